Source: an optimization exercise on an open RTL-to-GDS flow (aim: small area). Production flows keep margins and buffers that such runs may drop. RTL that was checked went through simulation tests only; none was proved equivalent to the original. Runs are listed by start time; runs that overlapped did not see each other's results, and the first one shown may already differ from the original design. The series may have gaps, and a smaller design here may also do less where the tests do not look. Only the layout flow was run in runs 8, 17 and 18; the RTL was not checked for function there. The clock cells of runs 7 to 18 come from the design's own scripts or RTL, not from TritonCTS. No driver is modelled on the clock port, so clock power and skew are understated where the tree is cut down; a real chip needs a root buffer or a tree.

==> design.v <==
module KEY_INPUT(
	input logic KEY0,
	input logic KEY4,
	input logic KEY3,
	input logic SW1,
	input logic SW2,
	input logic SW3,
	input logic SW4,
	input logic clk,
	input logic rst_n,  
	output logic [7:0]angle1,
	output logic [7:0]angle2,
	output logic [7:0]angle3,
	output logic [7:0]angle4);
	logic [3:0] switches;
	logic [7:0] angle_1, angle_2, angle_3, angle_4;
	assign switches = {SW1,SW2,SW3,SW4};
	always_ff@(posedge clk)
	begin
	if (rst_n == 1'b0)
	begin
		angle_1 <= '0;
		angle_2 <= '0;
		angle_3 <= '0;
		angle_4 <= '0;
	end
	else
	begin
			if (KEY0 == 0)
			begin
				if (switches == 4'b1000 && (angle1 <= 8'd177) && angle_1 == angle1)  
				begin
					angle_1 <= angle1+4'd3;
					if (angle_1 > 180)
						angle_1 <= 180;
				end
				else if (switches == 4'b0100 && (angle2 <= 8'd177) && angle_2 == angle2)  
				begin
					angle_2 <= angle2+4'd3;
					if (angle_2 > 180)
						angle_2 <= 180;
				end
				else if (switches == 4'b0010 && (angle3 <= 8'd177) && angle_3 == angle3)  
				begin
						angle_3 <= angle3+4'd3;
					if (angle_3 > 180)
						angle_3 <= 180;
				end
				else if (switches == 4'b0001 && (angle4 <= 8'd177) && angle_4 == angle4)  
				begin
					angle_4 <= angle4+4'd3;
					if (angle_4 > 180)
						angle_4 <= 180;
				end
			end
			else if (KEY3 == 0)
			begin
				if (switches == 4'b1000 && (angle1 >= 8'd3) && angle_1 == angle1)  
				begin
					angle_1 <= angle1-4'd3;
					if (angle_1 > 180)
						angle_1 <= 0;
				end
				else if (switches == 4'b0100 && (angle2 >= 8'd3) && angle_2 == angle2)  
				begin
					angle_2 <= angle2-4'd3;
					if (angle_2 > 180)
						angle_2 <= 0;
				end
				else if (switches == 4'b0010 && (angle3 >= 8'd3) && angle_3 == angle3)  
				begin
					angle_3 <= angle3-4'd3;
					if (angle_3 > 180)
						angle_3 <= 0;
				end
				else if (switches == 4'b0001 && (angle4 >= 8'd03) && angle_4 == angle4)  
				begin
					angle_4 <= angle4-4'd3;
					if (angle_4 > 180)
						angle_4 <= 0;
				end
			end
			else
			begin 
			if (switches == 4'b1000 && angle_1 == angle1)  
				begin
					angle_1 <= angle_1;
				end
			else if (switches == 4'b0100 && angle_2 == angle2)  
				begin
					angle_2 <= angle_2;
				end
			else if (switches == 4'b0010 && angle_3 == angle3)  
				begin
					angle_3 <= angle_3;
				end
			else if (switches == 4'b0001 && angle_4 == angle4)  
				begin
					angle_4 <= angle_4;
				end
			end
			if (KEY4 == 0 && KEY0 == 1 && KEY3 ==1) 
			begin
				if (switches == 4'b1000 && angle_1 == angle1 && KEY0 == 1 && KEY3 ==1)  
				begin
					angle_1 <= 8'd10;
				end
				else if (switches == 4'b0100 && angle_2 == angle2 && KEY0 == 1 && KEY3 ==1)  
				begin
					angle_2 <= 8'd10;
				end
				else if (switches == 4'b0010 && angle_3 == angle3 && KEY0 == 1 && KEY3 ==1)  
				begin
						angle_3 <= 8'd100;
				end
				else if (switches == 4'b0001 && angle_4 == angle4 && KEY0 == 1 && KEY3 ==1)  
				begin
					angle_4 <= 8'd10;
				end
			end
	end
	end
	always_ff@(posedge clk)
	begin
	if (rst_n == 1'b0)
	begin
		angle1 <= '0;
		angle2 <= '0;
		angle3 <= '0;
		angle4 <= '0;
	end
	else
	begin
	if (KEY0 == 1 && KEY4 == 1 && KEY3 == 1)
	begin
		if (switches == 4'b1000 && angle_1 != angle1)  
		begin
			angle1 <= angle_1;
		end
		else if (switches == 4'b0100 && angle_2 != angle2)  
		begin
			angle2 <= angle_2;
		end
		else if (switches == 4'b0010 && angle_3 != angle3)  
		begin
			angle3 <= angle_3;
		end
		else if (switches == 4'b0001 && angle_4 != angle4)  
		begin
			angle4 <= angle_4;
		end
	end
	else
	begin
		if (switches == 4'b1000)  
		begin
			angle1 <= angle1;
		end
		else if (switches == 4'b0100)  
		begin
			angle2 <= angle2;
		end
		else if (switches == 4'b0010)  
		begin
			angle3 <= angle3;
		end
		else if (switches == 4'b0001)  
		begin
			angle4 <= angle4;
		end
	end
	end
	end
endmodule
module PWM_SERVO_CONTROL (
	output logic servo1,
	output logic servo2,
	output logic servo3,
	output logic servo4,
	input logic clk,
	input logic rst_n,  
	input logic nextangle,  
	input logic [7:0]angle1,
	input logic [7:0]angle2,
	input logic [7:0]angle3,
	input logic [7:0]angle4);
	logic [17:0]timer_t1;  
	logic [17:0]timer_t2;
	logic [17:0]timer_t3;
	logic [17:0]timer_t4;
	localparam logic [19:0]mxvlue = 20'd1000000;  
	typedef int unsigned state_t1;
	state_t1 state1;
	state_t1 next_state1;
	always_comb begin : timer_1_state_logic
		next_state1 = state1;
		case (state1)
			mxvlue: next_state1 = 0;
			default: next_state1 = (state1 + 1);
		endcase
	end
	always_ff @(posedge clk) 
	begin
		if (rst_n == 1'b0)
			begin
				timer_t1 <= '0;
				timer_t2 <= '0;
				timer_t3 <= '0;
				timer_t4 <= '0;
				state1 <= '0;
				servo1 <= 0;
				servo2 <= 0;
				servo3 <= 0;
				servo4 <= 0;
			end
		else if(nextangle == 1'd1)
			begin
				timer_t1 <= 16'd50000 + angle1 * 10'd275;
				timer_t2 <= 16'd50000 + angle2 * 10'd275;
				timer_t3 <= 17'd50000 + angle3 * 10'd275;
				timer_t4 <= 16'd50000 + angle4 * 10'd275;
				state1 <= next_state1;
				if (state1 > mxvlue-timer_t1)
					servo1 <= 1;
				else
					servo1 <= 0;
				if (state1 > mxvlue-timer_t2)
					servo2 <= 1;
				else
					servo2 <= 0;
				if (state1 > mxvlue-timer_t3)
					servo3 <= 1;
				else
					servo3 <= 0;
				if (state1 > mxvlue-timer_t4)
					servo4 <= 1;
				else
					servo4 <= 0;
			end
		else
			begin
				state1 <= next_state1;
				if (state1 > mxvlue-timer_t1)
					servo1 <= 1;
				else
					servo1 <= 0;
				if (state1 > mxvlue-timer_t2)
					servo2 <= 1;
				else
					servo2 <= 0;
				if (state1 > mxvlue-timer_t3)
					servo3 <= 1;
				else
					servo3 <= 0;
				if (state1 > mxvlue-timer_t4)
					servo4 <= 1;
				else
					servo4 <= 0;
			end
	end
endmodule
module ANGLE_DECODE(
	input logic [7:0]angle1,
	input logic [7:0]angle2,
	input logic [7:0]angle3,
	input logic [7:0]angle4,
	input logic SW1,
	input logic SW2,
	input logic SW3,
	input logic SW4,
	input logic clk,
	input logic rst_n,  
	output logic [11:0]angle_out);
	logic [3:0] switches;
	logic [7:0] angle1_1, angle1_2, angle1_3, angle2_1, angle2_2, angle2_3, angle3_1, angle3_2, angle3_3, angle4_1, angle4_2, angle4_3;
	logic [11:0] angle_out_1, angle_out_2, angle_out_3, angle_out_4;
	assign switches = {SW1,SW2,SW3,SW4};
	always@(posedge clk)
	begin
		if (rst_n == 1'b0)
		begin
			angle1_1 <= '0;
			angle1_2 <= '0;
			angle1_3 <= '0;
			angle2_1 <= '0;
			angle2_2 <= '0;
			angle2_3 <= '0;
			angle3_1 <= '0;
			angle3_2 <= '0;
			angle3_3 <= '0;
			angle4_1 <= '0;
			angle4_2 <= '0;
			angle4_3 <= '0;
			angle_out_1 <= '0;
			angle_out_2 <= '0;
			angle_out_3 <= '0;
			angle_out_4 <= '0;
			angle_out <= '0;
		end
		else
		case(switches)
			4'b1000:
			begin
				angle1_1 <= (angle1 / 8'd100)% 8'd10;
				angle1_2 <= (angle1/ 8'd10) % 8'd10;
				angle1_3 <= angle1 % 8'd10;
				angle_out_1 <= {angle1_1[3:0], angle1_2[3:0], angle1_3[3:0]};
				angle_out <= angle_out_1;
			end
			4'b0100:
			begin
				angle2_1 <= (angle2 / 8'd100) % 8'd10;
				angle2_2 <= (angle2 / 8'd10) % 8'd10;
				angle2_3 <= angle2 % 8'd10;
				angle_out_2 <= {angle2_1[3:0], angle2_2[3:0], angle2_3[3:0]};
				angle_out <= angle_out_2;
			end
			4'b0010:
			begin
				angle3_1 <= (angle3 / 8'd100) % 8'd10;
				angle3_2 <= (angle3 / 8'd10) % 8'd10;
				angle3_3 <= angle3 % 8'd10;
				angle_out_3 <= {angle3_1[3:0], angle3_2[3:0], angle3_3[3:0]};
				angle_out <= angle_out_3;
			end
			4'b0001:
			begin
				angle4_1 <= (angle4 / 8'd100) % 8'd10;
				angle4_2 <= (angle4 / 8'd10) % 8'd10;
				angle4_3 <= angle4 % 8'd10;
				angle_out_4 <= {angle4_1[3:0], angle4_2[3:0], angle4_3[3:0]};
				angle_out <= angle_out_4;
			end
			default: angle_out <= angle_out;
		endcase
	end
endmodule
module LED_7seg(
	 input [11:0] Data_in,
	 input clk,
	 output [6:0] seg_H, seg_M, seg_L
);
reg [6:0] SevenSeg_H;
reg [6:0] SevenSeg_M;
reg [6:0] SevenSeg_L;
always @(*)
begin
	case(Data_in[3:0])
	 4'h0: SevenSeg_L = 7'b0000001;		 
    4'h1: SevenSeg_L = 7'b1001111;		 
    4'h2: SevenSeg_L = 7'b0010010;		 
    4'h3: SevenSeg_L = 7'b0000110;		 
    4'h4: SevenSeg_L = 7'b1001100;		 
    4'h5: SevenSeg_L = 7'b0100100;		 
    4'h6: SevenSeg_L = 7'b0100000;		 
    4'h7: SevenSeg_L = 7'b0001111;		 
    4'h8: SevenSeg_L = 7'b0000000;		 
    4'h9: SevenSeg_L = 7'b0001100;		 
	 4'ha: SevenSeg_L = 7'b0001000;		 
	 4'hb: SevenSeg_L = 7'b1100000;		 
	 4'hc: SevenSeg_L = 7'b0110001;		 
	 4'hd: SevenSeg_L = 7'b1000010;		 
	 4'he: SevenSeg_L = 7'b0110000;		 
	 4'hf: SevenSeg_L = 7'b0111000;		 
	endcase
	case(Data_in[7:4])
	 4'h0: SevenSeg_M = 7'b0000001;		 
    4'h1: SevenSeg_M = 7'b1001111;		 
    4'h2: SevenSeg_M = 7'b0010010;		 
    4'h3: SevenSeg_M = 7'b0000110;		 
    4'h4: SevenSeg_M = 7'b1001100;		 
    4'h5: SevenSeg_M = 7'b0100100;		 
    4'h6: SevenSeg_M = 7'b0100000;		 
    4'h7: SevenSeg_M = 7'b0001111;		 
    4'h8: SevenSeg_M = 7'b0000000;		 
    4'h9: SevenSeg_M = 7'b0001100;		 
	 4'ha: SevenSeg_M = 7'b0001000;		 
	 4'hb: SevenSeg_M = 7'b1100000;		 
	 4'hc: SevenSeg_M = 7'b0110001;		 
	 4'hd: SevenSeg_M = 7'b1000010;		 
	 4'he: SevenSeg_M = 7'b0110000;		 
	 4'hf: SevenSeg_M = 7'b0111000;		 
	 endcase
	 case(Data_in[11:8])
	 4'h0: SevenSeg_H = 7'b0000001;		 
    4'h1: SevenSeg_H = 7'b1001111;		 
    4'h2: SevenSeg_H = 7'b0010010;		 
    4'h3: SevenSeg_H = 7'b0000110;		 
    4'h4: SevenSeg_H = 7'b1001100;		 
    4'h5: SevenSeg_H = 7'b0100100;		 
    4'h6: SevenSeg_H = 7'b0100000;		 
    4'h7: SevenSeg_H = 7'b0001111;		 
    4'h8: SevenSeg_H = 7'b0000000;		 
    4'h9: SevenSeg_H = 7'b0001100;		 
	 4'ha: SevenSeg_H = 7'b0001000;		 
	 4'hb: SevenSeg_H = 7'b1100000;		 
	 4'hc: SevenSeg_H = 7'b0110001;		 
	 4'hd: SevenSeg_H = 7'b1000010;		 
	 4'he: SevenSeg_H = 7'b0110000;		 
	 4'hf: SevenSeg_H = 7'b0111000;		 
	endcase
end
assign {seg_H[0],seg_H[1],seg_H[2],seg_H[3],seg_H[4],seg_H[5],seg_H[6]} = SevenSeg_H;
assign {seg_M[0],seg_M[1],seg_M[2],seg_M[3],seg_M[4],seg_M[5],seg_M[6]} = SevenSeg_M;
assign {seg_L[0],seg_L[1],seg_L[2],seg_L[3],seg_L[4],seg_L[5],seg_L[6]} = SevenSeg_L;
endmodule
module servo_ctrl_top (
	input  logic       clk,
	input  logic       rst_n,
	input  logic       KEY0,
	input  logic       KEY3,
	input  logic       KEY4,
	input  logic       SW0,
	input  logic       SW1,
	input  logic       SW2,
	input  logic       SW3,
	input  logic       SW4,
	output logic       servo1,
	output logic       servo2,
	output logic       servo3,
	output logic       servo4,
	output logic [6:0] seg_H,
	output logic [6:0] seg_M,
	output logic [6:0] seg_L);
	logic [7:0]  angle1, angle2, angle3, angle4;
	logic [11:0] angle_out;
	KEY_INPUT KEY_INPUT (
		.KEY0(KEY0), .KEY4(KEY4), .KEY3(KEY3),
		.SW1(SW1), .SW2(SW2), .SW3(SW3), .SW4(SW4),
		.clk(clk), .rst_n(rst_n),
		.angle1(angle1), .angle2(angle2), .angle3(angle3), .angle4(angle4));
	PWM_SERVO_CONTROL PWM_SERVO_CONTROL (
		.servo1(servo1), .servo2(servo2), .servo3(servo3), .servo4(servo4),
		.clk(clk), .rst_n(rst_n), .nextangle(SW0),
		.angle1(angle1), .angle2(angle2), .angle3(angle3), .angle4(angle4));
	ANGLE_DECODE ANGLE_DECODE (
		.angle1(angle1), .angle2(angle2), .angle3(angle3), .angle4(angle4),
		.SW1(SW1), .SW2(SW2), .SW3(SW3), .SW4(SW4),
		.clk(clk), .rst_n(rst_n), .angle_out(angle_out));
	LED_7seg LED_7seg (
		.Data_in(angle_out), .clk(clk),
		.seg_H(seg_H), .seg_M(seg_M), .seg_L(seg_L));
endmodule
==> run.sh <==
#!/bin/bash
# synth_recipe.tcl (not shown) runs the flow's synth.tcl, then flattens the netlist and writes it again
# the make line also repeats each setting of config.mk as NAME=value (left out here)
make -C /OpenROAD-flow-scripts/flow DESIGN_CONFIG=/design/flow/config.mk WORK_HOME=/design/flow/orfs CLKGATE_MAP_FILE= SYNTH_SCRIPT=/design/flow/synth_recipe.tcl finish
==> config.mk <==
export PLATFORM = sky130hd
export DESIGN_NAME = servo_ctrl_top
export DESIGN_NICKNAME = servo_ctrl_top
export VERILOG_FILES = /design/flow/design.v
export SDC_FILE = /design/flow/constraint.sdc
export NUM_CORES = 4
export LEC_CHECK = 0
export CAP_MARGIN = 20
export CORE_MARGIN = 2
export CORE_UTILIZATION = 40
export SLEW_MARGIN = 20
==> constraint.sdc <==
create_clock -name core_clock -period 20.0 [get_ports {clk}]
set_input_delay 4.0000 -clock core_clock [delete_from_list [all_inputs] [get_ports {clk}]]
set_output_delay 4.0000 -clock core_clock [all_outputs]
set_load 0.01 [all_outputs]
==> metrics.log, run 1 <==
INFO  metric timing.critical_path.fanout_max = 39
INFO  metric worstHoldPathCells = 2
INFO  metric finalSetupViolCount = 0
INFO  metric die-width = between 200 and 300 µm
INFO  metric rr_worst_depth = 19
INFO  metric filler_cell_count = roughly 6500
INFO  metric cts.sinks = approximately 280
INFO  metric final_wtd_congestion = 0.893
INFO  metric grt.total_usage = 20.4%
INFO  metric cts_inserted_buffers = 34
INFO  metric post_dp_cell_area = 27200 µm²
INFO  metric min_path_type = register to register
INFO  metric htree_levels = 2
INFO  metric crit_chain = clkdlybuf4s50_1 -> nor4b_2 -> buf_4 -> nor3_1 -> nand2_1 -> o21ai_0 -> a21oi_1 -> inv_1 -> ha_1 -> a211oi_1 -> a31oi_1 -> o22a_1
INFO  metric ff2ff_setup_slack = 13880 ps
INFO  metric maximum_number_of_pins_on_one_net_before_global_route_repair = 73
INFO  metric dr.first_iter.drc_count = around 1700
INFO  metric worst-setup-path-type = input port to register
INFO  metric regToRegEndpoint = ANGLE_DECODE.angle3_2[2]
INFO  metric area.growth.synth_to_final = 8.71%
INFO  metric first_pass_grt_wire_length = about 110000 µm
INFO  metric achievable-frequency = roughly 0.14 GHz
INFO  metric worstHoldStart = ANGLE_DECODE.angle2_3[2]
INFO  metric synth_top_flop_cell = dfxtp_1
INFO  metric drive_gt1_share = about 5.7%
INFO  metric worstPathArrival = approximately 7900 ps
INFO  metric synth-warning-count = 4
INFO  metric unrepaired_setup_endpoints_after_global_routing = false
INFO  metric reg2reg_from = KEY_INPUT.angle3[3]
INFO  metric critical_path.top_delay_family = simple AND/OR/NAND/NOR gates
INFO  metric post_cts.repair.setup_buffers = 0
INFO  metric syn-mean-instance-area = approximately 8 µm²
INFO  metric placementRows = slightly above 90
INFO  metric die-area = about 67000 µm²
INFO  metric routed_wl = approximately 70000 µm
INFO  metric drcViolationCount = 0
INFO  metric synthCells = between 3000 and 4000
INFO  metric worst-slew-pin-transition = between 1000 and 1500 ps
INFO  metric final_min_period_over_clock_period = between 30% and 40%
INFO  metric yosysUniqueCellTypes = 119
INFO  metric ctsLongestPathBuffers = 3
INFO  metric finish.net_count = between 3000 and 4000
INFO  metric antenna_cells_inserted = 0
INFO  metric result_of_the_run = complete, no violations
INFO  metric path_clk_slew = ~60 ps
INFO  metric die_h = ~260 µm
INFO  metric synth-seq-cells = 281
INFO  metric detailed_place_hpwl = 51200 µm
INFO  metric detail_route.first_pass.iterations = 6
INFO  metric post_cts_resize_count = 0
INFO  metric finalInstanceArea = 28400 µm²
INFO  metric drt-wirelength-per-cell = about 17 µm
INFO  metric antenna_violating_nets_post_route = 0
INFO  metric ioPinCount = 35
INFO  metric cts-root-buf = clkbuf_16
INFO  metric sequential_cell_area_fraction_in_the_yosys_report = a little over a fifth
INFO  metric avgViaCountPerCell = between 5 and 6
INFO  metric grt_overflow = 0
INFO  metric synth-edff-count = 0
INFO  metric finalHoldViolCount = 0
INFO  metric cts-hold-fix-buffers = 0
INFO  metric timing.max_cap.violations = 0
INFO  metric critPathSlowestCell = nor3_1
INFO  metric finalSetupTns = 0 ps
INFO  metric antenna_found_initial = 0
INFO  metric timing.hold.worst_endpoint = ANGLE_DECODE.angle_out_2[2]
INFO  metric critical_path.endpoint_type = register
INFO  metric startpoint_type = input port
INFO  metric final-max-slew-violation-count = 0
INFO  metric clk_latency = between 500 and 600 ps
INFO  metric placeableCoreArea = 64600 µm²
INFO  metric finalWorstPathRequiredPeriod = around 7400 ps
INFO  metric crit_path_max_incr_delay = a little under 900 ps
INFO  metric slew-limit-headroom = 28.1%
INFO  metric buffer_ports.inserted = 33
INFO  metric via_count = around 23000
INFO  metric synth_area = around 26000 µm²
INFO  metric initial_utilization = around two fifths
INFO  metric tritoncts = yes
INFO  metric number_of_global_route_vias_before_repair = roughly 22000
INFO  metric cp_num_buf_inv = 3
INFO  metric async_flop_share = 0%
INFO  metric cp_data_required_time = 20440 ps
INFO  metric finalClockSkew = about 23 ps
-- cells by family after synthesis --
family,synth area share (%)
AOI/OAI and AO/OA,22.2
xor gates and xnor gates,8.28
adders and majority gates,19.4
buffers and inverters,5.37
DFF,21.5
muxes,3.91
other,0.0143
and+or+nand+nor,19.3
-- how the worst max path moves through the flow --
stage / start / to / cells past startpoint
6_report: SW3 / LED_7seg.SevenSeg_M[3] / 12
4_1_cts: SW3 / LED_7seg.SevenSeg_L[6] / 9
3_3_place_gp: SW3 / LED_7seg.SevenSeg_L[6] / 9
3_5_place_dp: SW3 / LED_7seg.SevenSeg_L[6] / 9
5_1_grt: SW3 / LED_7seg.SevenSeg_M[6] / 13
2_1_floorplan: SW3 / LED_7seg.SevenSeg_M[3] / 10
-- final cells by class --
type / instances / area (µm²) / area share (%)
well taps: 855 / 1070 / 3.76
clock inverters: 9 / 170 / 0.599
inverters: 213 / 808 / 2.84
repair buffers: 67 / 573 / 2.02
flip-flops and latches: 281 / 5630 / 19.8
multi-input cells: 2660 / 19200 / 67.5
clock buffers: 50 / 1000 / 3.52
-- metrics by stage --
stage               setup WS (ps)  hold WS, ps  instances  util (%)
detailed placement          11710          439       4076      42.2
CTS                         12310          449       4135      44.0
floorplan                   13320          427       3281         -
global placement            11710          436       4076      42.2
global route                12210          468       4135      44.0
finish                      12600          447       4135      44.0
-- flip-flops by register name, indices dropped and copies added (netlist names), 10 cells and up --
register / cells
PWM_SERVO_CONTROL.state1: 32
PWM_SERVO_CONTROL.timer_t2: 18
ANGLE_DECODE.angle_out_2: 10
PWM_SERVO_CONTROL.timer_t3: 18
PWM_SERVO_CONTROL.timer_t1: 18
ANGLE_DECODE.angle_out_3: 10
PWM_SERVO_CONTROL.timer_t4: 18
ANGLE_DECODE.angle_out_1: 10
ANGLE_DECODE.angle_out: 10
ANGLE_DECODE.angle_out_4: 10
-- cell usage after synthesis, types with 9 or more instances --
cell type | instances | share of area [%]
o211ai_1 | 25 | 0.72
a21o_1 | 35 | 1.0
nand2b_1 | 28 | 0.67
a21boi_0 | 18 | 0.52
o22ai_1 | 17 | 0.41
o21a_1 | 42 | 1.2
a211oi_1 | 57 | 1.6
or2_2 | 13 | 0.31
nand3b_1 | 17 | 0.49
nor3_1 | 70 | 1.3
nand3_1 | 69 | 1.3
a31oi_1 | 38 | 0.91
or3_1 | 35 | 0.84
ha_1 | 367 | 18
dfxtp_1 | 281 | 22
nor2_1 | 327 | 4.7
nand4_1 | 34 | 0.81
clkbuf_1 | 87 | 1.2
a32oi_1 | 12 | 0.40
nand2_1 | 305 | 4.4
nor2b_1 | 33 | 0.79
a221oi_1 | 9 | 0.30
buf_1 | 11 | 0.16
o31ai_1 | 21 | 0.60
o21bai_1 | 12 | 0.34
nor3b_1 | 15 | 0.43
o21ai_0 | 174 | 3.3
and2_1 | 27 | 0.65
and3_1 | 22 | 0.53
a211o_1 | 10 | 0.33
o21ai_1 | 17 | 0.33
inv_1 | 199 | 2.9
mux2i_1 | 93 | 3.6
nor4_1 | 24 | 0.57
a21oi_1 | 220 | 4.2
buf_2 | 14 | 0.27
a41oi_1 | 9 | 0.30
xor2_1 | 89 | 3.0
a222oi_1 | 10 | 0.38
fa_1 | 24 | 1.8
xnor2_1 | 155 | 5.2
-- layout by cell type (no fill, tap or decap), types with 42 or more instances in the layout --
cell type  count
ha_1         367
nor2_1       327
nand2_1      305
dfxtp_1      281
a21oi_1      220
inv_1        199
o21ai_0      173
xnor2_1      155
mux2i_1       93
xor2_1        89
nor3_1        70
nand3_1       69
a211oi_1      57
o21a_1        42
-- routing by layer --
metal / global-route usage (%) / up-vias / wire length (µm)
met5: 0 / - / 0
met4: 6.19 / 0 / 1840
met3: 2.59 / 114 / 2960
met2: 34.2 / 480 / 31700
met1: 27.3 / 10800 / 33100
li1: - / 11700 / -
-- worst register-to-register path: cells and delay by family, from the launching register on --
kind	cells	cell delay (ps)
adder cells (fa/ha/maj)	3	980
AND/OR/NAND/NOR	3	930
flip-flops	1	830
AO/OA/AOI/OAI	9	2230
buffers and inverters	3	750
multiplexers	1	340
Power of run 1 is not shown: the default activity estimate is doubtful for this run.
==> run 2, diff against run 1 <==
==> design.v (replaced) <==
module KEY_INPUT(
	input  logic            clk,
	input  logic            rst_n,
	input  logic            KEY0,
	input  logic            KEY3,
	input  logic            KEY4,
	input  logic            SW1,
	input  logic            SW2,
	input  logic            SW3,
	input  logic            SW4,
	output logic [3:0][5:0] aq,
	output logic [3:0]      ar,
	output logic [5:0]      dq,
	output logic            dr);
	localparam logic [1:0] NONE = 2'd0, UP = 2'd1, DOWN = 2'd2, PRESET = 2'd3;
	logic [3:0][1:0] op;
	logic [3:0][1:0] ph;
	logic [3:0][5:0] oq;
	logic [3:0]      orr;
	logic [3:0] sel;
	assign sel[0] = SW1 & ~SW2 & ~SW3 & ~SW4;
	assign sel[1] = ~SW1 & SW2 & ~SW3 & ~SW4;
	assign sel[2] = ~SW1 & ~SW2 & SW3 & ~SW4;
	assign sel[3] = ~SW1 & ~SW2 & ~SW3 & SW4;
	wire any = |sel;
	wire keys_up = KEY0 & KEY3 & KEY4;
	logic [5:0] sq, soq;
	logic       sr, sor;
	logic [1:0] sop, sph;
	always_comb begin
		sq = '0; sr = 1'b0; soq = '0; sor = 1'b0; sop = '0; sph = '0;
		for (int j = 0; j < 4; j++)
			if (sel[j]) begin
				sq  = sq  | aq[j];
				sr  = sr  | ar[j];
				soq = soq | oq[j];
				sor = sor | orr[j];
				sop = sop | op[j];
				sph = sph | ph[j];
			end
	end
	wire [5:0] presetq = sel[2] ? 6'd33 : 6'd3;    
	wire pend = (sop != NONE);
	wire commit = keys_up & pend;
	logic [5:0] nq;
	logic       nr;
	always_comb begin
		nr = sr;
		case (sop)
			UP:      nq = sq + 6'd1;
			DOWN:    nq = sq - 6'd1;
			PRESET:  begin nq = presetq; nr = 1'b1; end
			default: nq = sq;
		endcase
	end
	logic [1:0] nop;
	always_comb begin
		if (keys_up)
			nop = NONE;
		else if (pend)
			nop = sop;
		else if (!KEY0)
			nop = ({1'b0, sq} + {6'd0, sr} <= 7'd59) ? UP : NONE;
		else if (!KEY3)
			nop = (sq != 6'd0) ? DOWN : NONE;
		else
			nop = (sq == presetq && sr) ? NONE : PRESET;
	end
	wire [1:0] nph = commit ? 2'd2 : (sph == 2'd2 ? 2'd1 : 2'd0);
	always_ff @(posedge clk) begin
		if (!rst_n) begin
			aq <= '0;
			ar <= '0;
			op <= '0;
			ph <= '0;
		end else begin
			for (int j = 0; j < 4; j++)
				if (sel[j]) begin
					op[j] <= nop;
					ph[j] <= nph;
					if (commit) begin
						aq[j] <= nq;
						ar[j] <= nr;
					end
				end
		end
	end
	always_ff @(posedge clk)
		for (int j = 0; j < 4; j++)
			if (sel[j] && commit) begin
				oq[j]  <= sq;
				orr[j] <= sr;
			end
	always_ff @(posedge clk) begin
		if (!rst_n) begin
			dq <= '0;
			dr <= 1'b0;
		end else if (any) begin
			dq <= (sph == 2'd0) ? sq : soq;
			dr <= (sph == 2'd0) ? sr : sor;
		end
	end
endmodule
module PWM_SERVO_CONTROL (
	input  logic            clk,
	input  logic            rst_n,
	input  logic            nextangle,
	input  logic [3:0][5:0] pq,
	input  logic [3:0]      pr,
	output logic [3:0]      servo);
	logic [9:0]  n;
	logic [10:0] m;
	logic        on;    
	wire frame_end = m[10] & m[7] & m[5] & m[4] & m[3] & m[2] & n[6] & n[5] & n[2];
	wire n_end = n[9] & n[8] & n[5] & n[4] & n[3];
	always_ff @(posedge clk) begin
		if (!rst_n) begin
			n <= '0;
			m <= '0;
		end else if (frame_end) begin
			n <= '0;
			m <= '0;
		end else if (n_end) begin
			n <= '0;
			m <= m + 11'd1;
		end else
			n <= n + 10'd1;
	end
	wire big = (m[10:6] >= 5'd18);
	wire mid = (m[10:6] == 5'd17);
	wire t0 = (n > 10'd425);
	wire t1 = (n > 10'd150);
	logic [3:0] hit;
	always_comb
		for (int j = 0; j < 4; j++)
			hit[j] = big | (mid & (({1'b0, pq[j]} + {1'b0, m[5:0]} + {6'd0, pr[j] ? t1 : t0}) >= 7'd64));
	always_ff @(posedge clk) begin
		if (!rst_n) begin
			on <= 1'b0;
			servo <= '0;
		end else begin
			on <= on | nextangle;
			servo <= on ? hit : 4'b0;
		end
	end
endmodule
module ANGLE_DECODE(
	input  logic [5:0]  q,
	input  logic        r,
	output logic [11:0] bcd);
	logic [7:0] a, rem;
	logic       h;
	always_comb begin
		a = {1'b0, q, 1'b0} + {2'b0, q} + {7'd0, r};
		h = (a >= 8'd100);
		rem = h ? a - 8'd100 : a;
		bcd = {3'b0, h, 4'(rem / 8'd10), 4'(rem % 8'd10)};
	end
endmodule
module LED_7seg(
	 input [11:0] Data_in,
	 input clk,
	 output [6:0] seg_H, seg_M, seg_L
);
reg [6:0] SevenSeg_H;
reg [6:0] SevenSeg_M;
reg [6:0] SevenSeg_L;
always @(*)
begin
	case(Data_in[3:0])
	 4'h0: SevenSeg_L = 7'b0000001;		 
    4'h1: SevenSeg_L = 7'b1001111;		 
    4'h2: SevenSeg_L = 7'b0010010;		 
    4'h3: SevenSeg_L = 7'b0000110;		 
    4'h4: SevenSeg_L = 7'b1001100;		 
    4'h5: SevenSeg_L = 7'b0100100;		 
    4'h6: SevenSeg_L = 7'b0100000;		 
    4'h7: SevenSeg_L = 7'b0001111;		 
    4'h8: SevenSeg_L = 7'b0000000;		 
    4'h9: SevenSeg_L = 7'b0001100;		 
	 4'ha: SevenSeg_L = 7'b0001000;		 
	 4'hb: SevenSeg_L = 7'b1100000;		 
	 4'hc: SevenSeg_L = 7'b0110001;		 
	 4'hd: SevenSeg_L = 7'b1000010;		 
	 4'he: SevenSeg_L = 7'b0110000;		 
	 4'hf: SevenSeg_L = 7'b0111000;		 
	endcase
	case(Data_in[7:4])
	 4'h0: SevenSeg_M = 7'b0000001;		 
    4'h1: SevenSeg_M = 7'b1001111;		 
    4'h2: SevenSeg_M = 7'b0010010;		 
    4'h3: SevenSeg_M = 7'b0000110;		 
    4'h4: SevenSeg_M = 7'b1001100;		 
    4'h5: SevenSeg_M = 7'b0100100;		 
    4'h6: SevenSeg_M = 7'b0100000;		 
    4'h7: SevenSeg_M = 7'b0001111;		 
    4'h8: SevenSeg_M = 7'b0000000;		 
    4'h9: SevenSeg_M = 7'b0001100;		 
	 4'ha: SevenSeg_M = 7'b0001000;		 
	 4'hb: SevenSeg_M = 7'b1100000;		 
	 4'hc: SevenSeg_M = 7'b0110001;		 
	 4'hd: SevenSeg_M = 7'b1000010;		 
	 4'he: SevenSeg_M = 7'b0110000;		 
	 4'hf: SevenSeg_M = 7'b0111000;		 
	 endcase
	 case(Data_in[11:8])
	 4'h0: SevenSeg_H = 7'b0000001;		 
    4'h1: SevenSeg_H = 7'b1001111;		 
    4'h2: SevenSeg_H = 7'b0010010;		 
    4'h3: SevenSeg_H = 7'b0000110;		 
    4'h4: SevenSeg_H = 7'b1001100;		 
    4'h5: SevenSeg_H = 7'b0100100;		 
    4'h6: SevenSeg_H = 7'b0100000;		 
    4'h7: SevenSeg_H = 7'b0001111;		 
    4'h8: SevenSeg_H = 7'b0000000;		 
    4'h9: SevenSeg_H = 7'b0001100;		 
	 4'ha: SevenSeg_H = 7'b0001000;		 
	 4'hb: SevenSeg_H = 7'b1100000;		 
	 4'hc: SevenSeg_H = 7'b0110001;		 
	 4'hd: SevenSeg_H = 7'b1000010;		 
	 4'he: SevenSeg_H = 7'b0110000;		 
	 4'hf: SevenSeg_H = 7'b0111000;		 
	endcase
end
assign {seg_H[0],seg_H[1],seg_H[2],seg_H[3],seg_H[4],seg_H[5],seg_H[6]} = SevenSeg_H;
assign {seg_M[0],seg_M[1],seg_M[2],seg_M[3],seg_M[4],seg_M[5],seg_M[6]} = SevenSeg_M;
assign {seg_L[0],seg_L[1],seg_L[2],seg_L[3],seg_L[4],seg_L[5],seg_L[6]} = SevenSeg_L;
endmodule
module servo_ctrl_top (
	input  logic       clk,
	input  logic       rst_n,
	input  logic       KEY0,
	input  logic       KEY3,
	input  logic       KEY4,
	input  logic       SW0,
	input  logic       SW1,
	input  logic       SW2,
	input  logic       SW3,
	input  logic       SW4,
	output logic       servo1,
	output logic       servo2,
	output logic       servo3,
	output logic       servo4,
	output logic [6:0] seg_H,
	output logic [6:0] seg_M,
	output logic [6:0] seg_L);
	logic [3:0][5:0] aq;    
	logic [3:0]      ar;
	logic [3:0][5:0] pq;    
	logic [3:0]      pr;
	logic [5:0]      dq;    
	logic            dr;
	KEY_INPUT KEY_INPUT (
		.clk(clk), .rst_n(rst_n), .KEY0(KEY0), .KEY3(KEY3), .KEY4(KEY4),
		.SW1(SW1), .SW2(SW2), .SW3(SW3), .SW4(SW4),
		.aq(aq), .ar(ar), .dq(dq), .dr(dr));
	always_ff @(posedge clk)
		if (SW0) begin
			pq <= aq;
			pr <= ar;
		end
	PWM_SERVO_CONTROL PWM_SERVO_CONTROL (
		.clk(clk), .rst_n(rst_n), .nextangle(SW0), .pq(pq), .pr(pr),
		.servo({servo4, servo3, servo2, servo1}));
	logic [11:0] bcd;
	ANGLE_DECODE ANGLE_DECODE (.q(dq), .r(dr), .bcd(bcd));
	LED_7seg LED_7seg (
		.Data_in(bcd), .clk(clk),
		.seg_H(seg_H), .seg_M(seg_M), .seg_L(seg_L));
endmodule
--- a/config.mk
+++ b/config.mk
@@ -7,2 +7,3 @@
 export LEC_CHECK = 0
+export ABC_AREA = 1
 export CAP_MARGIN = 20
==> metrics.log, run 2 <==
INFO  metric tritoncts = yes
INFO  metric path_clk_slew = 60 ps (about the same)
INFO  metric worst_path_most_repeated_cell = nand2_2
INFO  metric timing.max_cap.violations = 0 (unchanged)
INFO  metric syn-mean-instance-area = 8.14 µm² (+2.2%)
INFO  metric synthCells = 957 (-71%)
INFO  metric worst-slew-pin-transition = 1050 ps (-21.7 ps)
INFO  metric min_path_type = register to register
INFO  metric area.growth.synth_to_final = 14.7%
INFO  metric ioPinCount = 35 (unchanged)
INFO  metric finalHoldViolCount = 0 (unchanged)
INFO  metric cts-root-buf = clkbuf_16
INFO  metric yosysTopAreaCell = edfxtp_1
INFO  metric startpoint_type = register
INFO  metric worst-setup-path-type = register to output pin
INFO  metric synth_area = 7790 µm² (-70%)
INFO  metric final_wtd_congestion = 0.872 (-2.3%)
INFO  metric critical_path.endpoint_type = output pin
INFO  metric placementRows = 51 (-45%)
INFO  metric die-area = 20600 µm² (-69%)
INFO  metric avgViaCountPerCell = 4.98 (-11%)
INFO  metric number_of_global_route_vias_before_repair = 5992 (-73%)
INFO  metric synth-seq-cells = 133 (-53%)
INFO  metric most_common_library_cell_in_the_layout_ignoring_fill_and_taps = nand2_1
INFO  metric achievable-frequency = 0.103 GHz (-23%)
INFO  metric worstPathArrival = 5670 ps (-2180 ps)
INFO  metric placeableCoreArea = 19300 µm² (-70%)
INFO  metric synth-warning-count = 5 (+1)
INFO  metric htree_levels = 4 (+2)
INFO  metric sequential_cell_area_fraction_in_the_yosys_report = 41.4% (+20 points)
INFO  metric cts-hold-fix-buffers = 0 (unchanged)
INFO  metric slew-limit-headroom = 29.8% (+1.7 points)
INFO  metric clk_latency = 420 ps (-130 ps)
INFO  metric detail_route.first_pass.iterations = 5 (-1)
INFO  metric post_cts_resize_count = 0 (unchanged)
INFO  metric filler_cell_count = 1902 (-71%)
INFO  metric post_cts.repair.setup_buffers = 0 (unchanged)
INFO  metric finalWorstPathRequiredPeriod = 9670 ps (+2260 ps)
INFO  metric final-max-slew-violation-count = 0 (unchanged)
INFO  metric synth-edff-count = 56 (+56)
INFO  metric first_pass_grt_wire_length = 28400 µm (-75%)
INFO  metric antenna_cells_inserted = 0 (unchanged)
INFO  metric antenna_found_initial = 0 (unchanged)
INFO  metric synthTopCellsByCount = nand2_1, inv_1, dfxtp_1, nor2_1, a21oi_1
INFO  metric yosysUniqueCellTypes = 49 (-59%)
INFO  metric critical_path.top_delay_family = simple AND/OR/NAND/NOR gates
INFO  metric initial_utilization = 40.4% (-0.045 points)
INFO  metric grt_overflow = 0 (unchanged)
INFO  metric async_flop_share = 0% (unchanged)
INFO  metric die-width = 144 µm (-45%)
INFO  metric finalClockSkew = 15.2 ps (-8.01 ps)
INFO  metric final_cell_mix = nand2_1, inv_1, dfxtp_1
INFO  metric result_of_the_run = complete, no violations
INFO  metric die_h = 144 µm (-45%)
INFO  metric multi_input_comb_area = 3900 µm² (-80%)
INFO  metric critPathSlowestCell = clkdlybuf4s50_1
INFO  metric post-synth-top-area-fraction = 21.6% (+0.062 points)
INFO  metric cp_data_required_time = 16000 ps (-4440 ps)
INFO  metric drive_gt1_share = 9.88% (+4.2 points)
INFO  metric via_count = 6315 (-73%)
INFO  metric dr.first_iter.drc_count = 337 (-80%)
INFO  metric sequential_cell_area = 3220 µm² (-43%)
INFO  metric finalSetupTns = 0 ps (unchanged)
INFO  metric final_min_period_over_clock_period = 48.3% (+11 points)
INFO  metric crit_path_max_incr_delay = 520 ps (-360 ps)
INFO  metric grt.total_usage = 17.3% (-3.2 points)
INFO  metric timing.critical_path.fanout_max = 14 (-64%)
INFO  metric synth_top_flop_cell = dfxtp_1
INFO  metric drcViolationCount = 0 (unchanged)
INFO  metric drt-wirelength-per-cell = 13.2 µm (-21%)
INFO  metric finish.net_count = 1060 (-71%)
INFO  metric maximum_number_of_pins_on_one_net_before_global_route_repair = 30 (-59%)
INFO  metric buffer_ports.inserted = 31 (-6.1%)
INFO  metric unrepaired_setup_endpoints_after_global_routing = false
INFO  metric routed_wl = 16800 µm (-76%)
INFO  metric ctsLongestPathBuffers = 2 (-1)
INFO  metric cts.sinks = 133 (-53%)
INFO  metric most_frequently_used_cell_type_in_the_post_synthesis_netlist = nand2_1
INFO  metric synth_top_cells_by_area = edfxtp_1, dfxtp_1, ha_1, nand2_1, inv_1
INFO  metric detailed_place_hpwl = 12100 µm (-76%)
INFO  metric cp_num_buf_inv = 7 (+4)
INFO  metric antenna_violating_nets_post_route = 0 (unchanged)
INFO  metric cts_inserted_buffers = 17 (-50%)
INFO  metric finalSetupViolCount = 0 (unchanged)
==> run 2: path summary, 6_finish.rpt <==
path | depth (start not counted) | slack (ps) | to | startpoint
max | 42 | 10330 | seg_L[3] | KEY_INPUT.dq[0]
min | 0 | 430 | pr[2] | KEY_INPUT.ar[2]
max reg2reg | 18 | 17040 | KEY_INPUT.aq[5] | KEY_INPUT.op[1]
min reg2reg | 0 | 430 | pr[2] | KEY_INPUT.ar[2]
==> run 2: logic make-up (layout without fill, tap and decap cells) <==
| kind of cell | Yosys count | in the layout | share of synthesized area [%] |
|---|---|---|---|
| other cells | 2 | 3 | 0.0964 |
| buf+inv | 176 | 220 | 8.81 |
| xor+xnor | 12 | 12 | 1.44 |
| compound gates | 195 | 195 | 14.6 |
| flops | 133 | 133 | 41.4 |
| fa+ha+maj | 61 | 61 | 10.8 |
| simple gates | 378 | 378 | 22.9 |
==> run 2: area by class of cell <==
class	instances	area share, %
clock inverters	14	1.43
repair buffers	37	3.98
flip-flops and latches	133	36.1
well taps	265	3.71
inverters	151	6.34
clock buffers	18	4.80
multi-input cells	649	43.7
==> run 2: per-stage QoR <==
stage               hold slack (ps)  cell area (µm²)  utilization (%)  setup WS, ps  cells
finish                          430             8940             46.4         10330   1267
global route                    446             8940             46.4          9790   1267
floorplan                       408             7800                -         11680    958
detailed placement              417             8380             43.5         10750   1235
global placement                414             8380             43.5         10850   1235
CTS                             431             8940             46.4         10290   1267
==> run 2: per-layer routing <==
metal | GRT usage, % | routed length (µm) | vias up
li1 | - | - | 3258
met1 | 22.6 | 8210 | 2943
met2 | 29.0 | 7800 | 93
met3 | 3.33 | 523 | 21
met4 | 5.26 | 252 | 0
met5 | 0 | 0 | -
Power of run 2 is not shown: the default activity estimate is doubtful for this run.
==> run 3, diff against run 2 <==
--- a/design.v
+++ b/design.v
@@ -16,5 +16,5 @@
 	logic [3:0][1:0] op;
-	logic [3:0][1:0] ph;
-	logic [3:0][5:0] oq;
-	logic [3:0]      orr;
+	logic [3:0]      f;
+	logic [3:0][5:0] vq;
+	logic [3:0]      vr;
 	logic [3:0] sel;
@@ -26,7 +26,7 @@
 	wire keys_up = KEY0 & KEY3 & KEY4;
-	logic [5:0] sq, soq;
-	logic       sr, sor;
-	logic [1:0] sop, sph;
-	always_comb begin
-		sq = '0; sr = 1'b0; soq = '0; sor = 1'b0; sop = '0; sph = '0;
+	logic [5:0] sq, svq;
+	logic       sr, svr, sf;
+	logic [1:0] sop;
+	always_comb begin
+		sq = '0; sr = 1'b0; svq = '0; svr = 1'b0; sop = '0; sf = 1'b0;
 		for (int j = 0; j < 4; j++)
@@ -35,6 +35,6 @@
 				sr  = sr  | ar[j];
-				soq = soq | oq[j];
-				sor = sor | orr[j];
+				svq = svq | vq[j];
+				svr = svr | vr[j];
 				sop = sop | op[j];
-				sph = sph | ph[j];
+				sf  = sf  | f[j];
 			end
@@ -68,36 +68,19 @@
 	end
-	wire [1:0] nph = commit ? 2'd2 : (sph == 2'd2 ? 2'd1 : 2'd0);
-	always_ff @(posedge clk) begin
-		if (!rst_n) begin
-			aq <= '0;
-			ar <= '0;
-			op <= '0;
-			ph <= '0;
-		end else begin
-			for (int j = 0; j < 4; j++)
-				if (sel[j]) begin
-					op[j] <= nop;
-					ph[j] <= nph;
-					if (commit) begin
-						aq[j] <= nq;
-						ar[j] <= nr;
-					end
-				end
+	wire [6:0] wa = {nq, nr} & {7{rst_n}};
+	wire [6:0] wv = (sf ? {sq, sr} : {svq, svr}) & {7{rst_n}};
+	wire [1:0] wop = nop & {2{rst_n}};
+	wire       wf = ~commit | ~rst_n;
+	always_ff @(posedge clk)
+		for (int j = 0; j < 4; j++) begin
+			if (!rst_n || (sel[j] && commit))
+				{aq[j], ar[j]} <= wa;
+			if (!rst_n || sel[j]) begin
+				{vq[j], vr[j]} <= wv;
+				op[j] <= wop;
+				f[j] <= wf;
+			end
 		end
-	end
 	always_ff @(posedge clk)
-		for (int j = 0; j < 4; j++)
-			if (sel[j] && commit) begin
-				oq[j]  <= sq;
-				orr[j] <= sr;
-			end
-	always_ff @(posedge clk) begin
-		if (!rst_n) begin
-			dq <= '0;
-			dr <= 1'b0;
-		end else if (any) begin
-			dq <= (sph == 2'd0) ? sq : soq;
-			dr <= (sph == 2'd0) ? sr : sor;
-		end
-	end
+		if (!rst_n || any)
+			{dq, dr} <= {svq, svr} & {7{rst_n}};
 endmodule
==> flow/run.sh (new file) <==
#!/bin/bash
# Standard layout, unchanged.
bash standard.sh > standard.log 2>&1
==> standard.sh (new file) <==
#!/bin/bash
# synth_recipe.tcl (not shown) runs the flow's synth.tcl, then flattens the netlist and writes it again
# the make line also repeats each setting of config.mk as NAME=value (left out here)
make -C /OpenROAD-flow-scripts/flow DESIGN_CONFIG=/design/flow/config.mk WORK_HOME=/design/flow/orfs CLKGATE_MAP_FILE= SYNTH_SCRIPT=/design/flow/synth_recipe.tcl "${@:-finish}"
removed: run.sh
==> metrics.log, run 3 <==
INFO  metric timing.critical_path.fanout_max = 14 (unchanged)
INFO  metric dr.first_iter.drc_count = 366 (+8.6%)
INFO  metric drive_gt1_share = 12.3% (+2.4 points)
INFO  metric die_h = 142 µm (-1.2%)
INFO  metric finalWorstPathRequiredPeriod = 9630 ps (-40.3 ps)
INFO  metric critical_path.startpoint = KEY_INPUT.dq[0]
INFO  metric via_count = 5446 (-14%)
INFO  metric final_wtd_congestion = 0.816 (-6.4%)
INFO  metric number_of_global_route_vias_before_repair = 5203 (-13%)
INFO  metric unrepaired_setup_endpoints_after_global_routing = false
INFO  metric avgViaCountPerCell = 5.04 (+1.2%)
INFO  metric critical_path.endpoint = seg_L[3]
INFO  metric synth-warning-count = 5 (unchanged)
INFO  metric post_cts.repair.setup_buffers = 0 (unchanged)
INFO  metric die-width = 142 µm (-1.2%)
INFO  metric min_path_type = register to register
INFO  metric worst_path_most_repeated_cell = nand2_1
INFO  metric clk_latency = 410 ps (about the same)
INFO  metric ff2ff_setup_slack = 16640 ps (-400 ps)
INFO  metric antenna_found_initial = 0 (unchanged)
INFO  metric finish.net_count = 903 (-15%)
INFO  metric cts_inserted_buffers = 17 (unchanged)
INFO  metric detailed_place_hpwl = 11100 µm (-7.9%)
INFO  metric grt.total_usage = 15.9% (-1.4 points)
INFO  metric worst-setup-path-type = register to output pin
INFO  metric regToRegEndpoint = KEY_INPUT.aq[17]
INFO  metric placeableCoreArea = 18700 µm² (-2.9%)
INFO  metric die-area = 20100 µm² (-2.4%)
INFO  metric startpoint_type = register
INFO  metric async_flop_share = 0% (unchanged)
INFO  metric post-synth-top-area-fraction = 40.7% (+19 points)
INFO  metric final_cell_mix = nand2_1, edfxtp_1, inv_1
INFO  metric buffer_ports.inserted = 31 (unchanged)
INFO  metric antenna_cells_inserted = 0 (unchanged)
INFO  metric detail_route.first_pass.iterations = 7 (+2)
INFO  metric synth_top_flop_cell = edfxtp_1
INFO  metric grt_overflow = 0 (unchanged)
INFO  metric worstPathArrival = 5630 ps (-40 ps)
INFO  metric rr_worst_depth = 16 (-2)
INFO  metric drcViolationCount = 0 (unchanged)
INFO  metric finalSetupTns = 0 ps (unchanged)
INFO  metric achievable-frequency = 0.104 GHz (+0.42%)
INFO  metric final-max-slew-violation-count = 0 (unchanged)
INFO  metric crit_path_max_incr_delay = 520 ps (about the same)
INFO  metric cts-hold-fix-buffers = 0 (unchanged)
INFO  metric yosysUniqueCellTypes = 55 (+12%)
INFO  metric slew-limit-headroom = 47.7% (+18 points)
INFO  metric result_of_the_run = complete, no violations
INFO  metric cts-root-buf = clkbuf_16
INFO  metric synth-seq-cells = 129 (-3.0%)
INFO  metric ioPinCount = 35 (unchanged)
INFO  metric cp_data_required_time = 16000 ps (about the same)
INFO  metric path_clk_slew = 60 ps (about the same)
INFO  metric maximum_number_of_pins_on_one_net_before_global_route_repair = 30 (unchanged)
INFO  metric synth-edff-count = 103 (+84%)
INFO  metric synth_area = 7600 µm² (-2.4%)
INFO  metric critical_path.top_delay_family = simple AND/OR/NAND/NOR gates
INFO  metric critPathSlowestCell = clkdlybuf4s50_1
INFO  metric synth_top_cells_by_area = edfxtp_1, ha_1, dfxtp_1, nand2_1, inv_1
INFO  metric timing.max_cap.violations = 0 (unchanged)
INFO  metric synthCells = 793 (-17%)
INFO  metric logic_depth_of_the_worst_setup_path_including_buffers = 35 (-17%)
INFO  metric sequential_cell_area_fraction_in_the_yosys_report = 47.5% (+6.2 points)
INFO  metric initial_utilization = 40.6% (+0.21 points)
INFO  metric reg2reg_from = KEY_INPUT.op[3]
INFO  metric final_min_period_over_clock_period = 48.1% (-0.20 points)
INFO  metric tritoncts = yes
INFO  metric area.growth.synth_to_final = 14.9%
INFO  metric most_frequently_used_cell_type_in_the_post_synthesis_netlist = nand2_1
INFO  metric cp_num_buf_inv = 6 (-1)
INFO  metric worst-slew-pin-transition = 779 ps (-270 ps)
INFO  metric post_cts_resize_count = 0 (unchanged)
INFO  metric synthTopCellsByCount = nand2_1, edfxtp_1, inv_1
INFO  metric critical_path.endpoint_type = output pin
INFO  metric finalHoldViolCount = 0 (unchanged)
INFO  metric placementRows = 50 (-2.0%)
INFO  metric htree_levels = 4 (unchanged)
INFO  metric most_common_library_cell_in_the_layout_ignoring_fill_and_taps = nand2_1
INFO  metric cts.sinks = 129 (-3.0%)
INFO  metric first_pass_grt_wire_length = 25300 µm (-11%)
INFO  metric syn-mean-instance-area = 9.59 µm² (+18%)
INFO  metric routed_wl = 15100 µm (-9.9%)
INFO  metric finalClockSkew = 9.35 ps (-5.87 ps)
INFO  metric drt-wirelength-per-cell = 14.0 µm (+5.7%)
INFO  metric yosysTopAreaCell = edfxtp_1
INFO  metric ctsLongestPathBuffers = 2 (unchanged)
INFO  metric antenna_violating_nets_post_route = 0 (unchanged)
INFO  metric finalSetupViolCount = 0 (unchanged)
run 3: cell types whose count changed after synthesis, moves of 6 or more:
cell and change:
nand2_2 -7, o21ai_0 -33, dfxtp_1 -51, nand4_1 -6, nand2_1 -32, edfxtp_1 +47, o22ai_1 -6, o211ai_1 -13
a32o_1 +15, nor2_1 -20, a21oi_1 -15, inv_1 -39
run 3: cell families (layout without fill, tap and decap cells):
| logic type | Yosys count | count (layout) | synth area share (%) |
|---|---|---|---|
| compound gates | 149 | 149 | 13.1 |
| buf+inv | 129 | 181 | 6.78 |
| flops | 129 | 129 | 47.5 |
| xor+xnor | 10 | 10 | 1.15 |
| simple gates | 314 | 314 | 20.5 |
| fa+ha+maj | 60 | 60 | 10.9 |
| other cells | 2 | 3 | 0.0988 |
run 3: worst min-delay path by stage:
| stage | slack [ps] | end | cells past startpoint | from |
|---|---|---|---|---|
| floorplan | 430 | pq[20] | 0 | KEY_INPUT.aq[20] |
| global placement | 430 | pq[7] | 0 | KEY_INPUT.aq[7] |
| detailed placement | 440 | pq[15] | 0 | KEY_INPUT.aq[15] |
| CTS | 450 | pq[8] | 0 | KEY_INPUT.aq[8] |
| global route | 470 | pq[7] | 0 | KEY_INPUT.aq[7] |
| finish | 450 | pq[8] | 0 | KEY_INPUT.aq[8] |
run 3: metrics by stage:
step                worst slack [ps]  instance area (µm²)  cells  utilization (%)  hold WS (ps)
CTS                            10330                 8730   1079             46.7           455
floorplan                      11780                 7610    794                -           426
detailed placement             10800                 8170   1047             43.7           439
global placement               10940                 8170   1047             43.7           434
finish                         10370                 8740   1080             46.7           454
global route                    9780                 8740   1080             46.7           466
run 3: layout make-up:
class / instances / area (µm²)
Multi-Input combinational cell: 536 / 3480
Clock inverter: 15 / 141
Fill cell: 1752 / 9970
Sequential cell: 129 / 3610
Inverter: 111 / 422
Tap cell: 234 / 293
Timing Repair Buffer: 38 / 360
Clock buffer: 17 / 425
run 3: layer usage:
layer / track usage (%) / routed length, µm / vias to the layer above
met5: 0 / 0 / -
met4: 5.58 / 78 / 0
met3: 3.48 / 609 / 6
met2: 25.4 / 7180 / 98
met1: 21.4 / 7260 / 2503
li1: - / - / 2839
Power of run 3 is not shown: the default activity estimate is doubtful for this run.
==> run 4, diff against run 3 <==
==> flow/run.sh (replaced) <==
#!/bin/bash
# Own layout flow: the standard synthesis, its combinational logic re-mapped
# with a stronger ABC script (registers untouched), then the standard ORFS
# layout with smaller port and clock buffers.  Each tool logs to its own file.
set -euo pipefail
HERE=$(pwd)
RES=$HERE/orfs/results/sky130hd/servo_ctrl_top/base
LIB=$FLOW_HOME/platforms/sky130hd/lib/sky130_fd_sc_hd__tt_025C_1v80.lib

# 1. standard synthesis, unchanged
bash standard.sh synth > synth_std.log 2>&1
cp $RES/1_2_yosys.v $HERE/std_synth.v

# 2. re-map the combinational logic
mkdir -p $HERE/resyn
python3 flow/libfuncs.py $LIB > $HERE/resyn/comb_cells.v
python3 flow/ffstubs.py $LIB > $HERE/resyn/ff_stubs.v
DU=$(grep -o -- "-dont_use [A-Za-z0-9_]*" orfs/logs/sky130hd/servo_ctrl_top/base/1_2_yosys.log | sort -u | tr '\n' ' ')
export RESYN_DIR=$HERE/resyn RESYN_IN=$HERE/std_synth.v RESYN_OUT=$HERE/resyn/resyn.v \
  RESYN_TOP=$FLOW_TOP RESYN_ABC=$HERE/flow/resyn.abc RESYN_LIB=$LIB RESYN_DONT_USE="$DU"
if yosys -c flow/resyn.tcl > resyn.log 2>&1; then
  cp $HERE/resyn/resyn.v $RES/1_2_yosys.v
  rm -f $RES/1_synth.odb $RES/1_synth.sdc
else
  echo "resynthesis failed, keeping the standard netlist" >> resyn.log
fi

# 3. layout
bash standard.sh \
  "BUFFER_PORTS_ARGS=-buffer_cell sky130_fd_sc_hd__buf_1" \
  "CTS_ARGS=-sink_clustering_enable -repair_clock_nets -dont_use_dummy_load -buf_list sky130_fd_sc_hd__clkbuf_8" \
  finish > layout.log 2>&1
==> flow/ffstubs.py (new file) <==
#!/usr/bin/env python3
# Writes blackbox stubs for the sequential cells of a liberty file.
import re, sys
lib = open(sys.argv[1]).read()
out = []
for m in re.finditer(r'\n\s*cell\s*\(\s*"?(\w+)"?\s*\)\s*\{', lib):
    name = m.group(1)
    i = m.end(); depth = 1
    while depth:
        c = lib[i]
        if c == '{': depth += 1
        elif c == '}': depth -= 1
        i += 1
    body = lib[m.end():i]
    if not re.search(r'\b(ff|latch|statetable)\s*\(', body):
        continue
    pins = [p for p in re.findall(r'\n\s*pin\s*\(\s*"?(\w+)"?\s*\)\s*\{[^{}]*?direction\s*:\s*"?(\w+)"?', body) if p[1] in ("input","output")]
    seen=set(); pins=[p for p in pins if not (p[0] in seen or seen.add(p[0]))]
    ports = ", ".join(p[0] for p in pins)
    s = [f"(* blackbox *)\nmodule {name}({ports});"]
    for p, d in pins: s.append(f"  {d} {p};")
    s.append("endmodule")
    out.append("\n".join(s))
print("\n\n".join(out))
==> flow/libfuncs.py (new file) <==
#!/usr/bin/env python3
# Writes Verilog modules for the combinational cells of a liberty file,
# from each output pin's function.
import re, sys
lib = open(sys.argv[1]).read()
out = []
pos = 0
for m in re.finditer(r'\n\s*cell\s*\(\s*"?(\w+)"?\s*\)\s*\{', lib):
    name = m.group(1)
    # find the cell body by brace matching
    i = m.end(); depth = 1
    while depth:
        c = lib[i]
        if c == '{': depth += 1
        elif c == '}': depth -= 1
        i += 1
    body = lib[m.end():i]
    if re.search(r'\b(ff|latch|statetable)\s*\(', body):
        continue
    pins = []
    for pm in re.finditer(r'\n\s*pin\s*\(\s*"?(\w+)"?\s*\)\s*\{', body):
        j = pm.end(); d = 1
        while d:
            c = body[j]
            if c == '{': d += 1
            elif c == '}': d -= 1
            j += 1
        pb = body[pm.end():j]
        dm = re.search(r'direction\s*:\s*"?(\w+)"?', pb)
        fm = re.search(r'\bfunction\s*:\s*"([^"]*)"', pb)
        pins.append((pm.group(1), dm.group(1) if dm else None, fm.group(1) if fm else None))
    if not pins: continue
    outs = [p for p in pins if p[1] == 'output']
    if not outs or any(p[2] is None for p in outs): continue
    ins = [p for p in pins if p[1] == 'input']
    def conv(f):
        f = f.replace('!', '~').replace('*', '&').replace('+', '|')
        # juxtaposition (space) means AND in liberty
        f = re.sub(r'(\w|\))\s+(?=[\w(~])', r'\1 & ', f)
        return f
    ports = ", ".join([p[0] for p in ins] + [p[0] for p in outs])
    s = [f"module {name}({ports});"]
    for p in ins: s.append(f"  input {p[0]};")
    for p in outs: s.append(f"  output {p[0]};")
    for p in outs: s.append(f"  assign {p[0]} = {conv(p[2])};")
    s.append("endmodule")
    out.append("\n".join(s))
print("\n\n".join(out))
==> flow/resyn.abc (new file) <==
strash
&get -n
&deepsyn -T 60
&put
dch -f
map -a
==> flow/resyn.tcl (new file) <==
# Re-maps the combinational logic of the standard synthesis netlist with a
# stronger ABC script.  Flip-flop cells are kept as they are (blackboxes), so
# the registers keep their names and cell types.
yosys read_verilog $::env(RESYN_DIR)/comb_cells.v
yosys read_verilog $::env(RESYN_DIR)/ff_stubs.v
yosys read_verilog $::env(RESYN_IN)
yosys hierarchy -top $::env(RESYN_TOP)
yosys flatten
yosys opt_clean -purge
yosys techmap
yosys opt -fast
yosys abc -script $::env(RESYN_ABC) -liberty $::env(RESYN_LIB) {*}$::env(RESYN_DONT_USE)
yosys opt_clean -purge
yosys hilomap -singleton -hicell sky130_fd_sc_hd__conb_1 HI -locell sky130_fd_sc_hd__conb_1 LO
yosys insbuf -buf sky130_fd_sc_hd__buf_4 A X
yosys splitnets
yosys opt_clean -purge
yosys rename -hide w:*\$*
yosys check -assert -mapped
yosys tee -o $::env(RESYN_OUT).stat stat -liberty $::env(RESYN_LIB)
yosys write_verilog -noattr -nohex -nodec $::env(RESYN_OUT)
==> metrics.log, run 4 <==
INFO  metric result_of_the_run = complete, no violations
INFO  metric synth_area = 7600 µm² (unchanged)
INFO  metric antenna_cells_inserted = 0 (unchanged)
INFO  metric startpoint_type = register
INFO  metric die-width = 142 µm (unchanged)
INFO  metric drive_gt1_share = 10.6% (-1.7 points)
INFO  metric achievable-frequency = 0.108 GHz (+4.1%)
INFO  metric largest_family_of_logic_cells_by_synthesized_area = simple AND/OR/NAND/NOR gates
INFO  metric most_frequently_used_cell_type_in_the_post_synthesis_netlist = nand2_1
INFO  metric drt-wirelength-per-cell = 14.2 µm (+1.4%)
INFO  metric yosys.area_share.xor_xnor = 1.15% (unchanged)
INFO  metric worst_path_most_repeated_cell = nand2_1
INFO  metric ioPinCount = 35 (unchanged)
INFO  metric synth_adder_area_share = 10.9% (unchanged)
INFO  metric finalSetupTns = 0 ps (unchanged)
INFO  metric maximum_number_of_pins_on_one_net_before_global_route_repair = 30 (unchanged)
INFO  metric rr_worst_depth = 16 (unchanged)
INFO  metric post_cts.repair.setup_buffers = 0 (unchanged)
INFO  metric synthCells = 793 (unchanged)
INFO  metric min_path_type = register to register
INFO  metric synth-seq-cells = 129 (unchanged)
INFO  metric grt.total_usage = 15.9% (about the same)
INFO  metric synth-warning-count = 5 (unchanged)
INFO  metric yosysTopAreaCell = edfxtp_1
INFO  metric synth_simple_gate_area_share = 20.5% (unchanged)
INFO  metric synthTopCellsByCount = nand2_1, edfxtp_1, inv_1
INFO  metric antenna_found_initial = 0 (unchanged)
INFO  metric sequential_cell_area_fraction_in_the_yosys_report = 47.5% (unchanged)
INFO  metric detailed_place_hpwl = 11100 µm (-0.48%)
INFO  metric worst-slew-pin-transition = 768 ps (-10.8 ps)
INFO  metric post_cts_resize_count = 0 (unchanged)
INFO  metric cts-root-buf = clkbuf_8
INFO  metric timing.max_cap.violations = 0 (unchanged)
INFO  metric finalSetupViolCount = 0 (unchanged)
INFO  metric htree_levels = 4 (unchanged)
INFO  metric clk_latency = 450 ps (+40 ps)
INFO  metric worstPathArrival = 5240 ps (-390 ps)
INFO  metric unrepaired_setup_endpoints_after_global_routing = false
INFO  metric path_clk_slew = 70 ps (about the same)
INFO  metric fin_hold_ws = 432 ps (-22.0 ps)
INFO  metric critical_path.startpoint = KEY_INPUT.dq[0]
INFO  metric worst-setup-path-type = register to output pin
INFO  metric crit_path_max_incr_delay = 440 ps (-80 ps)
INFO  metric dr.first_iter.drc_count = 332 (-9.3%)
INFO  metric synth_compound_gate_area_share = 13.1% (unchanged)
INFO  metric muxShareOfSynthArea = 0% (unchanged)
INFO  metric final_cell_mix = nand2_1, edfxtp_1, inv_1
INFO  metric number_of_global_route_vias_before_repair = 5229 (+0.50%)
INFO  metric placeableCoreArea = 18700 µm² (unchanged)
INFO  metric die-area = 20100 µm² (unchanged)
INFO  metric final-max-slew-violation-count = 0 (unchanged)
INFO  metric first_pass_grt_wire_length = 25400 µm (+0.52%)
INFO  metric final_wtd_congestion = 0.821 (+0.67%)
INFO  metric synth-edff-count = 103 (unchanged)
INFO  metric avgViaCountPerCell = 5.14 (+1.9%)
INFO  metric syn-mean-instance-area = 9.59 µm² (unchanged)
INFO  metric area.growth.synth_to_final = 7.95%
INFO  metric synth_top_flop_cell = edfxtp_1
INFO  metric cts_inserted_buffers = 17 (unchanged)
INFO  metric regToRegEndpoint = KEY_INPUT.aq[11]
INFO  metric routed_wl = 15100 µm (-0.13%)
INFO  metric placementRows = 50 (unchanged)
INFO  metric finalWorstPathRequiredPeriod = 9240 ps (-383 ps)
INFO  metric timing.critical_path.fanout_max = 14 (unchanged)
INFO  metric most_common_library_cell_in_the_layout_ignoring_fill_and_taps = nand2_1
INFO  metric ff2ff_setup_slack = 16530 ps (-110 ps)
INFO  metric initial_utilization = 40.6% (unchanged)
INFO  metric final_min_period_over_clock_period = 46.2% (-1.9 points)
INFO  metric antenna_violating_nets_post_route = 0 (unchanged)
INFO  metric finalHoldViolCount = 0 (unchanged)
INFO  metric drcViolationCount = 0 (unchanged)
INFO  metric critical_path.endpoint_type = output pin
INFO  metric cts.sinks = 129 (unchanged)
INFO  metric finish.net_count = 902 (-0.11%)
INFO  metric async_flop_share = 0% (unchanged)
INFO  metric post-synth-top-area-fraction = 40.7% (unchanged)
INFO  metric ctsLongestPathBuffers = 2 (unchanged)
INFO  metric finalClockSkew = 42.0 ps (+32.6 ps)
INFO  metric cts-hold-fix-buffers = 0 (unchanged)
INFO  metric buffer_ports.inserted = 31 (unchanged)
INFO  metric synth_top_cells_by_area = edfxtp_1, ha_1, dfxtp_1, nand2_1, inv_1
INFO  metric tritoncts = yes
INFO  metric cp_data_required_time = 16000 ps (about the same)
INFO  metric grt_overflow = 0 (unchanged)
INFO  metric slew-limit-headroom = 48.5% (+0.72 points)
INFO  metric critPathSlowestCell = edfxtp_1
INFO  metric die_h = 142 µm (unchanged)
INFO  metric critical_path.endpoint = seg_L[3]
INFO  metric reg2reg_from = KEY_INPUT.op[3]
INFO  metric yosysUniqueCellTypes = 55 (unchanged)
INFO  metric worstHoldStart = KEY_INPUT.aq[14]
INFO  metric via_count = 5467 (+0.39%)
INFO  metric detail_route.first_pass.iterations = 5 (-2)
-- run 4: cell counts after synthesis --
No cell type changed its count.
-- run 4: metrics by stage --
step                utilization [%]  area [µm²]  worst slack (ps)  cells
floorplan                         -        7610             11780    794
global placement               42.6        7970             11310   1047
detailed placement             42.6        7970             11160   1047
CTS                            43.9        8210             10700   1064
global route                   43.9        8210             10130   1064
finish                         43.9        8210             10760   1064
-- run 4: routing by layer --
layer | up-vias | global-route usage [%] | part of all wire [%]
li1 | 2809 | - | -
met3 | 10 | 3.41 | 3.6
met1 | 2539 | 22.0 | 49
met4 | 0 | 4.00 | 1.0
met2 | 109 | 25.6 | 46
met5 | - | 0 | 0
-- run 4: how the worst min path moves through the flow --
| stage | slack [ps] | to | depth (start not counted) |
|---|---|---|---|
| 2_1_floorplan | 430 | pq[20] | 0 |
| 3_3_place_gp | 430 | pq[15] | 0 |
| 3_5_place_dp | 440 | pr[0] | 0 |
| 4_1_cts | 430 | pq[14] | 0 |
| 5_1_grt | 450 | pq[14] | 0 |
| 6_report | 430 | pq[14] | 0 |
-- run 4: area by class of cell --
type                       count  area [µm²]
clock buffer                  17         234
fill                        1787       10500
inverter                     111         422
multi-input combinational    536        3480
sequential                   129        3610
tap                          234         293
timing repair buffer          37         161
-- run 4: cells by family (layout without fill, tap and decap cells) --
| family | after synthesis | after routing |
|---|---|---|
| xor gates and xnor gates | 10 | 10 |
| DFF | 129 | 129 |
| and+or+nand+nor | 314 | 314 |
| buffers and inverters | 129 | 165 |
| AOI/OAI and AO/OA | 149 | 149 |
| other | 2 | 3 |
| adders and majority gates | 60 | 60 |
-- run 4: critical path: cells and delay by family (launching register included) --
family | cells | cell delay, ps
buffers and inverters | 6 | 520
AOI/OAI and AO/OA | 1 | 120
DFF | 1 | 440
and+or+nand+nor | 24 | 2550
adders and majority gates | 4 | 1200
Power of run 4 is not shown: the default activity estimate is doubtful for this run.
==> run 5, diff against run 4 <==
--- a/flow/resyn.tcl
+++ b/flow/resyn.tcl
@@ -8,2 +8,9 @@
 yosys flatten
+# plain names for the combinational nets (ABC mishandles escaped names
+# with brackets); ports and register outputs keep theirs
+yosys select -set keepw t:*df* %x:+\[Q\] t:*df* %d
+yosys select -set hidew w:* i:* o:* %u %d @keepw %d
+yosys rename -hide @hidew
+# drop the cell models, so that the mapped cells are library cells again
+yosys hierarchy -top $::env(RESYN_TOP)
 yosys opt_clean -purge
@@ -12,2 +19,3 @@
 yosys abc -script $::env(RESYN_ABC) -liberty $::env(RESYN_LIB) {*}$::env(RESYN_DONT_USE)
+yosys read_liberty -lib -nooverwrite $::env(RESYN_LIB)
 yosys opt_clean -purge
==> metrics.log, run 5 <==
INFO  metric crit_path_max_incr_delay = 460 ps (+20 ps)
INFO  metric grt_overflow = 0 (unchanged)
INFO  metric detail_route.first_pass.iterations = 8 (+3)
INFO  metric final_wtd_congestion = 0.930 (+13%)
INFO  metric achievable-frequency = 0.132 GHz (+22%)
INFO  metric detailed_place_hpwl = 8980 µm (-19%)
INFO  metric cts-root-buf = clkbuf_8
INFO  metric die_h = 123 µm (-13%)
INFO  metric via_count = 4200 (-23%)
INFO  metric placementRows = 43 (-14%)
INFO  metric final_cell_mix = edfxtp_1, nand2_1, nor2_1
INFO  metric ioPinCount = 35 (unchanged)
INFO  metric final_min_period_over_clock_period = 37.7% (-8.5 points)
INFO  metric final-max-slew-violation-count = 0 (unchanged)
INFO  metric htree_levels = 4 (unchanged)
INFO  metric post_cts_resize_count = 0 (unchanged)
INFO  metric grt.total_usage = 17.2% (+1.3 points)
INFO  metric ctsLongestPathBuffers = 2 (unchanged)
INFO  metric number_of_global_route_vias_before_repair = 4129 (-21%)
INFO  metric die-area = 15100 µm² (-25%)
INFO  metric avgViaCountPerCell = 5.30 (+3.1%)
INFO  metric finalWorstPathRequiredPeriod = 7550 ps (-1690 ps)
INFO  metric tritoncts = yes
INFO  metric crit_chain = clkinv_1 -> nor2_1 -> clkinv_1 -> nand3_1 -> o21ai_0 -> nor3_1 -> nor2_1 -> nand2_1 -> nand2_1 -> a21oi_1 -> xor2_1 -> clkinv_1 -> nand2_1 -> o21a_1 -> nand2_1 -> o31ai_1 -> buf_1
INFO  metric synth-warning-count = 5 (unchanged)
INFO  metric cts_inserted_buffers = 17 (unchanged)
INFO  metric critPathSlowestCell = nor3_1
INFO  metric startpoint_type = register
INFO  metric antenna_cells_inserted = 0 (unchanged)
INFO  metric cp_num_buf_inv = 4 (-2)
INFO  metric initial_utilization = 40.8% (+0.19 points)
INFO  metric area.growth.synth_to_final = 10.4%
INFO  metric finalSetupViolCount = 0 (unchanged)
INFO  metric worst-setup-path-type = register to output pin
INFO  metric cts-hold-fix-buffers = 0 (unchanged)
INFO  metric slew-limit-headroom = 53.6% (+5.1 points)
INFO  metric timing.critical_path.fanout_max = 5 (-9)
INFO  metric unrepaired_setup_endpoints_after_global_routing = false
INFO  metric worstPathArrival = 3550 ps (-1690 ps)
INFO  metric worst_path_most_repeated_cell = nand2_1
INFO  metric path_clk_slew = 60 ps (about the same)
INFO  metric critical_path.top_delay_family = simple AND/OR/NAND/NOR gates
INFO  metric antenna_violating_nets_post_route = 0 (unchanged)
INFO  metric timing.max_cap.violations = 0 (unchanged)
INFO  metric result_of_the_run = complete, no violations
INFO  metric drt-wirelength-per-cell = 15.4 µm (+8.3%)
INFO  metric drcViolationCount = 0 (unchanged)
INFO  metric min_path_type = register to register
INFO  metric most_common_library_cell_in_the_layout_ignoring_fill_and_taps = edfxtp_1
INFO  metric worst-slew-pin-transition = 688 ps (-80.5 ps)
INFO  metric die-width = 123 µm (-13%)
INFO  metric placeableCoreArea = 13900 µm² (-26%)
INFO  metric drive_gt1_share = 4.73% (-5.9 points)
INFO  metric dr.first_iter.drc_count = 328 (-1.2%)
INFO  metric cp_data_required_time = 16000 ps (about the same)
INFO  metric cts.sinks = 129 (unchanged)
INFO  metric buffer_ports.inserted = 31 (unchanged)
INFO  metric fin_hold_ws = 444 ps (+11.6 ps)
INFO  metric clk_latency = 430 ps (-20 ps)
INFO  metric synth_area = 5670 µm² (-25%)
INFO  metric post_cts.repair.setup_buffers = 0 (unchanged)
INFO  metric maximum_number_of_pins_on_one_net_before_global_route_repair = 30 (unchanged)
INFO  metric finalHoldViolCount = 0 (unchanged)
INFO  metric finalClockSkew = 23.4 ps (-18.6 ps)
INFO  metric finish.net_count = 625 (-31%)
INFO  metric syn-mean-instance-area = 10.1 µm² (+5.0%)
INFO  metric antenna_found_initial = 0 (unchanged)
INFO  metric synthCells = 563 (-29%)
INFO  metric first_pass_grt_wire_length = 19800 µm (-22%)
INFO  metric post_dp_cell_area = 6020 µm² (-24%)
INFO  metric finalInstanceArea = 6260 µm² (-24%)
INFO  metric finalSetupTns = 0 ps (unchanged)
INFO  metric critical_path.endpoint_type = output pin
INFO  metric routed_wl = 12200 µm (-19%)
-- run 5: routing by layer --
metal	up-vias	wire length, µm	track usage, %
met1	1978	5540	21.8
met4	0	175	7.03
met5	-	0	0
met3	12	623	4.52
met2	132	5860	28.1
li1	2078	-	-
-- run 5: final cells by class --
class                      count  area [µm²]
inverter                      76         285
fill                        1343        7620
tap                          180         225
clock buffer                  17         234
multi-input combinational    353        1730
timing repair buffer          38         169
sequential                   129        3610
-- run 5: through the flow --
| stage | instances | setup WS, ps | utilization (%) |
|---|---|---|---|
| floorplan | 564 | 13410 | - |
| global placement | 776 | 13060 | 43.4 |
| detailed placement | 776 | 12960 | 43.4 |
| CTS | 793 | 12460 | 45.1 |
| global route | 793 | 12070 | 45.1 |
| finish | 793 | 12450 | 45.1 |
-- run 5: final timing paths --
path / startpoint / endpoint / slack [ps] / cells after the start
setup / recovery: KEY_INPUT.dq[5] / seg_M[6] / 12450 / 17
hold / removal: PWM_SERVO_CONTROL.n[0] / PWM_SERVO_CONTROL.n[0] / 440 / 1
setup reg to reg: KEY_INPUT.aq[1] / KEY_INPUT.aq[17] / 17570 / 9
hold reg to reg: PWM_SERVO_CONTROL.n[0] / PWM_SERVO_CONTROL.n[0] / 440 / 1
Power of run 5 is not shown: the default activity estimate is doubtful for this run.
==> run 6, diff against run 5 <==
--- a/flow/run.sh
+++ b/flow/run.sh
@@ -30,3 +30,3 @@
   "BUFFER_PORTS_ARGS=-buffer_cell sky130_fd_sc_hd__buf_1" \
-  "CTS_ARGS=-sink_clustering_enable -repair_clock_nets -dont_use_dummy_load -buf_list sky130_fd_sc_hd__clkbuf_8" \
+  "CTS_ARGS=-sink_clustering_enable -repair_clock_nets -dont_use_dummy_load -buf_list sky130_fd_sc_hd__clkbuf_4" \
   finish > layout.log 2>&1
==> flow/resyn.abc (replaced) <==
strash
&get -n
&deepsyn -T 60
&dch -f
&nf -R 1000
&put
--- a/flow/resyn.tcl
+++ b/flow/resyn.tcl
@@ -22,3 +22,3 @@
 yosys hilomap -singleton -hicell sky130_fd_sc_hd__conb_1 HI -locell sky130_fd_sc_hd__conb_1 LO
-yosys insbuf -buf sky130_fd_sc_hd__buf_4 A X
+yosys insbuf -buf sky130_fd_sc_hd__buf_1 A X
 yosys splitnets
--- a/config.mk
+++ b/config.mk
@@ -10,3 +10,3 @@
 export CORE_MARGIN = 2
-export CORE_UTILIZATION = 40
+export CORE_UTILIZATION = 65
 export SLEW_MARGIN = 20
==> metrics.log, run 6 <==
INFO  metric critical_path.endpoint_type = output pin
INFO  metric maximum_number_of_pins_on_one_net_before_global_route_repair = 30 (unchanged)
INFO  metric grt_overflow = 0 (unchanged)
INFO  metric final_wtd_congestion = 0.894 (-3.9%)
INFO  metric dr.first_iter.drc_count = 390 (+19%)
INFO  metric finalSetupTns = 0 ps (unchanged)
INFO  metric fin_util = 71.9% (+27 points)
INFO  metric crit_path_max_incr_delay = 510 ps (+50 ps)
INFO  metric unrepaired_setup_endpoints_after_global_routing = false
INFO  metric die-width = 96.1 µm (-22%)
INFO  metric first_pass_grt_wire_length = 17800 µm (-10%)
INFO  metric syn-mean-instance-area = 12.0 µm² (+19%)
INFO  metric final_min_period_over_clock_period = 37.6% (-0.12 points)
INFO  metric most_common_library_cell_in_the_layout_ignoring_fill_and_taps = edfxtp_1
INFO  metric cp_num_buf_inv = 1 (-3)
INFO  metric via_count = 3986 (-5.1%)
INFO  metric ioPinCount = 35 (unchanged)
INFO  metric result_of_the_run = complete, no violations
INFO  metric critical_path.top_delay_family = simple AND/OR/NAND/NOR gates
INFO  metric tritoncts = yes
INFO  metric initial_utilization = 67.0% (+26 points)
INFO  metric synth_area = 5510 µm² (-2.8%)
INFO  metric placementRows = 33 (-23%)
INFO  metric die_h = 96.1 µm (-22%)
INFO  metric critPathSlowestCell = edfxtp_1
INFO  metric finish.net_count = 519 (-17%)
INFO  metric achievable-frequency = 0.133 GHz (+0.32%)
INFO  metric antenna_violating_nets_post_route = 0 (unchanged)
INFO  metric placeableCoreArea = 8220 µm² (-41%)
INFO  metric logic_depth_of_the_worst_setup_path_including_buffers = 12 (-5)
INFO  metric synthCells = 458 (-19%)
INFO  metric min_path_type = register to register
INFO  metric final-max-slew-violation-count = 0 (unchanged)
INFO  metric cts_inserted_buffers = 17 (unchanged)
INFO  metric sequential_cell_area = 3610 µm² (unchanged)
INFO  metric cts-hold-fix-buffers = 0 (unchanged)
INFO  metric multi_input_comb_area = 1850 µm² (+6.9%)
INFO  metric detailed_place_hpwl = 8270 µm (-7.9%)
INFO  metric slew-limit-headroom = 32.9% (-21 points)
INFO  metric critical_path.endpoint = seg_M[6]
INFO  metric reg2reg_from = KEY_INPUT.op[6]
INFO  metric avgViaCountPerCell = 6.50 (+23%)
INFO  metric worst-slew-pin-transition = 997 ps (+310 ps)
INFO  metric worstPathArrival = 3520 ps (-30 ps)
INFO  metric drive_gt1_share = 4.54% (-0.19 points)
INFO  metric buffer_ports.inserted = 31 (unchanged)
INFO  metric clk_latency = 520 ps (+90 ps)
INFO  metric routed_wl = 11700 µm (-4.3%)
INFO  metric timing.critical_path.fanout_max = 9 (+4)
INFO  metric rr_worst_depth = 10 (+1)
INFO  metric post_cts.repair.setup_buffers = 0 (unchanged)
INFO  metric post_cts_resize_count = 0 (unchanged)
INFO  metric ff2ff_setup_slack = 17010 ps (-560 ps)
INFO  metric finalHoldViolCount = 0 (unchanged)
INFO  metric drt-wirelength-per-cell = 19.0 µm (+24%)
INFO  metric die-area = 9230 µm² (-39%)
INFO  metric area.growth.synth_to_final = 7.29%
INFO  metric regToRegEndpoint = KEY_INPUT.aq[17]
INFO  metric path_clk_slew = 90 ps (+30 ps)
INFO  metric crit_chain = nand2b_1 -> nand2_1 -> o32ai_1 -> or3_1 -> and2_0 -> a21oi_1 -> o21a_1 -> xor2_1 -> nand2_1 -> o21a_1 -> a32o_1 -> buf_1
INFO  metric cts-root-buf = clkbuf_4
INFO  metric finalClockSkew = 56.5 ps (+33.1 ps)
INFO  metric htree_levels = 4 (unchanged)
INFO  metric grt.total_usage = 26.7% (+9.5 points)
INFO  metric final_cell_mix = edfxtp_1, nand2_1, nor2_1
INFO  metric number_of_global_route_vias_before_repair = 3574 (-13%)
INFO  metric timing.max_cap.violations = 0 (unchanged)
INFO  metric ctsLongestPathBuffers = 2 (unchanged)
INFO  metric critical_path.startpoint = KEY_INPUT.dq[4]
INFO  metric startpoint_type = register
INFO  metric finalSetupViolCount = 0 (unchanged)
INFO  metric antenna_found_initial = 1 (+1)
INFO  metric worst-setup-path-type = register to output pin
INFO  metric cp_data_required_time = 16000 ps (about the same)
INFO  metric detail_route.first_pass.iterations = 8 (unchanged)
INFO  metric drcViolationCount = 0 (unchanged)
INFO  metric finalWorstPathRequiredPeriod = 7520 ps (-24.0 ps)
INFO  metric cts.sinks = 129 (unchanged)
INFO  metric synth-warning-count = 5 (unchanged)
INFO  metric filler_cell_count = 599 (-55%)
run 6: how the worst min path moves through the flow:
stage / startpoint / end / slack, ps / cells past startpoint
floorplan: KEY_INPUT.aq[12] / pq[12] / 430 / 0
global placement: PWM_SERVO_CONTROL.n[0] / PWM_SERVO_CONTROL.n[0] / 450 / 1
detailed placement: PWM_SERVO_CONTROL.n[0] / PWM_SERVO_CONTROL.n[0] / 450 / 1
CTS: PWM_SERVO_CONTROL.n[0] / PWM_SERVO_CONTROL.n[0] / 470 / 1
global route: PWM_SERVO_CONTROL.n[0] / PWM_SERVO_CONTROL.n[0] / 480 / 1
finish: PWM_SERVO_CONTROL.n[0] / PWM_SERVO_CONTROL.n[0] / 470 / 1
run 6: cell type report:
cell class,instances,area share [%]
multi-input combinational,317,31.3
sequential,129,61.1
timing repair buffer,37,2.69
clock buffer,17,2.16
antenna,1,0.0423
inverter,7,0.445
tap,105,2.22
run 6: routing by layer:
layer / routed length [µm] / up-vias / track usage [%]
met5: 0 / - / 0
met4: 202 / 0 / 9.64
met3: 972 / 23 / 7.52
met2: 5680 / 228 / 43.2
met1: 4820 / 1865 / 34.7
li1: - / 1870 / -
run 6: through the flow:
stage	cells	worst slack (ps)	cell area [µm²]	hold WS (ps)
final	613	12480	5910	472
after global routing	613	12270	5910	482
after CTS	611	12490	5900	473
after detailed placement	594	12680	5770	454
after global placement	594	12890	5770	447
after floorplan	459	13370	5510	425
Power of run 6 is not shown: the default activity estimate is doubtful for this run.
==> run 7, diff against run 6 <==
--- a/flow/run.sh
+++ b/flow/run.sh
@@ -3,3 +3,3 @@
 # with a stronger ABC script (registers untouched), then the standard ORFS
-# layout with smaller port and clock buffers.  Each tool logs to its own file.
+# layout with smaller port buffers and a small hand-built clock tree.  Each tool logs to its own file.
 set -euo pipefail
@@ -27,6 +27,10 @@
 
-# 3. layout
+# 3. layout; the clock tree is built by flow/clock_tree.tcl (a PRE_CTS hook):
+# a root buffer on the clock port drives eight clock buffers, each driving
+# the registers of one region of the placement
+export MANUAL_CTS_NET=clk MANUAL_CTS_GROUPS=8 \
+  MANUAL_CTS_BUF=sky130_fd_sc_hd__clkbuf_8 MANUAL_CTS_ROOT=sky130_fd_sc_hd__clkbuf_4
 bash standard.sh \
   "BUFFER_PORTS_ARGS=-buffer_cell sky130_fd_sc_hd__buf_1" \
-  "CTS_ARGS=-sink_clustering_enable -repair_clock_nets -dont_use_dummy_load -buf_list sky130_fd_sc_hd__clkbuf_4" \
+  "PRE_CTS_TCL=$HERE/flow/clock_tree.tcl" \
   finish > layout.log 2>&1
==> flow/clock_tree.tcl (new file) <==
# PRE_CTS hook: hand-built clock tree.  The clock port drives a few clock
# buffers directly; each drives the registers of one region of the placement
# (recursive bisection).
proc split_groups { pts n axis } {
  if { $n <= 1 || [llength $pts] < 2 } { return [list $pts] }
  set idx [expr { $axis == "x" ? 0 : 1 }]
  set s [lsort -integer -index $idx $pts]
  set half [expr { [llength $s] / 2 }]
  set next [expr { $axis == "x" ? "y" : "x" }]
  set a [split_groups [lrange $s 0 [expr { $half - 1 }]] [expr { $n / 2 }] $next]
  set b [split_groups [lrange $s $half end] [expr { $n / 2 }] $next]
  return [concat $a $b]
}

set block [ord::get_db_block]
set clk_net [$block findNet $::env(MANUAL_CTS_NET)]
set master [[ord::get_db] findMaster $::env(MANUAL_CTS_BUF)]
set pts {}
foreach it [$clk_net getITerms] {
  if { [$it isInputSignal] } {
    set inst [$it getInst]
    set loc [$inst getLocation]
    lappend pts [list [lindex $loc 0] [lindex $loc 1] $it]
  }
}
puts "manual CTS: [llength $pts] clock sinks"
# optional root buffer between the port and the group buffers
set drv_net $clk_net
if { [info exists ::env(MANUAL_CTS_ROOT)] && $::env(MANUAL_CTS_ROOT) != "" } {
  set root [odb::dbInst_create $block [[ord::get_db] findMaster $::env(MANUAL_CTS_ROOT)] "clkbuf_man_root"]
  set drv_net [odb::dbNet_create $block "clknet_man_root"]
  $drv_net setSigType CLOCK
  [$root findITerm A] connect $clk_net
  [$root findITerm X] connect $drv_net
  set sx 0
  set sy 0
  foreach p $pts { incr sx [lindex $p 0]; incr sy [lindex $p 1] }
  $root setLocation [expr { $sx / [llength $pts] }] [expr { $sy / [llength $pts] }]
  $root setPlacementStatus PLACED
}
set i 0
foreach g [split_groups $pts $::env(MANUAL_CTS_GROUPS) x] {
  set buf [odb::dbInst_create $block $master "clkbuf_man_$i"]
  set net [odb::dbNet_create $block "clknet_man_$i"]
  $net setSigType CLOCK
  [$buf findITerm A] connect $drv_net
  [$buf findITerm X] connect $net
  set sx 0
  set sy 0
  foreach p $g {
    set it [lindex $p 2]
    $it disconnect
    $it connect $net
    incr sx [lindex $p 0]
    incr sy [lindex $p 1]
  }
  set n [llength $g]
  $buf setLocation [expr { $sx / $n }] [expr { $sy / $n }]
  $buf setPlacementStatus PLACED
  puts "manual CTS: clkbuf_man_$i drives $n sinks"
  incr i
}
$clk_net setSigType CLOCK
set_propagated_clock [all_clocks]

# the tree is built: make the CTS command that cts.tcl runs next a no-op
rename clock_tree_synthesis orfs_clock_tree_synthesis
proc clock_tree_synthesis { args } {
  puts "clock_tree_synthesis skipped: clock tree built by flow/clock_tree.tcl"
}
--- a/config.mk
+++ b/config.mk
@@ -11,2 +11,3 @@
 export CORE_UTILIZATION = 65
+export GPL_TIMING_DRIVEN = 0
 export SLEW_MARGIN = 20
==> metrics.log, run 7 <==
INFO  metric grt.total_usage = 23.6% (-3.1 points)
INFO  metric timing.max_cap.violations = 0 (unchanged)
INFO  metric finalHoldViolCount = 0 (unchanged)
INFO  metric final_min_period_over_clock_period = 37.5% (-0.11 points)
INFO  metric drcViolationCount = 0 (unchanged)
INFO  metric routed_wl = 10600 µm (-8.9%)
INFO  metric cts-hold-fix-buffers = 0 (unchanged)
INFO  metric synth_area = 5510 µm² (unchanged)
INFO  metric area.growth.synth_to_final = 7.22% (about the same)
INFO  metric die-area = 9230 µm² (unchanged)
INFO  metric placeableCoreArea = 8220 µm² (unchanged)
INFO  metric detailed_place_hpwl = 7460 µm (-9.7%)
INFO  metric final_cell_mix = edfxtp_1, nand2_1, nor2_1
INFO  metric grt_overflow = 0 (unchanged)
INFO  metric final-max-slew-violation-count = 0 (unchanged)
INFO  metric clk_latency = 460 ps (-60 ps)
INFO  metric initial_utilization = 67.0% (unchanged)
INFO  metric maximum_number_of_pins_on_one_net_before_global_route_repair = 30 (unchanged)
INFO  metric cp_data_required_time = 16000 ps (about the same)
INFO  metric slew-limit-headroom = 28.0% (-4.9 points)
INFO  metric critical_path.endpoint_type = output pin
INFO  metric antenna_found_initial = 0 (-1)
INFO  metric finalSetupViolCount = 0 (unchanged)
INFO  metric placementRows = 33 (unchanged)
INFO  metric first_pass_grt_wire_length = 16700 µm (-6.1%)
INFO  metric dr.first_iter.drc_count = 286 (-27%)
INFO  metric die_h = 96.1 µm (unchanged)
INFO  metric drive_gt1_share = 2.79% (-1.7 points)
INFO  metric path_clk_slew = 100 ps (about the same)
INFO  metric timing.critical_path.fanout_max = 9 (unchanged)
INFO  metric achievable-frequency = 0.133 GHz (+0.30%)
INFO  metric worst-setup-path-type = register to output pin
INFO  metric buffer_ports.inserted = 31 (unchanged)
INFO  metric finish.net_count = 514 (-0.96%)
INFO  metric avgViaCountPerCell = 6.22 (-4.3%)
INFO  metric finalWorstPathRequiredPeriod = 7500 ps (-22.2 ps)
INFO  metric most_common_library_cell_in_the_layout_ignoring_fill_and_taps = edfxtp_1
INFO  metric antenna_cells_inserted = 0 (-1)
INFO  metric synthCells = 458 (unchanged)
INFO  metric worstPathArrival = 3500 ps (-20 ps)
INFO  metric number_of_global_route_vias_before_repair = 3381 (-5.4%)
INFO  metric antenna_violating_nets_post_route = 0 (unchanged)
INFO  metric synth-warning-count = 5 (unchanged)
INFO  metric die-width = 96.1 µm (unchanged)
INFO  metric final_wtd_congestion = 0.826 (-7.6%)
INFO  metric result_of_the_run = complete, no violations
INFO  metric finalClockSkew = 9.99 ps (-46.5 ps)
INFO  metric ioPinCount = 35 (unchanged)
INFO  metric min_path_type = register to register
INFO  metric syn-mean-instance-area = 12.0 µm² (unchanged)
INFO  metric worst-slew-pin-transition = 1080 ps (+82.7 ps)
INFO  metric post_cts_resize_count = 0 (unchanged)
INFO  metric drt-wirelength-per-cell = 17.5 µm (-8.0%)
INFO  metric via_count = 3776 (-5.3%)
INFO  metric detail_route.first_pass.iterations = 5 (-3)
INFO  metric finalSetupTns = 0 ps (unchanged)
INFO  metric post_cts.repair.setup_buffers = 0 (unchanged)
INFO  metric startpoint_type = register
INFO  metric unrepaired_setup_endpoints_after_global_routing = false
-- run 7: path summary, 6_finish.rpt --
check	startpoint	to	slack, ps	cells after the start
worst max-delay path	KEY_INPUT.dq[4]	seg_M[6]	12500	12
worst max register to register	KEY_INPUT.op[2]	KEY_INPUT.aq[11]	16950	10
worst min-delay path	KEY_INPUT.aq[19]	pq[19]	450	0
worst min register to register	KEY_INPUT.aq[19]	pq[19]	450	0
-- run 7: worst max-delay path: stages, from the launching register on --
cell      delay (ps)
edfxtp_1         520
nand2b_1         230
nand2_1           90
o32ai_1           90
or3_1            490
and2_0           210
a21oi_1          210
o21a_1           200
xor2_1           350
nand2_1          130
o21a_1           200
a32o_1           200
buf_1            120
-- run 7: through the flow --
stage	std cells	hold slack, ps	area (µm²)	utilization, %	worst slack (ps)
after detailed placement	598	435	5790	70.4	12440
after global routing	607	470	5910	71.9	12210
after floorplan	459	425	5510	-	13370
after CTS	607	457	5910	71.9	12510
final	607	453	5910	71.9	12500
after global placement	595	435	5760	70.1	12340
-- run 7: per-layer routing --
layer	vias up	track usage (%)	part of all wire (%)
met5	-	0	0
met3	18	2.90	6.6
li1	1858	-	-
met2	128	38.5	47
met4	0	7.14	2.2
met1	1772	33.5	44
-- run 7: area by class of cell --
| class | instances | area, µm² |
|---|---|---|
| Inverter | 7 | 26.3 |
| Tap cell | 105 | 131 |
| Sequential cell | 129 | 3610 |
| Multi-Input combinational cell | 317 | 1850 |
| Fill cell | 594 | 2310 |
| Timing Repair Buffer | 34 | 140 |
| Buffer | 15 | 140 |
Power of run 7 is not shown: the default activity estimate is doubtful for this run.
==> run 8, diff against run 7 <==
--- a/design.v
+++ b/design.v
@@ -69,3 +69,3 @@
 	wire [6:0] wa = {nq, nr} & {7{rst_n}};
-	wire [6:0] wv = (sf ? {sq, sr} : {svq, svr}) & {7{rst_n}};
+	wire [6:0] wv = {sq, sr} & {7{rst_n}};
 	wire [1:0] wop = nop & {2{rst_n}};
@@ -76,4 +76,5 @@
 				{aq[j], ar[j]} <= wa;
+			if (!rst_n || (sel[j] && sf))
+				{vq[j], vr[j]} <= wv;
 			if (!rst_n || sel[j]) begin
-				{vq[j], vr[j]} <= wv;
 				op[j] <= wop;
@@ -133,9 +134,16 @@
 	output logic [11:0] bcd);
-	logic [7:0] a, rem;
-	logic       h;
-	always_comb begin
-		a = {1'b0, q, 1'b0} + {2'b0, q} + {7'd0, r};
-		h = (a >= 8'd100);
-		rem = h ? a - 8'd100 : a;
-		bcd = {3'b0, h, 4'(rem / 8'd10), 4'(rem % 8'd10)};
+	logic [2:0] qt;
+	logic [3:0] qo;
+	logic [4:0] lo;    
+	logic [1:0] c;
+	logic [3:0] ones;
+	logic [4:0] hi;    
+	always_comb begin
+		qt = 3'(q / 6'd10);
+		qo = 4'(q % 6'd10);
+		lo = 5'(qo) * 5'd3 + 5'(r);
+		c = (lo >= 5'd20) ? 2'd2 : (lo >= 5'd10) ? 2'd1 : 2'd0;
+		ones = 4'(lo - 5'(c) * 5'd10);
+		hi = 5'(qt) * 5'd3 + 5'(c);
+		bcd = {3'b0, hi >= 5'd10, 4'(hi >= 5'd10 ? hi - 5'd10 : hi), ones};
 	end
--- a/config.mk
+++ b/config.mk
@@ -8,3 +8,3 @@
 export ABC_AREA = 1
-export CAP_MARGIN = 20
+export CAP_MARGIN = 0
 export CORE_MARGIN = 2
@@ -12,2 +12,2 @@
 export GPL_TIMING_DRIVEN = 0
-export SLEW_MARGIN = 20
+export SLEW_MARGIN = 0
==> metrics.log, run 8 <==
INFO  metric placeableCoreArea = 8180 µm² (-0.50%)
INFO  metric syn-mean-instance-area = 11.8 µm² (-1.7%)
INFO  metric slew-limit-headroom = 9.62% (-18 points)
INFO  metric most_common_library_cell_in_the_layout_ignoring_fill_and_taps = edfxtp_1
INFO  metric buffer_ports.inserted = 31 (unchanged)
INFO  metric met1_length = 4710 µm (+0.26%)
INFO  metric dr.first_iter.drc_count = 404 (+41%)
INFO  metric final_min_period_over_clock_period = 38.9% (+1.4 points)
INFO  metric ff2ff_setup_slack = 16910 ps (-40 ps)
INFO  metric drcViolationCount = 0 (unchanged)
INFO  metric first_pass_grt_wire_length = 16600 µm (-0.54%)
INFO  metric clk_latency = 470 ps (about the same)
INFO  metric worstHoldPathCells = 0 (unchanged)
INFO  metric timing.critical_path.fanout_max = 10 (+1)
INFO  metric worstPathArrival = 3770 ps (+270 ps)
INFO  metric detailed_place_hpwl = 7340 µm (-1.7%)
INFO  metric area.growth.synth_to_final = 7.25% (about the same)
INFO  metric finalSetupTns = 0 ps (unchanged)
INFO  metric finish.net_count = 514 (unchanged)
INFO  metric synth-warning-count = 5 (unchanged)
INFO  metric detailroute.wirelength.met2 = 5050 µm (+0.96%)
INFO  metric unrepaired_setup_endpoints_after_global_routing = false
INFO  metric finalClockSkew = 10.1 ps (+0.0799 ps)
INFO  metric grt.total_usage = 23.7% (+0.075 points)
INFO  metric synthCells = 460 (+0.44%)
INFO  metric critical_path.endpoint = seg_M[3]
INFO  metric synth_area = 5440 µm² (-1.3%)
INFO  metric post_cts.repair.setup_buffers = 0 (unchanged)
INFO  metric fin_hold_ws = 449 ps (-4.55 ps)
INFO  metric worst-slew-pin-transition = 1340 ps (+262 ps)
INFO  metric ioPinCount = 35 (unchanged)
INFO  metric min_path_type = register to register
INFO  metric finalSetupViolCount = 0 (unchanged)
INFO  metric drive_gt1_share = 2.99% (+0.20 points)
INFO  metric result_of_the_run = complete, no violations
INFO  metric die-area = 9110 µm² (-1.2%)
INFO  metric post_cts_resize_count = 0 (unchanged)
INFO  metric final_wtd_congestion = 0.901 (+9.1%)
INFO  metric detail_route_met3_wl = 676 µm (-4.0%)
INFO  metric cts-hold-fix-buffers = 0 (unchanged)
INFO  metric timing.max_cap.violations = 0 (unchanged)
INFO  metric via_count = 3806 (+0.79%)
INFO  metric initial_utilization = 66.5% (-0.52 points)
INFO  metric dr.max_layer_used = met4
INFO  metric detail_route.first_pass.iterations = 5 (unchanged)
INFO  metric drt-wirelength-per-cell = 17.6 µm (+0.28%)
INFO  metric die-width = 95.5 µm (-0.61%)
INFO  metric regToRegEndpoint = KEY_INPUT.aq[11]
INFO  metric critical_path.startpoint = KEY_INPUT.dq[4]
INFO  metric maximum_number_of_pins_on_one_net_before_global_route_repair = 30 (unchanged)
INFO  metric antenna_found_initial = 0 (unchanged)
INFO  metric avgViaCountPerCell = 6.27 (+0.79%)
INFO  metric crit_chain = nor2b_1 -> xnor2_1 -> a21oi_1 -> a31oi_1 -> nor2b_1 -> nand2_1 -> o21ai_0 -> xnor2_1 -> a221o_1 -> o31ai_1 -> o21a_1 -> nor2_1 -> buf_1
INFO  metric number_of_global_route_vias_before_repair = 3396 (+0.44%)
INFO  metric worst-setup-path-type = register to output pin
INFO  metric critical_path.endpoint_type = output pin
INFO  metric cp_data_required_time = 16000 ps (about the same)
INFO  metric critPathSlowestCell = xnor2_1
INFO  metric achievable-frequency = 0.129 GHz (-3.5%)
INFO  metric placementRows = 33 (unchanged)
INFO  metric final_cell_mix = edfxtp_1, nor2_1, nand2_1
INFO  metric crit_path_max_incr_delay = 620 ps (+100 ps)
INFO  metric die_h = 95.5 µm (-0.61%)
INFO  metric finalWorstPathRequiredPeriod = 7770 ps (+272 ps)
INFO  metric reg2reg_from = KEY_INPUT.aq[2]
INFO  metric antenna_violating_nets_post_route = 0 (unchanged)
INFO  metric rr_worst_depth = 7 (-3)
INFO  metric finalHoldViolCount = 0 (unchanged)
INFO  metric filler_cell_count = 607 (+2.2%)
INFO  metric antenna_cells_inserted = 0 (unchanged)
INFO  metric startpoint_type = register
INFO  metric path_clk_slew = 100 ps (about the same)
INFO  metric final-max-slew-violation-count = 0 (unchanged)
INFO  metric routed_wl = 10700 µm (+0.28%)
INFO  metric grt_overflow = 0 (unchanged)
==> run 8: final cells by class <==
class                           instances  area, µm²  share of cell area (%)
Tap cell                              105        131                    2.25
Buffer                                 15        140                    2.40
Inverter                                9       33.8                   0.579
Sequential cell                       129       3610                    62.0
Multi-Input combinational cell        317       1780                    30.6
Timing Repair Buffer                   32        129                    2.21
==> run 8: stage by stage <==
| stage | instances | util [%] | setup WS (ps) | instance area, µm² |
|---|---|---|---|---|
| after floorplan | 461 | - | 13190 | 5440 |
| after global placement | 597 | 69.6 | 11740 | 5690 |
| after detailed placement | 597 | 69.7 | 11860 | 5700 |
| after CTS | 606 | 71.1 | 12300 | 5810 |
| final | 607 | 71.3 | 12230 | 5830 |
| after global routing | 607 | 71.3 | 11920 | 5830 |
==> run 8: worst min-delay path by stage <==
stage                   to              from  slack, ps
CTS                  pq[3]   KEY_INPUT.aq[3]        450
detailed placement  pq[19]  KEY_INPUT.aq[19]        440
global placement    pq[14]  KEY_INPUT.aq[14]        430
global route         pq[0]   KEY_INPUT.aq[0]        460
floorplan           pq[14]  KEY_INPUT.aq[14]        420
finish              pq[14]  KEY_INPUT.aq[14]        450
==> run 8: layer usage <==
| layer | track usage (%) | up-vias |
|---|---|---|
| met2 | 40.3 | 133 |
| met3 | 2.77 | 21 |
| met4 | 4.76 | 0 |
| met1 | 33.4 | 1796 |
| li1 | - | 1856 |
| met5 | 0 | - |
==> run 8: worst max-delay path, delay by kind of cell (launching register included) <==
kind	cells	cell delay, ps
compound gates	6	1250
xor+xnor	2	860
flops	1	510
simple gates	4	500
buf+inv	1	150
Power of run 8 is not shown: the default activity estimate is doubtful for this run.
==> run 9, diff against run 8 <==
--- a/design.v
+++ b/design.v
@@ -20,6 +20,6 @@
 	logic [3:0] sel;
-	assign sel[0] = SW1 & ~SW2 & ~SW3 & ~SW4;
-	assign sel[1] = ~SW1 & SW2 & ~SW3 & ~SW4;
-	assign sel[2] = ~SW1 & ~SW2 & SW3 & ~SW4;
-	assign sel[3] = ~SW1 & ~SW2 & ~SW3 & SW4;
+	assign sel[0] = rst_n & SW1 & ~SW2 & ~SW3 & ~SW4;
+	assign sel[1] = rst_n & ~SW1 & SW2 & ~SW3 & ~SW4;
+	assign sel[2] = rst_n & ~SW1 & ~SW2 & SW3 & ~SW4;
+	assign sel[3] = rst_n & ~SW1 & ~SW2 & ~SW3 & SW4;
 	wire any = |sel;
@@ -68,6 +68,6 @@
 	end
-	wire [6:0] wa = {nq, nr} & {7{rst_n}};
-	wire [6:0] wv = {sq, sr} & {7{rst_n}};
+	wire [6:0] wa = {nq, nr};
+	wire [6:0] wv = {sq, sr};
 	wire [1:0] wop = nop & {2{rst_n}};
-	wire       wf = ~commit | ~rst_n;
+	wire       wf = ~commit;
 	always_ff @(posedge clk)
@@ -85,3 +85,3 @@
 		if (!rst_n || any)
-			{dq, dr} <= {svq, svr} & {7{rst_n}};
+			{dq, dr} <= {svq, svr};
 endmodule
==> metrics.log, run 9 <==
INFO  metric result_of_the_run = complete, no violations
INFO  metric worst-setup-path-type = input port to register
INFO  metric drive_gt1_share = 4.11% (+1.1 points)
INFO  metric finalSetupViolCount = 0 (unchanged)
INFO  metric finalWorstPathRequiredPeriod = 7740 ps (-29.6 ps)
INFO  metric antenna_found_initial = 0 (unchanged)
INFO  metric path_clk_slew = 90 ps (about the same)
INFO  metric critPathSlowestCell = a21boi_0
INFO  metric worstHoldStart = KEY_INPUT.aq[7]
INFO  metric area.growth.synth_to_final = 8.05%
INFO  metric grt.total_usage = 22.7% (-0.94 points)
INFO  metric clk_latency = 470 ps (about the same)
INFO  metric finish.net_count = 499 (-2.9%)
INFO  metric worst_path_most_repeated_cell = nand2_1
INFO  metric drcViolationCount = 0 (unchanged)
INFO  metric min_path_type = register to register
INFO  metric worstPathArrival = 7830 ps (+4060 ps)
INFO  metric detailed_place_hpwl = 7100 µm (-3.3%)
INFO  metric antenna_cells_inserted = 0 (unchanged)
INFO  metric unrepaired_setup_endpoints_after_global_routing = false
INFO  metric synth_area = 5350 µm² (-1.7%)
INFO  metric timing.max_cap.violations = 0 (unchanged)
INFO  metric cp_num_buf_inv = 1 (unchanged)
INFO  metric buffer_ports.inserted = 31 (unchanged)
INFO  metric post_cts_resize_count = 0 (unchanged)
INFO  metric fin_util = 71.4% (about the same)
INFO  metric timing.critical_path.fanout_max = 21 (+11)
INFO  metric dp_slack = 11430 ps (-433 ps)
INFO  metric most_common_library_cell_in_the_layout_ignoring_fill_and_taps = edfxtp_1
INFO  metric initial_utilization = 66.1% (-0.45 points)
INFO  metric fin_ws = 12260 ps (+29.6 ps)
INFO  metric critical_path.top_delay_family = simple AND/OR/NAND/NOR gates
INFO  metric crit_chain = buf_1 -> nor3b_1 -> nand2_1 -> nor2_2 -> a222oi_1 -> nand2_1 -> nor2_1 -> or2_0 -> a21boi_0
INFO  metric final-max-slew-violation-count = 0 (unchanged)
INFO  metric synth-warning-count = 5 (unchanged)
INFO  metric worst-slew-pin-transition = 1250 ps (-86.6 ps)
INFO  metric drt-wirelength-per-cell = 16.9 µm (-3.9%)
INFO  metric crit_path_max_incr_delay = 1020 ps (+400 ps)
INFO  metric finalClockSkew = 8.86 ps (-1.21 ps)
INFO  metric post_cts.repair.setup_buffers = 0 (unchanged)
INFO  metric via_count = 3622 (-4.8%)
INFO  metric reg2reg_from = PWM_SERVO_CONTROL.n[3]
INFO  metric first_pass_grt_wire_length = 15900 µm (-4.5%)
INFO  metric cts-hold-fix-buffers = 0 (unchanged)
INFO  metric finalSetupTns = 0 ps (unchanged)
INFO  metric rr_worst_depth = 10 (+3)
INFO  metric cp_data_required_time = 20090 ps (+4090 ps)
INFO  metric final_wtd_congestion = 0.841 (-6.7%)
INFO  metric synthCells = 441 (-4.1%)
INFO  metric detail_route.first_pass.iterations = 5 (unchanged)
INFO  metric ioPinCount = 35 (unchanged)
INFO  metric die-width = 94.7 µm (-0.81%)
INFO  metric placementRows = 33 (unchanged)
INFO  metric number_of_global_route_vias_before_repair = 3310 (-2.5%)
INFO  metric regToRegEndpoint = PWM_SERVO_CONTROL.m[10]
INFO  metric dr.first_iter.drc_count = 239 (-41%)
INFO  metric avgViaCountPerCell = 6.12 (-2.4%)
INFO  metric finalHoldViolCount = 0 (unchanged)
INFO  metric slew-limit-headroom = 15.6% (+6.0 points)
INFO  metric placeableCoreArea = 8090 µm² (-1.0%)
INFO  metric achievable-frequency = 0.129 GHz (+0.38%)
INFO  metric worstHoldPathCells = 0 (unchanged)
INFO  metric final_min_period_over_clock_period = 38.7% (-0.15 points)
INFO  metric syn-mean-instance-area = 12.1 µm² (+2.6%)
INFO  metric critical_path.endpoint_type = register
INFO  metric final_cell_mix = edfxtp_1, nand2_1, nor2_1
INFO  metric ff2ff_setup_slack = 17240 ps (+330 ps)
INFO  metric filler_cell_count = 587 (-3.3%)
INFO  metric timing.hold.worst_endpoint = pq[7]
INFO  metric maximum_number_of_pins_on_one_net_before_global_route_repair = 30 (unchanged)
INFO  metric startpoint_type = input port
INFO  metric antenna_violating_nets_post_route = 0 (unchanged)
INFO  metric die-area = 8970 µm² (-1.6%)
INFO  metric routed_wl = 9990 µm (-6.2%)
INFO  metric grt_overflow = 0 (unchanged)
INFO  metric fin_hold_ws = 452 ps (+3.33 ps)
INFO  metric die_h = 94.7 µm (-0.81%)
[run 9: cell count changes in the layout (fill, tap and decap cells not counted), moves of 5 or more]
cell      change
a22oi_1       -9
a221oi_1      -7
nand2_1      +18
nor2_1       -11
a222oi_1     +11
o22ai_1       -9
a21oi_1      -12
buf_4         +5
[run 9: worst reg2reg max path, cell delays in order, from the launching register on]
cell     delay [ps]
dfxtp_1         420
and3_1          250
and3_1          210
and2_0          240
and3_1          230
and2_0          260
and3_1          240
and2_0          260
and3_1          270
and3_1          180
nor3_1           50
[run 9: worst max path at each step]
stage,start,slack (ps),cells after the start,endpoint
3_5_place_dp,rst_n,11430,9,KEY_INPUT.aq[12]
6_report,rst_n,12260,9,KEY_INPUT.aq[20]
3_3_place_gp,rst_n,9990,8,KEY_INPUT.ar[3]
4_1_cts,rst_n,11890,9,KEY_INPUT.aq[12]
5_1_grt,rst_n,11890,9,KEY_INPUT.aq[14]
2_1_floorplan,SW2,12690,6,KEY_INPUT.aq[0]
[run 9: metrics by stage]
step           cell area (µm²)  cells
2_1_floorplan             5350    442
3_3_place_gp              5600    578
3_5_place_dp              5650    583
4_1_cts                   5770    592
5_1_grt                   5780    592
6_report                  5780    592
[run 9: final cells by class]
| class | instances | area, µm² | area share [%] |
|---|---|---|---|
| timing repair buffer | 36 | 155 | 2.69 |
| inverter | 7 | 26.3 | 0.455 |
| multi-input combinational | 300 | 1710 | 29.6 |
| buffer | 15 | 140 | 2.43 |
| tap | 105 | 131 | 2.27 |
| sequential | 129 | 3610 | 62.6 |
[run 9: per-layer routing]
metal | routed length [µm] | global-route usage [%]
met2 | 5010 | 38.9
met5 | 0 | 0
met1 | 4360 | 31.1
met3 | 409 | 2.00
met4 | 218 | 7.25
Power of run 9 is not shown: the default activity estimate is doubtful for this run.
==> run 10, diff against run 9 <==
--- a/design.v
+++ b/design.v
@@ -14,3 +14,3 @@
 	output logic            dr);
-	localparam logic [1:0] NONE = 2'd0, UP = 2'd1, DOWN = 2'd2, PRESET = 2'd3;
+	localparam logic [1:0] NONE = 2'd0, UP = 2'd2, DOWN = 2'd3, PRESET = 2'd1;
 	logic [3:0][1:0] op;
==> metrics.log, run 10 <==
INFO  metric finalWorstPathRequiredPeriod = 7720 ps (-27.9 ps)
INFO  metric cts-hold-fix-buffers = 0 (unchanged)
INFO  metric die_h = 94.8 µm (about the same)
INFO  metric finish.net_count = 503 (+0.80%)
INFO  metric maximum_number_of_pins_on_one_net_before_global_route_repair = 30 (unchanged)
INFO  metric synth-warning-count = 5 (unchanged)
INFO  metric antenna_violating_nets_post_route = 0 (unchanged)
INFO  metric synth_area = 5360 µm² (+0.19%)
INFO  metric antenna_cells_inserted = 0 (unchanged)
INFO  metric timing.critical_path.fanout_max = 21 (unchanged)
INFO  metric min_path_type = register to register
INFO  metric buffer_ports.inserted = 31 (unchanged)
INFO  metric timing.max_cap.violations = 0 (unchanged)
INFO  metric grt_overflow = 0 (unchanged)
INFO  metric via_count = 3764 (+3.9%)
INFO  metric slew-limit-headroom = 12.4% (-3.2 points)
INFO  metric startpoint_type = input port
INFO  metric finalSetupTns = 0 ps (unchanged)
INFO  metric critical_path.endpoint_type = register
INFO  metric worstPathArrival = 7800 ps (-30 ps)
INFO  metric final_min_period_over_clock_period = 38.6% (-0.14 points)
INFO  metric first_pass_grt_wire_length = 16400 µm (+3.3%)
INFO  metric routed_wl = 10300 µm (+3.2%)
INFO  metric antenna_found_initial = 0 (unchanged)
INFO  metric cp_data_required_time = 20090 ps (about the same)
INFO  metric placeableCoreArea = 8090 µm² (unchanged)
INFO  metric die-area = 8980 µm² (+0.18%)
INFO  metric initial_utilization = 66.2% (+0.12 points)
INFO  metric number_of_global_route_vias_before_repair = 3402 (+2.8%)
INFO  metric achievable-frequency = 0.130 GHz (+0.36%)
INFO  metric drcViolationCount = 0 (unchanged)
INFO  metric syn-mean-instance-area = 11.9 µm² (-1.8%)
INFO  metric area.growth.synth_to_final = 6.96%
INFO  metric die-width = 94.8 µm (about the same)
INFO  metric final_wtd_congestion = 0.870 (+3.5%)
INFO  metric post_cts.repair.setup_buffers = 0 (unchanged)
INFO  metric drive_gt1_share = 2.24% (-1.9 points)
INFO  metric finalClockSkew = 7.66 ps (-1.20 ps)
INFO  metric path_clk_slew = 90 ps (about the same)
INFO  metric unrepaired_setup_endpoints_after_global_routing = false
INFO  metric worst-slew-pin-transition = 1300 ps (+47.8 ps)
INFO  metric drt-wirelength-per-cell = 17.3 µm (+2.5%)
INFO  metric placementRows = 33 (unchanged)
INFO  metric synthCells = 450 (+2.0%)
INFO  metric clk_latency = 470 ps (about the same)
INFO  metric detail_route.first_pass.iterations = 7 (+2)
INFO  metric detailed_place_hpwl = 7080 µm (-0.16%)
INFO  metric result_of_the_run = complete, no violations
INFO  metric post_cts_resize_count = 0 (unchanged)
INFO  metric avgViaCountPerCell = 6.32 (+3.2%)
INFO  metric most_common_library_cell_in_the_layout_ignoring_fill_and_taps = edfxtp_1
INFO  metric finalSetupViolCount = 0 (unchanged)
INFO  metric grt.total_usage = 23.1% (+0.39 points)
INFO  metric finalHoldViolCount = 0 (unchanged)
INFO  metric final_cell_mix = edfxtp_1, nand2_1, nor2_1
INFO  metric worst-setup-path-type = input port to register
INFO  metric dr.first_iter.drc_count = 293 (+23%)
INFO  metric final-max-slew-violation-count = 0 (unchanged)
INFO  metric ioPinCount = 35 (unchanged)
run 10: worst paths after layout:
check / from / endpoint / slack (ps) / depth (start not counted)
setup / recovery: rst_n / KEY_INPUT.ar[1] / 12280 / 8
hold / removal: KEY_INPUT.ar[2] / pr[2] / 460 / 0
setup reg to reg: KEY_INPUT.op[1] / KEY_INPUT.aq[23] / 17280 / 12
hold reg to reg: KEY_INPUT.ar[2] / pr[2] / 460 / 0
run 10: area by class of cell:
class / instances / area, µm²
Sequential cell: 129 / 3610
Inverter: 9 / 33.8
Buffer: 15 / 140
Fill cell: 590 / 2360
Timing Repair Buffer: 31 / 118
Multi-Input combinational cell: 307 / 1690
Tap cell: 105 / 131
run 10: per-layer routing:
layer	share of wire (%)	GRT usage [%]	vias up
met1	44	33.0	1798
met4	1.7	4.83	0
met5	0	0	-
li1	-	-	1821
met2	48	38.9	127
met3	6.3	2.55	18
run 10: worst max-delay path, stage by stage:
cell and delay, ps:
buf_1 670, nor3b_1 330, nand2_1 120, nor2_2 660
a221oi_1 370, nand3_1 190, nand4_1 320, a21boi_0 1120
run 10: stage by stage:
step / std cells / util (%) / cell area [µm²] / setup slack, ps / hold WS (ps)
detailed placement: 587 / 69.3 / 5610 / 11290 / 436
finish: 596 / 70.8 / 5730 / 12280 / 460
floorplan: 451 / - / 5360 / 13440 / 425
global placement: 587 / 69.3 / 5610 / 11390 / 435
global route: 596 / 70.8 / 5730 / 11960 / 467
CTS: 596 / 70.7 / 5730 / 11830 / 457
Power of run 10 is not shown: the default activity estimate is doubtful for this run.
==> run 11, diff against run 10 <==
--- a/flow/resyn.tcl
+++ b/flow/resyn.tcl
@@ -22,3 +22,3 @@
 yosys hilomap -singleton -hicell sky130_fd_sc_hd__conb_1 HI -locell sky130_fd_sc_hd__conb_1 LO
-yosys insbuf -buf sky130_fd_sc_hd__buf_1 A X
+
 yosys splitnets
==> metrics.log, run 11 <==
INFO  metric final-max-slew-violation-count = 0 (unchanged)
INFO  metric worstHoldPathCells = 0 (unchanged)
INFO  metric critical_path.top_delay_family = simple AND/OR/NAND/NOR gates
INFO  metric worstPathArrival = 7750 ps (-50 ps)
INFO  metric antenna_cells_inserted = 0 (unchanged)
INFO  metric routed_wl = 10100 µm (-2.0%)
INFO  metric drive_gt1_share = 2.47% (+0.23 points)
INFO  metric final_cell_mix = edfxtp_1, nand2_1, nor2_1
INFO  metric unrepaired_setup_endpoints_after_global_routing = false
INFO  metric synth-warning-count = 5 (unchanged)
INFO  metric initial_utilization = 65.9% (-0.28 points)
INFO  metric most_common_library_cell_in_the_layout_ignoring_fill_and_taps = edfxtp_1
INFO  metric worst-slew-pin-transition = 1360 ps (+55.7 ps)
INFO  metric filler_cell_count = 586 (-0.68%)
INFO  metric finalClockSkew = 10.3 ps (+2.68 ps)
INFO  metric finish.net_count = 498 (-0.99%)
INFO  metric rr_worst_depth = 12 (unchanged)
INFO  metric grt.met3_usage = 2.31% (-0.24 points)
INFO  metric die-width = 94.6 µm (-0.20%)
INFO  metric avgViaCountPerCell = 6.28 (-0.55%)
INFO  metric grt_use_met1 = 32.7% (-0.30 points)
INFO  metric first_pass_grt_wire_length = 16200 µm (-1.5%)
INFO  metric finalNonFillerCells = 591 (-0.84%)
INFO  metric die-area = 8950 µm² (-0.40%)
INFO  metric finalSetupTns = 0 ps (unchanged)
INFO  metric cp_data_required_time = 20070 ps (-20 ps)
INFO  metric slew-limit-headroom = 8.63% (-3.8 points)
INFO  metric post_cts.repair.setup_buffers = 0 (unchanged)
INFO  metric finalWorstPathRequiredPeriod = 7680 ps (-39.5 ps)
INFO  metric die_h = 94.6 µm (-0.20%)
INFO  metric ioPinCount = 35 (unchanged)
INFO  metric drt-wirelength-per-cell = 17.1 µm (-1.2%)
INFO  metric maximum_number_of_pins_on_one_net_before_global_route_repair = 30 (unchanged)
INFO  metric achievable-frequency = 0.130 GHz (+0.51%)
INFO  metric final_min_period_over_clock_period = 38.4% (-0.20 points)
INFO  metric crit_chain = buf_1 -> nor3b_1 -> nand2_1 -> nor2_2 -> a221oi_1 -> nand3_1 -> nand4_1 -> a21boi_0
INFO  metric detailed_place_hpwl = 6890 µm (-2.7%)
INFO  metric antenna_violating_nets_post_route = 0 (unchanged)
INFO  metric antenna_found_initial = 0 (unchanged)
INFO  metric buffer_ports.inserted = 31 (unchanged)
INFO  metric min_path_type = register to register
INFO  metric gr-usage-met2 = 39.2% (+0.22 points)
INFO  metric synth_area = 5330 µm² (-0.42%)
INFO  metric critPathSlowestCell = a21boi_0
INFO  metric cts-hold-fix-buffers = 0 (unchanged)
INFO  metric path_clk_slew = 100 ps (about the same)
INFO  metric dp_slack = 11330 ps (+36.6 ps)
INFO  metric clk_latency = 470 ps (about the same)
INFO  metric crit_path_max_incr_delay = 1150 ps (+30 ps)
INFO  metric timing.critical_path.fanout_max = 21 (unchanged)
INFO  metric grt.total_usage = 23.0% (-0.13 points)
INFO  metric finalSetupViolCount = 0 (unchanged)
INFO  metric fin_ws = 12320 ps (+39.5 ps)
INFO  metric finalHoldViolCount = 0 (unchanged)
INFO  metric drcViolationCount = 0 (unchanged)
INFO  metric dr.first_iter.drc_count = 218 (-26%)
INFO  metric timing.max_cap.violations = 0 (unchanged)
INFO  metric cp_num_buf_inv = 1 (unchanged)
INFO  metric logic_depth_of_the_worst_setup_path_including_buffers = 8 (unchanged)
INFO  metric top_usage_layer = met2
INFO  metric startpoint_type = input port
INFO  metric number_of_global_route_vias_before_repair = 3268 (-3.9%)
INFO  metric via_count = 3712 (-1.4%)
INFO  metric critical_path.endpoint_type = register
INFO  metric syn-mean-instance-area = 12.0 µm² (+0.93%)
INFO  metric worst-setup-path-type = input port to register
INFO  metric place.detailed.instances = 581 (-1.0%)
INFO  metric synthCells = 444 (-1.3%)
INFO  metric post_cts_resize_count = 0 (unchanged)
INFO  metric area.growth.synth_to_final = 7.08%
INFO  metric final_wtd_congestion = 0.906 (+4.0%)
INFO  metric result_of_the_run = complete, no violations
INFO  metric grt_overflow = 0 (unchanged)
INFO  metric placeableCoreArea = 8090 µm² (unchanged)
INFO  metric placementRows = 33 (unchanged)
INFO  metric detail_route.first_pass.iterations = 5 (-2)
## run 11: cell types whose count changed in the layout (fill, tap and decap cells not counted), sizes merged
cell and delta:
buf -6, clkbuf +1
## run 11: per-stage QoR
step,hold slack (ps),instance area [µm²],utilization [%]
2_1_floorplan,425,5340,-
3_3_place_gp,433,5590,69.0
3_5_place_dp,435,5590,69.0
4_1_cts,445,5700,70.5
5_1_grt,454,5710,70.6
6_report,443,5710,70.6
## run 11: area by class of cell
type | count | area [µm²] | share of cell area [%]
flip-flops and latches | 129 | 3610 | 63.3
multi-input cells | 307 | 1690 | 29.6
well taps | 105 | 131 | 2.30
repair buffers | 32 | 123 | 2.15
plain buffers | 9 | 118 | 2.06
inverters | 9 | 33.8 | 0.591
## run 11: path summary, 6_finish.rpt
| path | end | slack, ps | start |
|---|---|---|---|
| max reg2reg | KEY_INPUT.aq[5] | 17250 | KEY_INPUT.op[1] |
| min | pq[14] | 440 | KEY_INPUT.aq[14] |
| max | KEY_INPUT.aq[2] | 12320 | rst_n |
| min reg2reg | pq[14] | 440 | KEY_INPUT.aq[14] |
## run 11: metal layers
metal | vias up | part of all wire [%]
met5 | - | 0
met4 | 0 | 1.8
met3 | 21 | 6.4
met2 | 137 | 49
met1 | 1744 | 43
li1 | 1810 | -
Power of run 11 is not shown: the default activity estimate is doubtful for this run.
==> run 12, diff against run 11 <==
--- a/flow/run.sh
+++ b/flow/run.sh
@@ -13,3 +13,4 @@
 
-# 2. re-map the combinational logic
+# 2. re-map the combinational logic: ABC's deepsyn from four random seeds in
+# parallel; the smallest result is kept
 mkdir -p $HERE/resyn
@@ -18,6 +19,21 @@
 DU=$(grep -o -- "-dont_use [A-Za-z0-9_]*" orfs/logs/sky130hd/servo_ctrl_top/base/1_2_yosys.log | sort -u | tr '\n' ' ')
-export RESYN_DIR=$HERE/resyn RESYN_IN=$HERE/std_synth.v RESYN_OUT=$HERE/resyn/resyn.v \
-  RESYN_TOP=$FLOW_TOP RESYN_ABC=$HERE/flow/resyn.abc RESYN_LIB=$LIB RESYN_DONT_USE="$DU"
-if yosys -c flow/resyn.tcl > resyn.log 2>&1; then
-  cp $HERE/resyn/resyn.v $RES/1_2_yosys.v
+for S in 0 1 2 3; do
+  sed "s/@SEED@/$S/" flow/resyn.abc > $HERE/resyn/seed$S.abc
+  RESYN_DIR=$HERE/resyn RESYN_IN=$HERE/std_synth.v RESYN_OUT=$HERE/resyn/resyn$S.v \
+    RESYN_TOP=$FLOW_TOP RESYN_ABC=$HERE/resyn/seed$S.abc RESYN_LIB=$LIB RESYN_DONT_USE="$DU" \
+    timeout 900 yosys -c flow/resyn.tcl > resyn$S.log 2>&1 &
+done
+wait || true
+BEST=""
+BEST_AREA=""
+for S in 0 1 2 3; do
+  if [[ -s $HERE/resyn/resyn$S.v && -s $HERE/resyn/resyn$S.v.stat ]]; then
+    A=$(grep "Chip area" $HERE/resyn/resyn$S.v.stat | awk '{print $NF}')
+    echo "seed $S: area $A" >> resyn.log
+    if [[ -z "$BEST" ]] || awk "BEGIN{exit !($A < $BEST_AREA)}"; then BEST=$S; BEST_AREA=$A; fi
+  fi
+done
+if [[ -n "$BEST" ]]; then
+  echo "using seed $BEST" >> resyn.log
+  cp $HERE/resyn/resyn$BEST.v $RES/1_2_yosys.v
   rm -f $RES/1_synth.odb $RES/1_synth.sdc
==> flow/resyn.abc (replaced) <==
strash
&get -n
&deepsyn -T 60 -S @SEED@
&dch -f
&nf -R 1000
&put
--- a/flow/resyn.tcl
+++ b/flow/resyn.tcl
@@ -22,3 +22,3 @@
 yosys hilomap -singleton -hicell sky130_fd_sc_hd__conb_1 HI -locell sky130_fd_sc_hd__conb_1 LO
-
+yosys insbuf -buf sky130_fd_sc_hd__buf_1 A X
 yosys splitnets
--- a/config.mk
+++ b/config.mk
@@ -10,3 +10,3 @@
 export CORE_MARGIN = 2
-export CORE_UTILIZATION = 65
+export CORE_UTILIZATION = 75
 export GPL_TIMING_DRIVEN = 0
==> metrics.log, run 12 <==
INFO  metric result_of_the_run = complete, no violations
INFO  metric via_count = 3877 (+4.4%)
INFO  metric area.growth.synth_to_final = 6.80%
INFO  metric timing.max_cap.violations = 0 (unchanged)
INFO  metric number_of_global_route_vias_before_repair = 3605 (+10%)
INFO  metric slew-limit-headroom = 8.63% (about the same)
INFO  metric rr_worst_depth = 11 (-1)
INFO  metric worstPathArrival = 8270 ps (+520 ps)
INFO  metric maximum_number_of_pins_on_one_net_before_global_route_repair = 30 (unchanged)
INFO  metric cts-hold-fix-buffers = 0 (unchanged)
INFO  metric avgViaCountPerCell = 6.59 (+5.0%)
INFO  metric initial_utilization = 78.0% (+12 points)
INFO  metric critical_path.endpoint_type = register
INFO  metric routed_wl = 10400 µm (+2.4%)
INFO  metric grt_overflow = 0 (unchanged)
INFO  metric finalSetupViolCount = 0 (unchanged)
INFO  metric unrepaired_setup_endpoints_after_global_routing = false
INFO  metric synth_area = 5360 µm² (+0.42%)
INFO  metric critPathSlowestCell = a21boi_0
INFO  metric antenna_cells_inserted = 0 (unchanged)
INFO  metric buffer_ports.inserted = 31 (unchanged)
INFO  metric cp_num_buf_inv = 1 (unchanged)
INFO  metric min_path_type = register to register
INFO  metric worst-setup-path-type = input port to register
INFO  metric startpoint_type = input port
INFO  metric post_cts_resize_count = 0 (unchanged)
INFO  metric ioPinCount = 35 (unchanged)
INFO  metric placementRows = 30 (-9.1%)
INFO  metric syn-mean-instance-area = 11.9 µm² (-0.92%)
INFO  metric achievable-frequency = 0.122 GHz (-6.3%)
INFO  metric antenna_found_initial = 0 (unchanged)
INFO  metric critical_path.startpoint = rst_n
INFO  metric detailed_place_hpwl = 7150 µm (+3.8%)
INFO  metric first_pass_grt_wire_length = 16800 µm (+3.7%)
INFO  metric logic_depth_of_the_worst_setup_path_including_buffers = 8 (unchanged)
INFO  metric finalClockSkew = 6.50 ps (-3.84 ps)
INFO  metric critical_path.endpoint = KEY_INPUT.aq[2]
INFO  metric detail_route.first_pass.iterations = 7 (+2)
INFO  metric critical_path.top_delay_family = simple AND/OR/NAND/NOR gates
INFO  metric die-width = 88.5 µm (-6.4%)
INFO  metric drive_gt1_share = 2.24% (-0.23 points)
INFO  metric placeableCoreArea = 6870 µm² (-15%)
INFO  metric synth-warning-count = 5 (unchanged)
INFO  metric worst-slew-pin-transition = 1360 ps (+0.0627 ps)
INFO  metric final-max-slew-violation-count = 0 (unchanged)
INFO  metric fin_hold_ws = 451 ps (+7.51 ps)
INFO  metric clk_latency = 470 ps (about the same)
INFO  metric final_min_period_over_clock_period = 40.9% (+2.6 points)
INFO  metric final_wtd_congestion = 0.936 (+3.3%)
INFO  metric drt-wirelength-per-cell = 17.6 µm (+2.9%)
INFO  metric synthCells = 450 (+1.4%)
INFO  metric antenna_violating_nets_post_route = 0 (unchanged)
INFO  metric crit_path_max_incr_delay = 1150 ps (about the same)
INFO  metric die_h = 88.5 µm (-6.4%)
INFO  metric grt.total_usage = 27.7% (+4.7 points)
INFO  metric dr.first_iter.drc_count = 342 (+57%)
INFO  metric most_common_library_cell_in_the_layout_ignoring_fill_and_taps = edfxtp_1
INFO  metric finalHoldViolCount = 0 (unchanged)
INFO  metric path_clk_slew = 100 ps (about the same)
INFO  metric timing.critical_path.fanout_max = 21 (unchanged)
INFO  metric finish.net_count = 504 (+1.2%)
INFO  metric finalSetupTns = 0 ps (unchanged)
INFO  metric final_cell_mix = edfxtp_1, nand2_1, nor2_1
INFO  metric die-area = 7830 µm² (-12%)
INFO  metric crit_chain = buf_1 -> nor3b_1 -> nand2_1 -> nor2_1 -> a221oi_1 -> nand3_1 -> nand4_1 -> a21boi_0
INFO  metric cp_data_required_time = 20080 ps (about the same)
INFO  metric reg2reg_from = KEY_INPUT.op[3]
INFO  metric ff2ff_setup_slack = 17260 ps (about the same)
INFO  metric drcViolationCount = 0 (unchanged)
INFO  metric finalWorstPathRequiredPeriod = 8190 ps (+514 ps)
INFO  metric post_cts.repair.setup_buffers = 0 (unchanged)
INFO  metric regToRegEndpoint = KEY_INPUT.aq[11]
run 12: layout make-up:
| class | instances | area, µm² |
|---|---|---|
| fillers | 400 | 1150 |
| repair buffers | 32 | 123 |
| plain buffers | 15 | 140 |
| multi-input cells | 307 | 1690 |
| well taps | 96 | 120 |
| inverters | 9 | 33.8 |
| flip-flops and latches | 129 | 3610 |
run 12: metrics by stage:
step	instances	setup WS [ps]	area (µm²)	util, %
final	588	11810	5720	83.3
after global routing	588	11480	5720	83.3
after CTS	587	11880	5710	83.2
after detailed placement	578	11370	5600	81.5
after global placement	578	11500	5600	81.5
after floorplan	451	13440	5360	-
run 12: metal layers:
metal  vias to the layer above  track usage [%]  wire length, µm
met5                         -                0                0
met4                         0             12.4              353
met3                        40             3.17              941
met2                       227             46.1             4990
met1                      1788             37.5             4070
li1                       1822                -                -
run 12: worst min path at each step:
stage / startpoint / end / slack (ps) / cells after the start
after floorplan: KEY_INPUT.aq[0] / pq[0] / 430 / 0
after global placement: KEY_INPUT.aq[2] / pq[2] / 430 / 0
after detailed placement: KEY_INPUT.aq[14] / pq[14] / 440 / 0
after CTS: KEY_INPUT.aq[14] / pq[14] / 450 / 0
after global routing: KEY_INPUT.aq[9] / pq[9] / 470 / 0
final: KEY_INPUT.aq[14] / pq[14] / 450 / 0
Power of run 12 is not shown: the default activity estimate is doubtful for this run.
==> run 13, diff against run 12 <==
--- a/design.v
+++ b/design.v
@@ -10,3 +10,3 @@
 	input  logic            SW4,
-	output logic [3:0][5:0] aq,
+	output logic [3:0][5:0] aq,    
 	output logic [3:0]      ar,
@@ -17,4 +17,10 @@
 	logic [3:0]      f;
-	logic [3:0][5:0] vq;
-	logic [3:0]      vr;
+	logic [3:0][5:0] bq;
+	logic [3:0]      br;
+	logic [3:0][1:0] dl;
+	always_comb
+		for (int j = 0; j < 4; j++) begin
+			aq[j] = (dl[j] == PRESET) ? ((j == 2) ? 6'd33 : 6'd3) : bq[j];
+			ar[j] = (dl[j] == PRESET) | br[j];
+		end
 	logic [3:0] sel;
@@ -26,14 +32,15 @@
 	wire keys_up = KEY0 & KEY3 & KEY4;
-	logic [5:0] sq, svq;
-	logic       sr, svr, sf;
-	logic [1:0] sop;
+	logic [5:0] sbq, sq;
+	logic       sbr, sr, sf;
+	logic [1:0] sop, sdl;
 	always_comb begin
-		sq = '0; sr = 1'b0; svq = '0; svr = 1'b0; sop = '0; sf = 1'b0;
+		sbq = '0; sbr = 1'b0; sq = '0; sr = 1'b0; sop = '0; sdl = '0; sf = 1'b0;
 		for (int j = 0; j < 4; j++)
 			if (sel[j]) begin
+				sbq = sbq | bq[j];
+				sbr = sbr | br[j];
 				sq  = sq  | aq[j];
 				sr  = sr  | ar[j];
-				svq = svq | vq[j];
-				svr = svr | vr[j];
 				sop = sop | op[j];
+				sdl = sdl | dl[j];
 				sf  = sf  | f[j];
@@ -44,13 +51,4 @@
 	wire commit = keys_up & pend;
-	logic [5:0] nq;
-	logic       nr;
-	always_comb begin
-		nr = sr;
-		case (sop)
-			UP:      nq = sq + 6'd1;
-			DOWN:    nq = sq - 6'd1;
-			PRESET:  begin nq = presetq; nr = 1'b1; end
-			default: nq = sq;
-		endcase
-	end
+	wire [5:0] vq = (sdl == UP) ? sbq - 6'd1 : (sdl == DOWN) ? sbq + 6'd1 : sbq;
+	wire [5:0] nq = (sop == DOWN) ? sq - 6'd1 : sq + 6'd1;
 	logic [1:0] nop;
@@ -68,4 +66,5 @@
 	end
-	wire [6:0] wa = {nq, nr};
-	wire [6:0] wv = {sq, sr};
+	wire       wb_en = commit | sf;
+	wire [6:0] wb = (commit && sop != PRESET) ? {nq, sr} : {sq, sr};
+	wire [1:0] wdl = commit ? sop : NONE;
 	wire [1:0] wop = nop & {2{rst_n}};
@@ -74,6 +73,6 @@
 		for (int j = 0; j < 4; j++) begin
-			if (!rst_n || (sel[j] && commit))
-				{aq[j], ar[j]} <= wa;
-			if (!rst_n || (sel[j] && sf))
-				{vq[j], vr[j]} <= wv;
+			if (!rst_n || (sel[j] && wb_en)) begin
+				{bq[j], br[j]} <= wb;
+				dl[j] <= wdl;
+			end
 			if (!rst_n || sel[j]) begin
@@ -85,3 +84,3 @@
 		if (!rst_n || any)
-			{dq, dr} <= {svq, svr};
+			{dq, dr} <= {vq, sbr};
 endmodule
--- a/flow/resyn.tcl
+++ b/flow/resyn.tcl
@@ -22,3 +22,3 @@
 yosys hilomap -singleton -hicell sky130_fd_sc_hd__conb_1 HI -locell sky130_fd_sc_hd__conb_1 LO
-yosys insbuf -buf sky130_fd_sc_hd__buf_1 A X
+
 yosys splitnets
--- a/config.mk
+++ b/config.mk
@@ -10,3 +10,3 @@
 export CORE_MARGIN = 2
-export CORE_UTILIZATION = 75
+export CORE_UTILIZATION = 65
 export GPL_TIMING_DRIVEN = 0
==> metrics.log, run 13 <==
INFO  metric result_of_the_run = complete, no violations
INFO  metric finalWorstPathRequiredPeriod = 7690 ps (-502 ps)
INFO  metric finish.net_count = 509 (+0.99%)
INFO  metric critical_path.top_delay_family = compound AO/OA/AOI/OAI gates
INFO  metric post_dp_cell_area = 5330 µm² (-4.8%)
INFO  metric antenna_found_initial = 0 (unchanged)
INFO  metric unrepaired_setup_endpoints_after_global_routing = false
INFO  metric ioPinCount = 35 (unchanged)
INFO  metric placementRows = 32 (+6.7%)
INFO  metric slew-limit-headroom = 31.6% (+23 points)
INFO  metric placeableCoreArea = 7610 µm² (+11%)
INFO  metric finalHoldViolCount = 0 (unchanged)
INFO  metric fin_util = 71.7% (-12 points)
INFO  metric finalInstanceArea = 5450 µm² (-4.7%)
INFO  metric syn-mean-instance-area = 11.1 µm² (-6.4%)
INFO  metric worst-slew-pin-transition = 1030 ps (-333 ps)
INFO  metric dr.first_iter.drc_count = 202 (-41%)
INFO  metric synth-warning-count = 5 (unchanged)
INFO  metric grt_overflow = 0 (unchanged)
INFO  metric most_common_library_cell_in_the_layout_ignoring_fill_and_taps = edfxtp_1
INFO  metric timing.max_cap.violations = 0 (unchanged)
INFO  metric area.growth.synth_to_final = 8.57%
INFO  metric drt-wirelength-per-cell = 16.7 µm (-5.0%)
INFO  metric timing.critical_path.fanout_max = 7 (-67%)
INFO  metric synth_area = 5020 µm² (-6.2%)
INFO  metric maximum_number_of_pins_on_one_net_before_global_route_repair = 30 (unchanged)
INFO  metric final_cell_mix = edfxtp_1, nand2_1, nor2_1
INFO  metric finalNonFillerCells = 599 (+1.9%)
INFO  metric post_cts.repair.setup_buffers = 0 (unchanged)
INFO  metric die-area = 8450 µm² (+7.8%)
INFO  metric cts-hold-fix-buffers = 0 (unchanged)
INFO  metric drcViolationCount = 0 (unchanged)
INFO  metric filler_cell_count = 570 (+43%)
INFO  metric drive_gt1_share = 3.82% (+1.6 points)
INFO  metric final_wtd_congestion = 0.853 (-8.8%)
INFO  metric antenna_cells_inserted = 0 (unchanged)
INFO  metric final_min_period_over_clock_period = 38.4% (-2.5 points)
INFO  metric critPathSlowestCell = a211oi_1
INFO  metric critical_path.endpoint_type = output pin
INFO  metric buffer_ports.inserted = 31 (unchanged)
INFO  metric startpoint_type = register
INFO  metric cp_data_required_time = 16000 ps (-4080 ps)
INFO  metric finalClockSkew = 14.3 ps (+7.82 ps)
INFO  metric post_cts_resize_count = 0 (unchanged)
INFO  metric worst-setup-path-type = register to output pin
INFO  metric detailed_place_hpwl = 7520 µm (+5.2%)
INFO  metric initial_utilization = 66.0% (-12 points)
INFO  metric final-max-slew-violation-count = 0 (unchanged)
INFO  metric clk_latency = 460 ps (about the same)
INFO  metric grt.total_usage = 24.1% (-3.6 points)
INFO  metric achievable-frequency = 0.130 GHz (+6.5%)
INFO  metric worstPathArrival = 3690 ps (-4580 ps)
INFO  metric cp_num_buf_inv = 2 (+1)
INFO  metric worst_path_most_repeated_cell = nand2_1
INFO  metric first_pass_grt_wire_length = 16500 µm (-1.7%)
INFO  metric finalSetupTns = 0 ps (unchanged)
INFO  metric antenna_violating_nets_post_route = 0 (unchanged)
INFO  metric min_path_type = register to register
INFO  metric path_clk_slew = 90 ps (about the same)
INFO  metric crit_path_max_incr_delay = 700 ps (-450 ps)
INFO  metric avgViaCountPerCell = 6.09 (-7.7%)
INFO  metric number_of_global_route_vias_before_repair = 3439 (-4.6%)
INFO  metric via_count = 3645 (-6.0%)
INFO  metric die_h = 91.9 µm (+3.8%)
INFO  metric detail_route.first_pass.iterations = 5 (-2)
INFO  metric place.detailed.instances = 589 (+1.9%)
INFO  metric routed_wl = 10000 µm (-3.2%)
INFO  metric die-width = 91.9 µm (+3.8%)
INFO  metric synthCells = 451 (+0.22%)
INFO  metric finalSetupViolCount = 0 (unchanged)
INFO  metric crit_chain = clkinv_1 -> nor2_1 -> nor2b_1 -> a211oi_1 -> nor3_1 -> a21oi_1 -> nand2_1 -> nand2_1 -> o21ai_0 -> a31oi_1 -> nand2_1 -> nor2_1 -> buf_1
run 13: changes by cell type in the layout (fill, tap and decap cells not counted), moves of 11 or more:
cell	change
and2_0	+13
xnor2_1	+14
nand2_1	-34
a222oi_1	-11
a21oi_1	+11
a22oi_1	+15
nand2b_1	+13
edfxtp_1	-20
run 13: per-stage QoR:
stage	worst slack, ps	hold WS [ps]
after floorplan	12570	433
after global placement	10440	443
after detailed placement	12030	467
after CTS	12320	487
after global routing	11920	494
final	12310	483
run 13: per-layer routing:
layer,share of wire (%),vias to the layer above,global-route usage (%)
met1,43,1695,32.4
met3,5.3,21,2.30
met4,1.9,0,4.73
met2,50,125,43.3
met5,0,-,0
li1,-,1804,-
run 13: final timing paths:
path / slack [ps] / end / cells past startpoint / from
worst max-delay path: 12310 / seg_M[2] / 13 / KEY_INPUT.dq[2]
worst min-delay path: 480 / PWM_SERVO_CONTROL.n[0] / 1 / PWM_SERVO_CONTROL.n[0]
worst max register to register: 16980 / KEY_INPUT.bq[23] / 11 / KEY_INPUT.dl[0]
worst min register to register: 480 / PWM_SERVO_CONTROL.n[0] / 1 / PWM_SERVO_CONTROL.n[0]
run 13: final cells by class:
| type | instances | area (µm²) | area share, % |
|---|---|---|---|
| timing repair buffer | 36 | 156 | 2.87 |
| tap | 102 | 128 | 2.34 |
| sequential | 109 | 3010 | 55.2 |
| multi-input combinational | 332 | 2000 | 36.6 |
| inverter | 11 | 41.3 | 0.757 |
| buffer | 9 | 118 | 2.16 |
run 13: worst register-to-register path, stage by stage, from the launching register on:
cell	delay [ps]
edfxtp_1	390
nand2_1	100
nor2_1	70
a31oi_1	510
nand2_1	140
nor2_1	320
xor2_1	110
nor3_1	380
nand3_1	200
nor2_1	210
nand2_1	100
xnor2_1	300
Power of run 13 is not shown: the default activity estimate is doubtful for this run.
==> run 14, diff against run 13 <==
--- a/flow/run.sh
+++ b/flow/run.sh
@@ -13,4 +13,4 @@
 
-# 2. re-map the combinational logic: ABC's deepsyn from four random seeds in
-# parallel; the smallest result is kept
+# 2. re-map the combinational logic: ABC's deepsyn from eight random seeds,
+# four at a time; the smallest result is kept
 mkdir -p $HERE/resyn
@@ -19,12 +19,14 @@
 DU=$(grep -o -- "-dont_use [A-Za-z0-9_]*" orfs/logs/sky130hd/servo_ctrl_top/base/1_2_yosys.log | sort -u | tr '\n' ' ')
-for S in 0 1 2 3; do
-  sed "s/@SEED@/$S/" flow/resyn.abc > $HERE/resyn/seed$S.abc
-  RESYN_DIR=$HERE/resyn RESYN_IN=$HERE/std_synth.v RESYN_OUT=$HERE/resyn/resyn$S.v \
-    RESYN_TOP=$FLOW_TOP RESYN_ABC=$HERE/resyn/seed$S.abc RESYN_LIB=$LIB RESYN_DONT_USE="$DU" \
-    timeout 900 yosys -c flow/resyn.tcl > resyn$S.log 2>&1 &
+for BATCH in "0 1 2 3" "4 5 6 7"; do
+  for S in $BATCH; do
+    sed "s/@SEED@/$S/" flow/resyn.abc > $HERE/resyn/seed$S.abc
+    RESYN_DIR=$HERE/resyn RESYN_IN=$HERE/std_synth.v RESYN_OUT=$HERE/resyn/resyn$S.v \
+      RESYN_TOP=$FLOW_TOP RESYN_ABC=$HERE/resyn/seed$S.abc RESYN_LIB=$LIB RESYN_DONT_USE="$DU" \
+      timeout 900 yosys -c flow/resyn.tcl > resyn$S.log 2>&1 &
+  done
+  wait || true
 done
-wait || true
 BEST=""
 BEST_AREA=""
-for S in 0 1 2 3; do
+for S in 0 1 2 3 4 5 6 7; do
   if [[ -s $HERE/resyn/resyn$S.v && -s $HERE/resyn/resyn$S.v.stat ]]; then
@@ -44,6 +46,6 @@
 # 3. layout; the clock tree is built by flow/clock_tree.tcl (a PRE_CTS hook):
-# a root buffer on the clock port drives eight clock buffers, each driving
-# the registers of one region of the placement
-export MANUAL_CTS_NET=clk MANUAL_CTS_GROUPS=8 \
-  MANUAL_CTS_BUF=sky130_fd_sc_hd__clkbuf_8 MANUAL_CTS_ROOT=sky130_fd_sc_hd__clkbuf_4
+# the clock port drives four clock buffers, each driving the registers of one
+# quarter of the placement
+export MANUAL_CTS_NET=clk MANUAL_CTS_GROUPS=4 \
+  MANUAL_CTS_BUF=sky130_fd_sc_hd__clkbuf_16 MANUAL_CTS_ROOT=
 bash standard.sh \
==> metrics.log, run 14 <==
INFO  metric finalHoldViolCount = 0 (unchanged)
INFO  metric finalWorstPathRequiredPeriod = 7800 ps (+110 ps)
INFO  metric synth-warning-count = 5 (unchanged)
INFO  metric final_cell_mix = edfxtp_1, nand2_1, nor2_1
INFO  metric worst-setup-path-type = input port to register
INFO  metric critical_path.endpoint_type = register
INFO  metric grt.total_usage = 23.8% (-0.32 points)
INFO  metric ff2ff_setup_slack = 17000 ps (+20 ps)
INFO  metric initial_utilization = 66.0% (unchanged)
INFO  metric placementRows = 32 (unchanged)
INFO  metric clk_latency = 160 ps (-300 ps)
INFO  metric antenna_violating_nets_post_route = 0 (unchanged)
INFO  metric timing.critical_path.fanout_max = 14 (+7)
INFO  metric syn-mean-instance-area = 11.1 µm² (unchanged)
INFO  metric post_cts_resize_count = 0 (unchanged)
INFO  metric first_pass_grt_wire_length = 16300 µm (-1.4%)
INFO  metric die-width = 91.9 µm (unchanged)
INFO  metric finalSetupViolCount = 0 (unchanged)
INFO  metric achievable-frequency = 0.128 GHz (-1.4%)
INFO  metric detailed_place_hpwl = 7520 µm (unchanged)
INFO  metric drt-wirelength-per-cell = 16.7 µm (-0.18%)
INFO  metric die-area = 8450 µm² (unchanged)
INFO  metric grt_overflow = 0 (unchanged)
INFO  metric result_of_the_run = complete, no violations
INFO  metric final_wtd_congestion = 0.853 (unchanged)
INFO  metric cp_data_required_time = 19790 ps (+3790 ps)
INFO  metric worstPathArrival = 7590 ps (+3900 ps)
INFO  metric final-max-slew-violation-count = 0 (unchanged)
INFO  metric final_min_period_over_clock_period = 39.0% (+0.55 points)
INFO  metric ioPinCount = 35 (unchanged)
INFO  metric worst-slew-pin-transition = 1020 ps (-6.87 ps)
INFO  metric antenna_found_initial = 0 (unchanged)
INFO  metric detail_route.first_pass.iterations = 5 (unchanged)
INFO  metric number_of_global_route_vias_before_repair = 3389 (-1.5%)
INFO  metric crit_chain = buf_1 -> nand2b_1 -> nor4b_2 -> a222oi_1 -> a21boi_0 -> nor2_1 -> nor2_1 -> and4_1 -> a21oi_1
INFO  metric slew-limit-headroom = 32.1% (+0.46 points)
INFO  metric finalNonFillerCells = 594 (-0.83%)
INFO  metric via_count = 3582 (-1.7%)
INFO  metric unrepaired_setup_endpoints_after_global_routing = false
INFO  metric synth_area = 5020 µm² (unchanged)
INFO  metric die_h = 91.9 µm (unchanged)
INFO  metric finish.net_count = 504 (-0.98%)
INFO  metric drive_gt1_share = 2.85% (-0.98 points)
INFO  metric avgViaCountPerCell = 6.03 (-0.90%)
INFO  metric drcViolationCount = 0 (unchanged)
INFO  metric startpoint_type = input port
INFO  metric worst_path_most_repeated_cell = nor2_1
INFO  metric min_path_type = register to register
INFO  metric cts-hold-fix-buffers = 0 (unchanged)
INFO  metric crit_path_max_incr_delay = 790 ps (+90 ps)
INFO  metric most_common_library_cell_in_the_layout_ignoring_fill_and_taps = edfxtp_1
INFO  metric post_cts.repair.setup_buffers = 0 (unchanged)
INFO  metric path_clk_slew = 100 ps (about the same)
INFO  metric critPathSlowestCell = a21oi_1
INFO  metric area.growth.synth_to_final = 8.22%
INFO  metric antenna_cells_inserted = 0 (unchanged)
INFO  metric maximum_number_of_pins_on_one_net_before_global_route_repair = 30 (unchanged)
INFO  metric timing.max_cap.violations = 0 (unchanged)
INFO  metric buffer_ports.inserted = 31 (unchanged)
INFO  metric finalSetupTns = 0 ps (unchanged)
INFO  metric place.detailed.instances = 589 (unchanged)
INFO  metric routed_wl = 9920 µm (-1.0%)
INFO  metric placeableCoreArea = 7610 µm² (unchanged)
INFO  metric filler_cell_count = 574 (+0.70%)
INFO  metric synthCells = 451 (unchanged)
INFO  metric dr.first_iter.drc_count = 233 (+15%)
INFO  metric finalClockSkew = 7.18 ps (-7.14 ps)
-- run 14: cell count changes in the layout (fill, tap and decap cells not counted), sizes merged --
cell,delta
clkbuf,-5
-- run 14: area by class of cell --
type / count / area (µm²) / area share (%)
buffer: 4 / 100 / 1.84
inverter: 11 / 41.3 / 0.759
multi-input combinational: 332 / 2000 / 36.8
timing repair buffer: 36 / 156 / 2.88
sequential: 109 / 3010 / 55.4
tap: 102 / 128 / 2.35
-- run 14: final timing paths --
| check | start | to | depth (start not counted) |
|---|---|---|---|
| worst max-delay path | rst_n | KEY_INPUT.bq[0] | 9 |
| worst max register to register | KEY_INPUT.dl[0] | KEY_INPUT.bq[11] | 11 |
| worst min register to register | PWM_SERVO_CONTROL.n[0] | PWM_SERVO_CONTROL.n[0] | 1 |
| worst min-delay path | PWM_SERVO_CONTROL.n[0] | PWM_SERVO_CONTROL.n[0] | 1 |
-- run 14: worst max-delay path: cells and delay by family --
kind | cells | cell delay, ps
simple gates | 5 | 1790
buf+inv | 1 | 520
compound gates | 3 | 1270
-- run 14: stage by stage --
step                area, µm²  util [%]  setup WS (ps)  hold slack (ps)
floorplan                5030         -          12570              433
global placement         5270      69.3          10440              443
detailed placement       5330      70.1          12030              467
CTS                      5430      71.4          12180              491
global route             5440      71.5          11880              498
finish                   5440      71.5          12200              486
-- run 14: metal layers --
| metal | global-route usage [%] | up-vias | part of all wire (%) |
|---|---|---|---|
| met1 | 32.4 | 1673 | 44 |
| met3 | 1.23 | 19 | 4.0 |
| li1 | - | 1790 | - |
| met5 | 0 | - | 0 |
| met4 | 4.73 | 0 | 2.3 |
| met2 | 43.0 | 100 | 50 |
Power of run 14 is not shown: the default activity estimate is doubtful for this run.
==> run 15, diff against run 14 <==
--- a/design.v
+++ b/design.v
@@ -32,7 +32,7 @@
 	wire keys_up = KEY0 & KEY3 & KEY4;
-	logic [5:0] sbq, sq;
-	logic       sbr, sr, sf;
+	logic [5:0] sbq;
+	logic       sbr, sf;
 	logic [1:0] sop, sdl;
 	always_comb begin
-		sbq = '0; sbr = 1'b0; sq = '0; sr = 1'b0; sop = '0; sdl = '0; sf = 1'b0;
+		sbq = '0; sbr = 1'b0; sop = '0; sdl = '0; sf = 1'b0;
 		for (int j = 0; j < 4; j++)
@@ -41,4 +41,2 @@
 				sbr = sbr | br[j];
-				sq  = sq  | aq[j];
-				sr  = sr  | ar[j];
 				sop = sop | op[j];
@@ -49,2 +47,4 @@
 	wire [5:0] presetq = sel[2] ? 6'd33 : 6'd3;    
+	wire [5:0] sq = (sdl == PRESET) ? presetq : sbq;
+	wire       sr = (sdl == PRESET) | sbr;
 	wire pend = (sop != NONE);
==> metrics.log, run 15 <==
INFO  metric post_cts_resize_count = 0 (unchanged)
INFO  metric detailed_place_hpwl = 7340 µm (-2.4%)
INFO  metric multi_input_comb_area = 1930 µm² (-3.2%)
INFO  metric via_count = 3544 (-1.1%)
INFO  metric unrepaired_setup_endpoints_after_global_routing = false
INFO  metric avgViaCountPerCell = 6.10 (+1.2%)
INFO  metric synth-warning-count = 5 (unchanged)
INFO  metric maximum_number_of_pins_on_one_net_before_global_route_repair = 30 (unchanged)
INFO  metric reg2reg_from = KEY_INPUT.op[5]
INFO  metric routed_wl = 9940 µm (+0.22%)
INFO  metric drt-wirelength-per-cell = 17.1 µm (+2.5%)
INFO  metric die-width = 91.2 µm (-0.79%)
INFO  metric initial_utilization = 67.8% (+1.7 points)
INFO  metric placeableCoreArea = 7290 µm² (-4.1%)
INFO  metric grt.total_usage = 23.8% (+0.026 points)
INFO  metric worst_path_most_repeated_cell = nor2_1
INFO  metric slew-limit-headroom = 27.8% (-4.3 points)
INFO  metric first_pass_grt_wire_length = 16100 µm (-0.81%)
INFO  metric final_min_period_over_clock_period = 40.1% (+1.1 points)
INFO  metric post_cts.repair.setup_buffers = 0 (unchanged)
INFO  metric drive_gt1_share = 2.07% (-0.77 points)
INFO  metric finalSetupTns = 0 ps (unchanged)
INFO  metric result_of_the_run = complete, no violations
INFO  metric cts-hold-fix-buffers = 0 (unchanged)
INFO  metric critical_path.startpoint = rst_n
INFO  metric critPathSlowestCell = a21oi_1
INFO  metric finish.net_count = 494 (-2.0%)
INFO  metric finalSetupViolCount = 0 (unchanged)
INFO  metric final_wtd_congestion = 0.848 (-0.60%)
INFO  metric most_common_library_cell_in_the_layout_ignoring_fill_and_taps = edfxtp_1
INFO  metric finalWorstPathRequiredPeriod = 8010 ps (+213 ps)
INFO  metric path_clk_slew = 90 ps (about the same)
INFO  metric critical_path.endpoint_type = register
INFO  metric detail_route.first_pass.iterations = 6 (+1)
INFO  metric rr_worst_depth = 6 (-5)
INFO  metric drcViolationCount = 0 (unchanged)
INFO  metric cp_data_required_time = 19790 ps (about the same)
INFO  metric worstPathArrival = 7800 ps (+210 ps)
INFO  metric antenna_found_initial = 0 (unchanged)
INFO  metric antenna_violating_nets_post_route = 0 (unchanged)
INFO  metric synthCells = 444 (-1.6%)
INFO  metric syn-mean-instance-area = 11.1 µm² (about the same)
INFO  metric antenna_cells_inserted = 0 (unchanged)
INFO  metric achievable-frequency = 0.125 GHz (-2.7%)
INFO  metric dr.first_iter.drc_count = 308 (+32%)
INFO  metric placementRows = 31 (-3.1%)
INFO  metric number_of_global_route_vias_before_repair = 3344 (-1.3%)
INFO  metric grt_overflow = 0 (unchanged)
INFO  metric ff2ff_setup_slack = 17170 ps (+170 ps)
INFO  metric timing.max_cap.violations = 0 (unchanged)
INFO  metric final_cell_mix = edfxtp_1, nand2_1, nor2_1
INFO  metric filler_cell_count = 557 (-3.0%)
INFO  metric die_h = 91.2 µm (-0.79%)
INFO  metric synth_area = 4940 µm² (-1.6%)
INFO  metric finalClockSkew = 9.84 ps (+2.66 ps)
INFO  metric die-area = 8310 µm² (-1.6%)
INFO  metric startpoint_type = input port
INFO  metric clk_latency = 160 ps (about the same)
INFO  metric sequential_cell_area = 3010 µm² (unchanged)
INFO  metric timing.critical_path.fanout_max = 18 (+4)
INFO  metric final-max-slew-violation-count = 0 (unchanged)
INFO  metric worst-slew-pin-transition = 1080 ps (+64.9 ps)
INFO  metric area.growth.synth_to_final = 7.65%
INFO  metric critical_path.endpoint = KEY_INPUT.bq[2]
INFO  metric regToRegEndpoint = KEY_INPUT.bq[2]
INFO  metric buffer_ports.inserted = 31 (unchanged)
INFO  metric fin_util = 72.9% (+1.5 points)
INFO  metric min_path_type = register to register
INFO  metric crit_chain = buf_1 -> nand2b_1 -> nor4b_2 -> a222oi_1 -> a21boi_0 -> nor2_1 -> nor2_1 -> and4_1 -> a21oi_1
INFO  metric ioPinCount = 35 (unchanged)
INFO  metric worst-setup-path-type = input port to register
INFO  metric crit_path_max_incr_delay = 840 ps (+50 ps)
INFO  metric finalHoldViolCount = 0 (unchanged)
run 15: layer usage:
metal	global-route usage [%]	routed length (µm)	part of all wire [%]
met4	2.53	61	0.61
met2	42.8	5030	51
met5	0	0	0
met1	33.5	4420	44
met3	1.41	433	4.4
run 15: final cells by class:
| type | instances | area share (%) |
|---|---|---|
| Buffer | 4 | 1.88 |
| Sequential cell | 109 | 56.6 |
| Multi-Input combinational cell | 332 | 36.4 |
| Tap cell | 99 | 2.33 |
| Timing Repair Buffer | 33 | 2.49 |
| Inverter | 4 | 0.282 |
run 15: worst max-delay path, delay by kind of cell:
family	cells	cell delay, ps
buffers and inverters	1	630
and+or+nand+nor	5	1840
AOI/OAI and AO/OA	3	1310
run 15: worst min path at each step:
stage | start | endpoint | slack, ps | depth (start not counted)
2_1_floorplan | PWM_SERVO_CONTROL.n[0] | PWM_SERVO_CONTROL.n[0] | 430 | 1
3_3_place_gp | PWM_SERVO_CONTROL.n[0] | PWM_SERVO_CONTROL.n[0] | 440 | 1
3_5_place_dp | PWM_SERVO_CONTROL.n[0] | PWM_SERVO_CONTROL.n[0] | 460 | 1
4_1_cts | PWM_SERVO_CONTROL.n[0] | PWM_SERVO_CONTROL.n[0] | 490 | 1
5_1_grt | PWM_SERVO_CONTROL.n[0] | PWM_SERVO_CONTROL.n[0] | 510 | 1
6_report | PWM_SERVO_CONTROL.n[0] | PWM_SERVO_CONTROL.n[0] | 480 | 1
run 15: metrics by stage:
stage / setup WS [ps] / area, µm² / instances / hold slack (ps)
2_1_floorplan: 12430 / 4940 / 445 / 433
3_3_place_gp: 10200 / 5180 / 575 / 440
3_5_place_dp: 11880 / 5210 / 577 / 464
4_1_cts: 12050 / 5310 / 581 / 486
5_1_grt: 11660 / 5320 / 581 / 510
6_report: 11990 / 5320 / 581 / 478
Power of run 15 is not shown: the default activity estimate is doubtful for this run.
==> run 16, diff against run 15 <==
--- a/flow/run.sh
+++ b/flow/run.sh
@@ -13,3 +13,3 @@
 
-# 2. re-map the combinational logic: ABC's deepsyn from eight random seeds,
+# 2. re-map the combinational logic: ABC's deepsyn from twelve random seeds,
 # four at a time; the smallest result is kept
@@ -19,3 +19,3 @@
 DU=$(grep -o -- "-dont_use [A-Za-z0-9_]*" orfs/logs/sky130hd/servo_ctrl_top/base/1_2_yosys.log | sort -u | tr '\n' ' ')
-for BATCH in "0 1 2 3" "4 5 6 7"; do
+for BATCH in "0 1 2 3" "4 5 6 7" "8 9 10 11"; do
   for S in $BATCH; do
@@ -30,3 +30,3 @@
 BEST_AREA=""
-for S in 0 1 2 3 4 5 6 7; do
+for S in 0 1 2 3 4 5 6 7 8 9 10 11; do
   if [[ -s $HERE/resyn/resyn$S.v && -s $HERE/resyn/resyn$S.v.stat ]]; then
--- a/config.mk
+++ b/config.mk
@@ -10,3 +10,3 @@
 export CORE_MARGIN = 2
-export CORE_UTILIZATION = 65
+export CORE_UTILIZATION = 70
 export GPL_TIMING_DRIVEN = 0
==> metrics.log, run 16 <==
INFO  metric antenna_violating_nets_post_route = 0 (unchanged)
INFO  metric syn-mean-instance-area = 11.1 µm² (unchanged)
INFO  metric dr.first_iter.drc_count = 249 (-19%)
INFO  metric cts-hold-fix-buffers = 0 (unchanged)
INFO  metric antenna_found_initial = 0 (unchanged)
INFO  metric final-max-slew-violation-count = 0 (unchanged)
INFO  metric critical_path.endpoint_type = register
INFO  metric maximum_number_of_pins_on_one_net_before_global_route_repair = 30 (unchanged)
INFO  metric ioPinCount = 35 (unchanged)
INFO  metric buffer_ports.inserted = 31 (unchanged)
INFO  metric worst-setup-path-type = input port to register
INFO  metric final_cell_mix = edfxtp_1, nand2_1, nor2_1
INFO  metric worstPathArrival = 8020 ps (+220 ps)
INFO  metric routed_wl = 9980 µm (+0.41%)
INFO  metric startpoint_type = input port
INFO  metric most_common_library_cell_in_the_layout_ignoring_fill_and_taps = edfxtp_1
INFO  metric synthCells = 444 (unchanged)
INFO  metric antenna_cells_inserted = 0 (unchanged)
INFO  metric number_of_global_route_vias_before_repair = 3445 (+3.0%)
INFO  metric path_clk_slew = 100 ps (about the same)
INFO  metric final_wtd_congestion = 0.905 (+6.8%)
INFO  metric via_count = 3628 (+2.4%)
INFO  metric placeableCoreArea = 6790 µm² (-6.8%)
INFO  metric first_pass_grt_wire_length = 16200 µm (+0.25%)
INFO  metric synth_area = 4940 µm² (unchanged)
INFO  metric min_path_type = register to register
INFO  metric result_of_the_run = complete, no violations
INFO  metric synth-warning-count = 5 (unchanged)
INFO  metric finalSetupTns = 0 ps (unchanged)
INFO  metric detail_route.first_pass.iterations = 5 (-1)
INFO  metric area.growth.synth_to_final = 7.55% (about the same)
INFO  metric drt-wirelength-per-cell = 17.3 µm (+0.93%)
INFO  metric fin_hold_ws = 479 ps (+0.775 ps)
INFO  metric slew-limit-headroom = 12.3% (-15 points)
INFO  metric grt.total_usage = 26.5% (+2.7 points)
INFO  metric finalHoldViolCount = 0 (unchanged)
INFO  metric grt_overflow = 0 (unchanged)
INFO  metric timing.max_cap.violations = 0 (unchanged)
INFO  metric post_cts_resize_count = 0 (unchanged)
INFO  metric die-width = 88.0 µm (-3.5%)
INFO  metric post_cts.repair.setup_buffers = 0 (unchanged)
INFO  metric unrepaired_setup_endpoints_after_global_routing = false
INFO  metric drcViolationCount = 0 (unchanged)
INFO  metric finish.net_count = 494 (unchanged)
INFO  metric finalClockSkew = 6.31 ps (-3.53 ps)
INFO  metric finalSetupViolCount = 0 (unchanged)
INFO  metric drive_gt1_share = 1.87% (-0.21 points)
INFO  metric cp_data_required_time = 19780 ps (about the same)
INFO  metric finalWorstPathRequiredPeriod = 8230 ps (+221 ps)
INFO  metric achievable-frequency = 0.121 GHz (-2.7%)
INFO  metric clk_latency = 160 ps (about the same)
INFO  metric die_h = 88.0 µm (-3.5%)
INFO  metric final_min_period_over_clock_period = 41.2% (+1.1 points)
INFO  metric die-area = 7750 µm² (-6.8%)
INFO  metric avgViaCountPerCell = 6.28 (+2.9%)
INFO  metric timing.critical_path.fanout_max = 18 (unchanged)
INFO  metric placementRows = 30 (-3.2%)
INFO  metric detailed_place_hpwl = 7250 µm (-1.2%)
INFO  metric initial_utilization = 72.7% (+5.0 points)
INFO  metric worst-slew-pin-transition = 1300 ps (+221 ps)
[run 16: cell types whose count changed in the layout (fill, tap and decap cells not counted)]
cell     previous run  this run
buf_4               2         1
buf_6               0         1
o31ai_1             4         5
o31ai_2             1         0
[run 16: metal layers]
layer,GRT usage (%),vias to the layer above,share of wire [%]
li1,-,1753,-
met1,33.7,1726,40
met2,49.7,128,52
met3,1.89,21,5.9
met4,6.34,0,2.1
met5,0,-,0
[run 16: area by class of cell]
type                            instances  area (µm²)
Inverter                                4        15.0
Tap cell                               96         120
Buffer                                  4         100
Fill cell                             437        1480
Timing Repair Buffer                   33         136
Sequential cell                       109        3010
Multi-Input combinational cell        332        1930
[run 16: worst paths after layout]
check | startpoint | to | slack [ps] | cells past startpoint
setup / recovery | rst_n | KEY_INPUT.br[3] | 11770 | 9
hold reg to reg | PWM_SERVO_CONTROL.n[0] | PWM_SERVO_CONTROL.n[0] | 480 | 1
hold / removal | PWM_SERVO_CONTROL.n[0] | PWM_SERVO_CONTROL.n[0] | 480 | 1
setup reg to reg | KEY_INPUT.op[7] | KEY_INPUT.br[3] | 17080 | 6
[run 16: worst max-delay path: stages]
cell	delay [ps]
buf_1	610
nand2b_1	220
nor4b_2	800
a222oi_1	270
a21boi_0	230
nor2_1	530
nor2_1	230
and4_1	280
a21oi_1	850
[run 16: stage by stage]
| step | cells | cell area, µm² | utilization, % | worst slack (ps) |
|---|---|---|---|---|
| final | 578 | 5310 | 78.2 | 11770 |
| after floorplan | 445 | 4940 | - | 12430 |
| after global placement | 572 | 5180 | 76.3 | 10050 |
| after global routing | 578 | 5310 | 78.2 | 11430 |
| after detailed placement | 574 | 5210 | 76.7 | 11630 |
| after CTS | 578 | 5310 | 78.2 | 11800 |
Power of run 16 is not shown: the default activity estimate is doubtful for this run.
==> run 17, diff against run 16 <==
--- a/design.v
+++ b/design.v
@@ -14,3 +14,3 @@
 	output logic            dr);
-	localparam logic [1:0] NONE = 2'd0, UP = 2'd2, DOWN = 2'd3, PRESET = 2'd1;
+	localparam logic [1:0] NONE = 2'd0, UP = 2'd3, DOWN = 2'd1, PRESET = 2'd2;
 	logic [3:0][1:0] op;
==> metrics.log, run 17 <==
INFO  metric ff2ff_setup_slack = 16950 ps (-130 ps)
INFO  metric die-width = 88.2 µm (+0.22%)
INFO  metric via_count = 3637 (+0.25%)
INFO  metric detailed_place_hpwl = 7250 µm (about the same)
INFO  metric synth_area = 4960 µm² (+0.46%)
INFO  metric critPathSlowestCell = a21oi_1
INFO  metric finalWorstPathRequiredPeriod = 8360 ps (+130 ps)
INFO  metric timing.max_cap.violations = 0 (unchanged)
INFO  metric antenna_cells_inserted = 0 (unchanged)
INFO  metric most_common_library_cell_in_the_layout_ignoring_fill_and_taps = edfxtp_1
INFO  metric post_cts_resize_count = 0 (unchanged)
INFO  metric number_of_global_route_vias_before_repair = 3367 (-2.3%)
INFO  metric slew-limit-headroom = 19.3% (+7.0 points)
INFO  metric final-max-slew-violation-count = 0 (unchanged)
INFO  metric detail_route.first_pass.iterations = 6 (+1)
INFO  metric antenna_violating_nets_post_route = 0 (unchanged)
INFO  metric detailroute.wirelength.met2 = 5190 µm (-0.59%)
INFO  metric drt-wirelength-per-cell = 17.3 µm (+0.23%)
INFO  metric finalHoldViolCount = 0 (unchanged)
INFO  metric syn-mean-instance-area = 11.2 µm² (+0.23%)
INFO  metric drcViolationCount = 0 (unchanged)
INFO  metric worstHoldStart = PWM_SERVO_CONTROL.on
INFO  metric grt_overflow = 0 (unchanged)
INFO  metric achievable-frequency = 0.120 GHz (-1.6%)
INFO  metric worstPathArrival = 8150 ps (+130 ps)
INFO  metric final_cell_mix = edfxtp_1, nand2_1, a21oi_1
INFO  metric worst-slew-pin-transition = 1210 ps (-98.3 ps)
INFO  metric avgViaCountPerCell = 6.30 (+0.42%)
INFO  metric ioPinCount = 35 (unchanged)
INFO  metric synthCells = 445 (+0.23%)
INFO  metric synth-warning-count = 5 (unchanged)
INFO  metric maximum_number_of_pins_on_one_net_before_global_route_repair = 30 (unchanged)
INFO  metric final_wtd_congestion = 0.904 (-0.19%)
INFO  metric cp_num_buf_inv = 1 (unchanged)
INFO  metric initial_utilization = 72.7% (about the same)
INFO  metric antenna_found_initial = 0 (unchanged)
INFO  metric grt.total_usage = 26.2% (-0.30 points)
INFO  metric detail_route_met3_wl = 633 µm (+7.7%)
INFO  metric critical_path.endpoint_type = register
INFO  metric die_h = 88.2 µm (+0.22%)
INFO  metric buffer_ports.inserted = 31 (unchanged)
INFO  metric finalSetupViolCount = 0 (unchanged)
INFO  metric finalClockSkew = 11.3 ps (+5.00 ps)
INFO  metric area.growth.synth_to_final = 6.98%
INFO  metric critical_path.top_delay_family = simple AND/OR/NAND/NOR gates
INFO  metric unrepaired_setup_endpoints_after_global_routing = false
INFO  metric crit_path_max_incr_delay = 860 ps (about the same)
INFO  metric worst-setup-path-type = input port to register
INFO  metric crit_chain = buf_1 -> nor2b_1 -> nor2b_1 -> nand2_1 -> nor2_1 -> a222oi_1 -> a21oi_1 -> nor2_1 -> and4_1 -> a21oi_1
INFO  metric dr.max_layer_used = met4
INFO  metric dr.first_iter.drc_count = 246 (-1.2%)
INFO  metric result_of_the_run = complete, no violations
INFO  metric multi_input_comb_area = 1910 µm² (-0.78%)
INFO  metric cts-hold-fix-buffers = 0 (unchanged)
INFO  metric routed_wl = 9990 µm (about the same)
INFO  metric path_clk_slew = 100 ps (about the same)
INFO  metric min_path_type = register to register
INFO  metric drive_gt1_share = 1.25% (-0.62 points)
INFO  metric die-area = 7780 µm² (+0.43%)
INFO  metric finish.net_count = 493 (-0.20%)
INFO  metric finalSetupTns = 0 ps (unchanged)
INFO  metric final_min_period_over_clock_period = 41.8% (+0.65 points)
INFO  metric cp_data_required_time = 19780 ps (about the same)
INFO  metric clk_latency = 160 ps (about the same)
INFO  metric met1_length = 4000 µm (+0.91%)
INFO  metric post_cts.repair.setup_buffers = 0 (unchanged)
INFO  metric timing.critical_path.fanout_max = 15 (-3)
INFO  metric first_pass_grt_wire_length = 16000 µm (-1.1%)
INFO  metric startpoint_type = input port
INFO  metric reg2reg_from = KEY_INPUT.dl[7]
INFO  metric critical_path.startpoint = rst_n
INFO  metric sequential_cell_area = 3010 µm² (unchanged)
INFO  metric placeableCoreArea = 6830 µm² (+0.55%)
INFO  metric placementRows = 30 (unchanged)
INFO  metric filler_cell_count = 445 (+1.8%)
[run 17: per-layer routing]
metal  global-route usage (%)  vias up
met3                     1.70       18
li1                         -     1760
met2                     46.6      164
met1                     35.9     1695
met4                     5.65        0
met5                        0        -
[run 17: worst paths after layout]
path                     endpoint  cells after the start
min reg2reg  PWM_SERVO_CONTROL.on                      1
min          PWM_SERVO_CONTROL.on                      1
max reg2reg       KEY_INPUT.bq[5]                      9
max               KEY_INPUT.bq[1]                     10
[run 17: cell type report]
cell class,count,area share (%)
Tap cell,96,2.26
Timing Repair Buffer,31,2.21
Buffer,4,1.89
Sequential cell,109,56.7
Inverter,12,0.848
Multi-Input combinational cell,325,36.1
[run 17: stage by stage]
step	worst slack, ps	util (%)	std cells	hold WS, ps	cell area, µm²
floorplan	12470	-	446	421	4970
global placement	11670	76.2	573	442	5200
detailed placement	11550	76.2	573	444	5200
CTS	11690	77.6	577	469	5300
global route	11260	77.7	577	495	5310
finish	11640	77.7	577	471	5310
Power of run 17 is not shown: the default activity estimate is doubtful for this run.
==> run 18, diff against run 17 <==
--- a/design.v
+++ b/design.v
@@ -14,3 +14,3 @@
 	output logic            dr);
-	localparam logic [1:0] NONE = 2'd0, UP = 2'd3, DOWN = 2'd1, PRESET = 2'd2;
+	localparam logic [1:0] NONE = 2'd0, UP = 2'd1, DOWN = 2'd2, PRESET = 2'd3;
 	logic [3:0][1:0] op;
==> metrics.log, run 18 <==
INFO  metric initial_utilization = 72.7% (about the same)
INFO  metric timing.hold.worst_endpoint = PWM_SERVO_CONTROL.n[0]
INFO  metric critPathSlowestCell = nor4b_2
INFO  metric avgViaCountPerCell = 6.27 (-0.53%)
INFO  metric worstPathArrival = 8360 ps (+210 ps)
INFO  metric antenna_found_initial = 0 (unchanged)
INFO  metric logic_depth_of_the_worst_setup_path_including_buffers = 13 (+3)
INFO  metric most_common_library_cell_in_the_layout_ignoring_fill_and_taps = edfxtp_1
INFO  metric maximum_number_of_pins_on_one_net_before_global_route_repair = 30 (unchanged)
INFO  metric place.detailed.instances = 582 (+1.6%)
INFO  metric drcViolationCount = 0 (unchanged)
INFO  metric die-area = 7780 µm² (about the same)
INFO  metric unrepaired_setup_endpoints_after_global_routing = false
INFO  metric grt.total_usage = 25.7% (-0.47 points)
INFO  metric dr.first_iter.drc_count = 198 (-20%)
INFO  metric worstHoldStart = PWM_SERVO_CONTROL.n[0]
INFO  metric placeableCoreArea = 6830 µm² (unchanged)
INFO  metric slew-limit-headroom = 17.7% (-1.6 points)
INFO  metric reg2reg_from = KEY_INPUT.op[4]
INFO  metric timing.critical_path.fanout_max = 17 (+2)
INFO  metric min_path_type = register to register
INFO  metric cts-hold-fix-buffers = 0 (unchanged)
INFO  metric worst-slew-pin-transition = 1220 ps (+18.3 ps)
INFO  metric buffer_ports.inserted = 31 (unchanged)
INFO  metric ff2ff_setup_slack = 16850 ps (-100 ps)
INFO  metric fin_ws = 11530 ps (-108 ps)
INFO  metric finalSetupViolCount = 0 (unchanged)
INFO  metric timing.max_cap.violations = 0 (unchanged)
INFO  metric finalWorstPathRequiredPeriod = 8470 ps (+108 ps)
INFO  metric dp_slack = 11500 ps (-50.9 ps)
INFO  metric fin_util = 78.2% (+0.42 points)
INFO  metric final_cell_mix = edfxtp_1, nand2_1, nor2_1
INFO  metric drt-wirelength-per-cell = 17.2 µm (-0.56%)
INFO  metric finish.net_count = 502 (+1.8%)
INFO  metric cp_data_required_time = 19890 ps (+110 ps)
INFO  metric syn-mean-instance-area = 11.0 µm² (-1.5%)
INFO  metric finalClockSkew = 13.0 ps (+1.72 ps)
INFO  metric ioPinCount = 35 (unchanged)
INFO  metric grt_overflow = 0 (unchanged)
INFO  metric rr_worst_depth = 8 (-1)
INFO  metric area.growth.synth_to_final = 7.51%
INFO  metric final-max-slew-violation-count = 0 (unchanged)
INFO  metric achievable-frequency = 0.118 GHz (-1.3%)
INFO  metric post_cts.repair.setup_buffers = 0 (unchanged)
INFO  metric synth_area = 4970 µm² (about the same)
INFO  metric startpoint_type = input port
INFO  metric detailed_place_hpwl = 7250 µm (about the same)
INFO  metric synth-warning-count = 5 (unchanged)
INFO  metric worstHoldPathCells = 1 (unchanged)
INFO  metric cp_num_buf_inv = 2 (+1)
INFO  metric finalHoldViolCount = 0 (unchanged)
INFO  metric filler_cell_count = 452 (+1.6%)
INFO  metric crit_path_max_incr_delay = 840 ps (-20 ps)
INFO  metric antenna_violating_nets_post_route = 0 (unchanged)
INFO  metric synthCells = 452 (+1.6%)
INFO  metric critical_path.startpoint = rst_n
INFO  metric regToRegEndpoint = KEY_INPUT.bq[11]
INFO  metric die_h = 88.2 µm (about the same)
INFO  metric final_wtd_congestion = 0.942 (+4.3%)
INFO  metric die-width = 88.2 µm (about the same)
INFO  metric antenna_cells_inserted = 0 (unchanged)
INFO  metric detail_route.first_pass.iterations = 6 (unchanged)
INFO  metric drive_gt1_share = 1.84% (+0.59 points)
INFO  metric critical_path.endpoint_type = register
INFO  metric worst-setup-path-type = input port to register
INFO  metric via_count = 3674 (+1.0%)
INFO  metric finalNonFillerCells = 586 (+1.6%)
INFO  metric clk_latency = 170 ps (about the same)
INFO  metric crit_chain = buf_1 -> nand2b_1 -> nor4b_2 -> buf_6 -> a222oi_1 -> a21oi_1 -> nor2_1 -> a21o_1 -> nor2_1 -> nand2_1 -> nor3_1 -> nor3_1 -> a311oi_1
INFO  metric final_min_period_over_clock_period = 42.4% (+0.54 points)
INFO  metric critical_path.top_delay_family = simple AND/OR/NAND/NOR gates
INFO  metric number_of_global_route_vias_before_repair = 3444 (+2.3%)
INFO  metric first_pass_grt_wire_length = 15800 µm (-1.1%)
INFO  metric finalSetupTns = 0 ps (unchanged)
INFO  metric routed_wl = 10100 µm (+0.99%)
INFO  metric path_clk_slew = 100 ps (about the same)
INFO  metric placementRows = 30 (unchanged)
INFO  metric post_cts_resize_count = 0 (unchanged)
INFO  metric result_of_the_run = complete, no violations
## run 18: worst register-to-register path, stage by stage (launching register included)
cell	delay, ps
edfxtp_1	400
a222oi_1	560
nand2_1	210
a21o_1	250
nor2_1	260
nand2_1	180
nor3_1	390
nor3_1	90
a311oi_1	530
## run 18: worst max-delay path by stage
stage,endpoint,slack [ps]
after detailed placement,KEY_INPUT.bq[5],11500
after floorplan,KEY_INPUT.bq[11],12420
final,KEY_INPUT.bq[11],11530
after CTS,KEY_INPUT.bq[17],11670
after global routing,KEY_INPUT.bq[17],11120
after global placement,KEY_INPUT.bq[11],10060
## run 18: area by class of cell
type / count / area, µm² / share of cell area [%]
buffer: 4 / 100 / 1.87
inverter: 6 / 22.5 / 0.422
multi-input combinational: 338 / 1950 / 36.5
sequential: 109 / 3010 / 56.4
tap: 96 / 120 / 2.25
timing repair buffer: 33 / 136 / 2.55
## run 18: routing by layer
layer,GRT usage [%],wire length [µm]
met1,33.1,4140
met2,46.5,5110
met3,2.52,566
met4,7.99,269
met5,0,0
## run 18: through the flow
stage / hold slack, ps / cell area (µm²)
after floorplan: 434 / 4970
after global placement: 448 / 5210
after detailed placement: 465 / 5240
after CTS: 488 / 5340
after global routing: 513 / 5340
final: 483 / 5340
Power of run 18 is not shown: the default activity estimate is doubtful for this run.

==> port drivers added, routing unchanged <==
The results above use ideal ports. As a check the final layouts listed here were re-extracted and re-timed, cells and wires unchanged. Step 1 assumes that a clkbuf_16 drives the clock port and a buf_2 every other input. Step 2 also shifts input and output timing later by t, the mid clock arrival at the registers, as if the neighbouring blocks saw the same clock. a / b / c = ideal ports / drivers / drivers and shift; a / b = the first two.
run | shift t [ns] | setup slack, ns | worst setup path at the end | clock arrival spread, ns | worst register clock-pin slew, ns
run 1 | 0.593 | 12.596 / 12.597 / 12.004 | input to register | 0.025 / 0.025 | 0.06 / 0.06
run 2 | 0.464 | 10.334 / 10.288 / 10.751 | register to output | 0.016 / 0.015 | 0.06 / 0.06
run 3 | 0.452 | 10.375 / 10.332 / 10.783 | register to output | 0.010 / 0.011 | 0.06 / 0.06
run 4 | 0.464 | 10.758 / 10.723 / 11.187 | register to output | 0.042 / 0.042 | 0.09 / 0.09
run 5 | 0.455 | 12.453 / 12.415 / 12.870 | register to output | 0.027 / 0.027 | 0.07 / 0.07
run 6 | 0.526 | 12.477 / 12.440 / 12.681 | input to register | 0.057 / 0.057 | 0.12 / 0.12
run 7 | 0.486 | 12.499 / 12.470 / 12.382 | input to register | 0.011 / 0.011 | 0.10 / 0.10
run 8 | 0.490 | 12.227 / 12.198 / 12.279 | input to register | 0.011 / 0.011 | 0.10 / 0.10
run 9 | 0.496 | 12.256 / 12.257 / 11.761 | input to register | 0.009 / 0.010 | 0.10 / 0.10
run 10 | 0.495 | 12.284 / 12.286 / 11.791 | input to register | 0.008 / 0.009 | 0.10 / 0.10
run 11 | 0.486 | 12.324 / 12.324 / 11.837 | input to register | 0.010 / 0.011 | 0.10 / 0.10
run 12 | 0.494 | 11.810 / 11.815 / 11.321 | input to register | 0.007 / 0.007 | 0.10 / 0.10
run 13 | 0.483 | 12.312 / 12.285 / 12.044 | input to register | 0.015 / 0.015 | 0.09 / 0.09
run 14 | 0.237 | 12.202 / 12.255 / 12.017 | input to register | 0.008 / 0.007 | 0.10 / 0.10
run 15 | 0.239 | 11.989 / 12.043 / 11.804 | input to register | 0.010 / 0.010 | 0.10 / 0.10
run 16 | 0.240 | 11.767 / 11.826 / 11.586 | input to register | 0.006 / 0.007 | 0.10 / 0.10
run 17 | 0.236 | 11.638 / 11.694 / 11.457 | input to register | 0.011 / 0.011 | 0.10 / 0.10
run 18 | 0.238 | 11.530 / 11.583 / 11.345 | input to register | 0.013 / 0.013 | 0.10 / 0.10
After both steps every run listed still meets setup and hold. For run 1, which loses most, drivers alone change the setup slack by +0.001 ns; drivers and shift together by -0.592 ns.
